Source: an optimization exercise on an open RTL-to-GDS flow (aim: small area). Production flows keep margins and buffers that such runs may drop. At most, simulation tests tie the RTL to the original design; equivalence was not proved. The runs stand in the order in which they began. Some may have run side by side, so a run need not build on the results above it, and the first need not be the original design. The series may have gaps, and a smaller design here may also do less where the tests do not look. Only the layout flow was run in run 4; the RTL was not checked for function there.

[design.v]
module regn(R, Rin, Clock, Q);
	parameter n = 9;
	input wire [n-1:0] R;
	input wire Rin, Clock;
	output reg [n-1:0] Q;
	always @(posedge Clock)
		if (Rin)
			Q <= R;
endmodule
module dec3to8(W, En, Y);
	input wire [2:0] W;
	input wire En; 
	output reg [7:0] Y;
	always @(W or En) 
	begin
		if (En == 1)
			case (W)
				3'b111: Y = 8'b10000000;
				3'b110: Y = 8'b01000000;
				3'b101: Y = 8'b00100000;
				3'b100: Y = 8'b00010000;
				3'b011: Y = 8'b00001000;
				3'b010: Y = 8'b00000100;
				3'b001: Y = 8'b00000010;
				3'b000: Y = 8'b00000001; 
			endcase 
		else
			Y = 8'b00000000;
	 end
endmodule
module num_on_bits(num_in, num_of_ones);
	input wire [7:0] num_in;
	output reg [3:0] num_of_ones;
	integer i;
	always @ (num_in)
	begin
		num_of_ones = 4'b0;
		for (i = 0; i < 8; i = i+1)
			num_of_ones = num_of_ones + num_in[i];
	end
endmodule
module ALU(instruction, input_a, input_b, result);
	input wire [8:0] input_a, input_b;
	input wire [2:0] instruction;
	output reg [8:0] result;
	wire [7:0] temp_a, temp_b;
	wire sign_a, sign_b;
	wire [3:0] num_of_ones;
	assign temp_a = input_a[7:0];
	assign temp_b = input_b[7:0];
	assign sign_a = input_a[8];
	assign sign_b = input_b[8];
	num_on_bits ones (.num_in(temp_b), .num_of_ones(num_of_ones));
	parameter ADD = 3'b010, SUB = 3'b011, SLL = 3'b111, SRL = 3'b110, POS = 1'b0, NEG = 1'b1;
	always @*
	begin
		result = 9'b0;
		case(instruction)
			ADD:
			begin
				if((sign_a == POS) && (sign_b == POS))
				begin
					result = temp_a + temp_b;
					result[8] = sign_a;
				end
				else if((sign_a == POS) && (sign_b == NEG))
				begin
					if(temp_a >= temp_b)
					begin
						result = temp_a - temp_b;
						result[8] = sign_a;
					end
					else
					begin
						result = temp_b - temp_a;
						result[8] = sign_b;
					end
				end
				else if((sign_a == NEG) && (sign_b == POS))
				begin
					if(temp_a >= temp_b)
					begin
						result = temp_a - temp_b;
						result[8] = sign_b;
					end
					else
					begin
						result = temp_b - temp_a;
						result[8] = sign_a;
					end
				end
				else
				begin
					result = temp_a + temp_b;
					result[8] = sign_a;
				end
			end
			SUB:
			begin
				if((sign_a == POS) && (sign_b == POS))
				begin
					if(temp_a >= temp_b)
					begin
						result = temp_a - temp_b;
						result[8] = sign_a;
					end
					else
					begin
						result = temp_b - temp_a;
						result[8] = ~sign_a;
					end
				end
				else if((sign_a == POS) && (sign_b == NEG))
				begin
					result = temp_a + temp_b;
					result[8] = sign_a;
				end
				else if((sign_a == NEG) && (sign_b == POS))
				begin
					result = temp_b - temp_a;
					result[8] = sign_a;
				end
				else
				begin
					if(temp_a >= temp_b)
					begin
						result = temp_a - temp_b;
						result[8] = sign_b;
					end
					else
					begin
						result = temp_b - temp_a;
						result[8] = ~sign_a;
					end
				end
			end
			SLL:
			begin
				result[7:0] = temp_a << num_of_ones;
				result[8] = sign_a;
			end
			SRL:
			begin
				result[7:0] = temp_a >> (num_of_ones);  
				result[8] = sign_a;
			end
		endcase
	end
endmodule
module mux_10_to_1(DIN, R0, R1, R2, R3, R4, R5, R6, R7, G, sel, bus_out);
	input wire [8:0] DIN, R0, R1, R2, R3, R4, R5, R6, R7, G;
	input wire [9:0] sel;
	output wire [8:0] bus_out;
	parameter DIN_code = 10'b000000001, G_code = 10'b0000000010, R0_code = 10'b0000000100,
			  R1_code = 10'b0000001000, R2_code = 10'b0000010000, R3_code = 10'b0000100000,
			  R4_code = 10'b0001000000, R5_code = 10'b0010000000, R6_code = 10'b0100000000,
			  R7_code = 10'b1000000000;
	assign bus_out = (sel == DIN_code) ? DIN:
					 (sel == R0_code) ? R0:
					 (sel == R1_code) ? R1:
					 (sel == R2_code) ? R2:
					 (sel == R3_code) ? R3:
					 (sel == R4_code) ? R4:
					 (sel == R5_code) ? R5:
					 (sel == R6_code) ? R6:
					 (sel == R7_code) ? R7:
					 (sel == G_code) ? G:
					 DIN;  
endmodule
module cpu_top (DIN, Resetn, Clock, Run, Done, BusWires, debug_reg0, debug_reg1,
debug_reg2, debug_reg3, debug_reg4, debug_reg5, debug_reg6, debug_reg7);
	input wire [8:0] DIN;
	input wire Resetn, Clock, Run;
	output reg Done;
	output wire[8:0] BusWires;
	reg reset_all;
	output wire [8:0] debug_reg0, debug_reg1;
	output wire [8:0] debug_reg2, debug_reg3, debug_reg4, debug_reg5, debug_reg6, debug_reg7;
	parameter T0 = 2'b00, T1 = 2'b01, T2 = 2'b10, T3 = 2'b11,  
			  mv = 3'b000, mvi = 3'b001, add = 3'b010, sub = 3'b011,  
			  sll = 3'b111, srl = 3'b110;  
	reg [1:0] Tstep_Q, Nstep_Q;  
	wire [2:0] I;
	wire [7:0] Xreg, Yreg;
	reg [7:0] Rin;
	wire [8:0] R0, R1, R2, R3, R4, R5, R6, R7, IR, G, A;
	reg [7:0] Rout;
	reg DIN_out, Gout, IRin, Ain, Gin;
	wire [9:0] mux_10_1_sel;
	wire [8:0] ALU_out;
	assign mux_10_1_sel = {Rout, Gout, DIN_out};
	assign I = IR[8:6];
	dec3to8 decX (IR[5:3], 1'b1, Xreg); 
	dec3to8 decY (IR[2:0], 1'b1, Yreg);
	regn reg_0 (.R(BusWires), .Rin(Rin[0]), .Clock(Clock), .Q(R0));
	regn reg_1 (BusWires, Rin[1], Clock, R1);
	regn reg_2 (BusWires, Rin[2], Clock, R2);
	regn reg_3 (BusWires, Rin[3], Clock, R3);
	regn reg_4 (BusWires, Rin[4], Clock, R4);
	regn reg_5 (BusWires, Rin[5], Clock, R5);
	regn reg_6 (BusWires, Rin[6], Clock, R6);
	regn reg_7 (BusWires, Rin[7], Clock, R7);
	regn Ireg (.R(DIN), .Rin(IRin), .Clock(Clock), .Q(IR));
	regn Greg (.R(ALU_out), .Rin (Gin), .Clock(Clock), .Q(G));
	regn Areg (.R(BusWires), .Rin (Ain), .Clock(Clock), .Q(A));
	mux_10_to_1 multiplexer (.DIN(DIN), .R0(R0), .R1(R1), .R2(R2), .R3(R3),
							 .R4(R4), .R5(R5), .R6(R6), .R7(R7), .G(G), .sel(mux_10_1_sel),
							 .bus_out(BusWires));
	ALU add_sub (.instruction(I), .input_a(A), .input_b(BusWires), .result(ALU_out));
	always @(Tstep_Q, Run, Done) 
	begin
		case (Tstep_Q)
		T0:
		begin
			if(~Run)
				Nstep_Q <= T0;
			else
				Nstep_Q <= T1;
		end
		T1:
		begin
			if(Done)
				Nstep_Q <= T0;
			else
				Nstep_Q <= T2;
		end
		T2:
		begin
			if(Done)
				Nstep_Q <= T0;
			else
				Nstep_Q <= T3;
		end
		T3:
		begin
			Nstep_Q <= T0;
		end
		endcase
	end
	always @(Tstep_Q or I or Xreg or Yreg or reset_all) 
	begin
		Rout <= 8'b0;
		DIN_out <= 1'b0;
		Gout <= 1'b0;
		Rin <= 8'b0;
		Ain <= 1'b0;
		IRin <= 1'b0; 
		Gin <= 1'b0;
		Done <= 1'b0;
		case (Tstep_Q) 
			T0: 
			begin   
				IRin <= 1'b1;
				if (reset_all)
					Rin <= 8'b11111111;
			end
			T1:  
			begin
				case (I)
					mv:
					begin
						Rin <= Xreg;
						Rout <= Yreg;
						Done <= 1'b1;
					end
					mvi:
					begin
						Rin <= Xreg;
						DIN_out <= 1'b1;
						Done <= 1'b1;
					end
					add:
					begin
						Rout <= Xreg;
						Ain <= 1'b1;
					end
					sub:
					begin
						Rout <= Xreg;
						Ain <= 1'b1;
					end
					sll:
					begin
						Rout <= Xreg;
						Ain <= 1'b1;
					end
					srl:
					begin
						Rout <= Xreg;
						Ain <= 1'b1;
					end
				endcase
			end
			T2:
			begin
				case(I)
					add:
					begin
						Rout <= Yreg;
						Gin <= 1'b1;
					end
					sub:
					begin
						Rout <= Yreg;
						Gin <= 1'b1;
					end
					sll:
					begin
						Rout <= Yreg;
						Gin <= 1'b1;
					end
					srl:
					begin
						Rout <= Yreg;
						Gin <= 1'b1;
					end
				endcase
			end
			T3:
			begin
				case(I)
					add:
					begin
						Gout <= 1'b1;
						Rin <= Xreg;
						Done <= 1'b1;
					end
					sub:
					begin
						Gout <= 1'b1;
						Rin <= Xreg;
						Done <= 1'b1;
					end
					sll:
					begin
						Gout <= 1'b1;
						Rin <= Xreg;
						Done <= 1'b1;
					end
					srl:
					begin
						Gout <= 1'b1;
						Rin <= Xreg;
						Done <= 1'b1;
					end
				endcase
			end
		endcase
	end
	always @(posedge Clock, negedge Resetn) 
	begin
		if (!Resetn)
		begin
			Tstep_Q <= T0;
			reset_all <= 1'b1;
		end
		else
		begin
			Tstep_Q <= Nstep_Q;
			reset_all <= 1'b0;
		end
	end
	assign debug_reg0 = R0;
	assign debug_reg1 = R1;
	assign debug_reg2 = R2;
	assign debug_reg3 = R3;
	assign debug_reg4 = R4;
	assign debug_reg5 = R5;
	assign debug_reg6 = R6;
	assign debug_reg7 = R7;
endmodule
[run.sh]
#!/bin/bash
# synth_recipe.tcl (not shown) runs the flow's synth.tcl, then flattens the netlist and writes it again
# the make line also repeats each setting of config.mk as NAME=value (left out here)
make -C /OpenROAD-flow-scripts/flow DESIGN_CONFIG=/design/flow/config.mk WORK_HOME=/design/flow/orfs CLKGATE_MAP_FILE= SYNTH_SCRIPT=/design/flow/synth_recipe.tcl finish
[config.mk]
export PLATFORM = sky130hd
export DESIGN_NAME = cpu_top
export DESIGN_NICKNAME = cpu_top
export VERILOG_FILES = /design/flow/design.v
export SDC_FILE = /design/flow/constraint.sdc
export NUM_CORES = 4
export LEC_CHECK = 0
export CAP_MARGIN = 20
export CORE_MARGIN = 2
export CORE_UTILIZATION = 40
export SLEW_MARGIN = 20
[constraint.sdc]
create_clock -name core_clock -period 12.0 [get_ports {Clock}]
set_input_delay 2.4000 -clock core_clock [delete_from_list [all_inputs] [get_ports {Clock}]]
set_output_delay 2.4000 -clock core_clock [all_outputs]
set_load 0.01 [all_outputs]
==> key figures, run 1 <==
Yosys
  – Syn Std Cell Area: 7600 sq um
  – Async S/R FF share, synth: 2.54%
  – Mean Syn Cell Area: 10.1 sq um
  – Syn nets: 805
  – Post-synthesis cell type count: 75
  – Yosys reg bits: 118
  – Synth Flop Type: edfxtp_1
  – Post-synth EDFFs: 99
  – Syn. warnings: 5
  – Sequential area share after synthesis: 44.3%
  – Post-Syn Instances: 756

Placed design
  – IO buf count: 93
  – GP Congestion: 0.958
  – Final HPWL DP: 18600 um

STA
  – Rel. slew slack: 24.0%
  – Fin crit period: 8040 ps
  – Slew Limit Fails: 0
  – # setup viols final: 0
  – Max Freq: 124 MHz
  – Final hold viol count: 0
  – Final period utilization: 67.0%
  – Total Neg Setup Slack: 0 ps
  – Worst slew pin tran: 1140 ps
  – RSZ-0062 raised after global routing: false
  – Clock skew: 13.3 ps

Hold path
  – Hold crit path type: reg -> reg
  – Hold depth: 2

Critical path
  – Worst-path fanout max: 22
  – Crit. path cell count: 26
  – WS Path Type: reg -> reg
  – CP Data Required Time: 12310 ps
  – CP peak stage delay: 980 ps
  – Reg2reg path depth: 26
  – CP Buf/Inv Count: 5
  – Critical-path top delay cell: fa_1
  – CP Launch Type: flop
  – Crit path max-delay family: adder cells
  – CP endpoint kind: flop
  – Arrival @ worst endpoint: 8340 ps

Die
  – Initial Util: 40.8%
  – Die height: 142 um
  – Die X: 142 um
  – I/O pins: 94
  – FP Rows: 50
  – Core area: 18600 sq um
  – Die area: 20100 sq um

Route
  – Remaining antenna violation count after routing: 0
  – Iter 0 DRT Violations: 486
  – Drt first pass iters: 5
  – Routed len/inst: 22.6 um
  – Routed via count: 6625
  – DR DRC count: 0
  – WL final: 24600 um
  – Vias per cell: 6.08

Finish
  – Fin nets: 892
  – Commonest non-fill, non-tap cell in the layout: edfxtp_1
  – Layout cells sized above 1: 8.53%
  – Number of fill cells: 1697
  – Antenna Cells: 0
  – Syn-to-layout area delta: 23.1%
  – Most frequent cells in the layout: 99 x edfxtp_1, 93 x clkdlybuf4s50_1, 72 x nand2_1

Global route
  – Vias in the first global route: 6414
  – Remaining global-route overflow: 0
  – Gr usage total: 24.7%
  – First-pass GRT wire length: 37600 um
  – Largest net degree at the start of global routing: 32
  – Initial antenna violation count: 0

Clocking
  – Worst-Skew Late Latency: 430 ps
  – Clk sink count: 118
  – Post-CTS sizing: 0
  – # H-tree levels: 4
  – CTS tree: yes
  – Hold_buf cts: 0
  – Clk root buf: clkbuf_16
  – TritonCTS Buffers: 17
  – Clock slew at reported path FFs: 70 ps
  – Post-CTS setup buffers: 0
  – CTS max path bufs: 2

Run
  – Max Cap Viol: 0

Run status
  – Status: timing/DRC/antenna clean
[flip-flops by register name, summed over array words and instances, names as in the netlist]
| signal | count |
|---|---|
| reg_1.Q | 9 |
| reg_5.Q | 9 |
| Yreg | 8 |
| reset_all | 1 |
| Xreg | 8 |
| Ireg.Q | 9 |
| Areg.Q | 9 |
| reg_7.Q | 9 |
| reg_2.Q | 9 |
| reg_0.Q | 9 |
| Tstep_Q | 2 |
| Greg.Q | 9 |
| reg_3.Q | 9 |
| reg_4.Q | 9 |
| reg_6.Q | 9 |
[worst paths after layout]
kind | start | endpoint | slack (ps)
worst max-delay path | Tstep_Q[1]$_DFF_PN0_ | Greg.Q[1]$_DFFE_PP_ | 3960
max in group asynchronous | Resetn | reset_all$_DFF_PN1_ | 9630
worst min-delay path | Ireg.Q[5]$_DFFE_PP_ | Xreg[6]$_SDFF_PN0_ | 590
worst min register to register | Ireg.Q[5]$_DFFE_PP_ | Xreg[6]$_SDFF_PN0_ | 590
min in group asynchronous | Resetn | Tstep_Q[1]$_DFF_PN0_ | 2150
worst max register to register | Tstep_Q[1]$_DFF_PN0_ | Greg.Q[1]$_DFFE_PP_ | 3960
[Yosys cell counts (4+ instances only)]
cell | instances | area [sq um]
dfxtp_1 | 16 | 320
nand2_1 | 72 | 270
a21boi_0 | 5 | 37.5
a211o_1 | 4 | 35.0
a211oi_1 | 6 | 45.0
a31oi_1 | 11 | 68.8
o21a_1 | 17 | 128
edfxtp_1 | 99 | 2970
or3_1 | 4 | 25.0
xnor2_1 | 7 | 61.3
nand3_1 | 23 | 115
nor3_1 | 8 | 40.0
nor2b_1 | 7 | 43.8
buf_2 | 6 | 30.0
fa_1 | 7 | 140
clkbuf_1 | 29 | 109
nor3b_1 | 7 | 52.6
o21bai_1 | 5 | 37.5
mux2i_1 | 40 | 400
buf_4 | 4 | 30.0
o211ai_1 | 29 | 218
a221o_1 | 6 | 60.1
mux2_2 | 7 | 78.8
and2_1 | 6 | 37.5
ha_1 | 30 | 375
o211a_1 | 11 | 110
a221oi_1 | 4 | 35.0
a21oi_1 | 44 | 220
nor2_1 | 63 | 236
o21ai_0 | 38 | 190
xor2_1 | 6 | 52.6
inv_1 | 40 | 150
a22oi_1 | 10 | 75.1
a22o_1 | 17 | 149
[layout make-up]
class	instances	area (sq um)	area share, %
sequential	118	3370	36.0
timing repair buffer	110	1060	11.3
tap	234	293	3.13
multi-input combinational	556	3910	41.8
inverter	40	150	1.60
clock inverter	15	153	1.63
clock buffer	17	425	4.55
[per-layer routing]
layer  share of wire, %  vias to the layer above  global-route usage, %
li1                   -                     3019                      -
met1                 43                     3318                   31.9
met2                 50                      247                   42.2
met3                5.2                       41                   4.29
met4                2.3                        0                   8.47
met5                  0                        -                      0
[tightest hold or removal path, cell delays in order (launching register included)]
cell      delay (ps)
edfxtp_1         400
a32oi_1           90
nor2_1            80
[cells by family (layout without fill, tap and decap cells)]
logic type	Yosys count	in the layout	share of synthesized area, %
flip-flops	118	118	44.3
other	1	1	0.0494
adder cells (fa/ha/maj)	37	37	6.78
multiplexers	48	48	6.50
AO/OA/AOI/OAI	235	235	22.1
XOR/XNOR	14	14	1.71
AND/OR/NAND/NOR	221	221	14.2
buffers and inverters	82	182	4.36
[per-stage QoR]
step | hold WS (ps) | util, % | cell area [sq um] | std cells | worst slack, ps
5_1_grt | 623 | 50.2 | 9360 | 1090 | 3390
6_report | 585 | 50.2 | 9360 | 1090 | 3960
2_1_floorplan | 534 | - | 7600 | 756 | 4610
4_1_cts | 581 | 50.1 | 9330 | 1088 | 4040
3_3_place_gp | 582 | 47.0 | 8750 | 1056 | 4000
3_5_place_dp | 574 | 47.0 | 8750 | 1056 | 3910
Power of run 1 is not shown: default switching activity piles up to over one toggle a cycle in this logic, so the estimate is an artifact.
==> run 2: changes to the inputs <==
==> design.v (replaced) <==
module regn(Clock, sh, hold, sel, res, Q);
	input wire Clock, sh, hold, sel, res;
	output reg [8:0] Q;
	wire top = sel ? res : Q[0];
	always @(posedge Clock)
		Q <= ({9{sh}} & {top, Q[8:1]}) | ({9{hold}} & Q);
endmodule
module cpu_top (DIN, Resetn, Clock, Run, Done, BusWires, debug_reg0, debug_reg1,
debug_reg2, debug_reg3, debug_reg4, debug_reg5, debug_reg6, debug_reg7);
	input wire [8:0] DIN;
	input wire Resetn, Clock, Run;
	output reg Done;
	output wire [8:0] BusWires;
	output wire [8:0] debug_reg0, debug_reg1;
	output wire [8:0] debug_reg2, debug_reg3, debug_reg4, debug_reg5, debug_reg6, debug_reg7;
	reg busy;             
	reg [3:0] t;          
	reg [1:0] q;          
	reg [8:0] ir;         
	reg cy;               
	reg ib, io;           
	reg [3:0] d;          
	reg [8:0] T;          
	wire [2:0] op = ir[8:6];
	wire [2:0] X = ir[5:3];
	wire [2:0] Y = ir[2:0];
	wire last = t[3];
	wire fin = ~q[1] & ~q[0];
	wire shiftc = op[2];
	wire aluc = ~op[2] & op[1];
	wire passP = shiftc & q[1];
	wire passS = shiftc & ~q[1] & q[0];
	wire [8:0] R0, R1, R2, R3, R4, R5, R6, R7;
	wire [7:0] selX;
	reg res;
	reg xb, yb;
	always @* begin
		case (X)
			3'd0: xb = R0[0];
			3'd1: xb = R1[0];
			3'd2: xb = R2[0];
			3'd3: xb = R3[0];
			3'd4: xb = R4[0];
			3'd5: xb = R5[0];
			3'd6: xb = R6[0];
			default: xb = R7[0];
		endcase
		case (Y)
			3'd0: yb = R0[0];
			3'd1: yb = R1[0];
			3'd2: yb = R2[0];
			3'd3: yb = R3[0];
			3'd4: yb = R4[0];
			3'd5: yb = R5[0];
			3'd6: yb = R6[0];
			default: yb = R7[0];
		endcase
	end
	assign selX = 8'b1 << X;
	wire sh = busy;
	wire hold = ~busy & Resetn;    
	regn reg_0 (Clock, sh, hold, selX[0], res, R0);
	regn reg_1 (Clock, sh, hold, selX[1], res, R1);
	regn reg_2 (Clock, sh, hold, selX[2], res, R2);
	regn reg_3 (Clock, sh, hold, selX[3], res, R3);
	regn reg_4 (Clock, sh, hold, selX[4], res, R4);
	regn reg_5 (Clock, sh, hold, selX[5], res, R5);
	regn reg_6 (Clock, sh, hold, selX[6], res, R6);
	regn reg_7 (Clock, sh, hold, selX[7], res, R7);
	wire yp = yb ^ (q[0] | ib);
	wire s = xb ^ yp ^ cy;
	wire co = (xb & yp) | (xb & cy) | (yp & cy);
	wire dflag = xb ^ yb ^ op[0];           
	wire bma = op[0] & xb & ~yb;            
	wire ns = dflag ? (io ^ (op[0] & xb)) : xb;
	wire tin0 = op[0] & xb;                 
	reg tap;
	always @* begin
		case (d)
			4'd0: tap = tin0;
			4'd1: tap = T[8];
			4'd2: tap = T[7];
			4'd3: tap = T[6];
			4'd4: tap = T[5];
			4'd5: tap = T[4];
			4'd6: tap = T[3];
			4'd7: tap = T[2];
			default: tap = T[1];
		endcase
	end
	wire dinb = last ? DIN[8] : DIN[t[2:0]];
	always @* begin
		if (!fin)
			res = (passS & ~last) ? tap : xb;
		else if (shiftc)
			res = xb;
		else if (op[1])
			res = last ? ns : (s ^ io);
		else if (op[0])
			res = dinb;
		else
			res = yb;
	end
	reg tin;
	always @* begin
		if (passP)
			tin = ~op[0] & cy;
		else if (passS)
			tin = tin0;
		else
			tin = res;
	end
	always @(posedge Clock, negedge Resetn)
		if (!Resetn) begin
			busy <= 1'b0;
			Done <= 1'b0;
		end else begin
			busy <= busy ? ~(last & fin) : Run;
			Done <= busy & last & fin;
		end
	always @(posedge Clock) begin
		T <= {tin, T[8:1]};
		t <= (busy & ~last) ? t + 4'd1 : 4'd0;
		if (!busy) begin
			ir <= DIN;
			q <= {DIN[8], ~DIN[8] & DIN[7]};
			d <= 4'd0;
			cy <= 1'b1;
		end else begin
			if (last)
				q <= q - 2'd1;
			if (passP & ~last & (yb == op[0]))
				d <= d + 4'd1;
			if (passP)
				cy <= xb;
			else if (last)
				cy <= dflag & cy;
			else
				cy <= co;
			if (last & q[0]) begin
				ib <= dflag | bma;
				io <= (dflag & ~cy) | bma;
			end
		end
	end
	assign BusWires = T;
	assign debug_reg0 = R0;
	assign debug_reg1 = R1;
	assign debug_reg2 = R2;
	assign debug_reg3 = R3;
	assign debug_reg4 = R4;
	assign debug_reg5 = R5;
	assign debug_reg6 = R6;
	assign debug_reg7 = R7;
endmodule
==> run 2 against run 1 <==
Against the previous run:
- hold slack got worse by 210 ps
- synthesized cell count decreased by 36%
- utilization increased by 2.7 points
- clock skew increased by 2.6 ps
- critical path depth decreased by 19
- via count decreased by 46%
- synthesized area decreased by 44%
- clock-buffer cell count decreased by 7
- non-clock buffer count decreased by 15
- critical path type is now in -> reg
- still clean
==> key figures, run 2 <==
STA
  – Final hold viol count: 0 (unchanged)
  – Worst setup margin: 8030 ps (+4060 ps)
  – Total Neg Setup Slack: 0 ps (unchanged)
  – Rel. slew slack: 44.1% (+20 points)
  – Slew Limit Fails: 0 (unchanged)
  – Worst slew pin tran: 838 ps (-302 ps)
  – Clock skew: 15.9 ps (+2.58 ps)
  – Fin crit period: 3970 ps (-4060 ps)
  – RSZ-0062 raised after global routing: false
  – # setup viols final: 0 (unchanged)
  – Final period utilization: 33.1% (-34 points)
  – Max Freq: 252 MHz (+100%)

Clocking
  – Clock slew at reported path FFs: 100 ps (+30 ps)
  – Post-CTS setup buffers: 0 (unchanged)
  – Post-CTS sizing: 0 (unchanged)
  – Worst-Skew Late Latency: 370 ps (-60 ps)
  – Clk sink count: 105 (-11%)
  – Clk root buf: clkbuf_8
  – TritonCTS Buffers: 9 (-8)
  – CTS tree: yes
  – Hold_buf cts: 0 (unchanged)
  – CTS max path bufs: 2 (unchanged)
  – # H-tree levels: 3 (-1)

Yosys
  – Syn. warnings: 2 (-3)
  – Synth top area cells: dfxtp_1 42%, nand2_1 12%, edfxtp_1 9.2%, o21ai_0 7.5%, ha_1 2.1%
  – Count leader, synth: nand2_1
  – Area leader, netlist: dfxtp_1
  – Post-Syn Instances: 486 (-36%)
  – Sequential area share after synthesis: 52.6% (+8.2 points)
  – Synth Flop Type: dfxtp_1
  – Post-synthesis cell type count: 58 (-23%)
  – Yosys reg bits: 105 (-11%)
  – Most frequent cells after synthesis: 140 x nand2_1, 90 x dfxtp_1, 64 x o21ai_0
  – Syn nets: 505 (-37%)
  – Post-synth EDFFs: 13 (-87%)
  – Async S/R FF share, synth: 1.90% (-0.64 points)
  – Mean Syn Cell Area: 8.78 sq um (-13%)
  – Syn Std Cell Area: 4270 sq um (-44%)
  – Post-synth top area share: 42.2% (+3.1 points)

Critical path
  – CP peak stage delay: 510 ps (-470 ps)
  – CP Data Required Time: 12280 ps (-30 ps)
  – CP Buf/Inv Count: 1 (-4)
  – Reg2reg path depth: 10 (-62%)
  – Critical-path top delay cell: clkdlybuf4s50_1
  – Worst-path fanout max: 8 (-64%)
  – RR Endpoint: T[8]$_DFF_P_
  – WS Path Type: in -> reg
  – Flop2flop setup slack: 8650 ps (+4690 ps)
  – Arrival @ worst endpoint: 4250 ps (-4090 ps)
  – CP endpoint kind: flop
  – Worst path cell trace: clkdlybuf4s50_1 -> mux2i_1 -> mux4_2 -> a21oi_1 -> or4_1 -> o211ai_2 -> o211ai_1
  – Launching point of the worst reg2reg path: ir[3]$_DFFE_PN_
  – Crit path max-delay family: multiplexers
  – CP Launch Type: input pin

Placed design
  – Placed cells: 688 (-35%)
  – DP Worst Slack: 7680 ps (+3780 ps)
  – Final HPWL DP: 6740 um (-64%)
  – IO buf count: 93 (unchanged)
  – GP Congestion: 0.833 (-13%)

Die
  – I/O pins: 94 (unchanged)
  – Die X: 107 um (-24%)
  – Die height: 107 um (-24%)
  – FP Rows: 37 (-26%)
  – Initial Util: 41.3% (+0.56 points)
  – Core area: 10300 sq um (-45%)
  – Die area: 11500 sq um (-43%)

Route
  – Routed len/inst: 13.9 um (-39%)
  – DR DRC count: 0 (unchanged)
  – Remaining antenna violation count after routing: 0 (unchanged)
  – Iter 0 DRT Violations: 157 (-68%)
  – Drt first pass iters: 4 (-1)
  – Routed via count: 3583 (-46%)
  – Vias per cell: 5.09 (-16%)
  – WL final: 9770 um (-60%)

Global route
  – First-pass GRT wire length: 16100 um (-57%)
  – Gr usage total: 17.4% (-7.3 points)
  – Remaining global-route overflow: 0 (unchanged)
  – M1 GR Usage: 23.5% (-8.4 points)
  – Met3 Track Usage GR: 4.72% (+0.44 points)
  – Largest net degree at the start of global routing: 139 (+330%)
  – Vias in the first global route: 3298 (-49%)
  – Busiest grt layer: met2
  – Initial antenna violation count: 0 (unchanged)
  – Grt met2 use: 27.0% (-15 points)

Finish
  – Antenna Cells: 0 (unchanged)
  – Number of fill cells: 982 (-42%)
  – Non-Filler Instances: 704 (-35%)
  – Fin nets: 582 (-35%)
  – Commonest non-fill, non-tap cell in the layout: nand2_1
  – Most frequent cells in the layout: 140 x nand2_1, 92 x clkdlybuf4s50_1, 90 x dfxtp_1
  – Layout cells sized above 1: 5.81% (-2.7 points)
  – Syn-to-layout area delta: 28.0%

Hold path
  – Hold path startpoint: T[6]$_DFF_P_
  – Hold crit path type: reg -> reg
  – Hold depth: 0 (-2)
  – Worst Hold Endpoint: T[5]$_DFF_P_

Run
  – Max Cap Viol: 0 (unchanged)

Run status
  – Status: timing/DRC/antenna clean
-- run 2: worst max path at each step --
stage,startpoint,to,slack [ps],cells after the start
after floorplan,DIN[5],reg_0.Q[8]$_DFF_P_,8390,6
after global placement,DIN[7],reg_0.Q[8]$_DFF_P_,7680,7
after detailed placement,DIN[7],T[8]$_DFF_P_,7680,7
after CTS,DIN[7],reg_0.Q[8]$_DFF_P_,8050,7
after global routing,DIN[7],reg_0.Q[8]$_DFF_P_,7940,7
final,DIN[7],reg_0.Q[8]$_DFF_P_,8030,7
-- run 2: cell type report --
class                           count  area (sq um)  area share, %
Multi-Input combinational cell    339          1860           34.0
Clock inverter                      6          57.6           1.05
Clock buffer                       10           138           2.52
Inverter                           13          48.8          0.893
Timing Repair Buffer               95           945           17.3
Tap cell                          136           170           3.12
Sequential cell                   105          2250           41.1
-- run 2: per-layer routing --
metal	share of wire (%)	vias to the layer above	wire [um]
li1	-	1829	-
met1	47	1657	4620
met2	45	89	4360
met3	6.9	8	675
met4	1.0	0	101
met5	0	-	0
-- run 2: stage by stage --
stage / hold slack [ps] / util (%) / area [sq um]
2_1_floorplan: 393 / - / 4270
3_3_place_gp: 367 / 51.0 / 5260
3_5_place_dp: 365 / 51.0 / 5260
4_1_cts: 379 / 52.9 / 5460
5_1_grt: 394 / 52.9 / 5460
6_report: 376 / 52.9 / 5460
-- run 2: cell families after synthesis --
kind of cell,synth area share [%]
multiplexers,4.11
buffers and inverters,3.90
adder cells (fa/ha/maj),2.05
AO/OA/AOI/OAI,16.1
flip-flops,52.6
AND/OR/NAND/NOR,20.0
XOR/XNOR,1.23
Power of run 2 is not shown: the default activity estimate is doubtful for this run.
==> run 3: changes to the inputs <==
==> flow/run.sh (new file) <==
#!/bin/bash
# Standard ORFS layout (standard.sh, unchanged synthesis), with two
# layout choices: ports are buffered with buf_1 instead of the default
# buffer, and CTS inserts no dummy loads.
set -euo pipefail
bash standard.sh \
  "BUFFER_PORTS_ARGS=-buffer_cell sky130_fd_sc_hd__buf_1" \
  "CTS_ARGS=-sink_clustering_enable -repair_clock_nets -dont_use_dummy_load" \
  finish > standard_make.log 2>&1
==> standard.sh (new file) <==
#!/bin/bash
# synth_recipe.tcl (not shown) runs the flow's synth.tcl, then flattens the netlist and writes it again
# the make line also repeats each setting of config.mk as NAME=value (left out here)
make -C /OpenROAD-flow-scripts/flow DESIGN_CONFIG=/design/flow/config.mk WORK_HOME=/design/flow/orfs CLKGATE_MAP_FILE= SYNTH_SCRIPT=/design/flow/synth_recipe.tcl "${@:-finish}"
--- a/config.mk
+++ b/config.mk
@@ -9,3 +9,5 @@
 export CORE_MARGIN = 2
 export CORE_UTILIZATION = 40
 export SLEW_MARGIN = 20
+export SYNTH_HIERARCHICAL = 1
+export SYNTH_MINIMUM_KEEP_SIZE = 0
removed: run.sh
==> run 3 against run 2 <==
Against the previous run:
- final area is 16% lower
- clock skew is 1.4 ps higher
- critical path depth is 6 higher
- hold slack worse by 15 ps
- setup slack worse by 600 ps
- via count is 19% lower
- utilization is 6.1 points lower
- critical endpoint is now reg_5.Q[8]$_DFF_P_
==> key figures, run 3 <==
Run status
  – Status: timing/DRC/antenna clean

Global route
  – Remaining global-route overflow: 0 (unchanged)
  – Vias in the first global route: 2615 (-21%)
  – First-pass GRT wire length: 13300 um (-17%)
  – Gr usage total: 15.0% (-2.4 points)
  – Largest net degree at the start of global routing: 84 (-40%)
  – Initial antenna violation count: 0 (unchanged)

Critical path
  – CP peak stage delay: 800 ps (+290 ps)
  – Most frequent CP cell: o21ai_0
  – Worst setup startpoint: ir[5]$_DFFE_PN_
  – Worst-path fanout max: 14 (+6)
  – Flop2flop setup slack: 7430 ps (-1220 ps)
  – Worst path cell trace: and3_1 -> a32o_1 -> o31ai_2 -> inv_1 -> fa_1 -> xor2_1 -> o21ai_0 -> o211a_1 -> o21ai_0 -> nor4_2 -> a311o_1 -> mux2_1 -> a22o_1
  – RR Endpoint: reg_5.Q[8]$_DFF_P_
  – Reg2reg path depth: 13 (+3)
  – Crit path max-delay family: compound AO/OA/AOI/OAI gates
  – Critical-path top delay cell: o31ai_2
  – Arrival @ worst endpoint: 4820 ps (+570 ps)
  – CP Launch Type: flop
  – CP Data Required Time: 12250 ps (-30 ps)
  – CP Buf/Inv Count: 1 (unchanged)
  – Launching point of the worst reg2reg path: ir[5]$_DFFE_PN_
  – CP endpoint kind: flop
  – WS Path Type: reg -> reg

Clocking
  – Clock slew at reported path FFs: 90 ps (about the same)
  – Post-CTS setup buffers: 0 (unchanged)
  – Worst-Skew Late Latency: 360 ps (about the same)
  – # H-tree levels: 3 (unchanged)
  – CTS max path bufs: 2 (unchanged)
  – Hold_buf cts: 0 (unchanged)
  – Clk root buf: clkbuf_8
  – TritonCTS Buffers: 9 (unchanged)
  – Clk sink count: 105 (unchanged)
  – CTS tree: yes
  – Post-CTS sizing: 0 (unchanged)

Die
  – Die height: 105 um (-2.3%)
  – Die X: 105 um (-2.3%)
  – I/O pins: 94 (unchanged)
  – FP Rows: 36 (-2.7%)
  – Die area: 11000 sq um (-4.6%)
  – Initial Util: 41.4% (+0.057 points)
  – Core area: 9820 sq um (-4.9%)

Finish
  – Syn-to-layout area delta: 13.1%
  – Register area: 2240 sq um (-0.11%)
  – Number of fill cells: 956 (-2.6%)
  – Area of the multi-input gates: 1650 sq um (-11%)
  – Layout cells sized above 1: 6.95% (+1.1 points)
  – Commonest non-fill, non-tap cell in the layout: buf_1
  – Fin nets: 438 (-25%)
  – Most frequent cells in the layout: 93 x buf_1, 90 x dfxtp_1, 73 x a22o_1
  – Antenna Cells: 0 (unchanged)

Route
  – Remaining antenna violation count after routing: 0 (unchanged)
  – Routed len/inst: 15.1 um (+8.5%)
  – Routed via count: 2914 (-19%)
  – Drt first pass iters: 4 (unchanged)
  – Vias per cell: 5.30 (+4.1%)
  – Iter 0 DRT Violations: 135 (-14%)
  – DR DRC count: 0 (unchanged)
  – WL final: 8280 um (-15%)

Yosys
  – Synth Flop Type: dfxtp_1
  – Yosys reg bits: 105 (unchanged)
  – Post-synth top area share: 44.3% (+2.1 points)
  – Async S/R FF share, synth: 1.90% (unchanged)
  – Synth top area cells: dfxtp_1 44%, a22o_1 16%, edfxtp_1 9.6%, mux2_1 2.2%, buf_2 2.1%
  – Post-synth EDFFs: 13 (unchanged)
  – Most frequent cells after synthesis: 90 x dfxtp_1, 73 x a22o_1, 17 x buf_2
  – Mean Syn Cell Area: 12.1 sq um (+38%)
  – Syn Std Cell Area: 4060 sq um (-4.8%)
  – Post-Syn Instances: 336 (-31%)
  – Count leader, synth: dfxtp_1
  – Syn. warnings: 8 (+6)
  – Sequential area share after synthesis: 55.2% (+2.6 points)
  – Area leader, netlist: dfxtp_1
  – Syn nets: 355 (-30%)
  – Post-synthesis cell type count: 56 (-3.4%)

Placed design
  – GP Congestion: 0.796 (-4.5%)
  – Final HPWL DP: 5660 um (-16%)
  – IO buf count: 93 (unchanged)

Hold path
  – Hold crit path type: reg -> reg
  – Hold path startpoint: T[5]$_DFF_P_
  – Hold depth: 0 (unchanged)
  – Worst Hold Endpoint: T[4]$_DFF_P_

STA
  – Clock skew: 17.3 ps (+1.41 ps)
  – Final hold viol count: 0 (unchanged)
  – # setup viols final: 0 (unchanged)
  – Total Neg Setup Slack: 0 ps (unchanged)
  – RSZ-0062 raised after global routing: false
  – Final period utilization: 38.1% (+5.0 points)
  – Rel. slew slack: 36.0% (-8.1 points)
  – Worst slew pin tran: 955 ps (+116 ps)
  – Slew Limit Fails: 0 (unchanged)
  – Fin crit period: 4570 ps (+598 ps)
  – Max Freq: 219 MHz (-13%)

Run
  – Max Cap Viol: 0 (unchanged)
-- run 3: changes by cell type in the layout (fill, tap and decap cells not counted), sizes merged, moves of 7 or more --
cell,delta
a22o,+70
a31oi,-7
buf,+92
clkdlybuf4s50,-92
nand2,-128
nand3,-11
o21ai,-62
-- run 3: final cells by class --
| cell class | instances | area share (%) |
|---|---|---|
| clock buffer | 9 | 2.70 |
| inverter | 13 | 1.06 |
| multi-input combinational | 195 | 35.9 |
| sequential | 105 | 48.8 |
| tap | 133 | 3.62 |
| timing repair buffer | 95 | 7.92 |
-- run 3: metrics by stage --
step / hold WS, ps / utilization (%) / setup slack [ps] / area [sq um] / instances
detailed placement: 362 / 45.5 / 7480 / 4470 / 541
global placement: 362 / 45.5 / 7530 / 4470 / 541
CTS: 361 / 46.8 / 7450 / 4600 / 550
global route: 368 / 46.8 / 7100 / 4600 / 550
floorplan: 390 / - / 7780 / 4060 / 336
finish: 361 / 46.8 / 7430 / 4600 / 550
-- run 3: Yosys stat by module, one instance, submodules excluded --
module   cells  flops+latches  cell area (sq um)
cpu_top    168             33               1820
regn        21              9                280
-- run 3: worst reg2reg max path: stages, from the launching register on --
cell and delay, ps:
edfxtp_1 590, and3_1 300, a32o_1 220, o31ai_2 800, inv_1 150, fa_1 560
xor2_1 200, o21ai_0 240, o211a_1 280, o21ai_0 100, nor4_2 70, a311o_1 450
mux2_1 340, a22o_1 170
-- run 3: kinds of logic (layout without fill, tap and decap cells) --
kind of cell | after synthesis | in the layout | share of synthesized area, %
fa+ha+maj | 7 | 7 | 2.34
simple gates | 60 | 60 | 8.41
flops | 105 | 105 | 55.2
buf+inv | 36 | 117 | 4.40
xor+xnor | 6 | 6 | 1.29
mux | 18 | 18 | 5.42
compound gates | 104 | 104 | 22.9
-- run 3: metal layers --
| layer | vias to the layer above | global-route usage (%) | part of all wire [%] |
|---|---|---|---|
| li1 | 1430 | - | - |
| met1 | 1393 | 21.8 | 51 |
| met2 | 80 | 20.9 | 43 |
| met3 | 11 | 4.05 | 4.6 |
| met4 | 0 | 6.48 | 1.6 |
| met5 | - | 0 | 0 |
-- run 3: worst max-delay path by stage --
| stage | endpoint | depth (start not counted) | slack [ps] |
|---|---|---|---|
| 2_1_floorplan | reg_0.Q[8]$_DFF_P_ | 7 | 7780 |
| 3_3_place_gp | reg_5.Q[8]$_DFF_P_ | 8 | 7530 |
| 3_5_place_dp | reg_3.Q[8]$_DFF_P_ | 13 | 7480 |
| 4_1_cts | reg_5.Q[8]$_DFF_P_ | 13 | 7450 |
| 5_1_grt | reg_1.Q[8]$_DFF_P_ | 13 | 7100 |
| 6_report | reg_5.Q[8]$_DFF_P_ | 13 | 7430 |
Power of run 3 is not shown: the default activity estimate is doubtful for this run.
==> run 4: changes to the inputs <==
--- a/design.v
+++ b/design.v
@@ -4,6 +4,14 @@
 	wire top = sel ? res : Q[0];
 	always @(posedge Clock)
 		Q <= ({9{sh}} & {top, Q[8:1]}) | ({9{hold}} & Q);
+endmodule
+module hreg(Clock, ld, hold, d, Q);
+	parameter n = 9;
+	input wire Clock, ld, hold;
+	input wire [n-1:0] d;
+	output reg [n-1:0] Q;
+	always @(posedge Clock)
+		Q <= ({n{ld}} & d) | ({n{hold}} & Q);
 endmodule
 module cpu_top (DIN, Resetn, Clock, Run, Done, BusWires, debug_reg0, debug_reg1,
 debug_reg2, debug_reg3, debug_reg4, debug_reg5, debug_reg6, debug_reg7);
@@ -16,10 +24,11 @@
 	reg busy;             
 	reg [3:0] t;          
 	reg [1:0] q;          
-	reg [8:0] ir;         
+	wire [8:0] ir;        
 	reg cy;               
-	reg ib, io;           
 	reg [3:0] d;          
+	wire ib = d[0];       
+	wire io = d[1];       
 	reg [8:0] T;          
 	wire [2:0] op = ir[8:6];
 	wire [2:0] X = ir[5:3];
@@ -122,7 +131,6 @@
 		T <= {tin, T[8:1]};
 		t <= (busy & ~last) ? t + 4'd1 : 4'd0;
 		if (!busy) begin
-			ir <= DIN;
 			q <= {DIN[8], ~DIN[8] & DIN[7]};
 			d <= 4'd0;
 			cy <= 1'b1;
@@ -137,12 +145,13 @@
 				cy <= dflag & cy;
 			else
 				cy <= co;
-			if (last & q[0]) begin
-				ib <= dflag | bma;
-				io <= (dflag & ~cy) | bma;
+			if (last & q[0] & aluc) begin
+				d[0] <= dflag | bma;
+				d[1] <= (dflag & ~cy) | bma;
 			end
 		end
 	end
+	hreg Ireg (Clock, ~busy, busy, DIN, ir);
 	assign BusWires = T;
 	assign debug_reg0 = R0;
 	assign debug_reg1 = R1;
==> flow/run.sh (replaced) <==
#!/bin/bash
# Standard ORFS layout (standard.sh, unchanged synthesis), with these
# layout choices: ports are buffered with buf_1 instead of the default buffer,
# CTS inserts no dummy loads, and after global routing gates on paths with
# slack are downsized (RECOVER_POWER).
set -euo pipefail
bash standard.sh \
  "BUFFER_PORTS_ARGS=-buffer_cell sky130_fd_sc_hd__buf_1" \
  "CTS_ARGS=-sink_clustering_enable -repair_clock_nets -dont_use_dummy_load" \
  "RECOVER_POWER=100" \
  finish > standard_make.log 2>&1
==> run 4 against run 3 <==
Against the previous run:
- now fails the layout checks on max-capacitance violations, max-slew violations
- register-to-register slack got worse by 20 ps
- hold slack lost 3.2 ps
- critical path depth fell by 9
- clock-buffer cell count unchanged
==> key figures, run 4 <==
Finish
  – Number of fill cells: 981 (+2.6%)
  – Layout cells sized above 1: 3.70% (-3.3 points)
  – Commonest non-fill, non-tap cell in the layout: dfxtp_1
  – Syn-to-layout area delta: 12.8%
  – Non-Filler Instances: 566 (+2.9%)
  – Antenna Cells: 0 (unchanged)
  – Fin nets: 454 (+3.7%)
  – Most frequent cells in the layout: 99 x dfxtp_1, 93 x buf_1, 82 x a22o_1

Critical path
  – RR Endpoint: d[1]$_SDFFE_PN0P_
  – Arrival @ worst endpoint: 5300 ps (+480 ps)
  – CP Data Required Time: 12290 ps (+40 ps)
  – Flop2flop setup slack: 7410 ps (-20 ps)
  – Worst-path fanout max: 72 (+58)
  – Launching point of the worst reg2reg path: busy$_DFF_PN0_
  – Reg2reg path depth: 4 (-9)
  – CP endpoint kind: flop
  – CP Launch Type: input pin
  – WS Path Type: in -> reg

Run
  – Max Cap Viol: 2 (+2)

Route
  – WL met2: 3980 um (+13%)
  – Vias per cell: 5.39 (+1.7%)
  – DR DRC count: 0 (unchanged)
  – Max layer used: met4
  – Routed via count: 3051 (+4.7%)
  – Routed len/inst: 15.7 um (+4.4%)
  – WL final: 8900 um (+7.5%)
  – Metal3 WL: 504 um (+32%)
  – Iter 0 DRT Violations: 146 (+8.1%)
  – Remaining antenna violation count after routing: 0 (unchanged)
  – Drt first pass iters: 4 (unchanged)
  – Met1 WL: 4300 um (+1.2%)

Placed design
  – Placed cells: 557 (+3.0%)
  – IO buf count: 93 (unchanged)
  – Final HPWL DP: 6000 um (+5.9%)
  – DP Worst Slack: 7490 ps (+5.28 ps)
  – GP Congestion: 0.886 (+11%)

Yosys
  – Simple-gate share of the synthesized area: 9.69% (+1.3 points)
  – Sequential area share after synthesis: 52.6% (-2.6 points)
  – Synth Flop Type: dfxtp_1
  – Count leader, synth: dfxtp_1
  – Post-Syn Instances: 355 (+5.7%)
  – Syn nets: 374 (+5.4%)
  – Area leader, netlist: dfxtp_1
  – Largest family of logic cells by synthesized area: compound AO/OA/AOI/OAI gates
  – Syn Std Cell Area: 3980 sq um (-2.1%)
  – Post-synthesis cell type count: 57 (+1.8%)
  – Xor and xnor area share after synthesis: 1.29% (-0.0034 points)
  – Syn. warnings: 9 (+1)
  – Post-synth EDFFs: 2 (-11)
  – Mean Syn Cell Area: 11.2 sq um (-7.4%)
  – Area share of fa/ha/maj cells after synthesis: 2.39% (+0.051 points)
  – Synth top area cells: dfxtp_1 50%, a22o_1 18%, mux2_1 2.3%, mux4_2 2.3%, buf_2 2.1%
  – Compound-Gate Fraction of Synth Area: 24.4% (+1.4 points)
  – Post-synth top area share: 49.8% (+5.5 points)
  – Mux share of post-synthesis cell area: 5.60% (+0.18 points)
  – Yosys reg bits: 103 (-1.9%)
  – Most frequent cells after synthesis: 99 x dfxtp_1, 82 x a22o_1, 17 x buf_2
  – Async S/R FF share, synth: 1.94% (+0.037 points)

STA
  – Max Freq: 199 MHz (-8.9%)
  – Clock skew: 21.6 ps (+4.34 ps)
  – RSZ-0062 raised after global routing: false
  – Worst slew pin tran: 3040 ps (+2090 ps)
  – Total Neg Setup Slack: 0 ps (unchanged)
  – # setup viols final: 0 (unchanged)
  – Worst setup margin: 6980 ps (-448 ps)
  – Final period utilization: 41.8% (+3.7 points)
  – Slew Limit Fails: 141 (+141)
  – Worst hold margin: 358 ps (-3.20 ps)
  – Final hold viol count: 0 (unchanged)
  – Fin crit period: 5020 ps (+448 ps)
  – Rel. slew slack: -103% (-140 points)

Die
  – Initial Util: 40.9% (-0.50 points)
  – I/O pins: 94 (unchanged)
  – Die height: 104 um (-1.0%)
  – Die area: 10800 sq um (-2.0%)
  – FP Rows: 36 (unchanged)
  – Die X: 104 um (-1.0%)
  – Core area: 9730 sq um (-0.92%)

Hold path
  – Hold crit path type: reg -> reg
  – Worst Hold Endpoint: T[7]$_DFF_P_
  – Hold path startpoint: T[8]$_DFF_P_
  – Hold depth: 0 (unchanged)

Clocking
  – Post-CTS sizing: 0 (unchanged)
  – Hold_buf cts: 0 (unchanged)
  – CTS max path bufs: 2 (unchanged)
  – Worst-Skew Late Latency: 360 ps (about the same)
  – TritonCTS Buffers: 9 (unchanged)
  – Clk root buf: clkbuf_8
  – # H-tree levels: 3 (unchanged)
  – CTS tree: yes
  – Clk sink count: 103 (-1.9%)
  – Post-CTS setup buffers: 0 (unchanged)
  – Clock slew at reported path FFs: 80 ps (about the same)

Global route
  – Gr usage total: 16.3% (+1.3 points)
  – Initial antenna violation count: 0 (unchanged)
  – First-pass GRT wire length: 14300 um (+7.3%)
  – Remaining global-route overflow: 0 (unchanged)
  – Largest net degree at the start of global routing: 73 (-13%)
  – Vias in the first global route: 2768 (+5.9%)

Run status
  – Status: finished with violations
  – Layout Check Fails: max-capacitance violations, max-slew violations
[run 4: cells by family (layout without fill, tap and decap cells)]
kind of cell / after synthesis / after routing
buffers and inverters: 35 / 113
DFF: 103 / 103
adders and majority gates: 7 / 7
muxes: 15 / 15
and+or+nand+nor: 72 / 72
AOI/OAI and AO/OA: 118 / 118
xor gates and xnor gates: 5 / 5
[run 4: final cells by class]
class / instances / area (sq um) / share of cell area (%)
timing repair buffer: 95 / 357 / 7.95
tap: 133 / 166 / 3.71
sequential: 103 / 2090 / 46.7
clock buffer: 9 / 124 / 2.76
inverter: 9 / 33.8 / 0.753
multi-input combinational: 217 / 1710 / 38.2
[run 4: routing by layer]
layer	GRT usage [%]	vias to the layer above
met4	5.79	0
met1	23.0	1459
li1	-	1500
met3	4.59	9
met2	24.0	83
met5	0	-
[run 4: Yosys stat by module, one instance, submodules excluded]
module   times used  cells  area [sq um]  flops+latches
cpu_top           1    167          1460             22
hreg              1     20           275              9
regn              8     21           280              9
[run 4: critical path, cell delays in order]
cell	delay, ps
buf_1	130
nor2b_1	150
clkbuf_1	2160
a22o_1	410
[run 4: how the worst max path moves through the flow]
stage | end | startpoint | cells past startpoint | slack, ps
floorplan | reg_0.Q[8]$_DFF_P_ | DIN[7] | 8 | 7950
detailed placement | reg_0.Q[8]$_DFF_P_ | DIN[7] | 9 | 7490
finish | reg_2.Q[8]$_DFF_P_ | Resetn | 4 | 6980
global placement | reg_3.Q[8]$_DFF_P_ | DIN[7] | 9 | 7550
global route | reg_4.Q[8]$_DFF_P_ | Resetn | 4 | 6660
CTS | reg_2.Q[8]$_DFF_P_ | DIN[7] | 9 | 7880
[run 4: metrics by stage]
step	util, %	area (sq um)
6_report	46.1	4480
5_1_grt	46.1	4480
4_1_cts	46.4	4510
3_5_place_dp	45.1	4390
3_3_place_gp	45.1	4390
2_1_floorplan	-	3980
Power of run 4 is not shown: the default activity estimate is doubtful for this run.
==> run 5: changes to the inputs <==
--- a/design.v
+++ b/design.v
@@ -17,28 +17,29 @@
 debug_reg2, debug_reg3, debug_reg4, debug_reg5, debug_reg6, debug_reg7);
 	input wire [8:0] DIN;
 	input wire Resetn, Clock, Run;
-	output reg Done;
+	output wire Done;
 	output wire [8:0] BusWires;
 	output wire [8:0] debug_reg0, debug_reg1;
 	output wire [8:0] debug_reg2, debug_reg3, debug_reg4, debug_reg5, debug_reg6, debug_reg7;
 	reg busy;             
 	reg [3:0] t;          
-	reg [1:0] q;          
+	reg pa;               
+	reg pb;               
 	wire [8:0] ir;        
 	reg cy;               
 	reg [3:0] d;          
 	wire ib = d[0];       
 	wire io = d[1];       
-	reg [8:0] T;          
+	reg [8:1] T;          
 	wire [2:0] op = ir[8:6];
 	wire [2:0] X = ir[5:3];
 	wire [2:0] Y = ir[2:0];
 	wire last = t[3];
-	wire fin = ~q[1] & ~q[0];
+	wire fin = ~pa & ~pb;
 	wire shiftc = op[2];
 	wire aluc = ~op[2] & op[1];
-	wire passP = shiftc & q[1];
-	wire passS = shiftc & ~q[1] & q[0];
+	wire passP = shiftc & pa;
+	wire passS = pb;
 	wire [8:0] R0, R1, R2, R3, R4, R5, R6, R7;
 	wire [7:0] selX;
 	reg res;
@@ -76,7 +77,7 @@
 	regn reg_5 (Clock, sh, hold, selX[5], res, R5);
 	regn reg_6 (Clock, sh, hold, selX[6], res, R6);
 	regn reg_7 (Clock, sh, hold, selX[7], res, R7);
-	wire yp = yb ^ (q[0] | ib);
+	wire yp = yb ^ (pa | ib);
 	wire s = xb ^ yp ^ cy;
 	wire co = (xb & yp) | (xb & cy) | (yp & cy);
 	wire dflag = xb ^ yb ^ op[0];           
@@ -120,23 +121,24 @@
 			tin = res;
 	end
 	always @(posedge Clock, negedge Resetn)
-		if (!Resetn) begin
+		if (!Resetn)
 			busy <= 1'b0;
-			Done <= 1'b0;
-		end else begin
+		else
 			busy <= busy ? ~(last & fin) : Run;
-			Done <= busy & last & fin;
-		end
+	assign Done = busy & last & fin;
 	always @(posedge Clock) begin
-		T <= {tin, T[8:1]};
+		T <= {tin, T[8:2]};
 		t <= (busy & ~last) ? t + 4'd1 : 4'd0;
 		if (!busy) begin
-			q <= {DIN[8], ~DIN[8] & DIN[7]};
+			pa <= DIN[8] | DIN[7];
+			pb <= 1'b0;
 			d <= 4'd0;
 			cy <= 1'b1;
 		end else begin
-			if (last)
-				q <= q - 2'd1;
+			if (last) begin
+				pa <= 1'b0;
+				pb <= passP;
+			end
 			if (passP & ~last & (yb == op[0]))
 				d <= d + 4'd1;
 			if (passP)
@@ -145,14 +147,14 @@
 				cy <= dflag & cy;
 			else
 				cy <= co;
-			if (last & q[0] & aluc) begin
+			if (last & pa & ~shiftc) begin
 				d[0] <= dflag | bma;
 				d[1] <= (dflag & ~cy) | bma;
 			end
 		end
 	end
 	hreg Ireg (Clock, ~busy, busy, DIN, ir);
-	assign BusWires = T;
+	assign BusWires = {tin, T[8:1]};
 	assign debug_reg0 = R0;
 	assign debug_reg1 = R1;
 	assign debug_reg2 = R2;
==> flow/run.sh (replaced) <==
#!/bin/bash
# Standard ORFS layout (standard.sh, unchanged synthesis), with two
# layout choices: ports are buffered with buf_1 instead of the default
# buffer, and CTS inserts no dummy loads.
set -euo pipefail
bash standard.sh \
  "BUFFER_PORTS_ARGS=-buffer_cell sky130_fd_sc_hd__buf_1" \
  "CTS_ARGS=-sink_clustering_enable -repair_clock_nets -dont_use_dummy_load" \
  finish > standard_make.log 2>&1
==> run 5 against run 4 <==
Against the previous run:
- now clean on timing, DRC and antenna
- fmax shrank 24%
- final cell count decreased by 2.7%
- synthesized cell count decreased by 5.4%
- setup slack worse by 1600 ps
- hold slack got worse by 4.3 ps
- wire length is 4.4% lower
- via count is 4.3% lower
- synthesized area shrank 1.3%
- critical endpoint is now BusWires[8]
==> key figures, run 5 <==
Yosys
  – Synth top area cells: dfxtp_1 50%, a22o_1 18%, mux2_1 2.3%, nor2_1 2.2%, buf_2 2.2%
  – Most frequent cells after synthesis: 99 x dfxtp_1, 81 x a22o_1, 23 x nor2_1
  – Post-Syn Instances: 336 (-5.4%)
  – Syn Std Cell Area: 3930 sq um (-1.3%)
  – Sequential area share after synthesis: 51.9% (-0.71 points)
  – Mean Syn Cell Area: 11.7 sq um (+4.3%)
  – Async S/R FF share, synth: 0.990% (-0.95 points)
  – Area leader, netlist: dfxtp_1
  – Post-synth EDFFs: 1 (-1)
  – Syn nets: 354 (-5.3%)
  – Post-synthesis cell type count: 59 (+3.5%)
  – Post-synth top area share: 50.5% (+0.65 points)
  – Yosys reg bits: 101 (-1.9%)
  – Count leader, synth: dfxtp_1
  – Synth Flop Type: dfxtp_1
  – Syn. warnings: 9 (unchanged)

Finish
  – Register area: 2040 sq um (-2.6%)
  – Fin nets: 438 (-3.5%)
  – Final Util: 46.2% (+0.12 points)
  – Most frequent cells in the layout: 99 x dfxtp_1, 93 x buf_1, 81 x a22o_1
  – Syn-to-layout area delta: 13.5%
  – Area of the multi-input gates: 1730 sq um (+0.95%)
  – Commonest non-fill, non-tap cell in the layout: dfxtp_1
  – Antenna Cells: 0 (unchanged)
  – Layout cells sized above 1: 6.46% (+2.8 points)
  – Number of fill cells: 953 (-2.9%)

Die
  – I/O pins: 94 (unchanged)
  – Die area: 10600 sq um (-1.2%)
  – Core area: 9640 sq um (-0.93%)
  – Die height: 103 um (-0.62%)
  – Initial Util: 40.7% (-0.15 points)
  – Die X: 103 um (-0.62%)
  – FP Rows: 36 (unchanged)

Clocking
  – Post-CTS setup buffers: 0 (unchanged)
  – Worst-Skew Late Latency: 360 ps (about the same)
  – Hold_buf cts: 0 (unchanged)
  – TritonCTS Buffers: 9 (unchanged)
  – Clk sink count: 101 (-1.9%)
  – CTS max path bufs: 2 (unchanged)
  – CTS tree: yes
  – Clk root buf: clkbuf_8
  – Post-CTS sizing: 0 (unchanged)
  – # H-tree levels: 3 (unchanged)
  – Clock slew at reported path FFs: 70 ps (about the same)

Global route
  – Vias in the first global route: 2719 (-1.8%)
  – Gr usage total: 16.3% (-0.044 points)
  – Remaining global-route overflow: 0 (unchanged)
  – First-pass GRT wire length: 13600 um (-4.7%)
  – Initial antenna violation count: 0 (unchanged)
  – Largest net degree at the start of global routing: 91 (+25%)

Run status
  – Status: timing/DRC/antenna clean

Critical path
  – CP endpoint kind: primary output
  – CP Data Required Time: 9600 ps (-2690 ps)
  – Worst setup startpoint: DIN[5]
  – Flop2flop setup slack: 7980 ps (+570 ps)
  – Launching point of the worst reg2reg path: Ireg.Q[5]$_DFF_P_
  – Worst-path fanout max: 2 (-97%)
  – WS Path Type: in -> out
  – Arrival @ worst endpoint: 4200 ps (-1100 ps)
  – CP Launch Type: input pin

Route
  – Drt first pass iters: 4 (unchanged)
  – Routed via count: 2921 (-4.3%)
  – WL final: 8510 um (-4.4%)
  – Vias per cell: 5.30 (-1.7%)
  – Routed len/inst: 15.4 um (-1.8%)
  – Iter 0 DRT Violations: 86 (-41%)
  – DR DRC count: 0 (unchanged)
  – Remaining antenna violation count after routing: 0 (unchanged)

STA
  – RSZ-0062 raised after global routing: false
  – Final period utilization: 55.0% (+13 points)
  – Clock skew: 36.5 ps (+14.9 ps)
  – Final hold viol count: 0 (unchanged)
  – Total Neg Setup Slack: 0 ps (unchanged)
  – Worst slew pin tran: 928 ps (-2110 ps)
  – Max Freq: 152 MHz (-24%)
  – # setup viols final: 0 (unchanged)
  – Rel. slew slack: 38.1% (+140 points)
  – Fin crit period: 6600 ps (+1580 ps)
  – Slew Limit Fails: 0 (-100%)

Placed design
  – IO buf count: 93 (unchanged)
  – Final HPWL DP: 5770 um (-3.7%)
  – GP Congestion: 0.887 (about the same)

Hold path
  – Hold path startpoint: T[6]$_DFF_P_
  – Hold crit path type: reg -> reg

Run
  – Max Cap Viol: 0 (-2)
run 5: final timing paths:
| path | end | cells past startpoint |
|---|---|---|
| setup / recovery | BusWires[8] | 7 |
| hold reg to reg | T[5]$_DFF_P_ | 0 |
| min in group asynchronous | busy$_DFF_PN0_ | 1 |
| max in group asynchronous | busy$_DFF_PN0_ | 1 |
| setup reg to reg | reg_3.Q[8]$_DFF_P_ | 12 |
| hold / removal | T[5]$_DFF_P_ | 0 |
run 5: cell type report:
class | count | share of cell area, %
flip-flops and latches | 101 | 45.8
clock buffers | 9 | 2.78
well taps | 133 | 3.74
repair buffers | 95 | 8.17
inverters | 9 | 0.758
multi-input cells | 204 | 38.8
run 5: kinds of logic (layout without fill, tap and decap cells):
kind of cell             Yosys count  in the layout  share of synthesized area (%)
AO/OA/AOI/OAI                    113            113                           26.3
XOR/XNOR                           6              6                           1.34
adder cells (fa/ha/maj)            6              6                           2.10
buffers and inverters             31            113                           4.27
flip-flops                       101            101                           51.9
multiplexers                      20             20                           6.44
AND/OR/NAND/NOR                   59             59                           7.68
run 5: per-stage QoR:
stage	hold slack (ps)	worst slack, ps	area [sq um]	cells
floorplan	393	5870	3930	336
global placement	365	5350	4330	542
detailed placement	368	5360	4330	542
CTS	356	5350	4450	551
global route	363	5100	4450	551
finish	354	5400	4450	551
run 5: per-layer routing:
metal	up-vias	wire length, um	GRT usage (%)
met5	-	0	0
met4	0	57	6.88
met3	4	438	3.25
met2	70	3800	24.4
met1	1407	4220	22.8
li1	1440	-	-
run 5: worst max-delay path, stage by stage:
cell	delay, ps
buf_1	130
mux4_1	250
mux2i_1	80
a2111oi_1	480
a311oi_2	90
o41ai_1	570
buf_1	210
run 5: per-module statistics from Yosys, one instance, submodules excluded:
module	area, sq um	copies in the design	cells inside	flip-flops and latches
regn	280	8	21	9
hreg	275	1	20	9
cpu_top	1410	1	148	20
Power of run 5 is not shown: the default activity estimate is doubtful for this run.
==> run 6: changes to the inputs <==
--- a/flow/run.sh
+++ b/flow/run.sh
@@ -5,5 +5,5 @@
 set -euo pipefail
 bash standard.sh \
   "BUFFER_PORTS_ARGS=-buffer_cell sky130_fd_sc_hd__buf_1" \
-  "CTS_ARGS=-sink_clustering_enable -repair_clock_nets -dont_use_dummy_load" \
+  "CTS_ARGS=-sink_clustering_enable -repair_clock_nets -dont_use_dummy_load -buf_list sky130_fd_sc_hd__clkbuf_8 -sink_clustering_size 20" \
   finish > standard_make.log 2>&1
==> run 6 against run 5 <==
Against the previous run:
- synthesized area did not move
- setup slack did not move
- utilization did not move
- sequential share of layout area did not move
- flip-flop and latch count did not move
- final cell count did not move
- via count did not move
- wire length did not move
- first-iteration DRC count did not move
- die area did not move
- fmax did not move
==> key figures, run 6 <==
Die
  – Die X: 103 um (unchanged)
  – Core area: 9640 sq um (unchanged)
  – Initial Util: 40.7% (unchanged)
  – I/O pins: 94 (unchanged)
  – Die height: 103 um (unchanged)
  – Die area: 10600 sq um (unchanged)
  – FP Rows: 36 (unchanged)

Placed design
  – IO buf count: 93 (unchanged)
  – GP Congestion: 0.887 (unchanged)
  – Final HPWL DP: 5770 um (unchanged)

Critical path
  – Flop2flop setup slack: 7980 ps (about the same)
  – CP peak stage delay: 570 ps (about the same)
  – Arrival @ worst endpoint: 4200 ps (about the same)
  – CP Data Required Time: 9600 ps (about the same)
  – CP Launch Type: input pin
  – Reg2reg path depth: 12 (unchanged)
  – Worst-path fanout max: 2 (unchanged)
  – WS Path Type: in -> out
  – CP endpoint kind: primary output
  – Worst setup startpoint: DIN[5]
  – Launching point of the worst reg2reg path: Ireg.Q[5]$_DFF_P_
  – Most frequent CP cell: buf_1
  – Critical-path top delay cell: o41ai_1
  – Worst path cell trace: buf_1 -> mux4_1 -> mux2i_1 -> a2111oi_1 -> a311oi_2 -> o41ai_1 -> buf_1
  – RR Endpoint: reg_3.Q[8]$_DFF_P_
  – CP endpoint: BusWires[8]

Clocking
  – # H-tree levels: 3 (unchanged)
  – Post-CTS setup buffers: 0 (unchanged)
  – Post-CTS sizing: 0 (unchanged)
  – Clock slew at reported path FFs: 70 ps (about the same)
  – Clk root buf: clkbuf_8
  – Hold_buf cts: 0 (unchanged)
  – Clk sink count: 101 (unchanged)
  – CTS tree: yes
  – Worst-Skew Late Latency: 360 ps (about the same)
  – CTS max path bufs: 2 (unchanged)
  – TritonCTS Buffers: 9 (unchanged)

Route
  – Routed len/inst: 15.4 um (unchanged)
  – Vias per cell: 5.30 (unchanged)
  – DR DRC count: 0 (unchanged)
  – Iter 0 DRT Violations: 86 (unchanged)
  – Remaining antenna violation count after routing: 0 (unchanged)
  – Routed via count: 2921 (unchanged)
  – Drt first pass iters: 4 (unchanged)
  – WL final: 8510 um (unchanged)

STA
  – Final period utilization: 55.0% (unchanged)
  – Clock skew: 36.5 ps (unchanged)
  – RSZ-0062 raised after global routing: false
  – Total Neg Setup Slack: 0 ps (unchanged)
  – Rel. slew slack: 38.1% (unchanged)
  – Final hold viol count: 0 (unchanged)
  – Slew Limit Fails: 0 (unchanged)
  – # setup viols final: 0 (unchanged)
  – Max Freq: 152 MHz (unchanged)
  – Worst slew pin tran: 928 ps (unchanged)
  – Fin crit period: 6600 ps (unchanged)

Global route
  – Initial antenna violation count: 0 (unchanged)
  – Largest net degree at the start of global routing: 91 (unchanged)
  – Remaining global-route overflow: 0 (unchanged)
  – Vias in the first global route: 2719 (unchanged)
  – Gr usage total: 16.3% (unchanged)
  – First-pass GRT wire length: 13600 um (unchanged)

Finish
  – Syn-to-layout area delta: 13.5% (unchanged)
  – Fin nets: 438 (unchanged)
  – Commonest non-fill, non-tap cell in the layout: dfxtp_1
  – Antenna Cells: 0 (unchanged)
  – Layout cells sized above 1: 6.46% (unchanged)
  – Most frequent cells in the layout: 99 x dfxtp_1, 93 x buf_1, 81 x a22o_1
  – Number of fill cells: 953 (unchanged)

Yosys
  – Post-synth top area share: 50.5% (unchanged)
  – Async S/R FF share, synth: 0.990% (unchanged)
  – Yosys reg bits: 101 (unchanged)
  – Synth top area cells: dfxtp_1 50%, a22o_1 18%, mux2_1 2.3%, nor2_1 2.2%, buf_2 2.2%
  – Post-synthesis cell type count: 59 (unchanged)
  – Post-synth EDFFs: 1 (unchanged)
  – Syn. warnings: 9 (unchanged)
  – Area leader, netlist: dfxtp_1
  – Synth Flop Type: dfxtp_1
  – Post-Syn Instances: 336 (unchanged)
  – Sequential area share after synthesis: 51.9% (unchanged)
  – Count leader, synth: dfxtp_1
  – Most frequent cells after synthesis: 99 x dfxtp_1, 81 x a22o_1, 23 x nor2_1
  – Syn nets: 354 (unchanged)
  – Syn Std Cell Area: 3930 sq um (unchanged)
  – Mean Syn Cell Area: 11.7 sq um (unchanged)

Hold path
  – Hold crit path type: reg -> reg
  – Hold path startpoint: T[6]$_DFF_P_

Run status
  – Status: timing/DRC/antenna clean

Run
  – Max Cap Viol: 0 (unchanged)
-- run 6: cell counts in the layout (fill, tap and decap cells not counted) --
Identical to the previous run, type by type.
-- run 6: cell type report --
type	count	area [sq um]	share of cell area, %
Multi-Input combinational cell	204	1730	38.8
Tap cell	133	166	3.74
Sequential cell	101	2040	45.8
Inverter	9	33.8	0.758
Timing Repair Buffer	95	364	8.17
Clock buffer	9	124	2.78
-- run 6: worst min path at each step --
stage                               to  slack, ps  depth (start not counted)
after CTS                 T[5]$_DFF_P_        360                          0
after detailed placement  T[5]$_DFF_P_        370                          0
after floorplan           T[4]$_DFF_P_        390                          0
after global placement    T[6]$_DFF_P_        370                          0
after global routing      T[5]$_DFF_P_        360                          0
final                     T[5]$_DFF_P_        350                          0
-- run 6: per-layer routing --
layer | GRT usage, % | wire, um
met2 | 24.4 | 3800
met4 | 6.88 | 57
met5 | 0 | 0
met3 | 3.25 | 438
met1 | 22.8 | 4220
-- run 6: cells by family after synthesis --
| group | synth area share, % |
|---|---|
| compound gates | 26.3 |
| flops | 51.9 |
| simple gates | 7.68 |
| buf+inv | 4.27 |
| mux | 6.44 |
| xor+xnor | 1.34 |
| fa+ha+maj | 2.10 |
-- run 6: worst max-delay path, delay by kind of cell --
kind / cells / cell delay [ps]
compound gates: 3 / 1140
buf+inv: 2 / 340
mux: 2 / 330
-- run 6: per-module statistics from Yosys (local to each module, per instance) --
| module | area [sq um] | flops+latches | times used | cells inside |
|---|---|---|---|---|
| cpu_top | 1410 | 20 | 1 | 148 |
| hreg | 275 | 9 | 1 | 20 |
| regn | 280 | 9 | 8 | 21 |
-- run 6: metrics by stage --
stage                     utilization (%)  std cells  area (sq um)  hold WS, ps  setup WS [ps]
after global placement               44.9        542          4330          365           5350
after floorplan                         -        336          3930          393           5870
after CTS                            46.2        551          4450          356           5350
after global routing                 46.2        551          4450          363           5100
final                                46.2        551          4450          354           5400
after detailed placement             44.9        542          4330          368           5360
Power of run 6 is not shown: the default activity estimate is doubtful for this run.
==> run 7: changes to the inputs <==
--- a/design.v
+++ b/design.v
@@ -12,6 +12,31 @@
 	output reg [n-1:0] Q;
 	always @(posedge Clock)
 		Q <= ({n{ld}} & d) | ({n{hold}} & Q);
+endmodule
+module ALU(xb, yb, cy, pa, ib, io, op0, last, res, co, dflag, ibn, ion);
+	input wire xb, yb, cy, pa, ib, io, op0, last;
+	output wire res, co, dflag, ibn, ion;
+	wire yp = yb ^ (pa | ib);
+	wire s = xb ^ yp ^ cy;
+	assign co = (xb & yp) | (xb & cy) | (yp & cy);
+	assign dflag = xb ^ yb ^ op0;           
+	wire bma = op0 & xb & ~yb;              
+	wire ns = dflag ? (io ^ (op0 & xb)) : xb;
+	assign res = last ? ns : (s ^ io);
+	assign ibn = dflag | bma;
+	assign ion = (dflag & ~cy) | bma;
+endmodule
+module mux8(s, i, y);
+	input wire [2:0] s;
+	input wire [7:0] i;
+	output wire y;
+	assign y = i[s];
+endmodule
+module mux9(s, i, y);
+	input wire [3:0] s;
+	input wire [8:0] i;
+	output wire y;
+	assign y = s[3] ? i[8] : i[s[2:0]];
 endmodule
 module cpu_top (DIN, Resetn, Clock, Run, Done, BusWires, debug_reg0, debug_reg1,
 debug_reg2, debug_reg3, debug_reg4, debug_reg5, debug_reg6, debug_reg7);
@@ -43,29 +68,9 @@
 	wire [8:0] R0, R1, R2, R3, R4, R5, R6, R7;
 	wire [7:0] selX;
 	reg res;
-	reg xb, yb;
-	always @* begin
-		case (X)
-			3'd0: xb = R0[0];
-			3'd1: xb = R1[0];
-			3'd2: xb = R2[0];
-			3'd3: xb = R3[0];
-			3'd4: xb = R4[0];
-			3'd5: xb = R5[0];
-			3'd6: xb = R6[0];
-			default: xb = R7[0];
-		endcase
-		case (Y)
-			3'd0: yb = R0[0];
-			3'd1: yb = R1[0];
-			3'd2: yb = R2[0];
-			3'd3: yb = R3[0];
-			3'd4: yb = R4[0];
-			3'd5: yb = R5[0];
-			3'd6: yb = R6[0];
-			default: yb = R7[0];
-		endcase
-	end
+	wire xb, yb;
+	mux8 muxX (X, {R7[0], R6[0], R5[0], R4[0], R3[0], R2[0], R1[0], R0[0]}, xb);
+	mux8 muxY (Y, {R7[0], R6[0], R5[0], R4[0], R3[0], R2[0], R1[0], R0[0]}, yb);
 	assign selX = 8'b1 << X;
 	wire sh = busy;
 	wire hold = ~busy & Resetn;    
@@ -77,35 +82,19 @@
 	regn reg_5 (Clock, sh, hold, selX[5], res, R5);
 	regn reg_6 (Clock, sh, hold, selX[6], res, R6);
 	regn reg_7 (Clock, sh, hold, selX[7], res, R7);
-	wire yp = yb ^ (pa | ib);
-	wire s = xb ^ yp ^ cy;
-	wire co = (xb & yp) | (xb & cy) | (yp & cy);
-	wire dflag = xb ^ yb ^ op[0];           
-	wire bma = op[0] & xb & ~yb;            
-	wire ns = dflag ? (io ^ (op[0] & xb)) : xb;
+	wire alures, co, dflag, ibn, ion;
+	ALU alu (xb, yb, cy, pa, ib, io, op[0], last, alures, co, dflag, ibn, ion);
 	wire tin0 = op[0] & xb;                 
-	reg tap;
-	always @* begin
-		case (d)
-			4'd0: tap = tin0;
-			4'd1: tap = T[8];
-			4'd2: tap = T[7];
-			4'd3: tap = T[6];
-			4'd4: tap = T[5];
-			4'd5: tap = T[4];
-			4'd6: tap = T[3];
-			4'd7: tap = T[2];
-			default: tap = T[1];
-		endcase
-	end
-	wire dinb = last ? DIN[8] : DIN[t[2:0]];
+	wire tap, dinb;
+	mux9 muxT (d, {T[1], T[2], T[3], T[4], T[5], T[6], T[7], T[8], tin0}, tap);
+	mux9 muxD (t, DIN, dinb);
 	always @* begin
 		if (!fin)
 			res = (passS & ~last) ? tap : xb;
 		else if (shiftc)
 			res = xb;
 		else if (op[1])
-			res = last ? ns : (s ^ io);
+			res = alures;
 		else if (op[0])
 			res = dinb;
 		else
@@ -148,8 +137,8 @@
 			else
 				cy <= co;
 			if (last & pa & ~shiftc) begin
-				d[0] <= dflag | bma;
-				d[1] <= (dflag & ~cy) | bma;
+				d[0] <= ibn;
+				d[1] <= ion;
 			end
 		end
 	end
==> flow/run.sh (replaced) <==
#!/bin/bash
# Standard ORFS layout (standard.sh, unchanged synthesis), with two
# layout choices: ports are buffered with buf_1 instead of the default
# buffer, and CTS inserts no dummy loads.
set -euo pipefail
bash standard.sh \
  "BUFFER_PORTS_ARGS=-buffer_cell sky130_fd_sc_hd__buf_1" \
  "CTS_ARGS=-sink_clustering_enable -repair_clock_nets -dont_use_dummy_load -buf_list sky130_fd_sc_hd__clkbuf_16 -sink_clustering_size 30 -sink_clustering_max_diameter 200" \
  finish > standard_make.log 2>&1
==> run 7 against run 6 <==
Against the previous run:
- still clean
- hold slack better by 15 ps
- utilization up 1.7 points
- synthesized area down 2.2%
- setup slack better by 210 ps
- flip-flop and latch count unchanged
- non-clock buffer count unchanged
- register-to-register slack better by 290 ps
- wire length down 2.9%
- critical endpoint unchanged
==> key figures, run 7 <==
Run status
  – Status: timing/DRC/antenna clean

Clocking
  – # H-tree levels: 3 (unchanged)
  – Clk sink count: 101 (unchanged)
  – Post-CTS sizing: 0 (unchanged)
  – Clock slew at reported path FFs: 60 ps (about the same)
  – CTS tree: yes
  – TritonCTS Buffers: 9 (unchanged)
  – Worst-Skew Late Latency: 340 ps (-20 ps)
  – CTS max path bufs: 2 (unchanged)
  – Post-CTS setup buffers: 0 (unchanged)
  – Hold_buf cts: 0 (unchanged)
  – Clk root buf: clkbuf_16

Yosys
  – Yosys reg bits: 101 (unchanged)
  – Post-Syn Instances: 326 (-3.0%)
  – Syn Std Cell Area: 3840 sq um (-2.2%)
  – Count leader, synth: dfxtp_1
  – Syn. warnings: 9 (unchanged)
  – Sequential area share after synthesis: 53.1% (+1.2 points)
  – Synth top area cells: dfxtp_1 52%, a22o_1 18%, mux2i_1 2.9%, mux4_1 2.7%, buf_2 2.3%
  – Post-synth top area share: 51.6% (+1.2 points)
  – Post-synth EDFFs: 1 (unchanged)
  – Post-synthesis cell type count: 48 (-19%)
  – Area leader, netlist: dfxtp_1
  – Async S/R FF share, synth: 0.990% (unchanged)
  – Synth Flop Type: dfxtp_1
  – Most frequent cells after synthesis: 99 x dfxtp_1, 81 x a22o_1, 18 x buf_2
  – Mean Syn Cell Area: 11.8 sq um (+0.77%)
  – Syn nets: 341 (-3.7%)

Critical path
  – CP endpoint kind: primary output
  – Flop2flop setup slack: 8270 ps (+290 ps)
  – CP Buf/Inv Count: 2 (unchanged)
  – Worst-path fanout max: 2 (unchanged)
  – Most frequent CP cell: buf_1
  – CP Launch Type: input pin
  – Critical-path top delay cell: mux4_2
  – Arrival @ worst endpoint: 3990 ps (-210 ps)
  – Worst path cell trace: buf_1 -> mux2i_1 -> mux4_2 -> o21ai_1 -> a211oi_1 -> o21ai_0 -> nand3_1 -> a31oi_1 -> buf_1
  – CP Data Required Time: 9600 ps (about the same)
  – CP peak stage delay: 480 ps (-90 ps)
  – Crit path max-delay family: compound AO/OA/AOI/OAI gates
  – WS Path Type: in -> out

Finish
  – Commonest non-fill, non-tap cell in the layout: dfxtp_1
  – Final Cell Area: 4450 sq um (-0.14%)
  – Register area: 2040 sq um (unchanged)
  – Fin nets: 421 (-3.9%)
  – Area of the multi-input gates: 1630 sq um (-5.9%)
  – Syn-to-layout area delta: 15.9%
  – Antenna Cells: 0 (unchanged)
  – Non-Filler Instances: 533 (-3.3%)
  – Layout cells sized above 1: 5.94% (-0.52 points)
  – Most frequent cells in the layout: 99 x dfxtp_1, 93 x buf_1, 81 x a22o_1
  – Number of fill cells: 890 (-6.6%)
  – Final Util: 47.9% (+1.7 points)

STA
  – # setup viols final: 0 (unchanged)
  – Clock skew: 20.6 ps (-15.8 ps)
  – Final hold viol count: 0 (unchanged)
  – Max Freq: 156 MHz (+3.3%)
  – Total Neg Setup Slack: 0 ps (unchanged)
  – Rel. slew slack: 35.7% (-2.4 points)
  – Slew Limit Fails: 0 (unchanged)
  – Fin crit period: 6390 ps (-209 ps)
  – Final period utilization: 53.3% (-1.7 points)
  – Worst slew pin tran: 964 ps (+35.4 ps)
  – RSZ-0062 raised after global routing: false

Die
  – Die area: 10400 sq um (-2.2%)
  – Die height: 102 um (-1.1%)
  – FP Rows: 35 (-2.8%)
  – I/O pins: 94 (unchanged)
  – Initial Util: 41.3% (+0.62 points)
  – Core area: 9280 sq um (-3.7%)
  – Die X: 102 um (-1.1%)

Placed design
  – GP Congestion: 0.806 (-9.1%)
  – Final HPWL DP: 5400 um (-6.4%)
  – IO buf count: 93 (unchanged)
  – Placed cell area: 4220 sq um (-2.5%)
  – Placed cells: 524 (-3.3%)

Route
  – Routed len/inst: 15.5 um (+0.33%)
  – WL final: 8260 um (-2.9%)
  – Drt first pass iters: 4 (unchanged)
  – Vias per cell: 5.23 (-1.3%)
  – Remaining antenna violation count after routing: 0 (unchanged)
  – DR DRC count: 0 (unchanged)
  – Iter 0 DRT Violations: 98 (+14%)
  – Routed via count: 2788 (-4.6%)

Hold path
  – Hold crit path type: reg -> reg

Run
  – Max Cap Viol: 0 (unchanged)

Global route
  – Vias in the first global route: 2579 (-5.1%)
  – Gr usage total: 15.9% (-0.34 points)
  – Remaining global-route overflow: 0 (unchanged)
  – Initial antenna violation count: 0 (unchanged)
  – First-pass GRT wire length: 12900 um (-5.4%)
  – Largest net degree at the start of global routing: 93 (+2.2%)
run 7: cells by family (layout without fill, tap and decap cells):
logic type | after synthesis | in the layout | synth area share (%)
flops | 101 | 101 | 53.1
simple gates | 46 | 46 | 6.78
xor+xnor | 7 | 7 | 1.60
compound gates | 106 | 106 | 22.6
fa+ha+maj | 4 | 4 | 1.47
buf+inv | 35 | 113 | 4.76
mux | 27 | 27 | 9.72
run 7: layer usage:
metal,GRT usage [%],vias up,part of all wire [%]
met5,0,-,0
met4,5.44,0,1.4
met3,5.27,6,4.4
met2,24.7,62,46
met1,21.0,1344,48
li1,-,1376,-
run 7: worst reg2reg max path, cell delays in order, from the launching register on:
cell and delay [ps]:
dfxtp_1 560, mux4_1 610, mux2_2 400, and2_1 230, mux2i_1 130, mux4_2 240, o21ai_1 60, nor2b_1 140
a211oi_1 250, o21ai_0 380, mux2_1 450, a22o_1 180
run 7: final timing paths:
kind / start / endpoint / depth (start not counted)
setup / recovery: DIN[1] / BusWires[8] / 9
hold / removal: T[2]$_DFF_P_ / T[1]$_DFF_P_ / 0
setup reg to reg: Ireg.Q[3]$_DFF_P_ / reg_6.Q[8]$_DFF_P_ / 11
hold reg to reg: T[2]$_DFF_P_ / T[1]$_DFF_P_ / 0
max in group asynchronous: Resetn / busy$_DFF_PN0_ / 1
min in group asynchronous: Resetn / busy$_DFF_PN0_ / 1
run 7: per-stage QoR:
| stage | worst slack (ps) | hold slack, ps |
|---|---|---|
| floorplan | 6020 | 393 |
| global placement | 5590 | 359 |
| detailed placement | 5590 | 362 |
| CTS | 5590 | 369 |
| global route | 5470 | 379 |
| finish | 5610 | 368 |
run 7: area by class of cell:
| class | instances | area share, % |
|---|---|---|
| clock buffer | 9 | 5.06 |
| inverter | 9 | 0.759 |
| multi-input combinational | 190 | 36.5 |
| sequential | 101 | 45.8 |
| tap | 129 | 3.63 |
| timing repair buffer | 95 | 8.19 |
run 7: modules after synthesis, one instance, submodules excluded:
module / area [sq um] / copies in the design / flops+latches
cpu_top: 867 / 1 / 20
regn: 280 / 8 / 9
hreg: 275 / 1 / 9
ALU: 173 / 1 / 0
mux9: 76.3 / 2 / 0
mux8: 63.8 / 2 / 0
Power of run 7 is not shown: the default activity estimate is doubtful for this run.
==> run 8: changes to the inputs <==
==> flow/run.sh (replaced) <==
#!/bin/bash
# Standard ORFS layout (standard.sh, unchanged synthesis), with two
# layout choices: ports are buffered with buf_1 instead of the default
# buffer, and CTS inserts no dummy loads.
set -euo pipefail
bash standard.sh \
  "BUFFER_PORTS_ARGS=-buffer_cell sky130_fd_sc_hd__buf_1" \
  "CTS_ARGS=-repair_clock_nets -dont_use_dummy_load" \
  finish > standard_make.log 2>&1
==> run 8 against run 7 <==
Against the previous run:
- still clean on timing, DRC and antenna
- sequential share of layout area up 1.1 points
- fmax about the same
- wire length about the same
- first-iteration DRC count down 4.1%
- non-clock buffer count unchanged
- final cell count unchanged
- via count up 0.39%
- register-to-register slack worse by 20 ps
- setup slack worse by 1.3 ps
- utilization down 1.1 points
- critical path type unchanged
- largest cell class unchanged
- highest routed layer unchanged
==> key figures, run 8 <==
Die
  – Die X: 102 um (unchanged)
  – I/O pins: 94 (unchanged)
  – FP Rows: 35 (unchanged)
  – Core area: 9280 sq um (unchanged)
  – Initial Util: 41.3% (unchanged)
  – Die height: 102 um (unchanged)
  – Die area: 10400 sq um (unchanged)

Critical path
  – CP peak stage delay: 480 ps (about the same)
  – Arrival @ worst endpoint: 3990 ps (about the same)
  – Worst-path fanout max: 2 (unchanged)
  – CP Data Required Time: 9600 ps (about the same)
  – CP Launch Type: input pin
  – WS Path Type: in -> out
  – Worst path cell trace: buf_1 -> mux2i_1 -> mux4_2 -> o21ai_1 -> a211oi_1 -> o21ai_0 -> nand3_1 -> a31oi_1 -> buf_1
  – Critical-path top delay cell: mux4_2
  – Most frequent CP cell: buf_1
  – Flop2flop setup slack: 8250 ps (-20 ps)
  – CP endpoint kind: primary output

Clocking
  – Clk sink count: 101 (unchanged)
  – Post-CTS sizing: 0 (unchanged)
  – TritonCTS Buffers: 9 (unchanged)
  – Worst-Skew Late Latency: 370 ps (+30 ps)
  – Clk root buf: clkbuf_8
  – CTS max path bufs: 2 (unchanged)
  – CTS tree: yes
  – Hold_buf cts: 0 (unchanged)
  – # H-tree levels: 3 (unchanged)
  – Post-CTS setup buffers: 0 (unchanged)
  – Clock slew at reported path FFs: 80 ps (+20 ps)

Yosys
  – Yosys reg bits: 101 (unchanged)
  – Synth Flop Type: dfxtp_1
  – Count leader, synth: dfxtp_1
  – Post-synth top area share: 51.6% (unchanged)
  – Syn nets: 341 (unchanged)
  – Post-synthesis cell type count: 48 (unchanged)
  – Async S/R FF share, synth: 0.990% (unchanged)
  – Most frequent cells after synthesis: 99 x dfxtp_1, 81 x a22o_1, 18 x buf_2
  – Post-synth EDFFs: 1 (unchanged)
  – Syn. warnings: 9 (unchanged)
  – Area leader, netlist: dfxtp_1
  – Synth top area cells: dfxtp_1 52%, a22o_1 18%, mux2i_1 2.9%, mux4_1 2.7%, buf_2 2.3%
  – Mean Syn Cell Area: 11.8 sq um (unchanged)
  – Post-Syn Instances: 326 (unchanged)
  – Syn Std Cell Area: 3840 sq um (unchanged)
  – Sequential area share after synthesis: 53.1% (unchanged)

Route
  – Drt first pass iters: 4 (unchanged)
  – WL final: 8260 um (about the same)
  – Iter 0 DRT Violations: 94 (-4.1%)
  – DR DRC count: 0 (unchanged)
  – Routed via count: 2799 (+0.39%)
  – Remaining antenna violation count after routing: 0 (unchanged)
  – Vias per cell: 5.25 (+0.39%)
  – Routed len/inst: 15.5 um (about the same)

Global route
  – Gr usage total: 15.9% (-0.017 points)
  – Vias in the first global route: 2570 (-0.35%)
  – Initial antenna violation count: 0 (unchanged)
  – Largest net degree at the start of global routing: 93 (unchanged)
  – Remaining global-route overflow: 0 (unchanged)
  – First-pass GRT wire length: 12900 um (+0.16%)

Placed design
  – IO buf count: 93 (unchanged)
  – GP Congestion: 0.806 (unchanged)
  – DP Worst Slack: 5590 ps (unchanged)
  – Placed cells: 524 (unchanged)
  – Final HPWL DP: 5400 um (unchanged)

Finish
  – Non-Filler Instances: 533 (unchanged)
  – Syn-to-layout area delta: 13.3%
  – Fin nets: 421 (unchanged)
  – Antenna Cells: 0 (unchanged)
  – Layout cells sized above 1: 5.94% (unchanged)
  – Commonest non-fill, non-tap cell in the layout: dfxtp_1
  – Most frequent cells in the layout: 99 x dfxtp_1, 93 x buf_1, 81 x a22o_1

STA
  – Worst setup margin: 5610 ps (-1.34 ps)
  – # setup viols final: 0 (unchanged)
  – Total Neg Setup Slack: 0 ps (unchanged)
  – RSZ-0062 raised after global routing: false
  – Clock skew: 37.3 ps (+16.6 ps)
  – Final period utilization: 53.3% (about the same)
  – Slew Limit Fails: 0 (unchanged)
  – Rel. slew slack: 35.1% (-0.69 points)
  – Final hold viol count: 0 (unchanged)
  – Max Freq: 156 MHz (about the same)
  – Worst slew pin tran: 964 ps (+0.107 ps)
  – Fin crit period: 6390 ps (+1.34 ps)

Hold path
  – Hold crit path type: reg -> reg

Run
  – Max Cap Viol: 0 (unchanged)

Run status
  – Status: timing/DRC/antenna clean
==> run 8: cell counts after synthesis <==
Identical to the previous run, type by type.
==> run 8: per-module statistics from Yosys, one instance, submodules excluded <==
module   cells  area (sq um)  copies in the design  flip-flops and latches
ALU         24           173                     1                       0
cpu_top     92           867                     1                      20
hreg        20           275                     1                       9
mux8         3          63.8                     2                       0
mux9         8          76.3                     2                       0
regn        21           280                     8                       9
==> run 8: cell type report <==
class | count | area, sq um
Tap cell | 129 | 161
Multi-Input combinational cell | 190 | 1630
Inverter | 9 | 33.8
Clock buffer | 9 | 124
Fill cell | 902 | 4940
Sequential cell | 101 | 2040
Timing Repair Buffer | 95 | 364
==> run 8: path summary, 6_finish.rpt <==
kind,from,cells after the start,to
min,T[4]$_DFF_P_,0,T[3]$_DFF_P_
max,DIN[1],9,BusWires[8]
max in group asynchronous,Resetn,1,busy$_DFF_PN0_
max reg2reg,Ireg.Q[3]$_DFF_P_,11,reg_6.Q[8]$_DFF_P_
min reg2reg,T[4]$_DFF_P_,0,T[3]$_DFF_P_
min in group asynchronous,Resetn,1,busy$_DFF_PN0_
==> run 8: through the flow <==
step                utilization (%)  hold slack (ps)  cell area, sq um
finish                         46.8              371              4350
global route                   46.8              383              4350
CTS                            46.8              372              4350
detailed placement             45.5              362              4220
floorplan                         -              393              3840
global placement               45.5              359              4220
==> run 8: critical path: cells and delay by family <==
kind / cells / cell delay, ps
muxes: 2 / 600
buffers and inverters: 2 / 280
AOI/OAI and AO/OA: 4 / 600
and+or+nand+nor: 1 / 110
==> run 8: cell families after synthesis <==
kind of cell,share of synthesized area [%]
adder cells (fa/ha/maj),1.47
buffers and inverters,4.76
multiplexers,9.72
flip-flops,53.1
AND/OR/NAND/NOR,6.78
AO/OA/AOI/OAI,22.6
XOR/XNOR,1.60
==> run 8: metal layers <==
metal / routed length, um / track usage [%]
met1: 3990 / 21.1
met2: 3800 / 24.7
met3: 355 / 5.06
met4: 118 / 5.44
met5: 0 / 0
Power of run 8 is not shown: the default activity estimate is doubtful for this run.
==> run 9: changes to the inputs <==
--- a/config.mk
+++ b/config.mk
@@ -5,9 +5,9 @@
 export SDC_FILE = /design/flow/constraint.sdc
 export NUM_CORES = 4
 export LEC_CHECK = 0
-export CAP_MARGIN = 20
+export CAP_MARGIN = 0
 export CORE_MARGIN = 2
 export CORE_UTILIZATION = 40
-export SLEW_MARGIN = 20
+export SLEW_MARGIN = 0
 export SYNTH_HIERARCHICAL = 1
 export SYNTH_MINIMUM_KEEP_SIZE = 0
==> run 9 against run 8 <==
Against the previous run:
- still clean on timing, DRC and antenna
- final area unchanged
- fmax unchanged
- synthesized area unchanged
- final cell count unchanged
- critical path depth unchanged
- die area unchanged
- synthesized cell count unchanged
- clock skew unchanged
- sequential share of layout area unchanged
- non-clock buffer count unchanged
- utilization unchanged
- largest cell class unchanged
- highest routed layer unchanged
==> key figures, run 9 <==
Run status
  – Status: timing/DRC/antenna clean

Die
  – Die area: 10400 sq um (unchanged)
  – I/O pins: 94 (unchanged)
  – Initial Util: 41.3% (unchanged)
  – FP Rows: 35 (unchanged)
  – Die height: 102 um (unchanged)
  – Die X: 102 um (unchanged)
  – Core area: 9280 sq um (unchanged)

Finish
  – Fin nets: 421 (unchanged)
  – Antenna Cells: 0 (unchanged)
  – Commonest non-fill, non-tap cell in the layout: dfxtp_1
  – Syn-to-layout area delta: 13.3% (unchanged)
  – Most frequent cells in the layout: 99 x dfxtp_1, 93 x buf_1, 81 x a22o_1
  – Layout cells sized above 1: 5.94% (unchanged)

Yosys
  – Sequential area share after synthesis: 53.1% (unchanged)
  – Yosys reg bits: 101 (unchanged)
  – Async S/R FF share, synth: 0.990% (unchanged)
  – Post-Syn Instances: 326 (unchanged)
  – Synth Flop Type: dfxtp_1
  – Syn nets: 341 (unchanged)
  – Mean Syn Cell Area: 11.8 sq um (unchanged)
  – Post-synth EDFFs: 1 (unchanged)
  – Most frequent cells after synthesis: 99 x dfxtp_1, 81 x a22o_1, 18 x buf_2
  – Post-synthesis cell type count: 48 (unchanged)
  – Count leader, synth: dfxtp_1
  – Syn Std Cell Area: 3840 sq um (unchanged)
  – Synth top area cells: dfxtp_1 52%, a22o_1 18%, mux2i_1 2.9%, mux4_1 2.7%, buf_2 2.3%
  – Area leader, netlist: dfxtp_1
  – Syn. warnings: 9 (unchanged)
  – Post-synth top area share: 51.6% (unchanged)

Critical path
  – Worst path cell trace: buf_1 -> mux2i_1 -> mux4_2 -> o21ai_1 -> a211oi_1 -> o21ai_0 -> nand3_1 -> a31oi_1 -> buf_1
  – Arrival @ worst endpoint: 3990 ps (about the same)
  – Worst-path fanout max: 2 (unchanged)
  – CP endpoint kind: primary output
  – Reg2reg path depth: 11 (unchanged)
  – Crit path max-delay family: compound AO/OA/AOI/OAI gates
  – CP peak stage delay: 480 ps (about the same)
  – Most frequent CP cell: buf_1
  – Worst setup startpoint: DIN[1]
  – WS Path Type: in -> out
  – CP Launch Type: input pin
  – CP Data Required Time: 9600 ps (about the same)
  – Launching point of the worst reg2reg path: Ireg.Q[3]$_DFF_P_
  – Critical-path top delay cell: mux4_2
  – Crit. path cell count: 9 (unchanged)
  – CP Buf/Inv Count: 2 (unchanged)

Clocking
  – Clock slew at reported path FFs: 80 ps (about the same)
  – CTS max path bufs: 2 (unchanged)
  – CTS tree: yes
  – Clk sink count: 101 (unchanged)
  – Post-CTS setup buffers: 0 (unchanged)
  – Post-CTS sizing: 0 (unchanged)
  – # H-tree levels: 3 (unchanged)
  – TritonCTS Buffers: 9 (unchanged)
  – Clk root buf: clkbuf_8
  – Hold_buf cts: 0 (unchanged)
  – Worst-Skew Late Latency: 370 ps (about the same)

Route
  – Vias per cell: 5.25 (unchanged)
  – Iter 0 DRT Violations: 94 (unchanged)
  – Remaining antenna violation count after routing: 0 (unchanged)
  – Routed len/inst: 15.5 um (unchanged)
  – Drt first pass iters: 4 (unchanged)
  – WL final: 8260 um (unchanged)
  – DR DRC count: 0 (unchanged)
  – Routed via count: 2799 (unchanged)

STA
  – Total Neg Setup Slack: 0 ps (unchanged)
  – Clock skew: 37.3 ps (unchanged)
  – Final hold viol count: 0 (unchanged)
  – Rel. slew slack: 35.1% (unchanged)
  – RSZ-0062 raised after global routing: false
  – Fin crit period: 6390 ps (unchanged)
  – Final period utilization: 53.3% (unchanged)
  – Slew Limit Fails: 0 (unchanged)
  – Max Freq: 156 MHz (unchanged)
  – # setup viols final: 0 (unchanged)
  – Worst slew pin tran: 964 ps (unchanged)

Run
  – Max Cap Viol: 0 (unchanged)

Global route
  – Remaining global-route overflow: 0 (unchanged)
  – Initial antenna violation count: 0 (unchanged)
  – First-pass GRT wire length: 12900 um (unchanged)
  – Largest net degree at the start of global routing: 93 (unchanged)
  – Gr usage total: 15.9% (unchanged)
  – Vias in the first global route: 2570 (unchanged)

Hold path
  – Hold path startpoint: T[4]$_DFF_P_
  – Hold crit path type: reg -> reg
  – Hold depth: 0 (unchanged)

Placed design
  – Final HPWL DP: 5400 um (unchanged)
  – IO buf count: 93 (unchanged)
  – GP Congestion: 0.806 (unchanged)
-- run 9: cell counts after synthesis --
No cell type changed its count.
-- run 9: modules after synthesis (local to each module, per instance) --
module   cells  copies in the design  area [sq um]
cpu_top     92                     1           867
regn        21                     8           280
hreg        20                     1           275
ALU         24                     1           173
mux9         8                     2          76.3
mux8         3                     2          63.8
-- run 9: cell type report --
type                       instances  area (sq um)
inverter                           9          33.8
timing repair buffer              95           364
tap                              129           161
clock buffer                       9           124
multi-input combinational        190          1630
sequential                       101          2040
fill                             902          4940
-- run 9: layer usage --
metal	wire (um)	global-route usage, %	part of all wire, %	vias up
li1	-	-	-	1378
met1	3990	21.1	48	1355
met2	3800	24.7	46	59
met3	355	5.06	4.3	7
met4	118	5.44	1.4	0
met5	0	0	0	-
-- run 9: path summary, 6_finish.rpt --
path | slack [ps] | to
min | 370 | T[3]$_DFF_P_
min reg2reg | 370 | T[3]$_DFF_P_
max in group asynchronous | 10050 | busy$_DFF_PN0_
min in group asynchronous | 1820 | busy$_DFF_PN0_
max | 5610 | BusWires[8]
max reg2reg | 8250 | reg_6.Q[8]$_DFF_P_
-- run 9: worst register-to-register path: stages, from the launching register on --
cell and delay, ps:
dfxtp_1 570, mux4_1 610, mux2_2 400, and2_1 230, mux2i_1 130, mux4_2 240
o21ai_1 60, nor2b_1 140, a211oi_1 240, o21ai_0 390, mux2_1 460, a22o_1 180
-- run 9: logic make-up (layout without fill, tap and decap cells) --
kind of cell,after synthesis,after routing,share of synthesized area [%]
AO/OA/AOI/OAI,106,106,22.6
flip-flops,101,101,53.1
AND/OR/NAND/NOR,46,46,6.78
buffers and inverters,35,113,4.76
multiplexers,27,27,9.72
XOR/XNOR,7,7,1.60
adder cells (fa/ha/maj),4,4,1.47
-- run 9: stage by stage --
step           setup slack [ps]  hold slack, ps  utilization [%]  cells  cell area [sq um]
4_1_cts                    5590             372             46.8    533               4350
6_report                   5610             371             46.8    533               4350
3_5_place_dp               5590             362             45.5    524               4220
3_3_place_gp               5590             359             45.5    524               4220
2_1_floorplan              6020             393                -    326               3840
5_1_grt                    5470             383             46.8    533               4350
Power of run 9 is not shown: the default activity estimate is doubtful for this run.
==> run 10: changes to the inputs <==
--- a/flow/run.sh
+++ b/flow/run.sh
@@ -5,5 +5,5 @@
 set -euo pipefail
 bash standard.sh \
   "BUFFER_PORTS_ARGS=-buffer_cell sky130_fd_sc_hd__buf_1" \
-  "CTS_ARGS=-repair_clock_nets -dont_use_dummy_load" \
+  "CTS_ARGS=-sink_clustering_enable -sink_clustering_size 30 -sink_clustering_max_diameter 1000 -sink_clustering_levels 1 -repair_clock_nets -dont_use_dummy_load -buf_list sky130_fd_sc_hd__clkbuf_8" \
   finish > standard_make.log 2>&1
--- a/config.mk
+++ b/config.mk
@@ -5,9 +5,9 @@
 export SDC_FILE = /design/flow/constraint.sdc
 export NUM_CORES = 4
 export LEC_CHECK = 0
-export CAP_MARGIN = 0
+export CAP_MARGIN = 20
 export CORE_MARGIN = 2
 export CORE_UTILIZATION = 40
-export SLEW_MARGIN = 0
+export SLEW_MARGIN = 20
 export SYNTH_HIERARCHICAL = 1
 export SYNTH_MINIMUM_KEEP_SIZE = 0
==> run 10 against run 9 <==
Against the previous run:
- synthesized cell count is the same
- critical path depth unchanged
- critical endpoint unchanged
- via count is the same
- still clean
- hold slack unchanged
- fmax unchanged
- register-to-register slack hardly changed
- clock skew is the same
- clock-buffer cell count stayed put
==> key figures, run 10 <==
Route
  – Routed via count: 2799 (unchanged)
  – Vias per cell: 5.25 (unchanged)
  – Routed len/inst: 15.5 um (unchanged)
  – WL final: 8260 um (unchanged)
  – Drt first pass iters: 4 (unchanged)
  – DR DRC count: 0 (unchanged)
  – Remaining antenna violation count after routing: 0 (unchanged)
  – Iter 0 DRT Violations: 94 (unchanged)

Yosys
  – Area leader, netlist: dfxtp_1
  – Post-synthesis cell type count: 48 (unchanged)
  – Synth Flop Type: dfxtp_1
  – Post-synth EDFFs: 1 (unchanged)
  – Most frequent cells after synthesis: 99 x dfxtp_1, 81 x a22o_1, 18 x buf_2
  – Sequential area share after synthesis: 53.1% (unchanged)
  – Mean Syn Cell Area: 11.8 sq um (unchanged)
  – Post-synth top area share: 51.6% (unchanged)
  – Yosys reg bits: 101 (unchanged)
  – Async S/R FF share, synth: 0.990% (unchanged)
  – Count leader, synth: dfxtp_1
  – Syn nets: 341 (unchanged)
  – Synth top area cells: dfxtp_1 52%, a22o_1 18%, mux2i_1 2.9%, mux4_1 2.7%, buf_2 2.3%
  – Post-Syn Instances: 326 (unchanged)
  – Syn. warnings: 9 (unchanged)
  – Syn Std Cell Area: 3840 sq um (unchanged)

Critical path
  – Worst-path fanout max: 2 (unchanged)
  – Critical-path top delay cell: mux4_2
  – Most frequent CP cell: buf_1
  – CP peak stage delay: 480 ps (about the same)
  – CP Buf/Inv Count: 2 (unchanged)
  – Arrival @ worst endpoint: 3990 ps (about the same)
  – CP Launch Type: input pin
  – CP Data Required Time: 9600 ps (about the same)
  – WS Path Type: in -> out
  – Crit path max-delay family: compound AO/OA/AOI/OAI gates
  – Worst path cell trace: buf_1 -> mux2i_1 -> mux4_2 -> o21ai_1 -> a211oi_1 -> o21ai_0 -> nand3_1 -> a31oi_1 -> buf_1
  – CP endpoint kind: primary output

Clocking
  – Clk root buf: clkbuf_8
  – Hold_buf cts: 0 (unchanged)
  – # H-tree levels: 3 (unchanged)
  – Clock slew at reported path FFs: 80 ps (about the same)
  – Post-CTS sizing: 0 (unchanged)
  – Clk sink count: 101 (unchanged)
  – CTS max path bufs: 2 (unchanged)
  – TritonCTS Buffers: 9 (unchanged)
  – Post-CTS setup buffers: 0 (unchanged)
  – CTS tree: yes
  – Worst-Skew Late Latency: 370 ps (about the same)

STA
  – Max Freq: 156 MHz (unchanged)
  – Worst hold margin: 371 ps (unchanged)
  – Final hold viol count: 0 (unchanged)
  – # setup viols final: 0 (unchanged)
  – RSZ-0062 raised after global routing: false
  – Rel. slew slack: 35.1% (unchanged)
  – Worst setup margin: 5610 ps (unchanged)
  – Worst slew pin tran: 964 ps (unchanged)
  – Slew Limit Fails: 0 (unchanged)
  – Fin crit period: 6390 ps (unchanged)
  – Final period utilization: 53.3% (unchanged)
  – Clock skew: 37.3 ps (unchanged)
  – Total Neg Setup Slack: 0 ps (unchanged)

Global route
  – M1 GR Usage: 21.1% (unchanged)
  – Grt met2 use: 24.7% (unchanged)
  – Remaining global-route overflow: 0 (unchanged)
  – First-pass GRT wire length: 12900 um (unchanged)
  – Largest net degree at the start of global routing: 93 (unchanged)
  – Met3 Track Usage GR: 5.06% (unchanged)
  – Busiest grt layer: met2
  – Vias in the first global route: 2570 (unchanged)
  – Gr usage total: 15.9% (unchanged)
  – Initial antenna violation count: 0 (unchanged)

Die
  – Initial Util: 41.3% (unchanged)
  – Core area: 9280 sq um (unchanged)
  – Die area: 10400 sq um (unchanged)
  – Die X: 102 um (unchanged)
  – FP Rows: 35 (unchanged)
  – Die height: 102 um (unchanged)
  – I/O pins: 94 (unchanged)

Placed design
  – IO buf count: 93 (unchanged)
  – DP Worst Slack: 5590 ps (unchanged)
  – GP Congestion: 0.806 (unchanged)
  – Final HPWL DP: 5400 um (unchanged)

Finish
  – Commonest non-fill, non-tap cell in the layout: dfxtp_1
  – Layout cells sized above 1: 5.94% (unchanged)
  – Antenna Cells: 0 (unchanged)
  – Fin nets: 421 (unchanged)
  – Syn-to-layout area delta: 13.3% (unchanged)
  – Final Util: 46.8% (unchanged)
  – Most frequent cells in the layout: 99 x dfxtp_1, 93 x buf_1, 81 x a22o_1

Run status
  – Status: timing/DRC/antenna clean

Run
  – Max Cap Viol: 0 (unchanged)

Hold path
  – Hold crit path type: reg -> reg
[run 10: per-stage QoR]
stage | instances | cell area, sq um
after global routing | 533 | 4350
final | 533 | 4350
after CTS | 533 | 4350
after floorplan | 326 | 3840
after detailed placement | 524 | 4220
after global placement | 524 | 4220
[run 10: logic make-up (layout without fill, tap and decap cells)]
| logic type | after synthesis | after routing | share of synthesized area, % |
|---|---|---|---|
| xor+xnor | 7 | 7 | 1.60 |
| flops | 101 | 101 | 53.1 |
| fa+ha+maj | 4 | 4 | 1.47 |
| buf+inv | 35 | 113 | 4.76 |
| compound gates | 106 | 106 | 22.6 |
| simple gates | 46 | 46 | 6.78 |
| mux | 27 | 27 | 9.72 |
[run 10: area by class of cell]
class                   count  area (sq um)
clock buffers               9           124
fillers                   902          4940
inverters                   9          33.8
multi-input cells         190          1630
flip-flops and latches    101          2040
well taps                 129           161
repair buffers             95           364
[run 10: per-layer routing]
layer,routed length [um],part of all wire (%),up-vias
li1,-,-,1378
met1,3990,48,1355
met2,3800,46,59
met3,355,4.3,7
met4,118,1.4,0
met5,0,0,-
[run 10: modules after synthesis, one instance, submodules excluded]
module,cell area [sq um],cells inside,copies in the design
ALU,173,24,1
regn,280,21,8
cpu_top,867,92,1
hreg,275,20,1
mux9,76.3,8,2
mux8,63.8,3,2
[run 10: path summary, 6_finish.rpt]
path	start	endpoint	slack (ps)	cells past startpoint
max in group asynchronous	Resetn	busy$_DFF_PN0_	10050	1
hold reg to reg	T[4]$_DFF_P_	T[3]$_DFF_P_	370	0
setup / recovery	DIN[1]	BusWires[8]	5610	9
setup reg to reg	Ireg.Q[3]$_DFF_P_	reg_6.Q[8]$_DFF_P_	8250	11
hold / removal	T[4]$_DFF_P_	T[3]$_DFF_P_	370	0
min in group asynchronous	Resetn	busy$_DFF_PN0_	1820	1
[run 10: worst register-to-register path, stage by stage, from the launching register on]
cell and delay [ps]:
dfxtp_1 570, mux4_1 610, mux2_2 400, and2_1 230, mux2i_1 130, mux4_2 240, o21ai_1 60, nor2b_1 140
a211oi_1 240, o21ai_0 390, mux2_1 460, a22o_1 180
Power of run 10 is not shown: the default activity estimate is doubtful for this run.
==> run 11: changes to the inputs <==
--- a/design.v
+++ b/design.v
@@ -17,8 +17,8 @@
 	input wire xb, yb, cy, pa, ib, io, op0, last;
 	output wire res, co, dflag, ibn, ion;
 	wire yp = yb ^ (pa | ib);
-	wire s = xb ^ yp ^ cy;
-	assign co = (xb & yp) | (xb & cy) | (yp & cy);
+	wire s;
+	assign {co, s} = xb + yp + cy;
 	assign dflag = xb ^ yb ^ op0;           
 	wire bma = op0 & xb & ~yb;              
 	wire ns = dflag ? (io ^ (op0 & xb)) : xb;
@@ -26,17 +26,32 @@
 	assign ibn = dflag | bma;
 	assign ion = (dflag & ~cy) | bma;
 endmodule
+module mux4(s, i, y);
+	input wire [1:0] s;
+	input wire [3:0] i;
+	output wire y;
+	assign y = i[s];
+endmodule
 module mux8(s, i, y);
 	input wire [2:0] s;
 	input wire [7:0] i;
 	output wire y;
-	assign y = i[s];
+	wire lo, hi;
+	mux4 m0 (s[1:0], i[3:0], lo);
+	mux4 m1 (s[1:0], i[7:4], hi);
+	assign y = s[2] ? hi : lo;
 endmodule
 module mux9(s, i, y);
 	input wire [3:0] s;
 	input wire [8:0] i;
 	output wire y;
 	assign y = s[3] ? i[8] : i[s[2:0]];
+endmodule
+module andor8(s, i, y);
+	input wire [7:0] s;
+	input wire [7:0] i;
+	output wire y;
+	assign y = |(s & i);
 endmodule
 module cpu_top (DIN, Resetn, Clock, Run, Done, BusWires, debug_reg0, debug_reg1,
 debug_reg2, debug_reg3, debug_reg4, debug_reg5, debug_reg6, debug_reg7);
@@ -69,7 +84,7 @@
 	wire [7:0] selX;
 	reg res;
 	wire xb, yb;
-	mux8 muxX (X, {R7[0], R6[0], R5[0], R4[0], R3[0], R2[0], R1[0], R0[0]}, xb);
+	andor8 muxX (selX, {R7[0], R6[0], R5[0], R4[0], R3[0], R2[0], R1[0], R0[0]}, xb);
 	mux8 muxY (Y, {R7[0], R6[0], R5[0], R4[0], R3[0], R2[0], R1[0], R0[0]}, yb);
 	assign selX = 8'b1 << X;
 	wire sh = busy;
@@ -117,17 +132,15 @@
 	assign Done = busy & last & fin;
 	always @(posedge Clock) begin
 		T <= {tin, T[8:2]};
+		pa <= (busy & pa & ~last) | (~busy & (DIN[8] | DIN[7]));
 		t <= (busy & ~last) ? t + 4'd1 : 4'd0;
 		if (!busy) begin
-			pa <= DIN[8] | DIN[7];
 			pb <= 1'b0;
 			d <= 4'd0;
 			cy <= 1'b1;
 		end else begin
-			if (last) begin
-				pa <= 1'b0;
+			if (last)
 				pb <= passP;
-			end
 			if (passP & ~last & (yb == op[0]))
 				d <= d + 4'd1;
 			if (passP)
==> flow/run.sh (replaced) <==
#!/bin/bash
# Standard ORFS layout (standard.sh, unchanged synthesis), with two
# layout choices: ports are buffered with buf_1 instead of the default
# buffer, and CTS builds its tree without sink clustering and without dummy
# loads.
set -euo pipefail
bash standard.sh \
  "BUFFER_PORTS_ARGS=-buffer_cell sky130_fd_sc_hd__buf_1" \
  "CTS_ARGS=-repair_clock_nets -dont_use_dummy_load" \
  finish > standard_make.log 2>&1
==> run 11 against run 10 <==
Against the previous run:
- largest cell class unchanged
- utilization decreased by 0.26 points
- final area shrank 1.5%
- setup slack gained 33 ps
- fmax increased by 0.52%
- clock skew increased by 3.2 ps
- global-route usage up 0.26 points
- synthesized cell count fell by 0.31%
- critical path depth is the same
- die area decreased by 1.6%
- sequential share of layout area grew 0.48 points
- non-clock buffer count unchanged
- register-to-register slack gained 30 ps
==> key figures, run 11 <==
Global route
  – Gr usage total: 16.2% (+0.26 points)
  – Busiest grt layer: met2
  – M1 GR Usage: 22.6% (+1.5 points)
  – Vias in the first global route: 2585 (+0.58%)
  – Initial antenna violation count: 0 (unchanged)
  – Met3 Track Usage GR: 5.66% (+0.60 points)
  – Grt met2 use: 24.0% (-0.65 points)
  – First-pass GRT wire length: 13100 um (+1.1%)
  – Largest net degree at the start of global routing: 93 (unchanged)
  – Remaining global-route overflow: 0 (unchanged)

Finish
  – Antenna Cells: 0 (unchanged)
  – Commonest non-fill, non-tap cell in the layout: dfxtp_1
  – Syn-to-layout area delta: 13.5%
  – Fin nets: 422 (+0.24%)
  – Non-Filler Instances: 516 (-3.2%)
  – Most frequent cells in the layout: 100 x dfxtp_1, 93 x buf_1, 81 x a22o_1
  – Layout cells sized above 1: 6.42% (+0.48 points)

Yosys
  – Synth top area cells: dfxtp_1 53%, a22o_1 19%, mux2i_1 2.9%, buf_2 2.5%, mux2_1 2.4%
  – Sequential area share after synthesis: 53.7% (+0.63 points)
  – Most frequent cells after synthesis: 100 x dfxtp_1, 81 x a22o_1, 19 x buf_2
  – Syn Std Cell Area: 3770 sq um (-1.7%)
  – Yosys reg bits: 101 (unchanged)
  – Syn. warnings: 9 (unchanged)
  – Synth Flop Type: dfxtp_1
  – Mean Syn Cell Area: 11.6 sq um (-1.4%)
  – Post-synthesis cell type count: 47 (-2.1%)
  – Count leader, synth: dfxtp_1
  – Syn nets: 340 (-0.29%)
  – Area leader, netlist: dfxtp_1
  – Post-Syn Instances: 325 (-0.31%)
  – Post-synth top area share: 53.1% (+1.4 points)
  – Post-synth EDFFs: 0 (-1)
  – Async S/R FF share, synth: 0.990% (unchanged)

Die
  – Die height: 101 um (-0.80%)
  – FP Rows: 35 (unchanged)
  – Die X: 101 um (-0.80%)
  – Die area: 10200 sq um (-1.6%)
  – Core area: 9200 sq um (-0.94%)
  – I/O pins: 94 (unchanged)
  – Initial Util: 41.0% (-0.30 points)

STA
  – RSZ-0062 raised after global routing: false
  – Rel. slew slack: 36.4% (+1.3 points)
  – Clock skew: 40.5 ps (+3.18 ps)
  – Max Freq: 157 MHz (+0.52%)
  – Worst slew pin tran: 954 ps (-9.67 ps)
  – Total Neg Setup Slack: 0 ps (unchanged)
  – Final period utilization: 53.0% (-0.27 points)
  – # setup viols final: 0 (unchanged)
  – Fin crit period: 6360 ps (-32.9 ps)
  – Final hold viol count: 0 (unchanged)
  – Slew Limit Fails: 0 (unchanged)

Route
  – WL final: 8030 um (-2.8%)
  – Routed len/inst: 15.6 um (+0.40%)
  – Routed via count: 2790 (-0.32%)
  – Remaining antenna violation count after routing: 0 (unchanged)
  – DR DRC count: 0 (unchanged)
  – Drt first pass iters: 4 (unchanged)
  – Iter 0 DRT Violations: 96 (+2.1%)
  – Vias per cell: 5.41 (+3.0%)

Run status
  – Status: timing/DRC/antenna clean

Critical path
  – CP Data Required Time: 9600 ps (about the same)
  – Launching point of the worst reg2reg path: Ireg.Q[3]$_DFF_P_
  – RR Endpoint: reg_2.Q[8]$_DFF_P_
  – WS Path Type: in -> out
  – Arrival @ worst endpoint: 3960 ps (-30 ps)
  – CP Launch Type: input pin
  – CP endpoint kind: primary output
  – CP Buf/Inv Count: 2 (unchanged)
  – Most frequent CP cell: buf_1
  – Crit path max-delay family: compound AO/OA/AOI/OAI gates
  – Worst path cell trace: buf_1 -> mux2i_1 -> mux4_2 -> o21ai_1 -> a211oi_1 -> o21ai_0 -> nand3_1 -> a31oi_1 -> buf_1
  – Reg2reg path depth: 12 (+1)
  – Worst-path fanout max: 3 (+1)
  – Critical-path top delay cell: mux4_2
  – CP peak stage delay: 460 ps (-20 ps)
  – Flop2flop setup slack: 8280 ps (+30 ps)

Clocking
  – Post-CTS sizing: 0 (unchanged)
  – Clk root buf: clkbuf_8
  – CTS tree: yes
  – # H-tree levels: 3 (unchanged)
  – CTS max path bufs: 2 (unchanged)
  – Hold_buf cts: 0 (unchanged)
  – Clk sink count: 101 (unchanged)
  – Worst-Skew Late Latency: 370 ps (about the same)
  – TritonCTS Buffers: 9 (unchanged)
  – Clock slew at reported path FFs: 80 ps (about the same)
  – Post-CTS setup buffers: 0 (unchanged)

Run
  – Max Cap Viol: 0 (unchanged)

Hold path
  – Hold path startpoint: T[7]$_DFF_P_
  – Hold depth: 0 (unchanged)
  – Worst Hold Endpoint: T[6]$_DFF_P_
  – Hold crit path type: reg -> reg

Placed design
  – Final HPWL DP: 5240 um (-3.1%)
  – Placed cells: 507 (-3.2%)
  – IO buf count: 93 (unchanged)
  – GP Congestion: 0.835 (+3.6%)
-- run 11: cell types whose count changed after synthesis, sizes merged, moves of 2 or more --
cell   delta
mux4      -2
a21oi     -2
nand2     +2
buf       -2
a22oi     +4
-- run 11: layout make-up --
class                   count  area (sq um)
clock buffers               9           124
fillers                   871          4910
inverters                   9          33.8
multi-input cells         191          1590
flip-flops and latches    101          2030
well taps                 111           139
repair buffers             95           364
-- run 11: how the worst max path moves through the flow --
stage | end | cells after the start | from | slack (ps)
2_1_floorplan | BusWires[8] | 8 | DIN[7] | 6010
3_3_place_gp | BusWires[8] | 9 | DIN[7] | 5630
3_5_place_dp | BusWires[8] | 9 | DIN[7] | 5630
4_1_cts | BusWires[8] | 9 | DIN[7] | 5630
5_1_grt | BusWires[8] | 9 | DIN[7] | 5520
6_report | BusWires[8] | 9 | DIN[7] | 5640
-- run 11: cells by family after synthesis --
| group | count (synthesis) | share of synthesized area (%) |
|---|---|---|
| xor gates and xnor gates | 8 | 2.06 |
| adders and majority gates | 3 | 1.19 |
| DFF | 101 | 53.7 |
| buffers and inverters | 33 | 4.28 |
| and+or+nand+nor | 48 | 7.13 |
| AOI/OAI and AO/OA | 108 | 23.5 |
| muxes | 24 | 8.09 |
-- run 11: Yosys stat by module (local to each module, per instance) --
module / area, sq um / copies in the design
regn: 280 / 8
mux4: 22.5 / 2
hreg: 275 / 1
ALU: 149 / 1
andor8: 36.3 / 1
mux8: 15.0 / 1
mux9: 76.3 / 2
cpu_top: 858 / 1
-- run 11: routing by layer --
| metal | up-vias | routed length [um] |
|---|---|---|
| met5 | - | 0 |
| met4 | 0 | 80 |
| met3 | 8 | 426 |
| met2 | 65 | 3680 |
| met1 | 1345 | 3840 |
| li1 | 1372 | - |
-- run 11: worst register-to-register path, cell delays in order, from the launching register on --
cell and delay [ps]:
dfxtp_1 490, and3b_1 240, a22oi_1 170, nand4_1 470, and2_2 440, mux2i_1 120
mux4_2 240, o21ai_1 60, nor2b_1 120, a211oi_1 250, o21ai_0 390, mux2_1 480
a22o_1 180
-- run 11: stage by stage --
stage,setup WS (ps),util [%],area [sq um],hold slack (ps)
after floorplan,6010,-,3770,393
after CTS,5630,46.6,4280,369
final,5640,46.6,4280,367
after detailed placement,5630,45.2,4160,360
after global placement,5630,45.2,4160,360
after global routing,5520,46.6,4280,379
Power of run 11 is not shown: the default activity estimate is doubtful for this run.
==> run 12: changes to the inputs <==
--- a/design.v
+++ b/design.v
@@ -155,7 +155,7 @@
 			end
 		end
 	end
-	hreg Ireg (Clock, ~busy, busy, DIN, ir);
+	hreg Ireg (Clock, hold, sh, DIN, ir);
 	assign BusWires = {tin, T[8:1]};
 	assign debug_reg0 = R0;
 	assign debug_reg1 = R1;
==> run 12 against run 11 <==
Against the previous run:
- synthesized area fell by 0.17%
- fmax fell by 1.6%
- first-iteration DRC count fell by 14%
- critical endpoint unchanged
- final area fell by 0.15%
- sequential share of layout area rose by 0.069 points
- synthesized cell count rose by 0.31%
- hold slack improved by 1.2 ps
- highest routed layer unchanged
- flip-flop and latch count did not move
- die area fell by 0.16%
- still clean on timing, DRC and antenna
- critical path depth did not move
==> key figures, run 12 <==
Critical path
  – Worst setup startpoint: DIN[7]
  – Worst path cell trace: buf_1 -> mux2i_1 -> mux4_2 -> o21ai_1 -> a211oi_1 -> o21ai_0 -> nand3_1 -> a31oi_1 -> buf_1
  – WS Path Type: in -> out
  – Launching point of the worst reg2reg path: Ireg.Q[5]$_DFF_P_
  – CP endpoint kind: primary output
  – CP peak stage delay: 510 ps (+50 ps)
  – Most frequent CP cell: buf_1
  – CP endpoint: BusWires[8]
  – Worst-path fanout max: 3 (unchanged)
  – Flop2flop setup slack: 8250 ps (-30 ps)
  – CP Data Required Time: 9600 ps (about the same)
  – CP Launch Type: input pin
  – Arrival @ worst endpoint: 4060 ps (+100 ps)
  – Reg2reg path depth: 12 (unchanged)
  – Critical-path top delay cell: mux4_2
  – RR Endpoint: reg_7.Q[8]$_DFF_P_

STA
  – Worst hold margin: 368 ps (+1.21 ps)
  – Rel. slew slack: 36.5% (+0.11 points)
  – Fin crit period: 6460 ps (+104 ps)
  – Final hold viol count: 0 (unchanged)
  – Slew Limit Fails: 0 (unchanged)
  – Max Freq: 155 MHz (-1.6%)
  – Total Neg Setup Slack: 0 ps (unchanged)
  – Clock skew: 31.7 ps (-8.75 ps)
  – # setup viols final: 0 (unchanged)
  – Final period utilization: 53.9% (+0.87 points)
  – Worst slew pin tran: 953 ps (-1.62 ps)
  – RSZ-0062 raised after global routing: false

Yosys
  – Area leader, netlist: dfxtp_1
  – Post-synthesis cell type count: 46 (-2.1%)
  – Compound-Gate Fraction of Synth Area: 23.7% (+0.17 points)
  – Mux share of post-synthesis cell area: 8.10% (+0.013 points)
  – Syn nets: 341 (+0.29%)
  – Async S/R FF share, synth: 0.990% (unchanged)
  – Xor and xnor area share after synthesis: 1.83% (-0.23 points)
  – Sequential area share after synthesis: 53.8% (+0.089 points)
  – Synth Flop Type: dfxtp_1
  – Post-Syn Instances: 326 (+0.31%)
  – Synth top area cells: dfxtp_1 53%, a22o_1 19%, mux2i_1 2.9%, buf_2 2.5%, mux2_1 2.4%
  – Post-synth EDFFs: 0 (unchanged)
  – Yosys reg bits: 101 (unchanged)
  – Syn. warnings: 9 (unchanged)
  – Syn Std Cell Area: 3770 sq um (-0.17%)
  – Area share of fa/ha/maj cells after synthesis: 1.20% (+0.0020 points)
  – Count leader, synth: dfxtp_1
  – Largest family of logic cells by synthesized area: compound AO/OA/AOI/OAI gates
  – Simple-gate share of the synthesized area: 7.17% (+0.045 points)
  – Post-synth top area share: 53.1% (+0.088 points)
  – Mean Syn Cell Area: 11.6 sq um (-0.47%)
  – Most frequent cells after synthesis: 100 x dfxtp_1, 81 x a22o_1, 19 x buf_2

Clocking
  – Clock slew at reported path FFs: 80 ps (about the same)
  – Post-CTS setup buffers: 0 (unchanged)
  – CTS max path bufs: 2 (unchanged)
  – Post-CTS sizing: 0 (unchanged)
  – # H-tree levels: 3 (unchanged)
  – Clk sink count: 101 (unchanged)
  – TritonCTS Buffers: 9 (unchanged)
  – CTS tree: yes
  – Hold_buf cts: 0 (unchanged)
  – Clk root buf: clkbuf_8
  – Worst-Skew Late Latency: 350 ps (-20 ps)

Global route
  – Remaining global-route overflow: 0 (unchanged)
  – Initial antenna violation count: 0 (unchanged)
  – Gr usage total: 15.8% (-0.37 points)
  – Vias in the first global route: 2561 (-0.93%)
  – First-pass GRT wire length: 12800 um (-1.8%)
  – Largest net degree at the start of global routing: 94 (+1.1%)

Die
  – Die X: 101 um (about the same)
  – Initial Util: 41.0% (-0.068 points)
  – FP Rows: 35 (unchanged)
  – Die area: 10200 sq um (-0.16%)
  – Die height: 101 um (about the same)
  – I/O pins: 94 (unchanged)
  – Core area: 9200 sq um (unchanged)

Route
  – Iter 0 DRT Violations: 83 (-14%)
  – WL final: 8120 um (+1.2%)
  – Remaining antenna violation count after routing: 0 (unchanged)
  – Drt first pass iters: 4 (unchanged)
  – Vias per cell: 5.44 (+0.59%)
  – Routed len/inst: 15.7 um (+1.0%)
  – Routed via count: 2812 (+0.79%)
  – DR DRC count: 0 (unchanged)

Placed design
  – Final HPWL DP: 5390 um (+3.0%)
  – GP Congestion: 0.757 (-9.4%)
  – IO buf count: 93 (unchanged)

Hold path
  – Hold crit path type: reg -> reg

Run
  – Max Cap Viol: 0 (unchanged)

Finish
  – Fin nets: 423 (+0.24%)
  – Register area: 2030 sq um (unchanged)
  – Commonest non-fill, non-tap cell in the layout: dfxtp_1
  – Area of the multi-input gates: 1590 sq um (-0.16%)
  – Number of fill cells: 887 (+1.8%)
  – Antenna Cells: 0 (unchanged)
  – Syn-to-layout area delta: 13.5% (about the same)
  – Most frequent cells in the layout: 100 x dfxtp_1, 93 x buf_1, 81 x a22o_1
  – Layout cells sized above 1: 6.16% (-0.26 points)

Run status
  – Status: timing/DRC/antenna clean
## run 12: cell count changes in the layout (fill, tap and decap cells not counted)
cell,change
o21ai_1,+1
nor4b_2,-1
and2_1,+1
nand2_1,+3
inv_1,-1
nor2_1,-2
xnor2_1,-1
nand2b_1,+1
## run 12: per-module statistics from Yosys, one instance, submodules excluded, excerpt
module	flops+latches	copies in the design	area (sq um)	cells
cpu_top	20	1	852	95
regn	9	8	280	21
hreg	9	1	275	20
mux9	0	2	76.3	8
mux4	0	2	22.5	1
mux8	0	1	15.0	1
## run 12: stage by stage
stage	std cells	utilization [%]	cell area (sq um)	setup WS, ps
after detailed placement	508	45.1	4150	5540
after floorplan	326	-	3770	6010
after global placement	508	45.1	4150	5570
after CTS	517	46.5	4280	5540
final	517	46.5	4280	5540
after global routing	517	46.5	4280	5420
## run 12: worst min-delay path by stage
stage                               to  cells past startpoint          from
after global placement    T[4]$_DFF_P_                      0  T[5]$_DFF_P_
after detailed placement  T[2]$_DFF_P_                      0  T[3]$_DFF_P_
after floorplan           T[2]$_DFF_P_                      0  T[3]$_DFF_P_
after CTS                 T[2]$_DFF_P_                      0  T[3]$_DFF_P_
after global routing      T[2]$_DFF_P_                      0  T[3]$_DFF_P_
final                     T[2]$_DFF_P_                      0  T[3]$_DFF_P_
## run 12: cell type report
cell class	count	area share [%]
sequential	101	47.4
multi-input combinational	193	37.2
tap	111	3.25
inverter	8	0.702
timing repair buffer	95	8.52
clock buffer	9	2.90
## run 12: cells by family after synthesis
logic type	Yosys count
AO/OA/AOI/OAI	109
XOR/XNOR	7
adder cells (fa/ha/maj)	3
buffers and inverters	32
flip-flops	101
multiplexers	24
AND/OR/NAND/NOR	50
## run 12: per-layer routing
| metal | global-route usage [%] | wire length [um] | share of wire [%] | up-vias |
|---|---|---|---|---|
| met5 | 0 | 0 | 0 | - |
| met4 | 5.72 | 60 | 0.74 | 0 |
| met3 | 3.88 | 302 | 3.7 | 5 |
| met2 | 23.6 | 3800 | 47 | 46 |
| met1 | 22.2 | 3960 | 49 | 1385 |
| li1 | - | - | - | 1376 |
## run 12: worst max-delay path, delay by kind of cell
family                 cells  cell delay, ps
muxes                      2             640
buffers and inverters      2             320
and+or+nand+nor            1             130
AOI/OAI and AO/OA          4             560
Power of run 12 is not shown: the default activity estimate is doubtful for this run.
==> run 13: changes to the inputs <==
==> flow/run.sh (replaced) <==
#!/bin/bash
# Layout flow: standard.sh (the standard ORFS flow) with these changes.
#  - Ports are buffered with buf_1 instead of the default buffer.
#  - CTS builds its tree without sink clustering and without dummy loads.
# Each make run's full output goes to its own log in this folder; ORFS keeps
# each tool's log under orfs/logs.
set -euo pipefail
W=$PWD
rm -rf "$W/scripts_abc"
cp -r "$FLOW_HOME/scripts" "$W/scripts_abc"
cp "$W/flow/abc_map.script" "$W/scripts_abc/abc_speed.script"
bash standard.sh "SCRIPTS_DIR=$W/scripts_abc" synth > synth_make.log 2>&1
bash standard.sh \
  "BUFFER_PORTS_ARGS=-buffer_cell sky130_fd_sc_hd__buf_1" \
  "CTS_ARGS=-repair_clock_nets -dont_use_dummy_load" \
  finish > layout_make.log 2>&1
==> flow/abc_map.script (new file) <==
&get -n
&st
&dch
&nf -R 1000 -p -E 100
&put
topo
dnsize -c
--- a/config.mk
+++ b/config.mk
@@ -9,5 +9,3 @@
 export CORE_MARGIN = 2
 export CORE_UTILIZATION = 40
 export SLEW_MARGIN = 20
-export SYNTH_HIERARCHICAL = 1
-export SYNTH_MINIMUM_KEEP_SIZE = 0
==> run 13 against run 12 <==
Against the previous run:
- fmax is 7.9% lower
- synthesized cell count down 8.3%
- still clean on timing, DRC and antenna
- non-clock buffer count did not move
- wire length down 4.7%
- clock skew is 17 ps lower
- largest cell class unchanged
- hold slack got worse by 3.0 ps
- first-iteration DRC count grew 96%
- utilization grew 1.4 points
- synthesized area down 6.7%
- register-to-register slack improved by 210 ps
==> key figures, run 13 <==
STA
  – RSZ-0062 raised after global routing: false
  – # setup viols final: 0 (unchanged)
  – Clock skew: 14.8 ps (-16.9 ps)
  – Fin crit period: 7020 ps (+553 ps)
  – Worst slew pin tran: 931 ps (-22.1 ps)
  – Final hold viol count: 0 (unchanged)
  – Total Neg Setup Slack: 0 ps (unchanged)
  – Worst hold margin: 365 ps (-3.04 ps)
  – Slew Limit Fails: 0 (unchanged)
  – Max Freq: 143 MHz (-7.9%)
  – Final period utilization: 58.5% (+4.6 points)
  – Rel. slew slack: 37.3% (+0.82 points)

Route
  – Drt first pass iters: 5 (+1)
  – WL final: 7740 um (-4.7%)
  – Iter 0 DRT Violations: 163 (+96%)
  – DR DRC count: 0 (unchanged)
  – Routed via count: 2747 (-2.3%)
  – Routed len/inst: 15.2 um (-3.4%)
  – Vias per cell: 5.39 (-0.97%)
  – Remaining antenna violation count after routing: 0 (unchanged)

Critical path
  – Worst setup startpoint: DIN[7]
  – CP Data Required Time: 9600 ps (about the same)
  – CP endpoint kind: primary output
  – Reg2reg path depth: 10 (-2)
  – CP Buf/Inv Count: 2 (unchanged)
  – CP Launch Type: input pin
  – Critical-path top delay cell: mux4_2
  – CP peak stage delay: 470 ps (-40 ps)
  – Worst-path fanout max: 9 (+6)
  – Worst path cell trace: buf_1 -> mux4_2 -> mux2i_1 -> o21ai_0 -> a211oi_1 -> a211oi_1 -> a21oi_1 -> nand2_1 -> o21ai_0 -> o21ai_0 -> nand2_1 -> o31ai_1 -> buf_1
  – WS Path Type: in -> out
  – Launching point of the worst reg2reg path: Ireg.Q[4]$_DFF_P_
  – Arrival @ worst endpoint: 4620 ps (+560 ps)
  – Crit. path cell count: 13 (+4)
  – Crit path max-delay family: compound AO/OA/AOI/OAI gates
  – Most frequent CP cell: o21ai_0

Global route
  – Largest net degree at the start of global routing: 92 (-2.1%)
  – First-pass GRT wire length: 12600 um (-1.8%)
  – Remaining global-route overflow: 0 (unchanged)
  – Initial antenna violation count: 0 (unchanged)
  – Vias in the first global route: 2509 (-2.0%)
  – Gr usage total: 16.1% (+0.33 points)

Finish
  – Antenna Cells: 0 (unchanged)
  – Most frequent cells in the layout: 100 x dfxtp_1, 93 x buf_1, 81 x a22o_1
  – Final Util: 47.9% (+1.4 points)
  – Commonest non-fill, non-tap cell in the layout: dfxtp_1
  – Number of fill cells: 844 (-4.8%)
  – Register area: 2030 sq um (unchanged)
  – Syn-to-layout area delta: 17.8%
  – Fin nets: 419 (-0.95%)
  – Area of the multi-input gates: 1470 sq um (-7.6%)
  – Non-Filler Instances: 510 (-1.4%)
  – Layout cells sized above 1: 4.73% (-1.4 points)

Yosys
  – Yosys reg bits: 101 (unchanged)
  – Sequential area share after synthesis: 57.7% (+3.9 points)
  – Most frequent cells after synthesis: 100 x dfxtp_1, 81 x a22o_1, 21 x nor2_1
  – Count leader, synth: dfxtp_1
  – Post-Syn Instances: 299 (-8.3%)
  – Post-synth top area share: 57.0% (+3.8 points)
  – Syn. warnings: 3 (-6)
  – Post-synthesis cell type count: 35 (-24%)
  – Synth Flop Type: dfxtp_1
  – Post-synth EDFFs: 0 (unchanged)
  – Async S/R FF share, synth: 0.990% (unchanged)
  – Syn nets: 314 (-7.9%)
  – Synth top area cells: dfxtp_1 57%, a22o_1 20%, mux4_2 3.8%, nor2_1 2.2%, a21oi_1 1.9%
  – Area leader, netlist: dfxtp_1
  – Mean Syn Cell Area: 11.8 sq um (+1.7%)
  – Syn Std Cell Area: 3510 sq um (-6.7%)

Die
  – Die area: 9550 sq um (-6.5%)
  – Initial Util: 40.7% (-0.27 points)
  – FP Rows: 34 (-2.9%)
  – Die X: 97.7 um (-3.3%)
  – Die height: 97.7 um (-3.3%)
  – I/O pins: 94 (unchanged)
  – Core area: 8640 sq um (-6.1%)

Placed design
  – IO buf count: 93 (unchanged)
  – Placed cells: 501 (-1.4%)
  – Final HPWL DP: 5150 um (-4.5%)
  – GP Congestion: 0.846 (+12%)

Clocking
  – Clock slew at reported path FFs: 80 ps (about the same)
  – Hold_buf cts: 0 (unchanged)
  – CTS max path bufs: 2 (unchanged)
  – Clk root buf: clkbuf_8
  – Post-CTS setup buffers: 0 (unchanged)
  – Worst-Skew Late Latency: 340 ps (about the same)
  – CTS tree: yes
  – Clk sink count: 101 (unchanged)
  – Post-CTS sizing: 0 (unchanged)
  – # H-tree levels: 3 (unchanged)
  – TritonCTS Buffers: 9 (unchanged)

Hold path
  – Hold crit path type: reg -> reg
  – Hold depth: 0 (unchanged)
  – Hold path startpoint: T[4]$_DFF_P_

Run
  – Max Cap Viol: 0 (unchanged)

Run status
  – Status: timing/DRC/antenna clean
==> run 13: layout make-up <==
class	count	share of cell area [%]
sequential	101	49.0
multi-input combinational	192	35.5
timing repair buffer	95	8.80
tap	108	3.26
clock buffer	9	2.99
inverter	5	0.453
==> run 13: per-stage QoR <==
step | area (sq um) | setup WS (ps)
after floorplan | 3510 | 5420
after global placement | 4020 | 5010
after detailed placement | 4020 | 4940
after CTS | 4140 | 4940
after global routing | 4140 | 4750
final | 4140 | 4980
==> run 13: logic make-up after synthesis <==
logic type	Yosys count	share of synthesized area, %
flip-flops	101	57.7
AND/OR/NAND/NOR	54	7.33
adder cells (fa/ha/maj)	3	1.28
AO/OA/AOI/OAI	119	26.5
buffers and inverters	6	0.748
multiplexers	10	4.98
XOR/XNOR	6	1.50
==> run 13: per-layer routing <==
| layer | wire length (um) | global-route usage (%) | vias up |
|---|---|---|---|
| met2 | 3310 | 22.2 | 89 |
| li1 | - | - | 1363 |
| met3 | 483 | 4.44 | 4 |
| met4 | 46 | 6.73 | 0 |
| met1 | 3900 | 23.9 | 1291 |
| met5 | 0 | 0 | - |
==> run 13: final timing paths <==
path | endpoint | slack, ps
min in group asynchronous | busy$_DFF_PN0_ | 1820
hold reg to reg | T[3]$_DFF_P_ | 370
max in group asynchronous | busy$_DFF_PN0_ | 10060
setup reg to reg | reg_0.Q[8]$_DFF_P_ | 8460
hold / removal | T[3]$_DFF_P_ | 370
setup / recovery | BusWires[8] | 4980
Power of run 13 is not shown: the default activity estimate is doubtful for this run.
==> run 14: changes to the inputs <==
--- a/design.v
+++ b/design.v
@@ -64,7 +64,6 @@
 	reg busy;             
 	reg [3:0] t;          
 	reg pa;               
-	reg pb;               
 	wire [8:0] ir;        
 	reg cy;               
 	reg [3:0] d;          
@@ -75,11 +74,10 @@
 	wire [2:0] X = ir[5:3];
 	wire [2:0] Y = ir[2:0];
 	wire last = t[3];
-	wire fin = ~pa & ~pb;
 	wire shiftc = op[2];
-	wire aluc = ~op[2] & op[1];
+	wire passS = shiftc & ~pa & cy;   
+	wire fin = ~pa & ~passS;
 	wire passP = shiftc & pa;
-	wire passS = pb;
 	wire [8:0] R0, R1, R2, R3, R4, R5, R6, R7;
 	wire [7:0] selX;
 	reg res;
@@ -135,16 +133,15 @@
 		pa <= (busy & pa & ~last) | (~busy & (DIN[8] | DIN[7]));
 		t <= (busy & ~last) ? t + 4'd1 : 4'd0;
 		if (!busy) begin
-			pb <= 1'b0;
 			d <= 4'd0;
 			cy <= 1'b1;
 		end else begin
-			if (last)
-				pb <= passP;
 			if (passP & ~last & (yb == op[0]))
 				d <= d + 4'd1;
 			if (passP)
-				cy <= xb;
+				cy <= last | xb;
+			else if (shiftc)
+				cy <= cy & ~last;
 			else if (last)
 				cy <= dflag & cy;
 			else
==> run 14 against run 13 <==
Against the previous run:
- still clean on timing, DRC and antenna
- wire length hardly changed
- clock-buffer cell count unchanged
- sequential share of layout area down 0.41 points
- critical path depth decreased by 2
- final area down 0.15%
- global-route usage fell by 0.22 points
- via count is 1.7% higher
- highest routed layer unchanged
==> key figures, run 14 <==
Route
  – Routed len/inst: 15.2 um (about the same)
  – WL final: 7740 um (about the same)
  – Remaining antenna violation count after routing: 0 (unchanged)
  – Vias per cell: 5.48 (+1.7%)
  – DR DRC count: 0 (unchanged)
  – Iter 0 DRT Violations: 126 (-23%)
  – Drt first pass iters: 4 (-1)
  – Routed via count: 2794 (+1.7%)

Yosys
  – Syn. warnings: 3 (unchanged)
  – Post-synthesis cell type count: 41 (+17%)
  – Count leader, synth: dfxtp_1
  – Post-synth EDFFs: 0 (unchanged)
  – Syn Std Cell Area: 3510 sq um (-0.18%)
  – Syn nets: 314 (unchanged)
  – Synth top area cells: dfxtp_1 56%, a22o_1 20%, mux4_2 3.2%, nor2_1 2.2%, a21oi_1 1.9%
  – Sequential area share after synthesis: 57.2% (-0.47 points)
  – Post-synth top area share: 56.5% (-0.47 points)
  – Async S/R FF share, synth: 1.00% (+0.0099 points)
  – Area leader, netlist: dfxtp_1
  – Synth Flop Type: dfxtp_1
  – Most frequent cells after synthesis: 99 x dfxtp_1, 81 x a22o_1, 21 x nor2_1
  – Post-Syn Instances: 299 (unchanged)
  – Mean Syn Cell Area: 11.7 sq um (-0.18%)
  – Yosys reg bits: 100 (-0.99%)

Run status
  – Status: timing/DRC/antenna clean

STA
  – Rel. slew slack: 30.1% (-7.3 points)
  – # setup viols final: 0 (unchanged)
  – Max Freq: 145 MHz (+1.4%)
  – RSZ-0062 raised after global routing: false
  – Clock skew: 28.5 ps (+13.7 ps)
  – Final period utilization: 57.6% (-0.83 points)
  – Final hold viol count: 0 (unchanged)
  – Worst slew pin tran: 1040 ps (+108 ps)
  – Total Neg Setup Slack: 0 ps (unchanged)
  – Slew Limit Fails: 0 (unchanged)
  – Fin crit period: 6920 ps (-99.4 ps)

Die
  – Core area: 8590 sq um (-0.49%)
  – FP Rows: 34 (unchanged)
  – Die height: 97.7 um (about the same)
  – Die area: 9540 sq um (-0.16%)
  – Die X: 97.7 um (about the same)
  – I/O pins: 94 (unchanged)
  – Initial Util: 40.8% (+0.13 points)

Global route
  – Largest net degree at the start of global routing: 92 (unchanged)
  – Vias in the first global route: 2581 (+2.9%)
  – Remaining global-route overflow: 0 (unchanged)
  – First-pass GRT wire length: 12600 um (+0.11%)
  – Gr usage total: 15.9% (-0.22 points)
  – Initial antenna violation count: 0 (unchanged)

Placed design
  – IO buf count: 93 (unchanged)
  – Placed cell area: 4010 sq um (-0.16%)
  – GP Congestion: 0.750 (-11%)
  – Final HPWL DP: 5090 um (-1.3%)

Clocking
  – Clock slew at reported path FFs: 80 ps (about the same)
  – Post-CTS sizing: 0 (unchanged)
  – Post-CTS setup buffers: 0 (unchanged)
  – TritonCTS Buffers: 9 (unchanged)
  – Clk sink count: 100 (-0.99%)
  – # H-tree levels: 3 (unchanged)
  – Clk root buf: clkbuf_8
  – CTS tree: yes
  – Worst-Skew Late Latency: 350 ps (about the same)
  – CTS max path bufs: 2 (unchanged)
  – Hold_buf cts: 0 (unchanged)

Finish
  – Syn-to-layout area delta: 17.8% (about the same)
  – Final Cell Area: 4130 sq um (-0.15%)
  – Fin nets: 419 (unchanged)
  – Commonest non-fill, non-tap cell in the layout: dfxtp_1
  – Antenna Cells: 0 (unchanged)
  – Most frequent cells in the layout: 99 x dfxtp_1, 93 x buf_1, 81 x a22o_1
  – Layout cells sized above 1: 4.48% (-0.25 points)

Critical path
  – CP endpoint kind: primary output
  – WS Path Type: in -> out
  – CP Launch Type: input pin
  – Worst-path fanout max: 9 (unchanged)
  – CP Data Required Time: 9600 ps (about the same)
  – Arrival @ worst endpoint: 4520 ps (-100 ps)

Run
  – Max Cap Viol: 0 (unchanged)

Hold path
  – Hold crit path type: reg -> reg
-- run 14: through the flow --
stage,std cells,hold slack (ps),worst slack (ps),util (%)
global placement,501,355,5130,46.7
detailed placement,501,356,5060,46.7
global route,510,381,4820,48.1
CTS,510,368,5050,48.1
finish,510,367,5080,48.1
floorplan,299,390,5520,-
-- run 14: cell type report --
cell class                 count  area (sq um)
sequential                   100          2010
clock buffer                   9           124
fill                         825          4460
inverter                       4          15.0
timing repair buffer          95           364
multi-input combinational    194          1490
tap                          108           135
-- run 14: logic make-up after synthesis --
family                     share of synthesized area, %
AOI/OAI and AO/OA                                  27.6
DFF                                                57.2
and+or+nand+nor                                    7.20
muxes                                              4.35
xor gates and xnor gates                           1.75
buffers and inverters                             0.642
adders and majority gates                          1.28
-- run 14: worst paths after layout --
check,startpoint,endpoint,slack (ps),cells after the start
setup / recovery,DIN[7],BusWires[8],5080,11
hold / removal,T[8]$_DFF_P_,T[7]$_DFF_P_,370,0
setup reg to reg,Ireg.Q[3]$_DFF_P_,reg_7.Q[8]$_DFF_P_,8200,12
hold reg to reg,T[8]$_DFF_P_,T[7]$_DFF_P_,370,0
max in group asynchronous,Resetn,busy$_DFF_PN0_,10040,1
min in group asynchronous,Resetn,busy$_DFF_PN0_,1820,1
-- run 14: worst max-delay path, stage by stage --
cell and delay [ps]:
buf_1 100, mux4_2 470, mux2i_1 160, o21ai_0 90
a211oi_1 240, o311ai_0 130, o21ai_0 420, mux2i_1 160
nand2_1 110, o31ai_1 90, buf_1 150
-- run 14: metal layers --
layer	vias up	share of wire [%]	track usage (%)
met1	1319	52	23.9
met4	0	1.6	5.98
met2	86	41	22.2
met3	12	5.5	3.60
li1	1377	-	-
met5	-	0	0
Power of run 14 is not shown: the default activity estimate is doubtful for this run.
==> run 15: changes to the inputs <==
--- a/design.v
+++ b/design.v
@@ -85,8 +85,8 @@
 	andor8 muxX (selX, {R7[0], R6[0], R5[0], R4[0], R3[0], R2[0], R1[0], R0[0]}, xb);
 	mux8 muxY (Y, {R7[0], R6[0], R5[0], R4[0], R3[0], R2[0], R1[0], R0[0]}, yb);
 	assign selX = 8'b1 << X;
-	wire sh = busy;
-	wire hold = ~busy & Resetn;    
+	wire sh = busy & Resetn;
+	wire hold = ~busy & Resetn;
 	regn reg_0 (Clock, sh, hold, selX[0], res, R0);
 	regn reg_1 (Clock, sh, hold, selX[1], res, R1);
 	regn reg_2 (Clock, sh, hold, selX[2], res, R2);
@@ -122,11 +122,8 @@
 		else
 			tin = res;
 	end
-	always @(posedge Clock, negedge Resetn)
-		if (!Resetn)
-			busy <= 1'b0;
-		else
-			busy <= busy ? ~(last & fin) : Run;
+	always @(posedge Clock)
+		busy <= Resetn & (busy ? ~(last & fin) : Run);
 	assign Done = busy & last & fin;
 	always @(posedge Clock) begin
 		T <= {tin, T[8:2]};
==> run 15 against run 14 <==
Against the previous run:
- sequential share of layout area about the same
- die area decreased by 0.28%
- largest cell class unchanged
- fmax decreased by 0.55%
- utilization decreased by 0.12 points
- hold slack got worse by 1.7 ps
- first-iteration DRC count decreased by 22%
- via count decreased by 1.4%
- still clean on timing, DRC and antenna
- setup slack got worse by 38 ps
- clock skew increased by 5.4 ps
- synthesized cell count decreased by 1.7%
- global-route usage increased by 0.35 points
==> key figures, run 15 <==
Critical path
  – Worst-path fanout max: 9 (unchanged)
  – Worst path cell trace: buf_1 -> mux4_2 -> mux2i_1 -> o21ai_0 -> a211oi_1 -> o311ai_0 -> o21ai_0 -> o21ai_0 -> o211ai_1 -> o31ai_1 -> buf_1
  – CP Buf/Inv Count: 2 (unchanged)
  – Critical-path top delay cell: mux4_2
  – Most frequent CP cell: o21ai_0
  – Arrival @ worst endpoint: 4560 ps (+40 ps)
  – CP Data Required Time: 9600 ps (about the same)
  – WS Path Type: in -> out
  – CP Launch Type: input pin
  – CP endpoint kind: primary output
  – CP peak stage delay: 480 ps (about the same)
  – Crit path max-delay family: compound AO/OA/AOI/OAI gates

Yosys
  – Most frequent cells after synthesis: 100 x dfxtp_1, 81 x a22o_1, 20 x nor2_1
  – Sequential area share after synthesis: 57.2% (about the same)
  – Count leader, synth: dfxtp_1
  – Syn nets: 309 (-1.6%)
  – Area leader, netlist: dfxtp_1
  – Async S/R FF share, synth: 0% (-1.0 points)
  – Synth top area cells: dfxtp_1 57%, a22o_1 20%, mux4_2 3.9%, nor2_1 2.1%, a21oi_1 2.0%
  – Syn. warnings: 3 (unchanged)
  – Syn Std Cell Area: 3500 sq um (-0.29%)
  – Post-synth top area share: 57.2% (+0.73 points)
  – Post-synthesis cell type count: 40 (-2.4%)
  – Post-synth EDFFs: 0 (unchanged)
  – Mean Syn Cell Area: 11.9 sq um (+1.4%)
  – Yosys reg bits: 100 (unchanged)
  – Synth Flop Type: dfxtp_1
  – Post-Syn Instances: 294 (-1.7%)

Run
  – Max Cap Viol: 0 (unchanged)

Route
  – WL final: 7810 um (+0.94%)
  – Iter 0 DRT Violations: 98 (-22%)
  – Remaining antenna violation count after routing: 0 (unchanged)
  – Routed len/inst: 15.5 um (+1.9%)
  – DR DRC count: 0 (unchanged)
  – Routed via count: 2756 (-1.4%)
  – Drt first pass iters: 4 (unchanged)
  – Vias per cell: 5.46 (-0.38%)

Finish
  – Commonest non-fill, non-tap cell in the layout: dfxtp_1
  – Most frequent cells in the layout: 100 x dfxtp_1, 93 x buf_1, 81 x a22o_1
  – Register area: 2000 sq um (-0.31%)
  – Number of fill cells: 832 (+0.85%)
  – Syn-to-layout area delta: 17.8% (about the same)
  – Area of the multi-input gates: 1480 sq um (-0.51%)
  – Layout cells sized above 1: 4.79% (+0.31 points)
  – Antenna Cells: 0 (unchanged)
  – Non-Filler Instances: 505 (-0.98%)
  – Final Cell Area: 4120 sq um (-0.24%)
  – Fin nets: 414 (-1.2%)

Clocking
  – # H-tree levels: 3 (unchanged)
  – TritonCTS Buffers: 9 (unchanged)
  – Post-CTS setup buffers: 0 (unchanged)
  – CTS tree: yes
  – Post-CTS sizing: 0 (unchanged)
  – Clk sink count: 100 (unchanged)
  – CTS max path bufs: 2 (unchanged)
  – Hold_buf cts: 0 (unchanged)
  – Clock slew at reported path FFs: 70 ps (about the same)
  – Clk root buf: clkbuf_8
  – Worst-Skew Late Latency: 370 ps (+20 ps)

Global route
  – Initial antenna violation count: 0 (unchanged)
  – Met3 Track Usage GR: 4.39% (+0.79 points)
  – Busiest grt layer: met1
  – Remaining global-route overflow: 0 (unchanged)
  – First-pass GRT wire length: 12700 um (+0.38%)
  – M1 GR Usage: 24.2% (+0.32 points)
  – Vias in the first global route: 2434 (-5.7%)
  – Gr usage total: 16.3% (+0.35 points)
  – Largest net degree at the start of global routing: 82 (-11%)
  – Grt met2 use: 23.2% (+1.0 points)

Die
  – Die height: 97.5 um (-0.14%)
  – FP Rows: 34 (unchanged)
  – Die X: 97.5 um (-0.14%)
  – I/O pins: 94 (unchanged)
  – Initial Util: 40.7% (-0.12 points)
  – Core area: 8590 sq um (unchanged)
  – Die area: 9510 sq um (-0.28%)

STA
  – Rel. slew slack: 38.7% (+8.6 points)
  – Final hold viol count: 0 (unchanged)
  – Total Neg Setup Slack: 0 ps (unchanged)
  – Clock skew: 33.9 ps (+5.37 ps)
  – Fin crit period: 6960 ps (+38.1 ps)
  – Final period utilization: 58.0% (+0.32 points)
  – Worst slew pin tran: 910 ps (-128 ps)
  – # setup viols final: 0 (unchanged)
  – RSZ-0062 raised after global routing: false
  – Max Freq: 144 MHz (-0.55%)
  – Slew Limit Fails: 0 (unchanged)

Placed design
  – Final HPWL DP: 5130 um (+0.89%)
  – IO buf count: 93 (unchanged)
  – GP Congestion: 0.814 (+8.6%)
  – Placed cells: 496 (-1.0%)
  – Placed cell area: 4000 sq um (-0.25%)

Hold path
  – Hold crit path type: reg -> reg

Run status
  – Status: timing/DRC/antenna clean
run 15: routing by layer:
layer / up-vias / wire length (um)
met2: 68 / 3290
met5: - / 0
met1: 1315 / 4040
met3: 8 / 392
li1: 1365 / -
met4: 0 / 77
run 15: cells by family (layout without fill, tap and decap cells):
group                      count (synthesis)  count (layout)  share of synthesized area [%]
AOI/OAI and AO/OA                        123             123                           27.9
DFF                                      100             100                           57.2
and+or+nand+nor                           47              47                           6.62
muxes                                      8               8                           4.43
xor gates and xnor gates                   7               7                           1.75
buffers and inverters                      6             109                          0.751
adders and majority gates                  3               3                           1.29
run 15: final timing paths:
check	from	to	slack [ps]	cells after the start
hold / removal	T[5]$_DFF_P_	T[4]$_DFF_P_	360	0
setup reg to reg	Ireg.Q[4]$_DFF_P_	T[8]$_DFF_P_	8310	11
setup / recovery	DIN[7]	BusWires[8]	5040	11
hold reg to reg	T[5]$_DFF_P_	T[4]$_DFF_P_	360	0
run 15: final cells by class:
cell class | instances | share of cell area (%)
Timing Repair Buffer | 95 | 8.83
Clock buffer | 9 | 3.00
Tap cell | 108 | 3.28
Inverter | 5 | 0.455
Sequential cell | 100 | 48.6
Multi-Input combinational cell | 188 | 35.9
run 15: through the flow:
| stage | utilization, % | hold WS (ps) | setup WS, ps |
|---|---|---|---|
| floorplan | - | 390 | 5430 |
| global placement | 46.5 | 358 | 5050 |
| detailed placement | 46.5 | 358 | 5000 |
| CTS | 48.0 | 367 | 4990 |
| global route | 48.0 | 382 | 4730 |
| finish | 48.0 | 365 | 5040 |
Power of run 15 is not shown: the default activity estimate is doubtful for this run.

-- separate check: timing with driven ports --
In the flow no input, the clock included, has a driving cell. The finished layouts below were timed again as built, in two steps. Step 1: set_driving_cell puts a clkbuf_16 on Clock and a buf_2 on each other input, an assumption about the parent block. Step 2 times the ports against the registers' clock, not the clock port: input delays grow and output delays shrink by t, the midpoint of the rising clock arrivals with the driver on. a / b / c = ideal ports / drivers / drivers and shift; a / b = the first two.
run | shift t [ns] | setup WS [ns] | worst setup path at the end | latest minus earliest clock arrival (ns)
run 1 | 0.473 | 3.965 / 3.965 / 3.819 | input to register | 0.014 / 0.013
run 2 | 0.393 | 8.028 / 8.035 / 7.642 | input to register | 0.017 / 0.016
run 3 | 0.386 | 7.429 / 7.429 / 7.429 | register to register | 0.017 / 0.017
run 4 | 0.386 | 6.981 / 6.993 / 6.607 | input to register | 0.024 / 0.025
run 5 | 0.370 | 5.400 / 5.358 / 5.358 | input to output | 0.036 / 0.037
run 6 | 0.370 | 5.400 / 5.358 / 5.358 | input to output | 0.036 / 0.037
run 7 | 0.368 | 5.609 / 5.581 / 5.581 | input to output | 0.024 / 0.024
run 8 | 0.385 | 5.608 / 5.580 / 5.580 | input to output | 0.037 / 0.038
run 9 | 0.385 | 5.608 / 5.580 / 5.580 | input to output | 0.037 / 0.038
run 10 | 0.385 | 5.608 / 5.580 / 5.580 | input to output | 0.037 / 0.038
run 11 | 0.386 | 5.641 / 5.617 / 5.617 | input to output | 0.040 / 0.041
run 12 | 0.367 | 5.536 / 5.512 / 5.512 | input to output | 0.033 / 0.033
run 13 | 0.369 | 4.983 / 4.963 / 4.963 | input to output | 0.017 / 0.017
run 14 | 0.368 | 5.082 / 5.063 / 5.063 | input to output | 0.029 / 0.029
run 15 | 0.382 | 5.044 / 5.024 / 5.024 | input to output | 0.035 / 0.035
For run 2, which loses most, drivers alone change the setup slack by +0.007 ns; drivers and shift together by -0.386 ns.
